Context: an optimization exercise on an open-source flow, tuned for small area, a short achievable clock period and few clock cycles. The choices shown serve that exercise and are no tape-out recipe. At most, simulation tests tie the RTL to the original design; equivalence was not proved. Order is by start time. A run may have started before the one above it ended, and the first run may already hold edits. The series may have gaps, and a smaller design here may also do less where the tests do not look. Function not checked in runs 2 to 7, 9, 10, 15 and 16: the RTL went through the layout flow alone. Power figures rest on the tool's default switching activity, not on a simulated workload.

==> flow/config.mk <==
export PLATFORM = sky130hd
export DESIGN_NAME = mvm_top
export DESIGN_NICKNAME = mvm_top
export VERILOG_FILES = /design/flow/design.v
export SDC_FILE = /design/flow/constraint.sdc
export NUM_CORES = 4
export LEC_CHECK = 0
export CAP_MARGIN = 20
export CORE_MARGIN = 2
export CORE_UTILIZATION = 40
export SLEW_MARGIN = 20
==> flow/design.v <==
module mem #(
    parameter DATAW = 64,
    parameter DEPTH = 16,
    parameter ADDRW = $clog2(DEPTH)
)(
    input  clk,
    input  [DATAW-1:0] wdata,
    input  [ADDRW-1:0] waddr,
    input  wen,
    input  [ADDRW-1:0] raddr,
    output logic [DATAW-1:0] rdata
);
logic [DATAW-1:0] mem_array [0:DEPTH-1];
always_ff @(posedge clk) begin
    if (wen)
        mem_array[waddr] <= wdata;
    rdata <= mem_array[raddr];
end
endmodule
module dot8 # (
    parameter IWIDTH = 8,
    parameter OWIDTH = 32
)(
    input clk,
    input rst,
    input signed [8*IWIDTH-1:0] vec0,
    input signed [8*IWIDTH-1:0] vec1,
    input ivalid,
    output signed [OWIDTH-1:0] result,
    output ovalid
);
logic signed [IWIDTH-1:0] a0, a1, a2, a3, a4, a5, a6, a7;
logic signed [IWIDTH-1:0] b0, b1, b2, b3, b4, b5, b6, b7;
logic signed [2*IWIDTH+1:0] mul_1, mul_2, mul_3, mul_4, mul_5, mul_6, mul_7, mul_8;
logic signed [2*IWIDTH+2:0] f_add_1, f_add_2, f_add_3, f_add_4;
logic signed [2*IWIDTH+3:0] s_add_1, s_add_2;
logic signed [OWIDTH-1:0] final_result;
logic ro_valid1, ro_valid2, ro_valid3, ro_valid4, ro_valid5;
always_ff @ (posedge clk) begin
    if (rst) begin
        ro_valid1 <= 0;
        ro_valid2 <= 0;
        ro_valid3 <= 0;
        ro_valid4 <= 0;
        ro_valid5 <= 0;
        mul_1 <= 0;
        mul_2 <= 0;
        mul_3 <= 0;
        mul_4 <= 0;
        mul_5 <= 0;
        mul_6 <= 0;
        mul_7 <= 0;
        mul_8 <= 0;
        f_add_1 <= 0;
        f_add_2 <= 0;
        f_add_3 <= 0;
        f_add_4 <= 0;
        s_add_1 <= 0;
        s_add_2 <= 0;
        final_result <= 0;
    end else begin
        ro_valid1 <= ivalid;
        a0 <= vec0[8*IWIDTH-1:7*IWIDTH];
        a1 <= vec0[7*IWIDTH-1:6*IWIDTH];
        a2 <= vec0[6*IWIDTH-1:5*IWIDTH];
        a3 <= vec0[5*IWIDTH-1:4*IWIDTH];
        a4 <= vec0[4*IWIDTH-1:3*IWIDTH];
        a5 <= vec0[3*IWIDTH-1:2*IWIDTH];
        a6 <= vec0[2*IWIDTH-1:1*IWIDTH];
        a7 <= vec0[1*IWIDTH-1:0*IWIDTH];
        b0 <= vec1[8*IWIDTH-1:7*IWIDTH];
        b1 <= vec1[7*IWIDTH-1:6*IWIDTH];
        b2 <= vec1[6*IWIDTH-1:5*IWIDTH];
        b3 <= vec1[5*IWIDTH-1:4*IWIDTH];
        b4 <= vec1[4*IWIDTH-1:3*IWIDTH];
        b5 <= vec1[3*IWIDTH-1:2*IWIDTH];
        b6 <= vec1[2*IWIDTH-1:1*IWIDTH];
        b7 <= vec1[1*IWIDTH-1:0*IWIDTH];
        ro_valid2 <= ro_valid1;
        mul_1 <= a0 * b0;
        mul_2 <= a1 * b1;
        mul_3 <= a2 * b2;
        mul_4 <= a3 * b3;
        mul_5 <= a4 * b4;
        mul_6 <= a5 * b5;
        mul_7 <= a6 * b6;
        mul_8 <= a7 * b7;
        ro_valid3 <= ro_valid2;
        f_add_1 <= mul_1 + mul_2;
        f_add_2 <= mul_3 + mul_4;
        f_add_3 <= mul_5 + mul_6;
        f_add_4 <= mul_7 + mul_8;
        ro_valid4 <= ro_valid3;
        s_add_1 <= f_add_1 + f_add_2;
        s_add_2 <= f_add_3 + f_add_4;
        ro_valid5 <= ro_valid4;
        final_result <= s_add_1 + s_add_2;
    end
end
assign result = final_result;
assign ovalid = ro_valid5;
endmodule
module accum # (
    parameter DATAW = 32,
    parameter ACCUMW = 32
)(
    input  clk,
    input  rst,
    input  signed [DATAW-1:0] data,
    input  ivalid,
    input  first,
    input  last,
    output signed [ACCUMW-1:0] result,
    output ovalid
);
logic signed [ACCUMW-1:0] accum_reg;
logic ovalid_reg;
always_ff @(posedge clk) begin
    if (rst) begin
        accum_reg <= 0;
        ovalid_reg <= 1'b0;
    end else begin
        ovalid_reg <= 1'b0;
        if (ivalid) begin
            if (first) begin
                accum_reg <= data;
            end else begin
                accum_reg <= accum_reg + data;
            end
            if (last) begin
                ovalid_reg <= 1'b1;
            end
        end
    end
end
assign result = accum_reg;
assign ovalid = ovalid_reg;
endmodule
module ctrl # (
    parameter VEC_ADDRW = 8,
    parameter MAT_ADDRW = 9, 
    parameter VEC_SIZEW = VEC_ADDRW + 1,
    parameter MAT_SIZEW = MAT_ADDRW + 1
)(
    input  clk,
    input  rst,
    input  start,
    input  [VEC_ADDRW-1:0] vec_start_addr,
    input  [VEC_SIZEW-1:0] vec_num_words,
    input  [MAT_ADDRW-1:0] mat_start_addr,
    input  [MAT_SIZEW-1:0] mat_num_rows_per_olane,
    output [VEC_ADDRW-1:0] vec_raddr,
    output [MAT_ADDRW-1:0] mat_raddr,
    output accum_first,
    output accum_last,
    output ovalid,
    output busy
);
typedef enum logic {
    IDLE = 1'b0,
    COMPUTE = 1'b1
} state_t;
state_t current_state, next_state;
logic [VEC_ADDRW-1:0] reg_vec_start_addr;
logic [VEC_SIZEW-1:0] reg_vec_num_words;
logic [MAT_ADDRW-1:0] reg_mat_start_addr;
logic [MAT_SIZEW-1:0] reg_mat_num_rows_per_olane;
logic [VEC_SIZEW-1:0] vec_word_counter;
logic [MAT_SIZEW-1:0] mat_row_counter;
logic [VEC_ADDRW-1:0] reg_vec_raddr;
logic [MAT_ADDRW-1:0] reg_mat_raddr;
logic reg_accum_first;
logic reg_accum_last;
logic reg_ovalid;
logic reg_busy;
always_comb begin
    case (current_state)
        IDLE: begin
            if (start)
                next_state = COMPUTE;
            else
                next_state = IDLE;
        end
        COMPUTE: begin
            if ((mat_row_counter == reg_mat_num_rows_per_olane - 1) && 
                (vec_word_counter == reg_vec_num_words - 1))
                next_state = IDLE;
            else
                next_state = COMPUTE;
        end
        default: next_state = IDLE;
    endcase
end
always_ff @(posedge clk) begin
    if (rst) begin
        current_state <= IDLE;
    end else begin
        current_state <= next_state;
    end
end
always_ff @(posedge clk) begin
    if (rst) begin
        reg_vec_start_addr <= 0;
        reg_vec_num_words <= 0;
        reg_mat_start_addr <= 0;
        reg_mat_num_rows_per_olane <= 0;
        vec_word_counter <= 0;
        mat_row_counter <= 0;
        reg_vec_raddr <= 0;
        reg_mat_raddr <= 0;
        reg_accum_first <= 1'b0;
        reg_accum_last <= 1'b0;
        reg_ovalid <= 1'b0;
        reg_busy <= 1'b0;
    end else begin
        case (current_state)
            IDLE: begin
                if (start) begin
                    reg_vec_start_addr <= vec_start_addr;
                    reg_vec_num_words <= vec_num_words;
                    reg_mat_start_addr <= mat_start_addr;
                    reg_mat_num_rows_per_olane <= mat_num_rows_per_olane;
                    vec_word_counter <= 0;
                    mat_row_counter <= 0;
                    reg_vec_raddr <= vec_start_addr;
                    reg_mat_raddr <= mat_start_addr;
                    reg_accum_first <= 1'b1;
                    reg_accum_last <= (vec_num_words == 1);
                    reg_ovalid <= 1'b1;
                    reg_busy <= 1'b1;
                end else begin
                    reg_accum_first <= 1'b0;
                    reg_accum_last <= 1'b0;
                    reg_ovalid <= 1'b0;
                    reg_busy <= 1'b0;
                    reg_ovalid <= 1'b0;
                    reg_accum_first <= 1'b0;
                    reg_accum_last <= 1'b0;
                end
            end
            COMPUTE: begin
                reg_busy <= 1'b1;
                reg_ovalid <= 1'b1;
                if (vec_word_counter == reg_vec_num_words - 1) begin
                    vec_word_counter <= 0;
                    mat_row_counter <= mat_row_counter + 1;
                    reg_vec_raddr <= reg_vec_start_addr;
                    reg_mat_raddr <= reg_mat_start_addr + (mat_row_counter + 1) * reg_vec_num_words;
                    reg_accum_first <= 1'b1;
                    reg_accum_last <= (reg_vec_num_words == 1);
                end else begin
                    vec_word_counter <= vec_word_counter + 1;
                    reg_vec_raddr <= reg_vec_raddr + 1;
                    reg_mat_raddr <= reg_mat_raddr + 1;
                    reg_accum_first <= 1'b0;
                    reg_accum_last <= (vec_word_counter == reg_vec_num_words - 2);
                end
                if ((mat_row_counter == reg_mat_num_rows_per_olane - 1) && 
                    (vec_word_counter == reg_vec_num_words - 1)) begin
                    reg_busy <= 1'b0;
                    reg_ovalid <= 1'b0;
                    reg_accum_first <= 1'b0;
                    reg_accum_last <= 1'b0;
                end
            end
            default: begin
                reg_accum_first <= 1'b0;
                reg_accum_last <= 1'b0;
                reg_ovalid <= 1'b0;
                reg_busy <= 1'b0;
            end
        endcase
    end
end
assign vec_raddr = reg_vec_raddr;
assign mat_raddr = reg_mat_raddr;
assign accum_first = reg_accum_first;
assign accum_last = reg_accum_last;
assign ovalid = reg_ovalid;
assign busy = reg_busy;
endmodule
module mvm # (
    parameter IWIDTH = 8,
    parameter OWIDTH = 32,
    parameter MEM_DATAW = IWIDTH * 8,
    parameter VEC_MEM_DEPTH = 256,
    parameter VEC_ADDRW = $clog2(VEC_MEM_DEPTH),
    parameter MAT_MEM_DEPTH = 512,
    parameter MAT_ADDRW = $clog2(MAT_MEM_DEPTH),
    parameter NUM_OLANES = 8
)(
    input clk,
    input rst,
    input [MEM_DATAW-1:0] i_vec_wdata,
    input [VEC_ADDRW-1:0] i_vec_waddr,
    input i_vec_wen,
    input [MEM_DATAW-1:0] i_mat_wdata,
    input [MAT_ADDRW-1:0] i_mat_waddr,
    input [NUM_OLANES-1:0] i_mat_wen,
    input i_start,
    input [VEC_ADDRW-1:0] i_vec_start_addr,
    input [VEC_ADDRW:0] i_vec_num_words,
    input [MAT_ADDRW-1:0] i_mat_start_addr,
    input [MAT_ADDRW:0] i_mat_num_rows_per_olane,
    output o_busy,
    output [NUM_OLANES*OWIDTH-1:0] o_result,
    output o_valid
);
localparam VEC_SIZEW = VEC_ADDRW + 1;
localparam MAT_SIZEW = MAT_ADDRW + 1;
logic [VEC_ADDRW-1:0] vec_raddr;
logic [MAT_ADDRW-1:0] mat_raddr;
logic accum_first;
logic accum_last;
logic ctrl_ovalid;
logic ctrl_busy;
logic [MEM_DATAW-1:0] vec_rdata;
logic [NUM_OLANES-1:0][MEM_DATAW-1:0] mat_rdata;
logic [NUM_OLANES-1:0][OWIDTH-1:0] dot_result;
logic [NUM_OLANES-1:0] dot_ovalid;
logic [NUM_OLANES-1:0][OWIDTH-1:0] accum_result;
logic [NUM_OLANES-1:0] accum_ovalid;
logic ctrl_ovalid_1;
logic accum_first_1, accum_first_2, accum_first_3, accum_first_4, accum_first_5, accum_first_6;
logic accum_last_1, accum_last_2, accum_last_3, accum_last_4, accum_last_5, accum_last_6;
always_ff @(posedge clk) begin
    if (rst) begin
        ctrl_ovalid_1 <= 0;
        accum_first_1 <= 0;
        accum_first_2 <= 0;
        accum_first_3 <= 0;
        accum_first_4 <= 0;
        accum_first_5 <= 0;
        accum_first_6 <= 0;
        accum_last_1 <= 0;
        accum_last_2 <= 0;
        accum_last_3 <= 0;
        accum_last_4 <= 0;
        accum_last_5 <= 0;
        accum_last_6 <= 0;
    end else begin
        ctrl_ovalid_1 <= ctrl_ovalid;
        accum_first_1 <= accum_first;
        accum_last_1 <= accum_last;
        accum_first_2 <= accum_first_1;
        accum_last_2 <= accum_last_1;
        accum_first_3 <= accum_first_2;
        accum_last_3 <= accum_last_2;
        accum_first_4 <= accum_first_3;
        accum_last_4 <= accum_last_3;
        accum_first_5 <= accum_first_4;
        accum_last_5 <= accum_last_4;
        accum_first_6 <= accum_first_5;
        accum_last_6 <= accum_last_5;
    end
end
mem #(
    .DATAW(MEM_DATAW),
    .DEPTH(VEC_MEM_DEPTH)
) vec_memory (
    .clk(clk),
    .wdata(i_vec_wdata),
    .waddr(i_vec_waddr),
    .wen(i_vec_wen),
    .raddr(vec_raddr),
    .rdata(vec_rdata)
);
genvar i;
generate
    for (i = 0; i < NUM_OLANES; i++) begin : output_lane
        mem #(
            .DATAW(MEM_DATAW),
            .DEPTH(MAT_MEM_DEPTH)
        ) mat_memory (
            .clk(clk),
            .wdata(i_mat_wdata),
            .waddr(i_mat_waddr),
            .wen(i_mat_wen[i]),
            .raddr(mat_raddr),
            .rdata(mat_rdata[i])
        );
        dot8 #(
            .IWIDTH(IWIDTH),
            .OWIDTH(OWIDTH)
        ) dot_unit (
            .clk(clk),
            .rst(rst),
            .vec0(vec_rdata),
            .vec1(mat_rdata[i]),
            .ivalid(ctrl_ovalid_1),
            .result(dot_result[i]),
            .ovalid(dot_ovalid[i])
        );
        accum #(
            .DATAW(OWIDTH),
            .ACCUMW(OWIDTH)
        ) accumulator (
            .clk(clk),
            .rst(rst),
            .data(dot_result[i]),
            .ivalid(dot_ovalid[i]),
            .first(accum_first_6),
            .last(accum_last_6),
            .result(accum_result[i]),
            .ovalid(accum_ovalid[i])
        );
    end
endgenerate
ctrl #(
    .VEC_ADDRW(VEC_ADDRW),
    .MAT_ADDRW(MAT_ADDRW),
    .VEC_SIZEW(VEC_SIZEW),
    .MAT_SIZEW(MAT_SIZEW)
) controller (
    .clk(clk),
    .rst(rst),
    .start(i_start),
    .vec_start_addr(i_vec_start_addr),
    .vec_num_words(i_vec_num_words),
    .mat_start_addr(i_mat_start_addr),
    .mat_num_rows_per_olane(i_mat_num_rows_per_olane),
    .vec_raddr(vec_raddr),
    .mat_raddr(mat_raddr),
    .accum_first(accum_first),
    .accum_last(accum_last),
    .ovalid(ctrl_ovalid),
    .busy(ctrl_busy)
);
assign o_busy = ctrl_busy;
assign o_valid = accum_ovalid[0];
assign o_result = accum_result;
endmodule
module mvm_top (
    input  clk,
    input  rst,
    input  [63:0] i_vec_wdata,
    input  [2:0]  i_vec_waddr,
    input  i_vec_wen,
    input  [63:0] i_mat_wdata,
    input  [3:0]  i_mat_waddr,
    input  [1:0]  i_mat_wen,
    input  i_start,
    input  [2:0]  i_vec_start_addr,
    input  [3:0]  i_vec_num_words,
    input  [3:0]  i_mat_start_addr,
    input  [4:0]  i_mat_num_rows_per_olane,
    output o_busy,
    output [63:0] o_result,
    output o_valid
);
mvm #(
    .IWIDTH(8),
    .OWIDTH(32),
    .VEC_MEM_DEPTH(8),
    .MAT_MEM_DEPTH(16),
    .NUM_OLANES(2)
) u_mvm (
    .clk(clk),
    .rst(rst),
    .i_vec_wdata(i_vec_wdata),
    .i_vec_waddr(i_vec_waddr),
    .i_vec_wen(i_vec_wen),
    .i_mat_wdata(i_mat_wdata),
    .i_mat_waddr(i_mat_waddr),
    .i_mat_wen(i_mat_wen),
    .i_start(i_start),
    .i_vec_start_addr(i_vec_start_addr),
    .i_vec_num_words(i_vec_num_words),
    .i_mat_start_addr(i_mat_start_addr),
    .i_mat_num_rows_per_olane(i_mat_num_rows_per_olane),
    .o_busy(o_busy),
    .o_result(o_result),
    .o_valid(o_valid)
);
endmodule
==> flow/run.sh <==
#!/bin/bash
# synth_recipe.tcl (not shown) runs the flow's synth.tcl, then flattens the netlist and writes it again
# the make line also repeats each setting of config.mk as NAME=value (left out here)
make -C /OpenROAD-flow-scripts/flow DESIGN_CONFIG=/design/flow/config.mk WORK_HOME=/design/flow/orfs CLKGATE_MAP_FILE= SYNTH_SCRIPT=/design/flow/synth_recipe.tcl finish
==> flow/constraint.sdc <==
create_clock -name core_clock -period 5.3 [get_ports {clk}]
set_input_delay 1.0600 -clock core_clock [delete_from_list [all_inputs] [get_ports {clk}]]
set_output_delay 1.0600 -clock core_clock [all_outputs]
set_load 0.01 [all_outputs]
==> flow_summary.ini, run 1 <==
[setup_path]
worstSetupEndpointType = flop
crit_arrival_ns = 5.94
setup.worst_path.class = reg2reg
cp_cell_sequence = buf_4 -> and2_1 -> fa_1 -> inv_1 -> fa_1 -> inv_1 -> fa_1 -> inv_1 -> fa_1 -> inv_1 -> ha_1 -> inv_1 -> o21bai_1 -> a21oi_1 -> o21bai_1 -> a21oi_1 -> o21ai_0 -> o41ai_1 -> xnor2_1 -> nor2_1
r2r-end = u_mvm.output_lane[1].dot_unit.mul_3[16]$_SDFF_PP0_
slowest_stage = edfxtp_1
slowest_delay_ns = 0.54
crit_top_cell = inv_1
r2r-start = u_mvm.output_lane[0].dot_unit.a2[6]$_DFFE_PN_
reg2reg_depth = 20
worstPathRequired_ns = 6.13
critical_path.max_fanout = 8
reg2reg_slack_ns = 0.19
start_kind = flop

[clocking]
cts.path.max_buffers = 4
clk_latency_ns = 0.97
path_clk_slew_ns = 0.06
cts_buffers = 379
root_buffer = clkbuf_16
cts_sinks = 3592
cts_tree = done
cts-htree-levels = 5

[logic_synthesis]
syn_nets = 13820
ys_warn_count = 6
synth-seq-cells = 3592
seq_area_frac_synth_pct = 56.6
ys.flop_type = edfxtp_1
async_reset_ff_share_pct = 0
synth_cells = 11980
synth_cell_types = 84
avgSynthCellArea_um2 = 14.7
synth_area_um2 = 176000
synth_edf_count = 2752

[finish]
regArea_um2 = 99500
multi_input_area_um2 = 69800
syn_to_final_growth_pct = 13.6
largest_register_ff_count = 2048
fin_nets = 14339
drive_gt1_share_pct = 14.2
n_fill_cell = 38361
top_register = u_mvm.output_lane.mat_memory.mem_array
stdcell_area_um2 = 200000
final_util_pct = 45.6

[timing]
period_needed_ns = 5.11
worstMarginPinSlew_ns = 1.07
setup_viol = 0
drv_slew = 0
finClkSkew_ns = 0.0671
fin_crit_sh_pct = 96.4
timing.hold.ws_ns = 0.398
setup_tns_ns = 0
maxSlewHeadroom_pct = 28.8
hold_violations = 0
fmax_mhz = 196

[global_routing]
grt.overflow.total = 0
grt_pass1_wl_um = 638000
gr-usage-all-layers_pct = 19.2
grt_pass1_vias = 97521
antenna_found_initial = 83
grt_max_degree = 159

[route]
drt_pass1_iterations = 6
antenna_left = 0
wire_per_inst_um = 22.9
drt_iter0_markers = 7503
vias_per_cell = 5.13
drc = 0
wirelength_um = 427000
vias = 95705

[worst_hold_path]
worstHoldEndpoint = u_mvm.output_lane[1].dot_unit.b0[7]$_DFFE_PN_
min_path_type = reg2reg
hold_start = u_mvm.output_lane[1].mat_memory.rdata[63]$_DFF_P_
hold_depth = 0

[place]
place_area_um2 = 186000
io_buffers = 222
gp_congestion = 0.847
hpwl_um = 280000

[pwr]
power_switching_mw = 37.4
swShare_pct = 35.6
seq_power_share_pct = 33.5
total_power_mw = 105
clockPowerShare_pct = 25.6
ir_drop_uv = 566
combinationalPowerShare_pct = 40.9
power_density_nw_per_um2 = 526
power_leakage_nw = 74.9
cellInternalPower_mw = 67.6

[run]
drv_cap = 0

[floorplanning]
core_um2 = 438000
start_util_pct = 40.1
die_w_um = 667
die_h_um = 667
io_pins = 223
die_area_um2 = 445000
rows = 243

[outcome]
outcome = timing/DRC/antenna clean
-- area by class of cell --
cell class | instances | share of cell area (%)
diodes | 71 | 0.0890
clock buffers | 514 | 5.31
clock inverters | 194 | 1.05
inverters | 1448 | 2.73
multi-input cells | 6578 | 35.0
flip-flops and latches | 3592 | 49.8
well taps | 5757 | 3.61
repair buffers | 500 | 2.44
-- routing by layer --
layer  GRT usage (%)  up-vias  wire length [µm]  share of wire [%]
met2            31.7     2207            205000                 48
met1            26.7    49312            188000                 44
li1                -    43667                 -                  -
met3            2.79      501             23400                5.5
met5               0        -               125              0.029
met4            4.64       18             10000                2.3
-- cells in the final DEF (no fill, tap or decap), types with 240 or more instances in the layout --
cell type,synthesis,routed
ha_1,785,785
dfxtp_1,840,831
inv_1,1447,1447
xnor2_1,300,300
nor2_1,636,598
and2_1,666,666
o21ai_0,245,240
nand2_1,506,506
mux4_2,756,756
a21oi_1,287,287
edfxtp_1,2752,2752
fa_1,898,898
clkbuf_16,0,389
nor2b_1,298,297
-- per-stage QoR --
step	instances	setup WS, ns
6_report	18654	0.193
5_1_grt	18635	-0.00792
4_1_cts	18512	0.0700
3_5_place_dp	17804	0.108
3_3_place_gp	17804	0.204
2_1_floorplan	11980	0.559
-- critical path: cells and delay by family, from the launching register on --
| family | cells | cell delay (ns) |
|---|---|---|
| AND/OR/NAND/NOR | 2 | 0.22 |
| XOR/XNOR | 1 | 0.25 |
| flip-flops | 1 | 0.54 |
| buffers and inverters | 6 | 0.49 |
| AO/OA/AOI/OAI | 6 | 1.18 |
| adder cells (fa/ha/maj) | 5 | 2.28 |
-- Yosys cell counts (64+ instances only) --
master | count | area (µm²)
edfxtp_1 | 2752 | 82600
inv_1 | 1447 | 5430
fa_1 | 898 | 18000
dfxtp_1 | 840 | 16800
ha_1 | 785 | 9820
mux4_2 | 756 | 17000
and2_1 | 666 | 4170
nor2_1 | 636 | 2390
nand2_1 | 506 | 1900
xnor2_1 | 300 | 2630
nor2b_1 | 298 | 1860
clkbuf_1 | 296 | 1110
a21oi_1 | 287 | 1440
o21ai_0 | 245 | 1230
nor3_1 | 157 | 786
xor2_1 | 143 | 1250
a21o_1 | 105 | 788
mux2_2 | 102 | 1150
nand2b_1 | 100 | 626
buf_1 | 65 | 244
nand3_1 | 64 | 320
-- cells by family after synthesis --
kind of cell / count (synthesis) / synth area share, %
AOI/OAI and AO/OA: 995 / 3.62
xor gates and xnor gates: 443 / 2.21
adders and majority gates: 1683 / 15.8
buffers and inverters: 1810 / 3.87
DFF: 3592 / 56.6
muxes: 879 / 10.5
and+or+nand+nor: 2578 / 7.43
-- power groups by stage --
stage	clock [mW]	combinational, mW	sequential (mW)
3_3_place_gp	0	42.7	35.9
2_1_floorplan	0	32.4	34.4
6_report	26.9	42.9	35.1
5_1_grt	28.6	49.4	35.3
3_5_place_dp	0	42.9	35.9
4_1_cts	27.5	43.3	35.3
-- worst max-delay path by stage --
| stage | start | to | slack (ns) | cells past startpoint |
|---|---|---|---|---|
| 2_1_floorplan | i_mat_waddr[3] | u_mvm.output_lane[0].mat_memory.mem_array[0][0]$_DFFE_PP_ | 0.56 | 2 |
| 3_3_place_gp | u_mvm.output_lane[0].dot_unit.a7[2]$_DFFE_PN_ | u_mvm.output_lane[0].dot_unit.mul_8[14]$_SDFF_PP0_ | 0.20 | 19 |
| 3_5_place_dp | u_mvm.output_lane[0].dot_unit.a7[2]$_DFFE_PN_ | u_mvm.output_lane[0].dot_unit.mul_8[14]$_SDFF_PP0_ | 0.11 | 19 |
| 4_1_cts | u_mvm.output_lane[0].dot_unit.a7[2]$_DFFE_PN_ | u_mvm.output_lane[0].dot_unit.mul_8[14]$_SDFF_PP0_ | 0.07 | 19 |
| 5_1_grt | u_mvm.output_lane[0].dot_unit.a7[4]$_DFFE_PN_ | u_mvm.output_lane[1].dot_unit.mul_8[14]$_SDFF_PP0_ | -0.008 | 20 |
| 6_report | u_mvm.output_lane[0].dot_unit.a2[6]$_DFFE_PN_ | u_mvm.output_lane[1].dot_unit.mul_3[16]$_SDFF_PP0_ | 0.19 | 20 |
-- repair_timing --
item                                    in CTS  in global routing
hold buffers                                 0                  0
endpoints found under the hold margin        0                  0
setup buffers                                0                 70
endpoints found under the setup margin       0                 21
gates resized for setup                      0                  7
Testbench counts, summed over its fixed seeds: cycles 22,636.
## Run 2: large edit since run 1, in outline
flow/design.v: 475 -> 3953 lines; modules unchanged: 0
  mem: edited, 19 -> 25 lines
  dot8: edited, 83 -> 3516 lines, shown in part
  accum: edited, 36 -> 159 lines
  ctrl: edited, 143 -> 95 lines
  mvm: edited, 151 -> 121 lines
  mvm_top: edited, 43 -> 37 lines
==> module mem as of run 2 <==
module mem #(
    parameter DATAW = 64,
    parameter DEPTH = 16,
    parameter ADDRW = $clog2(DEPTH)
)(
    input  clk,
    input  [DATAW-1:0] wdata,
    input  [ADDRW-1:0] waddr,
    input  wen,
    input  [ADDRW-2:0] raddr0,    
    input  [ADDRW-2:0] raddr1,    
    output [DATAW-1:0] rdata0,
    output [DATAW-1:0] rdata1
);
logic [DATAW-1:0] bank0 [0:DEPTH/2-1];
logic [DATAW-1:0] bank1 [0:DEPTH/2-1];
always_ff @(posedge clk) begin
    if (wen && !waddr[0])
        bank0[waddr[ADDRW-1:1]] <= wdata;
    if (wen && waddr[0])
        bank1[waddr[ADDRW-1:1]] <= wdata;
end
assign rdata0 = bank0[raddr0];
assign rdata1 = bank1[raddr1];
endmodule
==> module dot8, changes in run 2, first 60 of 3597 lines <==
@@ -1,83 +1,3516 @@
-module dot8 # (
-    parameter IWIDTH = 8,
-    parameter OWIDTH = 32
-)(
-    input clk,
-    input rst,
-    input signed [8*IWIDTH-1:0] vec0,
-    input signed [8*IWIDTH-1:0] vec1,
-    input ivalid,
-    output signed [OWIDTH-1:0] result,
-    output ovalid
+module dot8 (
+    input  clk,
+    input  [63:0] m0,
+    input  [63:0] m1,
+    input  [63:0] v0,
+    input  [63:0] v1,
+    output [131:0] rows
 );
-logic signed [IWIDTH-1:0] a0, a1, a2, a3, a4, a5, a6, a7;
-logic signed [IWIDTH-1:0] b0, b1, b2, b3, b4, b5, b6, b7;
-logic signed [2*IWIDTH+1:0] mul_1, mul_2, mul_3, mul_4, mul_5, mul_6, mul_7, mul_8;
-logic signed [2*IWIDTH+2:0] f_add_1, f_add_2, f_add_3, f_add_4;
-logic signed [2*IWIDTH+3:0] s_add_1, s_add_2;
-logic signed [OWIDTH-1:0] final_result;
-logic ro_valid1, ro_valid2, ro_valid3, ro_valid4, ro_valid5;
-always_ff @ (posedge clk) begin
-    if (rst) begin
-        ro_valid1 <= 0;
-        ro_valid2 <= 0;
-        ro_valid3 <= 0;
-        ro_valid4 <= 0;
-        ro_valid5 <= 0;
-        mul_1 <= 0;
-        mul_2 <= 0;
-        mul_3 <= 0;
-        mul_4 <= 0;
-        mul_5 <= 0;
-        mul_6 <= 0;
-        mul_7 <= 0;
-        mul_8 <= 0;
-        f_add_1 <= 0;
-        f_add_2 <= 0;
-        f_add_3 <= 0;
-        f_add_4 <= 0;
-        s_add_1 <= 0;
-        s_add_2 <= 0;
-        final_result <= 0;
-    end else begin
-        ro_valid1 <= ivalid;
-        a0 <= vec0[8*IWIDTH-1:7*IWIDTH];
-        a1 <= vec0[7*IWIDTH-1:6*IWIDTH];
-        a2 <= vec0[6*IWIDTH-1:5*IWIDTH];
-        a3 <= vec0[5*IWIDTH-1:4*IWIDTH];
-        a4 <= vec0[4*IWIDTH-1:3*IWIDTH];
-        a5 <= vec0[3*IWIDTH-1:2*IWIDTH];
-        a6 <= vec0[2*IWIDTH-1:1*IWIDTH];
-        a7 <= vec0[1*IWIDTH-1:0*IWIDTH];
-        b0 <= vec1[8*IWIDTH-1:7*IWIDTH];
==> module accum as of run 2 <==
module accum (
    input  clk,
    input  [131:0] rows,
    input  first,
    output logic [21:0] result
);
logic [21:0] acc_s, acc_c;
wire s1 = rows[9] ^ rows[31];
wire c2 = rows[9] & rows[31];
wire s3 = rows[10] ^ rows[32] ^ rows[54];
wire c4 = (rows[10] & rows[32]) | (rows[10] & rows[54]) | (rows[32] & rows[54]);
wire s5 = rows[76] ^ rows[98];
wire c6 = rows[76] & rows[98];
wire s7 = rows[11] ^ rows[33] ^ rows[55];
wire c8 = (rows[11] & rows[33]) | (rows[11] & rows[55]) | (rows[33] & rows[55]);
wire s9 = rows[77] ^ rows[99];
wire c10 = rows[77] & rows[99];
wire s11 = rows[12] ^ rows[34] ^ rows[56];
wire c12 = (rows[12] & rows[34]) | (rows[12] & rows[56]) | (rows[34] & rows[56]);
wire s13 = rows[13] ^ rows[35] ^ rows[57];
wire c14 = (rows[13] & rows[35]) | (rows[13] & rows[57]) | (rows[35] & rows[57]);
wire s15 = rows[14] ^ rows[36] ^ rows[58];
wire c16 = (rows[14] & rows[36]) | (rows[14] & rows[58]) | (rows[36] & rows[58]);
wire s17 = rows[6] ^ rows[28];
wire c18 = rows[6] & rows[28];
wire s19 = rows[7] ^ rows[29] ^ rows[51];
wire c20 = (rows[7] & rows[29]) | (rows[7] & rows[51]) | (rows[29] & rows[51]);
wire s21 = rows[73] ^ (acc_s[7] & ~first);
wire c22 = rows[73] & (acc_s[7] & ~first);
wire s23 = rows[8] ^ rows[30] ^ rows[52];
wire c24 = (rows[8] & rows[30]) | (rows[8] & rows[52]) | (rows[30] & rows[52]);
wire s25 = (acc_s[8] & ~first) ^ (acc_c[8] & ~first);
wire c26 = (acc_s[8] & ~first) & (acc_c[8] & ~first);
wire s27 = s1 ^ rows[53] ^ rows[75];
wire c28 = (s1 & rows[53]) | (s1 & rows[75]) | (rows[53] & rows[75]);
wire s29 = rows[97] ^ (acc_s[9] & ~first) ^ (acc_c[9] & ~first);
wire c30 = (rows[97] & (acc_s[9] & ~first)) | (rows[97] & (acc_c[9] & ~first)) | ((acc_s[9] & ~first) & (acc_c[9] & ~first));
wire s31 = c2 ^ s3 ^ s5;
wire c32 = (c2 & s3) | (c2 & s5) | (s3 & s5);
wire s33 = rows[120] ^ (acc_s[10] & ~first) ^ (acc_c[10] & ~first);
wire c34 = (rows[120] & (acc_s[10] & ~first)) | (rows[120] & (acc_c[10] & ~first)) | ((acc_s[10] & ~first) & (acc_c[10] & ~first));
wire s35 = c4 ^ c6 ^ s7;
wire c36 = (c4 & c6) | (c4 & s7) | (c6 & s7);
wire s37 = s9 ^ (acc_s[11] & ~first) ^ (acc_c[11] & ~first);
wire c38 = (s9 & (acc_s[11] & ~first)) | (s9 & (acc_c[11] & ~first)) | ((acc_s[11] & ~first) & (acc_c[11] & ~first));
wire s39 = c8 ^ c10 ^ s11;
wire c40 = (c8 & c10) | (c8 & s11) | (c10 & s11);
wire s41 = rows[78] ^ (acc_s[12] & ~first) ^ (acc_c[12] & ~first);
wire c42 = (rows[78] & (acc_s[12] & ~first)) | (rows[78] & (acc_c[12] & ~first)) | ((acc_s[12] & ~first) & (acc_c[12] & ~first));
wire s43 = c12 ^ s13 ^ rows[79];
wire c44 = (c12 & s13) | (c12 & rows[79]) | (s13 & rows[79]);
wire s45 = rows[101] ^ (acc_s[13] & ~first) ^ (acc_c[13] & ~first);
wire c46 = (rows[101] & (acc_s[13] & ~first)) | (rows[101] & (acc_c[13] & ~first)) | ((acc_s[13] & ~first) & (acc_c[13] & ~first));
wire s47 = c14 ^ s15 ^ rows[80];
wire c48 = (c14 & s15) | (c14 & rows[80]) | (s15 & rows[80]);
wire s49 = rows[102] ^ (acc_s[14] & ~first) ^ (acc_c[14] & ~first);
wire c50 = (rows[102] & (acc_s[14] & ~first)) | (rows[102] & (acc_c[14] & ~first)) | ((acc_s[14] & ~first) & (acc_c[14] & ~first));
wire s51 = c16 ^ rows[15] ^ rows[37];
wire c52 = (c16 & rows[15]) | (c16 & rows[37]) | (rows[15] & rows[37]);
wire s53 = rows[59] ^ (acc_s[15] & ~first) ^ (acc_c[15] & ~first);
wire c54 = (rows[59] & (acc_s[15] & ~first)) | (rows[59] & (acc_c[15] & ~first)) | ((acc_s[15] & ~first) & (acc_c[15] & ~first));
wire s55 = rows[16] ^ rows[38] ^ (acc_s[16] & ~first);
wire c56 = (rows[16] & rows[38]) | (rows[16] & (acc_s[16] & ~first)) | (rows[38] & (acc_s[16] & ~first));
wire s57 = rows[17] ^ rows[39] ^ rows[61];
wire c58 = (rows[17] & rows[39]) | (rows[17] & rows[61]) | (rows[39] & rows[61]);
wire s59 = rows[0] ^ rows[22];
wire c60 = rows[0] & rows[22];
wire s61 = rows[1] ^ (acc_s[1] & ~first);
wire c62 = rows[1] & (acc_s[1] & ~first);
wire s63 = rows[2] ^ (acc_s[2] & ~first);
wire c64 = rows[2] & (acc_s[2] & ~first);
wire s65 = rows[3] ^ (acc_s[3] & ~first);
wire c66 = rows[3] & (acc_s[3] & ~first);
wire s67 = rows[4] ^ rows[26] ^ (acc_s[4] & ~first);
wire c68 = (rows[4] & rows[26]) | (rows[4] & (acc_s[4] & ~first)) | (rows[26] & (acc_s[4] & ~first));
wire s69 = rows[5] ^ (acc_s[5] & ~first);
wire c70 = rows[5] & (acc_s[5] & ~first);
wire s71 = s17 ^ rows[50] ^ (acc_s[6] & ~first);
wire c72 = (s17 & rows[50]) | (s17 & (acc_s[6] & ~first)) | (rows[50] & (acc_s[6] & ~first));
wire s73 = c18 ^ s19 ^ s21;
wire c74 = (c18 & s19) | (c18 & s21) | (s19 & s21);
wire s75 = c20 ^ c22 ^ s23;
wire c76 = (c20 & c22) | (c20 & s23) | (c22 & s23);
wire s77 = c24 ^ c26 ^ s27;
wire c78 = (c24 & c26) | (c24 & s27) | (c26 & s27);
wire s79 = c28 ^ c30 ^ s31;
wire c80 = (c28 & c30) | (c28 & s31) | (c30 & s31);
wire s81 = c32 ^ c34 ^ s35;
wire c82 = (c32 & c34) | (c32 & s35) | (c34 & s35);
wire s83 = c36 ^ c38 ^ s39;
wire c84 = (c36 & c38) | (c36 & s39) | (c38 & s39);
wire s85 = c40 ^ c42 ^ s43;
wire c86 = (c40 & c42) | (c40 & s43) | (c42 & s43);
wire s87 = c44 ^ c46 ^ s47;
wire c88 = (c44 & c46) | (c44 & s47) | (c46 & s47);
wire s89 = c48 ^ c50 ^ s51;
wire c90 = (c48 & c50) | (c48 & s51) | (c50 & s51);
wire s91 = c52 ^ c54 ^ s55;
wire c92 = (c52 & c54) | (c52 & s55) | (c54 & s55);
wire s93 = c56 ^ s57 ^ (acc_s[17] & ~first);
wire c94 = (c56 & s57) | (c56 & (acc_s[17] & ~first)) | (s57 & (acc_s[17] & ~first));
wire s95 = c58 ^ rows[18] ^ (acc_s[18] & ~first);
wire c96 = (c58 & rows[18]) | (c58 & (acc_s[18] & ~first)) | (rows[18] & (acc_s[18] & ~first));
wire s97 = rows[19] ^ (acc_s[19] & ~first);
wire c98 = rows[19] & (acc_s[19] & ~first);
wire s99 = rows[20] ^ (acc_s[20] & ~first);
wire c100 = rows[20] & (acc_s[20] & ~first);
wire s101 = rows[21] ^ (acc_s[21] & ~first);
wire c102 = rows[21] & (acc_s[21] & ~first);
wire s103 = s59 ^ (acc_s[0] & ~first);
wire c104 = s59 & (acc_s[0] & ~first);
wire s105 = c60 ^ s61 ^ (acc_c[1] & ~first);
wire c106 = (c60 & s61) | (c60 & (acc_c[1] & ~first)) | (s61 & (acc_c[1] & ~first));
wire s107 = c62 ^ s63 ^ (acc_c[2] & ~first);
wire c108 = (c62 & s63) | (c62 & (acc_c[2] & ~first)) | (s63 & (acc_c[2] & ~first));
wire s109 = c64 ^ s65 ^ (acc_c[3] & ~first);
wire c110 = (c64 & s65) | (c64 & (acc_c[3] & ~first)) | (s65 & (acc_c[3] & ~first));
wire s111 = c66 ^ s67 ^ (acc_c[4] & ~first);
wire c112 = (c66 & s67) | (c66 & (acc_c[4] & ~first)) | (s67 & (acc_c[4] & ~first));
wire s113 = c68 ^ s69 ^ (acc_c[5] & ~first);
wire c114 = (c68 & s69) | (c68 & (acc_c[5] & ~first)) | (s69 & (acc_c[5] & ~first));
wire s115 = c70 ^ s71 ^ (acc_c[6] & ~first);
wire c116 = (c70 & s71) | (c70 & (acc_c[6] & ~first)) | (s71 & (acc_c[6] & ~first));
wire s117 = c72 ^ s73 ^ (acc_c[7] & ~first);
wire c118 = (c72 & s73) | (c72 & (acc_c[7] & ~first)) | (s73 & (acc_c[7] & ~first));
wire s119 = c74 ^ s75 ^ s25;
wire c120 = (c74 & s75) | (c74 & s25) | (s75 & s25);
wire s121 = c76 ^ s77 ^ s29;
wire c122 = (c76 & s77) | (c76 & s29) | (s77 & s29);
wire s123 = c78 ^ s79 ^ s33;
wire c124 = (c78 & s79) | (c78 & s33) | (s79 & s33);
wire s125 = c80 ^ s81 ^ s37;
wire c126 = (c80 & s81) | (c80 & s37) | (s81 & s37);
wire s127 = c82 ^ s83 ^ s41;
wire c128 = (c82 & s83) | (c82 & s41) | (s83 & s41);
wire s129 = c84 ^ s85 ^ s45;
wire c130 = (c84 & s85) | (c84 & s45) | (s85 & s45);
wire s131 = c86 ^ s87 ^ s49;
wire c132 = (c86 & s87) | (c86 & s49) | (s87 & s49);
wire s133 = c88 ^ s89 ^ s53;
wire c134 = (c88 & s89) | (c88 & s53) | (s89 & s53);
wire s135 = c90 ^ s91 ^ (acc_c[16] & ~first);
wire c136 = (c90 & s91) | (c90 & (acc_c[16] & ~first)) | (s91 & (acc_c[16] & ~first));
wire s137 = c92 ^ s93 ^ (acc_c[17] & ~first);
wire c138 = (c92 & s93) | (c92 & (acc_c[17] & ~first)) | (s93 & (acc_c[17] & ~first));
wire s139 = c94 ^ s95 ^ (acc_c[18] & ~first);
wire c140 = (c94 & s95) | (c94 & (acc_c[18] & ~first)) | (s95 & (acc_c[18] & ~first));
wire s141 = c96 ^ s97 ^ (acc_c[19] & ~first);
wire c142 = (c96 & s97) | (c96 & (acc_c[19] & ~first)) | (s97 & (acc_c[19] & ~first));
wire s143 = c98 ^ s99 ^ (acc_c[20] & ~first);
wire c144 = (c98 & s99) | (c98 & (acc_c[20] & ~first)) | (s99 & (acc_c[20] & ~first));
wire s145 = c100 ^ s101 ^ (acc_c[21] & ~first);
wire c146 = (c100 & s101) | (c100 & (acc_c[21] & ~first)) | (s101 & (acc_c[21] & ~first));
always_ff @(posedge clk) begin
    acc_s <= {c144, c142, c140, c138, c136, c134, c132, c130, c128, c126, c124, c122, c120, c118, c116, c114, c112, c110, c108, c106, c104, s103};
    acc_c <= {s145, s143, s141, s139, s137, s135, s133, s131, s129, s127, s125, s123, s121, s119, s117, s115, s113, s111, s109, s107, s105, (acc_c[0] & ~first)};
    result <= acc_s + acc_c;
end
endmodule
==> module ctrl as of run 2 <==
module ctrl (
    input  clk,
    input  rst,
    input  start,
    input  [2:0] vec_start_addr,
    input  [3:0] vec_num_words,
    input  [3:0] mat_start_addr,
    input  [4:0] mat_num_rows_per_olane,
    output logic       g_valid,
    output logic       g_first,      
    output logic       g_last,       
    output logic [1:0] vrow0,        
    output logic [1:0] vrow1,
    output logic [2:0] mrow0,        
    output logic [2:0] mrow1,
    output logic       psel,         
    output logic       mask0,        
    output logic       mask1,        
    output logic       busy
);
logic [2:0] j_vs;
logic [1:0] j_g;        
logic       j_odd;      
logic [4:0] r;          
logic [1:0] g;          
logic [2:0] va;         
logic [3:0] ma;         
logic       n_valid, n_first, n_last;
logic [4:0] n_r;
logic [1:0] n_g;
logic [2:0] n_va;
logic [3:0] n_ma;
logic       accept;
assign accept = start && !busy;
always_comb begin
    n_valid = g_valid;
    n_r = r;
    n_g = g;
    n_va = va;
    n_ma = ma;
    n_first = 1'b0;
    if (accept) begin
        n_valid = 1'b1;
        n_r = mat_num_rows_per_olane - 5'd1;
        n_g = 2'((vec_num_words - 4'd1) >> 1);
        n_va = vec_start_addr;
        n_ma = mat_start_addr;
        n_first = 1'b1;
    end else if (g_valid) begin
        if (g == 2'd0) begin
            if (r == 5'd0) begin
                n_valid = 1'b0;
            end else begin
                n_r = r - 5'd1;
                n_g = j_g;
                n_va = j_vs;
                n_ma = ma + (j_odd ? 4'd1 : 4'd2);
                n_first = 1'b1;
            end
        end else begin
            n_g = g - 2'd1;
            n_va = va + 3'd2;
            n_ma = ma + 4'd2;
        end
    end
    n_last = (n_g == 2'd0);
end
always_ff @(posedge clk) begin
    if (accept) begin
        j_vs <= vec_start_addr;
        j_g <= 2'((vec_num_words - 4'd1) >> 1);
        j_odd <= vec_num_words[0];
    end
    r <= n_r;
    g <= n_g;
    va <= n_va;
    ma <= n_ma;
    g_first <= n_first;
    g_last <= n_last;
    vrow0 <= 2'((n_va + 3'd1) >> 1);
    vrow1 <= n_va[2:1];
    mrow0 <= 3'((n_ma + 4'd1) >> 1);
    mrow1 <= n_ma[3:1];
    psel <= n_va[0] ^ n_ma[0];
    mask0 <= n_last && (accept ? vec_num_words[0] : j_odd) && n_ma[0];
    mask1 <= n_last && (accept ? vec_num_words[0] : j_odd) && !n_ma[0];
    if (rst) begin
        g_valid <= 1'b0;
        busy <= 1'b0;
    end else begin
        g_valid <= n_valid;
        busy <= n_valid && !(n_g == 2'd0 && n_r == 5'd0);
    end
end
endmodule
==> module mvm as of run 2 <==
module mvm (
    input  clk,
    input  rst,
    input  [63:0] i_vec_wdata,
    input  [2:0]  i_vec_waddr,
    input  i_vec_wen,
    input  [63:0] i_mat_wdata,
    input  [3:0]  i_mat_waddr,
    input  [1:0]  i_mat_wen,
    input  i_start,
    input  [2:0]  i_vec_start_addr,
    input  [3:0]  i_vec_num_words,
    input  [3:0]  i_mat_start_addr,
    input  [4:0]  i_mat_num_rows_per_olane,
    output o_busy,
    output [63:0] o_result,
    output o_valid
);
localparam NL = 2;
logic       g_valid, g_first, g_last, psel, mask0, mask1;
logic [1:0] vrow0, vrow1;
logic [2:0] mrow0, mrow1;
ctrl controller (
    .clk(clk),
    .rst(rst),
    .start(i_start),
    .vec_start_addr(i_vec_start_addr),
    .vec_num_words(i_vec_num_words),
    .mat_start_addr(i_mat_start_addr),
    .mat_num_rows_per_olane(i_mat_num_rows_per_olane),
    .g_valid(g_valid),
    .g_first(g_first),
    .g_last(g_last),
    .vrow0(vrow0),
    .vrow1(vrow1),
    .mrow0(mrow0),
    .mrow1(mrow1),
    .psel(psel),
    .mask0(mask0),
    .mask1(mask1),
    .busy(o_busy)
);
logic [63:0] vb0, vb1;
logic [NL-1:0][63:0] mb0, mb1;
mem #(.DATAW(64), .DEPTH(8)) vec_memory (
    .clk(clk),
    .wdata(i_vec_wdata),
    .waddr(i_vec_waddr),
    .wen(i_vec_wen),
    .raddr0(vrow0),
    .raddr1(vrow1),
    .rdata0(vb0),
    .rdata1(vb1)
);
logic valid1, valid2, valid3, first1, first2, first3, last1, last2, last3;
logic out4, out5;
logic [63:0] w_v0, w_v1;
logic [NL-1:0][63:0] w_m0, w_m1;
logic [NL-1:0][21:0] res;
always_ff @(posedge clk) begin
    w_v0 <= (psel ? vb1 : vb0) & {64{!mask0}};
    w_v1 <= (psel ? vb0 : vb1) & {64{!mask1}};
end
genvar i;
generate
    for (i = 0; i < NL; i++) begin : lane
        logic [131:0] rows;
        mem #(.DATAW(64), .DEPTH(16)) mat_memory (
            .clk(clk),
            .wdata(i_mat_wdata),
            .waddr(i_mat_waddr),
            .wen(i_mat_wen[i]),
            .raddr0(mrow0),
            .raddr1(mrow1),
            .rdata0(mb0[i]),
            .rdata1(mb1[i])
        );
        always_ff @(posedge clk) begin
            w_m0[i] <= mb0[i];
            w_m1[i] <= mb1[i];
        end
        dot8 dot_unit (
            .clk(clk),
            .m0(w_m0[i]),
            .m1(w_m1[i]),
            .v0(w_v0),
            .v1(w_v1),
            .rows(rows)
        );
        accum accumulator (
            .clk(clk),
            .rows(rows),
            .first(first3),
            .result(res[i])
        );
        assign o_result[32*i +: 32] = {{10{res[i][21]}}, res[i]};
    end
endgenerate
always_ff @(posedge clk) begin
    first1 <= g_first;
    first2 <= first1;
    first3 <= first2;
    last1 <= g_last;
    last2 <= last1;
    last3 <= last2;
    if (rst) begin
        valid1 <= 1'b0;
        valid2 <= 1'b0;
        valid3 <= 1'b0;
        out4 <= 1'b0;
        out5 <= 1'b0;
    end else begin
        valid1 <= g_valid;
        valid2 <= valid1;
        valid3 <= valid2;
        out4 <= valid3 && last3;
        out5 <= out4;
    end
end
assign o_valid = out5;
endmodule
==> module mvm_top, changes in run 2 <==
@@ -17,11 +17,5 @@
     output o_valid
 );
-mvm #(
-    .IWIDTH(8),
-    .OWIDTH(32),
-    .VEC_MEM_DEPTH(8),
-    .MAT_MEM_DEPTH(16),
-    .NUM_OLANES(2)
-) u_mvm (
+mvm u_mvm (
     .clk(clk),
     .rst(rst),
--- a/flow/config.mk
+++ b/flow/config.mk
@@ -6,4 +6,5 @@
 export NUM_CORES = 4
 export LEC_CHECK = 0
+export ABC_CLOCK_PERIOD_IN_PS = 2500
 export CAP_MARGIN = 20
 export CORE_MARGIN = 2
==> flow_summary.ini, run 2 <==
[worst_hold_path]
min_path_type = reg2reg

[logic_synthesis]
syn_nets = 14151
synth_top_area_share_pct = 42.2
synth_common_cells = edfxtp_1, fa_1, inv_1, dfxtp_1, nand2_1
synth_cells = 11867
synthTopCellsByArea = edfxtp_1, fa_1, dfxtp_1
async_reset_ff_share_pct = 0
synth.most_common_cell = edfxtp_1
seq_area_frac_synth_pct = 54.3
avgSynthCellArea_um2 = 15.4
ys.flop_type = edfxtp_1
synth_area_um2 = 182000
synth_top_area_cell = edfxtp_1
synth-seq-cells = 3663
synth_cell_types = 64
ys_warn_count = 6
synth_edf_count = 2565

[timing]
rsz0062_at_grt = false
setup_tns_ns = 0
setup_viol = 0
period_needed_ns = 4.02
finClkSkew_ns = 0.118
fmax_mhz = 248
worstMarginPinSlew_ns = 1.25
drv_slew = 0
hold_violations = 0
maxSlewHeadroom_pct = 16.5
fin_crit_sh_pct = 75.9

[setup_path]
start_kind = flop
critical_path.max_fanout = 8
worstPathRequired_ns = 6.16
crit_arrival_ns = 4.88
worstSetupEndpointType = flop
setup.worst_path.class = reg2reg

[clocking]
cts.path.max_buffers = 4
path_clk_slew_ns = 0.06
clk_latency_ns = 1.05
cts_hold_buf = 0
cts_buffers = 376
root_buffer = clkbuf_16
cts_setup_buffers = 0
cts_sinks = 3663
cts-htree-levels = 5
cts_tree = done
cts_resized = 0

[floorplanning]
die_area_um2 = 461000
die_w_um = 679
start_util_pct = 40.2
core_um2 = 453000
io_pins = 223
die_h_um = 679
rows = 247

[global_routing]
grt_max_degree = 108
grt_pass1_wl_um = 787000
grt_pass1_vias = 101149
antenna_found_initial = 96
grt.overflow.total = 0
gr-usage-all-layers_pct = 24.5

[finish]
syn_to_final_growth_pct = 13.2
multi_input_area_um2 = 74500
final_util_pct = 45.5
final_cell_mix = edfxtp_1, fa_1, inv_1, dfxtp_1, nand2_1
final_cells = 18775
fin_nets = 14636
drive_gt1_share_pct = 14.6
stdcell_area_um2 = 206000
regArea_um2 = 99100
final_common_cell = edfxtp_1
n_fill_cell = 39661

[place]
dp.cells = 17949
io_buffers = 221
place_area_um2 = 193000
gp_congestion = 1.03
hpwl_um = 429000

[route]
drt_pass1_iterations = 6
antenna_left = 0
drt_iter0_markers = 10455
wirelength_um = 566000
wire_per_inst_um = 30.2
vias = 98680
drc = 0
vias_per_cell = 5.26

[run]
drv_cap = 0

[outcome]
outcome = timing/DRC/antenna clean
[run 2: final timing paths]
path / to / startpoint / cells after the start / slack, ns
max: u_mvm.lane[0].dot_unit.ra_c9_21$_DFF_P_ / u_mvm.w_m1[61]$_DFF_P_ / 6 / 1.28
min: u_mvm.first1$_DFF_P_ / u_mvm.controller.g_first$_SDFF_PP1_ / 0 / 0.31
max reg2reg: u_mvm.lane[0].dot_unit.ra_c9_21$_DFF_P_ / u_mvm.w_m1[61]$_DFF_P_ / 6 / 1.28
min reg2reg: u_mvm.first1$_DFF_P_ / u_mvm.controller.g_first$_SDFF_PP1_ / 0 / 0.31
[run 2: per-layer routing]
layer	track usage [%]	up-vias	part of all wire (%)
li1	-	40088	-
met2	36.4	4469	44
met3	7.08	998	10
met4	8.76	28	4.0
met5	0	-	0.031
met1	34.3	53097	42
[run 2: layout make-up]
class,count,area share (%)
inverter,2018,3.67
multi-input combinational,5805,36.1
clock inverter,183,1.07
tap,5976,3.62
sequential,3663,48.0
timing repair buffer,488,2.26
antenna,121,0.147
clock buffer,521,5.14
[run 2: logic make-up (layout without fill, tap and decap cells)]
group	after synthesis	in the layout	synth area share, %
adder cells (fa/ha/maj)	2127	2127	23.0
buffers and inverters	2399	3210	5.03
AO/OA/AOI/OAI	155	155	0.544
flip-flops	3663	3663	54.3
multiplexers	1026	1026	10.2
XOR/XNOR	49	49	0.235
other	0	121	0
AND/OR/NAND/NOR	2448	2448	6.67
[run 2: stage by stage]
step / setup slack [ns] / hold WS [ns]
after global routing: 1.32 / 0.318
final: 1.28 / 0.309
after CTS: 1.44 / 0.318
after global placement: 1.50 / 0.311
after floorplan: 0.541 / 0.310
after detailed placement: 1.48 / 0.312
[run 2: critical path, cell delays in order, from the launching register on]
cell	delay (ns)
dfxtp_1	1.01
nand2_1	0.20
fa_1	0.68
fa_1	0.85
inv_1	0.11
fa_1	0.47
fa_1	0.52
Power of run 2 is not shown: default switching activity piles up to over one toggle a cycle in this logic, so the estimate is an artifact.
==> run 3, diff against run 2 <==
--- a/flow/config.mk
+++ b/flow/config.mk
@@ -10,3 +10,4 @@
 export CORE_MARGIN = 2
 export CORE_UTILIZATION = 40
+export SETUP_SLACK_MARGIN = 2.5
 export SLEW_MARGIN = 20
==> flow_summary.ini, run 3 <==
[outcome]
outcome = complete, but fails checks
so_faults = antenna rules

[setup_path]
reg2reg_slack_ns = 2.04
setup.worst_path.class = reg2reg
worstPathRequired_ns = 6.21
r2r-start = u_mvm.w_v0[60]$_DFF_P_
worstSetupEndpointType = flop
crit_arrival_ns = 4.18
reg2reg_depth = 9
start_kind = flop
r2r-end = u_mvm.lane[1].dot_unit.ra_c7_18$_DFF_P_
critical_path.max_fanout = 4

[global_routing]
grt.overflow.total = 0
grt_max_degree = 79
antenna_found_initial = 96
grt_pass1_vias = 102976
grt_pass1_wl_um = 815000
gr-usage-all-layers_pct = 25.6

[timing]
drv_slew = 0
worstMarginPinSlew_ns = 0.926
fin_crit_sh_pct = 61.6
finClkSkew_ns = 0.105
setup_viol = 0
timing.hold.ws_ns = 0.273
maxSlewHeadroom_pct = 38.3
rsz0062_at_grt = true
fmax_mhz = 306
hold_violations = 0
period_needed_ns = 3.26
setup_tns_ns = 0

[place]
gp_congestion = 1.04
io_buffers = 221
hpwl_um = 423000

[logic_synthesis]
syn_nets = 14151
synth_edf_count = 2565
seq_area_frac_synth_pct = 54.3
synth_top_area_share_pct = 42.2
ys_warn_count = 6
synth_top_area_cell = edfxtp_1
avgSynthCellArea_um2 = 15.4
synth-seq-cells = 3663
synth.most_common_cell = edfxtp_1
synth_cells = 11867
ys.flop_type = edfxtp_1
synth_common_cells = edfxtp_1, fa_1, inv_1, dfxtp_1, nand2_1
synth_cell_types = 64
async_reset_ff_share_pct = 0
synthTopCellsByArea = edfxtp_1, fa_1, dfxtp_1
synth_area_um2 = 182000

[route]
wirelength_um = 605000
antenna_left = 1
vias = 101925
drt_pass1_iterations = 6
drc = 0
wire_per_inst_um = 31.6
vias_per_cell = 5.32
drt_iter0_markers = 11740

[floorplanning]
die_h_um = 679
io_pins = 223
core_um2 = 453000
start_util_pct = 40.2
die_w_um = 679
die_area_um2 = 461000
rows = 247

[clocking]
cts.path.max_buffers = 4
root_buffer = clkbuf_16
cts_tree = done
cts_sinks = 3663
path_clk_slew_ns = 0.07
cts-htree-levels = 5
cts_buffers = 382
clk_latency_ns = 1.06
cts_hold_buf = 0

[finish]
fin_nets = 15033
syn_to_final_growth_pct = 18.7
n_fill_cell = 38520
final_common_cell = edfxtp_1
final_util_pct = 47.8
drive_gt1_share_pct = 32.8
final_cell_mix = edfxtp_1, inv_1, fa_1, nand2_1, fa_2

[worst_hold_path]
min_path_type = reg2reg
hold_start = u_mvm.lane[1].dot_unit.ra_c13_12$_DFF_P_
worstHoldEndpoint = u_mvm.lane[1].dot_unit.rb_c13_4$_DFF_P_
hold_depth = 0

[run]
drv_cap = 0
## run 3: final cells by class
type / count / area, µm² / share of cell area (%)
clock buffers: 501 / 10500 / 4.85
flip-flops and latches: 3663 / 100000 / 46.2
well taps: 5976 / 7480 / 3.45
inverters: 2018 / 7630 / 3.53
clock inverters: 215 / 2430 / 1.12
repair buffers: 879 / 10500 / 4.86
multi-input cells: 5805 / 77700 / 35.9
diodes: 97 / 243 / 0.112
## run 3: kinds of logic after synthesis
kind of cell	count (synthesis)	synth area share, %
multiplexers	1026	10.2
AO/OA/AOI/OAI	155	0.544
adder cells (fa/ha/maj)	2127	23.0
AND/OR/NAND/NOR	2448	6.67
buffers and inverters	2399	5.03
XOR/XNOR	49	0.235
flip-flops	3663	54.3
## run 3: critical path, stage by stage, from the launching register on
cell     delay [ns]
dfxtp_4        0.50
buf_6          0.17
nand2_4        0.05
fa_1           0.53
inv_2          0.05
fa_1           0.53
inv_1          0.05
fa_2           0.61
inv_2          0.06
fa_2           0.59
## run 3: how the worst max path moves through the flow
stage	startpoint	end	slack [ns]	cells past startpoint
floorplan	i_vec_waddr[1]	u_mvm.vec_memory.bank1[2][0]$_DFFE_PP_	1.96	2
global placement	i_mat_wen[1]	u_mvm.lane[1].mat_memory.bank0[0][20]$_DFFE_PP_	1.45	4
detailed placement	i_mat_wen[1]	u_mvm.lane[1].mat_memory.bank0[0][14]$_DFFE_PP_	1.44	4
CTS	u_mvm.w_v0[44]$_DFF_P_	u_mvm.lane[1].dot_unit.ra_c7_18$_DFF_P_	2.13	8
global route	u_mvm.w_v0[0]$_DFF_P_	u_mvm.lane[1].dot_unit.ra_c7_16$_DFF_P_	2.05	9
finish	u_mvm.w_v0[60]$_DFF_P_	u_mvm.lane[1].dot_unit.ra_c7_18$_DFF_P_	2.04	9
## run 3: per-layer routing
layer | track usage (%) | wire [µm] | vias up
li1 | - | - | 40922
met1 | 34.5 | 237000 | 54223
met2 | 37.2 | 260000 | 5274
met3 | 7.78 | 65300 | 1494
met4 | 13.5 | 41800 | 12
met5 | 0.354 | 272 | -
## run 3: through the flow
| stage | instances | setup WS [ns] | cell area [µm²] |
|---|---|---|---|
| 2_1_floorplan | 11867 | 1.96 | 183000 |
| 3_3_place_gp | 17941 | 1.45 | 193000 |
| 3_5_place_dp | 17941 | 1.44 | 193000 |
| 4_1_cts | 18924 | 2.13 | 212000 |
| 5_1_grt | 19116 | 2.05 | 216000 |
| 6_report | 19154 | 2.04 | 217000 |
## run 3: what timing repair did
action                     4_1_cts  5_1_grt
pin swaps                      349      630
resized for setup             1653     1100
cloned                           3        8
setup buffers                  264      125
setup endpoints to repair      504      383
Power of run 3 is left out for the same reason.
==> run 4: too many edits to list; what changed since run 3 <==
flow/design.v: 3953 -> 3963 lines; modules unchanged: 4
  dot8: edited, 3516 -> 3516 lines, shown in part
  fa: new, 10 lines
  accum: edited, 159 -> 159 lines
==> module dot8 as of run 4, first 62 of 3516 lines <==
module dot8 (
    input  clk,
    input  [63:0] m0,
    input  [63:0] m1,
    input  [63:0] v0,
    input  [63:0] v1,
    output [131:0] rows
);
wire t1 = ~(m0[0] & v0[0]);
wire t2 = ~(m0[8] & v0[8]);
wire t3 = ~(m0[16] & v0[16]);
wire t4 = ~(m0[24] & v0[24]);
wire t5 = ~(m0[32] & v0[32]);
wire t6 = ~(m0[40] & v0[40]);
wire t7 = ~(m0[48] & v0[48]);
wire t8 = ~(m0[56] & v0[56]);
wire t9 = ~(m1[0] & v1[0]);
wire t10 = ~(m1[8] & v1[8]);
wire t11 = ~(m1[16] & v1[16]);
wire t12 = ~(m1[24] & v1[24]);
wire t13 = ~(m1[32] & v1[32]);
wire t14 = ~(m1[40] & v1[40]);
wire t15 = ~(m1[48] & v1[48]);
wire t16 = ~(m1[56] & v1[56]);
wire t17 = ~(m0[0] & v0[1]);
wire t18 = ~(m0[1] & v0[0]);
wire t19 = ~(m0[8] & v0[9]);
wire t20 = ~(m0[9] & v0[8]);
wire t21 = ~(m0[16] & v0[17]);
wire t22 = ~(m0[17] & v0[16]);
wire t23 = ~(m0[24] & v0[25]);
wire t24 = ~(m0[25] & v0[24]);
wire t25 = ~(m0[32] & v0[33]);
wire t26 = ~(m0[33] & v0[32]);
wire t27 = ~(m0[40] & v0[41]);
wire t28 = ~(m0[41] & v0[40]);
wire t29 = ~(m0[48] & v0[49]);
wire t30 = ~(m0[49] & v0[48]);
wire t31 = ~(m0[56] & v0[57]);
wire t32 = ~(m0[57] & v0[56]);
wire t33 = ~(m1[0] & v1[1]);
wire t34 = ~(m1[1] & v1[0]);
wire t35 = ~(m1[8] & v1[9]);
wire t36 = ~(m1[9] & v1[8]);
wire t37 = ~(m1[16] & v1[17]);
wire t38 = ~(m1[17] & v1[16]);
wire t39 = ~(m1[24] & v1[25]);
wire t40 = ~(m1[25] & v1[24]);
wire t41 = ~(m1[32] & v1[33]);
wire t42 = ~(m1[33] & v1[32]);
wire t43 = ~(m1[40] & v1[41]);
wire t44 = ~(m1[41] & v1[40]);
wire t45 = ~(m1[48] & v1[49]);
wire t46 = ~(m1[49] & v1[48]);
wire t47 = ~(m1[56] & v1[57]);
wire t48 = ~(m1[57] & v1[56]);
wire t49 = ~(m0[0] & v0[2]);
wire t50 = ~(m0[1] & v0[1]);
wire t51 = ~(m0[2] & v0[0]);
wire t52 = ~(m0[8] & v0[10]);
wire t53 = ~(m0[9] & v0[9]);
wire t54 = ~(m0[10] & v0[8]);
==> module fa as of run 4 <==
module fa (
    input  a,
    input  b,
    input  c,
    output s,
    output co
);
assign s = a ^ b ^ c;
assign co = (a & b) | (a & c) | (b & c);
endmodule
==> module accum as of run 4 <==
module accum (
    input  clk,
    input  [131:0] rows,
    input  first,
    output logic [21:0] result
);
logic [21:0] acc_s, acc_c;
wire s2961 = ~(rows[9] ^ rows[31]);
wire c2962 = rows[9] | rows[31];
wire s2963, c2964;
fa u_s2963 (.a(rows[10]), .b(rows[32]), .c(rows[54]), .s(s2963), .co(c2964));
wire s2965 = ~(rows[76] ^ rows[98]);
wire c2966 = rows[76] | rows[98];
wire s2967, c2968;
fa u_s2967 (.a(rows[11]), .b(rows[33]), .c(rows[55]), .s(s2967), .co(c2968));
wire s2969 = ~(rows[77] ^ rows[99]);
wire c2970 = rows[77] | rows[99];
wire s2971, c2972;
fa u_s2971 (.a(rows[12]), .b(rows[34]), .c(rows[56]), .s(s2971), .co(c2972));
wire s2973, c2974;
fa u_s2973 (.a(rows[13]), .b(rows[35]), .c(rows[57]), .s(s2973), .co(c2974));
wire s2975, c2976;
fa u_s2975 (.a(rows[14]), .b(rows[36]), .c(rows[58]), .s(s2975), .co(c2976));
wire s2977 = ~(rows[6] ^ rows[28]);
wire c2978 = rows[6] | rows[28];
wire s2979, c2980;
fa u_s2979 (.a(rows[7]), .b(rows[29]), .c(rows[51]), .s(s2979), .co(c2980));
wire s2981 = ~(rows[73] ^ (acc_s[7] | first));
wire c2982 = rows[73] | (acc_s[7] | first);
wire s2983, c2984;
fa u_s2983 (.a(rows[8]), .b(rows[30]), .c(rows[52]), .s(s2983), .co(c2984));
wire s2985 = ~((acc_s[8] | first) ^ (acc_c[8] | first));
wire c2986 = (acc_s[8] | first) | (acc_c[8] | first);
wire s2987, c2988;
fa u_s2987 (.a(s2961), .b(rows[53]), .c(rows[75]), .s(s2987), .co(c2988));
wire s2989, c2990;
fa u_s2989 (.a(rows[97]), .b((acc_s[9] | first)), .c((acc_c[9] | first)), .s(s2989), .co(c2990));
wire s2991, c2992;
fa u_s2991 (.a(c2962), .b(s2963), .c(s2965), .s(s2991), .co(c2992));
wire s2993, c2994;
fa u_s2993 (.a(rows[120]), .b((acc_s[10] | first)), .c((acc_c[10] | first)), .s(s2993), .co(c2994));
wire s2995, c2996;
fa u_s2995 (.a(c2964), .b(c2966), .c(s2967), .s(s2995), .co(c2996));
wire s2997, c2998;
fa u_s2997 (.a(s2969), .b((acc_s[11] | first)), .c((acc_c[11] | first)), .s(s2997), .co(c2998));
wire s2999, c3000;
fa u_s2999 (.a(c2968), .b(c2970), .c(s2971), .s(s2999), .co(c3000));
wire s3001, c3002;
fa u_s3001 (.a(rows[78]), .b((acc_s[12] | first)), .c((acc_c[12] | first)), .s(s3001), .co(c3002));
wire s3003, c3004;
fa u_s3003 (.a(c2972), .b(s2973), .c(rows[79]), .s(s3003), .co(c3004));
wire s3005, c3006;
fa u_s3005 (.a(rows[101]), .b((acc_s[13] | first)), .c((acc_c[13] | first)), .s(s3005), .co(c3006));
wire s3007, c3008;
fa u_s3007 (.a(c2974), .b(s2975), .c(rows[80]), .s(s3007), .co(c3008));
wire s3009, c3010;
fa u_s3009 (.a(rows[102]), .b((acc_s[14] | first)), .c((acc_c[14] | first)), .s(s3009), .co(c3010));
wire s3011, c3012;
fa u_s3011 (.a(c2976), .b(rows[15]), .c(rows[37]), .s(s3011), .co(c3012));
wire s3013, c3014;
fa u_s3013 (.a(rows[59]), .b((acc_s[15] | first)), .c((acc_c[15] | first)), .s(s3013), .co(c3014));
wire s3015, c3016;
fa u_s3015 (.a(rows[16]), .b(rows[38]), .c((acc_s[16] | first)), .s(s3015), .co(c3016));
wire s3017, c3018;
fa u_s3017 (.a(rows[17]), .b(rows[39]), .c(rows[61]), .s(s3017), .co(c3018));
wire s3019 = ~(rows[0] ^ rows[22]);
wire c3020 = rows[0] | rows[22];
wire s3021 = ~(rows[1] ^ (acc_s[1] | first));
wire c3022 = rows[1] | (acc_s[1] | first);
wire s3023 = ~(rows[2] ^ (acc_s[2] | first));
wire c3024 = rows[2] | (acc_s[2] | first);
wire s3025 = ~(rows[3] ^ (acc_s[3] | first));
wire c3026 = rows[3] | (acc_s[3] | first);
wire s3027, c3028;
fa u_s3027 (.a(rows[4]), .b(rows[26]), .c((acc_s[4] | first)), .s(s3027), .co(c3028));
wire s3029 = ~(rows[5] ^ (acc_s[5] | first));
wire c3030 = rows[5] | (acc_s[5] | first);
wire s3031, c3032;
fa u_s3031 (.a(s2977), .b(rows[50]), .c((acc_s[6] | first)), .s(s3031), .co(c3032));
wire s3033, c3034;
fa u_s3033 (.a(c2978), .b(s2979), .c(s2981), .s(s3033), .co(c3034));
wire s3035, c3036;
fa u_s3035 (.a(c2980), .b(c2982), .c(s2983), .s(s3035), .co(c3036));
wire s3037, c3038;
fa u_s3037 (.a(c2984), .b(c2986), .c(s2987), .s(s3037), .co(c3038));
wire s3039, c3040;
fa u_s3039 (.a(c2988), .b(c2990), .c(s2991), .s(s3039), .co(c3040));
wire s3041, c3042;
fa u_s3041 (.a(c2992), .b(c2994), .c(s2995), .s(s3041), .co(c3042));
wire s3043, c3044;
fa u_s3043 (.a(c2996), .b(c2998), .c(s2999), .s(s3043), .co(c3044));
wire s3045, c3046;
fa u_s3045 (.a(c3000), .b(c3002), .c(s3003), .s(s3045), .co(c3046));
wire s3047, c3048;
fa u_s3047 (.a(c3004), .b(c3006), .c(s3007), .s(s3047), .co(c3048));
wire s3049, c3050;
fa u_s3049 (.a(c3008), .b(c3010), .c(s3011), .s(s3049), .co(c3050));
wire s3051, c3052;
fa u_s3051 (.a(c3012), .b(c3014), .c(s3015), .s(s3051), .co(c3052));
wire s3053, c3054;
fa u_s3053 (.a(c3016), .b(s3017), .c((acc_s[17] | first)), .s(s3053), .co(c3054));
wire s3055, c3056;
fa u_s3055 (.a(c3018), .b(rows[18]), .c((acc_s[18] | first)), .s(s3055), .co(c3056));
wire s3057 = ~(acc_s[19] | first);
wire c3058 = (acc_s[19] | first);
wire s3059 = ~(acc_s[20] | first);
wire c3060 = (acc_s[20] | first);
wire s3061 = ~(acc_s[21] | first);
wire c3062 = (acc_s[21] | first);
wire s3063 = ~(s3019 ^ (acc_s[0] | first));
wire c3064 = s3019 | (acc_s[0] | first);
wire s3065, c3066;
fa u_s3065 (.a(c3020), .b(s3021), .c((acc_c[1] | first)), .s(s3065), .co(c3066));
wire s3067, c3068;
fa u_s3067 (.a(c3022), .b(s3023), .c((acc_c[2] | first)), .s(s3067), .co(c3068));
wire s3069, c3070;
fa u_s3069 (.a(c3024), .b(s3025), .c((acc_c[3] | first)), .s(s3069), .co(c3070));
wire s3071, c3072;
fa u_s3071 (.a(c3026), .b(s3027), .c((acc_c[4] | first)), .s(s3071), .co(c3072));
wire s3073, c3074;
fa u_s3073 (.a(c3028), .b(s3029), .c((acc_c[5] | first)), .s(s3073), .co(c3074));
wire s3075, c3076;
fa u_s3075 (.a(c3030), .b(s3031), .c((acc_c[6] | first)), .s(s3075), .co(c3076));
wire s3077, c3078;
fa u_s3077 (.a(c3032), .b(s3033), .c((acc_c[7] | first)), .s(s3077), .co(c3078));
wire s3079, c3080;
fa u_s3079 (.a(c3034), .b(s3035), .c(s2985), .s(s3079), .co(c3080));
wire s3081, c3082;
fa u_s3081 (.a(c3036), .b(s3037), .c(s2989), .s(s3081), .co(c3082));
wire s3083, c3084;
fa u_s3083 (.a(c3038), .b(s3039), .c(s2993), .s(s3083), .co(c3084));
wire s3085, c3086;
fa u_s3085 (.a(c3040), .b(s3041), .c(s2997), .s(s3085), .co(c3086));
wire s3087, c3088;
fa u_s3087 (.a(c3042), .b(s3043), .c(s3001), .s(s3087), .co(c3088));
wire s3089, c3090;
fa u_s3089 (.a(c3044), .b(s3045), .c(s3005), .s(s3089), .co(c3090));
wire s3091, c3092;
fa u_s3091 (.a(c3046), .b(s3047), .c(s3009), .s(s3091), .co(c3092));
wire s3093, c3094;
fa u_s3093 (.a(c3048), .b(s3049), .c(s3013), .s(s3093), .co(c3094));
wire s3095, c3096;
fa u_s3095 (.a(c3050), .b(s3051), .c((acc_c[16] | first)), .s(s3095), .co(c3096));
wire s3097, c3098;
fa u_s3097 (.a(c3052), .b(s3053), .c((acc_c[17] | first)), .s(s3097), .co(c3098));
wire s3099, c3100;
fa u_s3099 (.a(c3054), .b(s3055), .c((acc_c[18] | first)), .s(s3099), .co(c3100));
wire s3101, c3102;
fa u_s3101 (.a(c3056), .b(s3057), .c((acc_c[19] | first)), .s(s3101), .co(c3102));
wire s3103, c3104;
fa u_s3103 (.a(c3058), .b(s3059), .c((acc_c[20] | first)), .s(s3103), .co(c3104));
wire s3105, c3106;
fa u_s3105 (.a(c3060), .b(s3061), .c((acc_c[21] | first)), .s(s3105), .co(c3106));
always_ff @(posedge clk) begin
    acc_s <= {c3104, c3102, c3100, c3098, c3096, c3094, c3092, c3090, c3088, c3086, c3084, c3082, c3080, c3078, c3076, c3074, c3072, c3070, c3068, c3066, c3064, s3063};
    acc_c <= {s3105, s3103, s3101, s3099, s3097, s3095, s3093, s3091, s3089, s3087, s3085, s3083, s3081, s3079, s3077, s3075, s3073, s3071, s3069, s3067, s3065, (acc_c[0] | first)};
    result <= ~(acc_s + acc_c + 22'd1);
end
endmodule
--- a/flow/config.mk
+++ b/flow/config.mk
@@ -6,8 +6,8 @@
 export NUM_CORES = 4
 export LEC_CHECK = 0
-export ABC_CLOCK_PERIOD_IN_PS = 2500
 export CAP_MARGIN = 20
 export CORE_MARGIN = 2
 export CORE_UTILIZATION = 40
-export SETUP_SLACK_MARGIN = 2.5
 export SLEW_MARGIN = 20
+export SYNTH_HIERARCHICAL = 1
+export SYNTH_MINIMUM_KEEP_SIZE = 0
==> flow_summary.ini, run 4 <==
[outcome]
outcome = timing/DRC/antenna clean

[setup_path]
reg2reg_slack_ns = 1.44
start_kind = flop
critical_path.max_fanout = 8
worstPathRequired_ns = 6.11
crit_arrival_ns = 4.67
worstSetupEndpointType = flop
reg2reg_depth = 5
setup.worst_path.class = reg2reg

[route]
antenna_left = 0
drt_pass1_iterations = 7
wire_per_inst_um = 36.0
vias = 95291
vias_per_cell = 5.74
drc = 0
drt_iter0_markers = 11758
wirelength_um = 597000

[floorplanning]
die_w_um = 667
io_pins = 223
start_util_pct = 40.2
rows = 243
core_um2 = 438000
die_h_um = 667
die_area_um2 = 445000

[place]
dp_worst_setup_slack_ns = 1.23
io_buffers = 221
gp_congestion = 1.04
hpwl_um = 430000

[logic_synthesis]
avgSynthCellArea_um2 = 17.5
syn_nets = 12305
ys_warn_count = 12
synth_cells = 10019
synth_area_um2 = 176000

[finish]
fin_nets = 12720
final_cell_mix = edfxtp_1, fa_1, nand2_1, dfxtp_1, mux4_2
syn_to_final_growth_pct = 12.7
drive_gt1_share_pct = 18.5
final_common_cell = edfxtp_1

[clocking]
cts_setup_buffers = 0
cts_resized = 0
cts_tree = done
cts_sinks = 3663
root_buffer = clkbuf_16
path_clk_slew_ns = 0.06
cts_hold_buf = 0
cts.path.max_buffers = 4
clk_latency_ns = 1.00
cts_buffers = 382
cts-htree-levels = 5

[worst_hold_path]
hold_depth = 0
min_path_type = reg2reg

[global_routing]
grt.overflow.total = 0
grt_pass1_wl_um = 813000
gr-usage-all-layers_pct = 26.8
grt_max_degree = 95
grt_pass1_vias = 99691
antenna_found_initial = 94

[timing]
fmax_mhz = 259
drv_slew = 0
maxSlewHeadroom_pct = 11.1
fin_crit_sh_pct = 72.9
hold_violations = 0
worstMarginPinSlew_ns = 1.33
setup_tns_ns = 0
finClkSkew_ns = 0.0888
period_needed_ns = 3.86
setup_viol = 0
setup_ws_ns = 1.44
rsz0062_at_grt = false

[run]
drv_cap = 0
-- run 4: path summary, 6_finish.rpt --
| check | to | startpoint |
|---|---|---|
| min | u_mvm.first2$_DFF_P_ | u_mvm.first1$_DFF_P_ |
| max reg2reg | u_mvm.lane[0].dot_unit.ra_c7_17$_DFF_P_ | u_mvm.w_m0[16]$_DFF_P_ |
| min reg2reg | u_mvm.first2$_DFF_P_ | u_mvm.first1$_DFF_P_ |
| max | u_mvm.lane[0].dot_unit.ra_c7_17$_DFF_P_ | u_mvm.w_m0[16]$_DFF_P_ |
-- run 4: final cells by class --
cell class	instances	area (µm²)
timing repair buffer	479	4770
clock buffer	520	10800
antenna	77	193
fill	37466	240000
multi-input combinational	5804	73300
tap	5757	7200
sequential	3663	99200
clock inverter	197	2270
inverter	104	390
-- run 4: critical path: stages, from the launching register on --
cell and delay (ns):
dfxtp_1 1.15, and2_1 0.28, fa_1 0.48, fa_1 0.49
fa_1 0.72, fa_1 0.52
-- run 4: stage by stage --
step           hold slack [ns]  util [%]  instances  cell area, µm²
2_1_floorplan            0.310         -      10019          176000
3_3_place_gp             0.310      42.2      15805          185000
3_5_place_dp             0.312      42.2      15806          185000
4_1_cts                  0.323      45.2      16523          198000
5_1_grt                  0.330      45.2      16531          198000
6_report                 0.324      45.2      16601          198000
-- run 4: layer usage --
layer,wire length (µm),GRT usage (%)
met1,233000,36.0
met2,265000,40.3
met3,63600,7.47
met4,35200,12.9
met5,266,0.119
Power of run 4 is left out for the same reason.
==> run 5, diff against run 4 <==
--- a/flow/config.mk
+++ b/flow/config.mk
@@ -8,5 +8,6 @@
 export CAP_MARGIN = 20
 export CORE_MARGIN = 2
-export CORE_UTILIZATION = 40
+export CORE_UTILIZATION = 60
+export CTS_CLUSTER_SIZE = 30
 export SLEW_MARGIN = 20
 export SYNTH_HIERARCHICAL = 1
==> flow_summary.ini, run 5 <==
[outcome]
outcome = timing/DRC/antenna clean

[route]
drc = 0
drt_pass1_iterations = 8
vias = 96159
wirelength_um = 554000
drt_iter0_markers = 13384
wire_per_inst_um = 37.5
vias_per_cell = 6.51
antenna_left = 0

[timing]
maxSlewHeadroom_pct = 7.59
drv_slew = 0
setup_tns_ns = 0
hold_violations = 0
fmax_mhz = 251
rsz0062_at_grt = false
setup_viol = 0
period_needed_ns = 3.99
worstMarginPinSlew_ns = 1.39
finClkSkew_ns = 0.105
fin_crit_sh_pct = 75.3

[floorplanning]
die_h_um = 545
start_util_pct = 60.3
io_pins = 223
die_area_um2 = 297000
core_um2 = 291000
rows = 198
die_w_um = 545

[place]
io_buffers = 221
gp_congestion = 1.08
hpwl_um = 404000
place_area_um2 = 182000

[setup_path]
cp_cell_sequence = nand2_1 -> fa_1 -> fa_1 -> fa_1 -> fa_1
slowest_delay_ns = 1.20
slowest_stage = dfxtp_1
crit_arrival_ns = 4.77
crit_path_start = u_mvm.w_v1[47]$_DFF_P_
worstPathRequired_ns = 6.08
reg2reg_depth = 5
worstSetupPathDepth = 5
r2r-start = u_mvm.w_v1[47]$_DFF_P_
crit_top_cell = fa_1
start_kind = flop
worstSetupEndpointType = flop
r2r-end = u_mvm.lane[1].dot_unit.ra_c14_9$_DFF_P_
critical-path-top-delay-family = adder cells
setup.worst_path.class = reg2reg
reg2reg_slack_ns = 1.31
critPathBufInv = 0
crit_path_end = u_mvm.lane[1].dot_unit.ra_c14_9$_DFF_P_
critical_path.max_fanout = 9

[clocking]
cts_hold_buf = 0
cts_setup_buffers = 0
clk_latency_ns = 1.00
root_buffer = clkbuf_16
cts_tree = done
path_clk_slew_ns = 0.06
cts_resized = 0
cts.path.max_buffers = 4
cts_buffers = 372
cts-htree-levels = 5
cts_sinks = 3663

[global_routing]
grt_pass1_vias = 99207
grt_max_degree = 101
gr-usage-all-layers_pct = 37.7
grt.overflow.total = 0
grt_pass1_wl_um = 764000
antenna_found_initial = 111

[finish]
final_common_cell = edfxtp_1
drive_gt1_share_pct = 17.7
fin_nets = 12719
final_cell_mix = edfxtp_1, fa_1, nand2_1, dfxtp_1, mux4_2
syn_to_final_growth_pct = 11.0
stdcell_area_um2 = 195000

[run]
drv_cap = 0

[logic_synthesis]
ys_warn_count = 12
synth_cells = 10019
syn_nets = 12305
synth_area_um2 = 176000
avgSynthCellArea_um2 = 17.5

[worst_hold_path]
min_path_type = reg2reg
## run 5: changes by cell type in the layout (fill, tap and decap cells not counted), moves of 4 or more
cell and change:
buf_4 +14, clkinvlp_4 -13, dfxtp_2 -67, clkinv_2 -4
buf_2 +9, clkdlybuf4s50_1 -9, buf_12 -4, clkinv_4 -10
clkbuf_16 -11, clkinv_1 -8, dfxtp_1 +66, bufinv_16 -10
clkbuf_1 +23, diode_2 +51
## run 5: worst reg2reg max path, stage by stage, from the launching register on
cell	delay, ns
dfxtp_1	1.20
nand2_1	0.22
fa_1	0.59
fa_1	0.44
fa_1	0.49
fa_1	0.89
## run 5: stage by stage
stage / std cells / utilization, % / hold slack [ns] / setup WS [ns]
global route: 14690 / 66.9 / 0.333 / 1.35
detailed placement: 13958 / 62.6 / 0.312 / 1.36
global placement: 13958 / 62.6 / 0.311 / 1.41
finish: 14775 / 67.0 / 0.327 / 1.31
CTS: 14646 / 66.9 / 0.326 / 1.50
floorplan: 10019 / - / 0.310 / 0.105
## run 5: final cells by class
type / instances / area, µm²
Sequential cell: 3663 / 99100
Fill cell: 19637 / 96300
Multi-Input combinational cell: 5804 / 73300
Clock buffer: 535 / 10600
Tap cell: 3900 / 4880
Timing Repair Buffer: 488 / 4740
Clock inverter: 153 / 1740
Inverter: 104 / 390
Antenna cell: 128 / 320
## run 5: worst min-delay path by stage
| stage | startpoint | end | cells past startpoint |
|---|---|---|---|
| 6_report | u_mvm.controller.g_first$_SDFF_PP1_ | u_mvm.first1$_DFF_P_ | 0 |
| 5_1_grt | u_mvm.lane[1].dot_unit.ra_c10_21$_DFF_P_ | u_mvm.lane[1].dot_unit.rb_c10_5$_DFF_P_ | 0 |
| 4_1_cts | u_mvm.lane[0].dot_unit.ra_c0_1$_DFF_P_ | u_mvm.lane[0].dot_unit.rb_c0_1$_DFF_P_ | 0 |
| 3_5_place_dp | u_mvm.lane[0].dot_unit.ra_c0_1$_DFF_P_ | u_mvm.lane[0].dot_unit.rb_c0_1$_DFF_P_ | 0 |
| 3_3_place_gp | u_mvm.first2$_DFF_P_ | u_mvm.first3$_DFF_P_ | 0 |
| 2_1_floorplan | u_mvm.controller.g_first$_SDFF_PP1_ | u_mvm.first1$_DFF_P_ | 0 |
## run 5: layer usage
| layer | track usage [%] | wire length [µm] | vias up |
|---|---|---|---|
| met5 | 1.96 | 1040 | - |
| met4 | 15.9 | 27000 | 47 |
| met3 | 14.9 | 81600 | 1489 |
| met2 | 52.7 | 235000 | 6853 |
| met1 | 52.9 | 209000 | 51480 |
| li1 | - | - | 36290 |
Power of run 5 is left out for the same reason.
==> run 6, diff against run 5 <==
--- a/flow/design.v
+++ b/flow/design.v
@@ -3858,6 +3858,10 @@
     .rdata1(vb1)
 );
-logic valid1, valid2, valid3, first1, first2, first3, last1, last2, last3;
-logic out4, out5;
+localparam TREE_STAGES = 2;
+localparam ROWW = 132;                
+localparam TD = TREE_STAGES + 1;      
+logic [TD:1] valid_d, first_d, last_d;
+logic out_a, out_b;
+wire  first_t = first_d[TD];
 logic [63:0] w_v0, w_v1;
 logic [NL-1:0][63:0] w_m0, w_m1;
@@ -3870,5 +3874,5 @@
 generate
     for (i = 0; i < NL; i++) begin : lane
-        logic [131:0] rows;
+        logic [ROWW-1:0] rows;
         mem #(.DATAW(64), .DEPTH(16)) mat_memory (
             .clk(clk),
@@ -3896,5 +3900,5 @@
             .clk(clk),
             .rows(rows),
-            .first(first3),
+            .first(first_t),
             .result(res[i])
         );
@@ -3903,25 +3907,17 @@
 endgenerate
 always_ff @(posedge clk) begin
-    first1 <= g_first;
-    first2 <= first1;
-    first3 <= first2;
-    last1 <= g_last;
-    last2 <= last1;
-    last3 <= last2;
+    first_d <= {first_d[TD-1:1], g_first};
+    last_d <= {last_d[TD-1:1], g_last};
     if (rst) begin
-        valid1 <= 1'b0;
-        valid2 <= 1'b0;
-        valid3 <= 1'b0;
-        out4 <= 1'b0;
-        out5 <= 1'b0;
+        valid_d <= '0;
+        out_a <= 1'b0;
+        out_b <= 1'b0;
     end else begin
-        valid1 <= g_valid;
-        valid2 <= valid1;
-        valid3 <= valid2;
-        out4 <= valid3 && last3;
-        out5 <= out4;
+        valid_d <= {valid_d[TD-1:1], g_valid};
+        out_a <= valid_d[TD] && last_d[TD];    
+        out_b <= out_a;                        
     end
 end
-assign o_valid = out5;
+assign o_valid = out_b;
 endmodule
 module mvm_top (
--- a/flow/config.mk
+++ b/flow/config.mk
@@ -8,6 +8,6 @@
 export CAP_MARGIN = 20
 export CORE_MARGIN = 2
-export CORE_UTILIZATION = 60
-export CTS_CLUSTER_SIZE = 30
+export CORE_UTILIZATION = 40
+export SETUP_SLACK_MARGIN = 2.3
 export SLEW_MARGIN = 20
 export SYNTH_HIERARCHICAL = 1
==> flow_summary.ini, run 6 <==
[outcome]
outcome = timing/DRC/antenna clean

[clocking]
cts_hold_buf = 0
path_clk_slew_ns = 0.06
root_buffer = clkbuf_16
cts_sinks = 3663
cts_tree = done
cts_buffers = 383
cts.path.max_buffers = 4
clk_latency_ns = 1.03
cts-htree-levels = 5

[worst_hold_path]
hold_start = u_mvm.lane[1].dot_unit.ra_c1_0$_DFF_P_
hold_depth = 0
min_path_type = reg2reg
worstHoldEndpoint = u_mvm.lane[1].dot_unit.rb_c1_0$_DFF_P_

[setup_path]
crit_arrival_ns = 4.05
r2r-end = u_mvm.lane[0].dot_unit.ra_c13_12$_DFF_P_
slowest_delay_ns = 0.75
critical_path.max_fanout = 7
reg2reg_depth = 6
reg2reg_slack_ns = 2.09
worstSetupEndpointType = flop
slowest_stage = fa_2
r2r-start = u_mvm.w_v0[39]$_DFF_P_
worstPathRequired_ns = 6.14
setup.worst_path.class = reg2reg
cp_cell_sequence = buf_12 -> and2_1 -> fa_1 -> fa_2 -> fa_1 -> fa_2
start_kind = flop

[route]
drc = 0
vias_per_cell = 5.68
drt_pass1_iterations = 6
vias = 96684
wirelength_um = 634000
wire_per_inst_um = 37.2
antenna_left = 0
drt_iter0_markers = 11689

[place]
io_buffers = 221
hpwl_um = 436000
gp_congestion = 1.01

[finish]
multi_input_area_um2 = 74800
syn_to_final_growth_pct = 17.9
drive_gt1_share_pct = 28.8
n_fill_cell = 36647
fin_nets = 13167
final_common_cell = edfxtp_1
final_cell_mix = edfxtp_1, fa_1, nand2_1, dfxtp_1, mux4_2
regArea_um2 = 100000
final_util_pct = 47.3

[floorplanning]
core_um2 = 438000
die_area_um2 = 445000
die_w_um = 667
die_h_um = 667
start_util_pct = 40.2
io_pins = 223
rows = 243

[timing]
worstMarginPinSlew_ns = 1.08
finClkSkew_ns = 0.106
period_needed_ns = 3.21
maxSlewHeadroom_pct = 27.6
hold_violations = 0
fin_crit_sh_pct = 60.5
setup_viol = 0
drv_slew = 0
rsz0062_at_grt = true
fmax_mhz = 312
setup_tns_ns = 0

[global_routing]
grt_pass1_wl_um = 840000
grt_pass1_vias = 100848
antenna_found_initial = 76
grt_max_degree = 94
grt.overflow.total = 0
gr-usage-all-layers_pct = 27.9

[logic_synthesis]
syn_nets = 12305
synth_area_um2 = 176000
synth_cells = 10019
ys_warn_count = 12
avgSynthCellArea_um2 = 17.5

[run]
drv_cap = 0
==> run 6: cell types whose count changed in the layout (fill, tap and decap cells not counted), moves of 30 or more <==
cell     before   now
fa_1       2053  1612
fa_2          0   441
dfxtp_1    1066   735
dfxtp_4      11   260
buf_12       50   273
buf_4       216   299
dfxtp_2      21   103
buf_6         1    82
nand2_1    1637  1572
diode_2     128    64
nand2_2       0    39
and2_1      453   423
and2_4        0    30
==> run 6: how the worst max path moves through the flow <==
stage	start	slack, ns	to
final	u_mvm.w_v0[39]$_DFF_P_	2.09	u_mvm.lane[0].dot_unit.ra_c13_12$_DFF_P_
after detailed placement	i_mat_waddr[3]	1.37	u_mvm.lane[0].mat_memory.bank1[4][50]$_DFFE_PP_
after global placement	i_mat_waddr[3]	1.46	u_mvm.lane[0].mat_memory.bank1[4][44]$_DFFE_PP_
after CTS	u_mvm.w_m1[39]$_DFF_P_	2.15	u_mvm.lane[0].dot_unit.ra_c14_9$_DFF_P_
after global routing	u_mvm.w_v0[39]$_DFF_P_	2.09	u_mvm.lane[0].dot_unit.ra_c13_12$_DFF_P_
after floorplan	i_vec_wen	1.64	u_mvm.vec_memory.bank0[1][0]$_DFFE_PP_
==> run 6: final cells by class <==
cell class	instances	area share [%]
Antenna cell	64	0.0773
Clock buffer	529	5.13
Clock inverter	181	1.08
Inverter	104	0.188
Multi-Input combinational cell	5804	36.1
Sequential cell	3663	48.3
Tap cell	5757	3.47
Timing Repair Buffer	925	5.66
==> run 6: timing repair <==
item,CTS,global route
gates cloned,3,18
pin swaps,225,398
resized for setup,873,457
setup endpoints to repair,431,197
hold endpoints to repair,0,0
buffers inserted,327,88
==> run 6: per-stage QoR <==
step,cell area [µm²],std cells,setup WS (ns),hold slack [ns]
global placement,185000,15815,1.46,0.312
detailed placement,185000,15817,1.37,0.313
global route,207000,16969,2.09,0.326
floorplan,176000,10019,1.64,0.310
finish,207000,17027,2.09,0.324
CTS,204000,16857,2.15,0.323
==> run 6: metal layers <==
layer	GRT usage [%]	wire, µm
met1	37.3	246000
met2	42.0	281000
met3	7.53	64800
met4	13.9	41100
met5	0.402	358
==> run 6: critical path, delay by kind of cell (launching register included) <==
kind          cells  cell delay, ns
simple gates      1            0.18
buf+inv           1            0.16
flops             1            0.35
fa+ha+maj         4            2.37
Power of run 6 is left out for the same reason.
==> run 7: too many edits to list; what changed since run 6 <==
flow/design.v: 3959 -> 4358 lines; modules unchanged: 4
  dot8: edited, 3516 -> 3926 lines, shown in part
  accum: edited, 159 -> 135 lines
  mvm: edited, 117 -> 130 lines
==> module dot8, changes in run 7, first 44 of 1904 lines <==
@@ -5,5 +5,5 @@
     input  [63:0] v0,
     input  [63:0] v1,
-    output [131:0] rows
+    output [109:0] rows
 );
 wire t1 = ~(m0[0] & v0[0]);
@@ -2451,207 +2451,9 @@
 wire s2443, c2444;
 fa u_s2443 (.a(c2140), .b(c2142), .c(s2143), .s(s2443), .co(c2444));
-wire s2445, c2446;
-fa u_s2445 (.a(s2145), .b(s2147), .c(s2149), .s(s2445), .co(c2446));
-wire s2447, c2448;
-fa u_s2447 (.a(c2146), .b(c2148), .c(c2150), .s(s2447), .co(c2448));
-wire s2449, c2450;
-fa u_s2449 (.a(s2151), .b(s2153), .c(s2155), .s(s2449), .co(c2450));
-wire s2451, c2452;
-fa u_s2451 (.a(c2152), .b(c2154), .c(c2156), .s(s2451), .co(c2452));
-wire s2453, c2454;
-fa u_s2453 (.a(c2158), .b(c2160), .c(s2161), .s(s2453), .co(c2454));
-wire s2455, c2456;
-fa u_s2455 (.a(s2163), .b(s2165), .c(s2167), .s(s2455), .co(c2456));
-wire s2457, c2458;
-fa u_s2457 (.a(s2169), .b(s2171), .c(s2173), .s(s2457), .co(c2458));
-wire s2459, c2460;
-fa u_s2459 (.a(c2162), .b(c2164), .c(c2166), .s(s2459), .co(c2460));
-wire s2461, c2462;
-fa u_s2461 (.a(c2168), .b(c2170), .c(c2172), .s(s2461), .co(c2462));
-wire s2463, c2464;
-fa u_s2463 (.a(c2174), .b(s2175), .c(s2177), .s(s2463), .co(c2464));
-wire s2465, c2466;
-fa u_s2465 (.a(s2179), .b(s2181), .c(s2183), .s(s2465), .co(c2466));
-wire s2467, c2468;
-fa u_s2467 (.a(s2185), .b(s2187), .c(s2189), .s(s2467), .co(c2468));
-wire s2469, c2470;
-fa u_s2469 (.a(s2191), .b(s1781), .c(t240), .s(s2469), .co(c2470));
-wire s2471, c2472;
-fa u_s2471 (.a(c2176), .b(c2178), .c(c2180), .s(s2471), .co(c2472));
-wire s2473, c2474;
-fa u_s2473 (.a(c2182), .b(c2184), .c(c2186), .s(s2473), .co(c2474));
-wire s2475, c2476;
-fa u_s2475 (.a(c2188), .b(c2190), .c(c2192), .s(s2475), .co(c2476));
-wire s2477, c2478;
-fa u_s2477 (.a(s2193), .b(s2195), .c(s2197), .s(s2477), .co(c2478));
==> module accum as of run 7 <==
module accum (
    input  clk,
    input  [109:0] rows,
    input  first,
    output logic [21:0] result
);
logic [21:0] acc_s, acc_c;
wire s2985 = ~(rows[11] ^ rows[33]);
wire c2986 = rows[11] | rows[33];
wire s2987 = ~(rows[7] ^ rows[29]);
wire c2988 = rows[7] | rows[29];
wire s2989 = ~(rows[8] ^ rows[30]);
wire c2990 = rows[8] | rows[30];
wire s2991, c2992;
fa u_s2991 (.a(rows[9]), .b(rows[31]), .c(rows[53]), .s(s2991), .co(c2992));
wire s2993 = ~(rows[75] ^ (acc_s[9] | first));
wire c2994 = rows[75] | (acc_s[9] | first);
wire s2995, c2996;
fa u_s2995 (.a(rows[10]), .b(rows[32]), .c(rows[54]), .s(s2995), .co(c2996));
wire s2997 = ~((acc_s[10] | first) ^ (acc_c[10] | first));
wire c2998 = (acc_s[10] | first) | (acc_c[10] | first);
wire s2999, c3000;
fa u_s2999 (.a(s2985), .b(rows[55]), .c(rows[77]), .s(s2999), .co(c3000));
wire s3001, c3002;
fa u_s3001 (.a(rows[99]), .b((acc_s[11] | first)), .c((acc_c[11] | first)), .s(s3001), .co(c3002));
wire s3003, c3004;
fa u_s3003 (.a(c2986), .b(rows[12]), .c(rows[34]), .s(s3003), .co(c3004));
wire s3005, c3006;
fa u_s3005 (.a(rows[56]), .b((acc_s[12] | first)), .c((acc_c[12] | first)), .s(s3005), .co(c3006));
wire s3007, c3008;
fa u_s3007 (.a(rows[13]), .b(rows[35]), .c(rows[57]), .s(s3007), .co(c3008));
wire s3009, c3010;
fa u_s3009 (.a(rows[79]), .b((acc_s[13] | first)), .c((acc_c[13] | first)), .s(s3009), .co(c3010));
wire s3011, c3012;
fa u_s3011 (.a(rows[14]), .b(rows[36]), .c(rows[58]), .s(s3011), .co(c3012));
wire s3013, c3014;
fa u_s3013 (.a(rows[80]), .b((acc_s[14] | first)), .c((acc_c[14] | first)), .s(s3013), .co(c3014));
wire s3015, c3016;
fa u_s3015 (.a(rows[15]), .b(rows[37]), .c((acc_s[15] | first)), .s(s3015), .co(c3016));
wire s3017, c3018;
fa u_s3017 (.a(rows[16]), .b(rows[38]), .c(rows[60]), .s(s3017), .co(c3018));
wire s3019 = ~(rows[0] ^ rows[22]);
wire c3020 = rows[0] | rows[22];
wire s3021 = ~(rows[1] ^ (acc_s[1] | first));
wire c3022 = rows[1] | (acc_s[1] | first);
wire s3023 = ~(rows[2] ^ (acc_s[2] | first));
wire c3024 = rows[2] | (acc_s[2] | first);
wire s3025 = ~(rows[3] ^ (acc_s[3] | first));
wire c3026 = rows[3] | (acc_s[3] | first);
wire s3027, c3028;
fa u_s3027 (.a(rows[4]), .b(rows[26]), .c((acc_s[4] | first)), .s(s3027), .co(c3028));
wire s3029 = ~(rows[5] ^ (acc_s[5] | first));
wire c3030 = rows[5] | (acc_s[5] | first);
wire s3031 = ~(rows[6] ^ (acc_s[6] | first));
wire c3032 = rows[6] | (acc_s[6] | first);
wire s3033, c3034;
fa u_s3033 (.a(s2987), .b(rows[51]), .c((acc_s[7] | first)), .s(s3033), .co(c3034));
wire s3035, c3036;
fa u_s3035 (.a(c2988), .b(s2989), .c((acc_s[8] | first)), .s(s3035), .co(c3036));
wire s3037, c3038;
fa u_s3037 (.a(c2990), .b(s2991), .c(s2993), .s(s3037), .co(c3038));
wire s3039, c3040;
fa u_s3039 (.a(c2992), .b(c2994), .c(s2995), .s(s3039), .co(c3040));
wire s3041, c3042;
fa u_s3041 (.a(c2996), .b(c2998), .c(s2999), .s(s3041), .co(c3042));
wire s3043, c3044;
fa u_s3043 (.a(c3000), .b(c3002), .c(s3003), .s(s3043), .co(c3044));
wire s3045, c3046;
fa u_s3045 (.a(c3004), .b(c3006), .c(s3007), .s(s3045), .co(c3046));
wire s3047, c3048;
fa u_s3047 (.a(c3008), .b(c3010), .c(s3011), .s(s3047), .co(c3048));
wire s3049, c3050;
fa u_s3049 (.a(c3012), .b(c3014), .c(s3015), .s(s3049), .co(c3050));
wire s3051, c3052;
fa u_s3051 (.a(c3016), .b(s3017), .c((acc_s[16] | first)), .s(s3051), .co(c3052));
wire s3053, c3054;
fa u_s3053 (.a(c3018), .b(rows[17]), .c((acc_s[17] | first)), .s(s3053), .co(c3054));
wire s3055, c3056;
fa u_s3055 (.a(rows[18]), .b(rows[40]), .c((acc_s[18] | first)), .s(s3055), .co(c3056));
wire s3057 = ~(acc_s[19] | first);
wire c3058 = (acc_s[19] | first);
wire s3059 = ~(acc_s[20] | first);
wire c3060 = (acc_s[20] | first);
wire s3061 = ~(acc_s[21] | first);
wire c3062 = (acc_s[21] | first);
wire s3063 = ~(s3019 ^ (acc_s[0] | first));
wire c3064 = s3019 | (acc_s[0] | first);
wire s3065, c3066;
fa u_s3065 (.a(c3020), .b(s3021), .c((acc_c[1] | first)), .s(s3065), .co(c3066));
wire s3067, c3068;
fa u_s3067 (.a(c3022), .b(s3023), .c((acc_c[2] | first)), .s(s3067), .co(c3068));
wire s3069, c3070;
fa u_s3069 (.a(c3024), .b(s3025), .c((acc_c[3] | first)), .s(s3069), .co(c3070));
wire s3071, c3072;
fa u_s3071 (.a(c3026), .b(s3027), .c((acc_c[4] | first)), .s(s3071), .co(c3072));
wire s3073, c3074;
fa u_s3073 (.a(c3028), .b(s3029), .c((acc_c[5] | first)), .s(s3073), .co(c3074));
wire s3075, c3076;
fa u_s3075 (.a(c3030), .b(s3031), .c((acc_c[6] | first)), .s(s3075), .co(c3076));
wire s3077, c3078;
fa u_s3077 (.a(c3032), .b(s3033), .c((acc_c[7] | first)), .s(s3077), .co(c3078));
wire s3079, c3080;
fa u_s3079 (.a(c3034), .b(s3035), .c((acc_c[8] | first)), .s(s3079), .co(c3080));
wire s3081, c3082;
fa u_s3081 (.a(c3036), .b(s3037), .c((acc_c[9] | first)), .s(s3081), .co(c3082));
wire s3083, c3084;
fa u_s3083 (.a(c3038), .b(s3039), .c(s2997), .s(s3083), .co(c3084));
wire s3085, c3086;
fa u_s3085 (.a(c3040), .b(s3041), .c(s3001), .s(s3085), .co(c3086));
wire s3087, c3088;
fa u_s3087 (.a(c3042), .b(s3043), .c(s3005), .s(s3087), .co(c3088));
wire s3089, c3090;
fa u_s3089 (.a(c3044), .b(s3045), .c(s3009), .s(s3089), .co(c3090));
wire s3091, c3092;
fa u_s3091 (.a(c3046), .b(s3047), .c(s3013), .s(s3091), .co(c3092));
wire s3093, c3094;
fa u_s3093 (.a(c3048), .b(s3049), .c((acc_c[15] | first)), .s(s3093), .co(c3094));
wire s3095, c3096;
fa u_s3095 (.a(c3050), .b(s3051), .c((acc_c[16] | first)), .s(s3095), .co(c3096));
wire s3097, c3098;
fa u_s3097 (.a(c3052), .b(s3053), .c((acc_c[17] | first)), .s(s3097), .co(c3098));
wire s3099, c3100;
fa u_s3099 (.a(c3054), .b(s3055), .c((acc_c[18] | first)), .s(s3099), .co(c3100));
wire s3101, c3102;
fa u_s3101 (.a(c3056), .b(s3057), .c((acc_c[19] | first)), .s(s3101), .co(c3102));
wire s3103, c3104;
fa u_s3103 (.a(c3058), .b(s3059), .c((acc_c[20] | first)), .s(s3103), .co(c3104));
wire s3105, c3106;
fa u_s3105 (.a(c3060), .b(s3061), .c((acc_c[21] | first)), .s(s3105), .co(c3106));
always_ff @(posedge clk) begin
    acc_s <= {c3104, c3102, c3100, c3098, c3096, c3094, c3092, c3090, c3088, c3086, c3084, c3082, c3080, c3078, c3076, c3074, c3072, c3070, c3068, c3066, c3064, s3063};
    acc_c <= {s3105, s3103, s3101, s3099, s3097, s3095, s3093, s3091, s3089, s3087, s3085, s3083, s3081, s3079, s3077, s3075, s3073, s3071, s3069, s3067, s3065, (acc_c[0] | first)};
    result <= ~(acc_s + acc_c + 22'd1);
end
endmodule
==> module mvm, changes in run 7 <==
@@ -41,11 +41,24 @@
     .busy(o_busy)
 );
+logic [63:0] wr_vdata, wr_mdata;
+logic [2:0]  wr_vaddr;
+logic [3:0]  wr_maddr;
+logic        wr_ven;
+logic [1:0]  wr_men;
+always_ff @(posedge clk) begin
+    wr_vdata <= i_vec_wdata;
+    wr_vaddr <= i_vec_waddr;
+    wr_ven <= i_vec_wen;
+    wr_mdata <= i_mat_wdata;
+    wr_maddr <= i_mat_waddr;
+    wr_men <= i_mat_wen;
+end
 logic [63:0] vb0, vb1;
 logic [NL-1:0][63:0] mb0, mb1;
 mem #(.DATAW(64), .DEPTH(8)) vec_memory (
     .clk(clk),
-    .wdata(i_vec_wdata),
-    .waddr(i_vec_waddr),
-    .wen(i_vec_wen),
+    .wdata(wr_vdata),
+    .waddr(wr_vaddr),
+    .wen(wr_ven),
     .raddr0(vrow0),
     .raddr1(vrow1),
@@ -53,6 +66,6 @@
     .rdata1(vb1)
 );
-localparam TREE_STAGES = 2;
-localparam ROWW = 132;                
+localparam TREE_STAGES = 3;
+localparam ROWW = 110;                
 localparam TD = TREE_STAGES + 1;      
 logic [TD:1] valid_d, first_d, last_d;
@@ -72,7 +85,7 @@
         mem #(.DATAW(64), .DEPTH(16)) mat_memory (
             .clk(clk),
-            .wdata(i_mat_wdata),
-            .waddr(i_mat_waddr),
-            .wen(i_mat_wen[i]),
+            .wdata(wr_mdata),
+            .waddr(wr_maddr),
+            .wen(wr_men[i]),
             .raddr0(mrow0),
             .raddr1(mrow1),
--- a/flow/config.mk
+++ b/flow/config.mk
@@ -9,5 +9,5 @@
 export CORE_MARGIN = 2
 export CORE_UTILIZATION = 40
-export SETUP_SLACK_MARGIN = 2.3
+export SETUP_SLACK_MARGIN = 2.8
 export SLEW_MARGIN = 20
 export SYNTH_HIERARCHICAL = 1
==> flow_summary.ini, run 7 <==
[outcome]
outcome = timing/DRC/antenna clean

[setup_path]
worstPathRequired_ns = 4.24
critical_path.max_fanout = 5
r2r-end = u_mvm.lane[0].mat_memory.bank0[3][29]$_DFFE_PP_
r2r-start = u_mvm.wr_maddr[2]$_DFF_P_
start_kind = flop
reg2reg_slack_ns = 2.50
crit_arrival_ns = 1.77
reg2reg_depth = 3
setup.worst_path.class = reg2out
worstSetupEndpointType = primary output

[floorplanning]
die_w_um = 686
core_um2 = 464000
die_area_um2 = 471000
start_util_pct = 40.2
die_h_um = 686
io_pins = 223
rows = 250

[global_routing]
antenna_found_initial = 86
grt_max_degree = 92
grt.overflow.total = 0
grt_pass1_vias = 104851
grt_pass1_wl_um = 863000
gr-usage-all-layers_pct = 26.9

[logic_synthesis]
syn_nets = 12821
ys_warn_count = 12
synth_cells = 10535
synth_area_um2 = 186000
avgSynthCellArea_um2 = 17.7

[route]
drc = 0
wire_per_inst_um = 35.7
drt_iter0_markers = 12503
drt_pass1_iterations = 8
vias = 99684
antenna_left = 0
vias_per_cell = 5.54
wirelength_um = 642000

[worst_hold_path]
hold_start = u_mvm.lane[0].dot_unit.rb_c9_9$_DFF_P_
min_path_type = reg2reg
worstHoldEndpoint = u_mvm.lane[0].dot_unit.rc_c9_3$_DFF_P_
hold_depth = 0

[place]
gp_congestion = 0.989
io_buffers = 221
dp_worst_setup_slack_ns = 2.07
hpwl_um = 442000

[finish]
fin_nets = 13600
final_common_cell = edfxtp_1
drive_gt1_share_pct = 24.6
final_cell_mix = edfxtp_1, fa_1, nand2_1, dfxtp_1, mux4_2
syn_to_final_growth_pct = 16.6

[timing]
fmax_mhz = 354
setup_viol = 0
maxSlewHeadroom_pct = 27.5
setup_tns_ns = 0
hold_violations = 0
fin_crit_sh_pct = 53.4
drv_slew = 0
setup_ws_ns = 2.47
worstMarginPinSlew_ns = 1.09
period_needed_ns = 2.83
rsz0062_at_grt = true
finClkSkew_ns = 0.144

[clocking]
path_clk_slew_ns = 0.06
cts_sinks = 4190
cts.path.max_buffers = 4
cts_buffers = 438
cts_tree = done
cts-htree-levels = 5
clk_latency_ns = 1.10
root_buffer = clkbuf_16

[run]
drv_cap = 0
==> run 7: timing repair <==
item / 4_1_cts / 5_1_grt
endpoints found under the setup margin: 1290 / 454
hold buffers: 0 / 0
hold endpoints to repair: 0 / 0
resized for setup: 848 / 216
pin swaps: 65 / 116
gates cloned: 1 / 5
setup buffers: 311 / 40
==> run 7: how the worst max path moves through the flow <==
stage	start	endpoint
floorplan	u_mvm.wr_vaddr[0]$_DFF_P_	u_mvm.vec_memory.bank1[0][0]$_DFFE_PP_
global placement	u_mvm.w_v1[39]$_DFF_P_	u_mvm.lane[0].dot_unit.ra_c8_33$_DFF_P_
detailed placement	i_start	u_mvm.controller.busy$_SDFF_PP0_
CTS	u_mvm.lane[1].accumulator.result[21]$_DFF_P_	o_result[63]
global route	u_mvm.wr_maddr[2]$_DFF_P_	u_mvm.lane[0].mat_memory.bank0[7][37]$_DFFE_PP_
finish	u_mvm.lane[0].accumulator.result[21]$_DFF_P_	o_result[22]
==> run 7: cell type report <==
| type | instances | area, µm² |
|---|---|---|
| multi-input combinational | 5815 | 73700 |
| antenna | 104 | 260 |
| sequential | 4190 | 111000 |
| clock inverter | 246 | 2720 |
| timing repair buffer | 763 | 9400 |
| clock buffer | 584 | 12200 |
| tap | 6174 | 7720 |
| inverter | 106 | 398 |
| fill | 38987 | 246000 |
==> run 7: stage by stage <==
stage / std cells / util [%] / hold WS (ns) / area [µm²]
global placement: 16689 / 42.1 / 0.312 / 195000
CTS: 17833 / 46.5 / 0.287 / 216000
finish: 17982 / 46.8 / 0.312 / 217000
floorplan: 10535 / - / 0.310 / 187000
global route: 17925 / 46.8 / 0.305 / 217000
detailed placement: 16691 / 42.1 / 0.312 / 195000
==> run 7: worst max-delay path: stages, from the launching register on <==
cell	delay, ns
dfxtp_4	0.37
buf_6	0.13
buf_12	0.12
buf_6	0.11
==> run 7: routing by layer <==
metal  GRT usage, %  up-vias  share of wire (%)
met5              0        -              0.019
met2           39.9     5737                 44
met4           14.1       20                6.2
li1               -    38696                  -
met3           7.17     1186                 11
met1           36.6    54045                 39
Power of run 7 is left out for the same reason.
==> run 8, diff against run 7 <==
--- a/flow/design.v
+++ b/flow/design.v
@@ -4232,24 +4232,11 @@
     .busy(o_busy)
 );
-logic [63:0] wr_vdata, wr_mdata;
-logic [2:0]  wr_vaddr;
-logic [3:0]  wr_maddr;
-logic        wr_ven;
-logic [1:0]  wr_men;
-always_ff @(posedge clk) begin
-    wr_vdata <= i_vec_wdata;
-    wr_vaddr <= i_vec_waddr;
-    wr_ven <= i_vec_wen;
-    wr_mdata <= i_mat_wdata;
-    wr_maddr <= i_mat_waddr;
-    wr_men <= i_mat_wen;
-end
 logic [63:0] vb0, vb1;
 logic [NL-1:0][63:0] mb0, mb1;
 mem #(.DATAW(64), .DEPTH(8)) vec_memory (
     .clk(clk),
-    .wdata(wr_vdata),
-    .waddr(wr_vaddr),
-    .wen(wr_ven),
+    .wdata(i_vec_wdata),
+    .waddr(i_vec_waddr),
+    .wen(i_vec_wen),
     .raddr0(vrow0),
     .raddr1(vrow1),
@@ -4276,7 +4263,7 @@
         mem #(.DATAW(64), .DEPTH(16)) mat_memory (
             .clk(clk),
-            .wdata(wr_mdata),
-            .waddr(wr_maddr),
-            .wen(wr_men[i]),
+            .wdata(i_mat_wdata),
+            .waddr(i_mat_waddr),
+            .wen(i_mat_wen[i]),
             .raddr0(mrow0),
             .raddr1(mrow1),
--- a/flow/config.mk
+++ b/flow/config.mk
@@ -9,5 +9,5 @@
 export CORE_MARGIN = 2
 export CORE_UTILIZATION = 40
-export SETUP_SLACK_MARGIN = 2.8
+export SETUP_SLACK_MARGIN = 2.6
 export SLEW_MARGIN = 20
 export SYNTH_HIERARCHICAL = 1
==> flow_summary.ini, run 8 <==
[global_routing]
grt_max_degree = 103
grt_pass1_vias = 103718
antenna_found_initial = 114
grt.overflow.total = 0
grt_pass1_wl_um = 848000
gr-usage-all-layers_pct = 26.8

[floorplanning]
start_util_pct = 40.2
die_area_um2 = 464000
die_w_um = 681
rows = 248
core_um2 = 456000
io_pins = 223
die_h_um = 681

[worst_hold_path]
hold_start = u_mvm.lane[1].dot_unit.rb_c2_0$_DFF_P_
hold_depth = 0
worstHoldEndpoint = u_mvm.lane[1].dot_unit.rc_c2_0$_DFF_P_
min_path_type = reg2reg

[setup_path]
reg2reg_depth = 4
r2r-end = u_mvm.lane[1].dot_unit.ra_c10_29$_DFF_P_
start_kind = flop
reg2reg_slack_ns = 2.51
crit_arrival_ns = 3.63
worstPathRequired_ns = 6.14
worstSetupEndpointType = flop
setup.worst_path.class = reg2reg
critical_path.max_fanout = 16
r2r-start = u_mvm.w_v1[52]$_DFF_P_

[clocking]
clk_latency_ns = 1.02
cts.path.max_buffers = 4
cts_tree = done
cts_buffers = 415
cts-htree-levels = 5
cts_hold_buf = 0
root_buffer = clkbuf_16
cts_sinks = 4052
path_clk_slew_ns = 0.06

[finish]
fin_nets = 13249
final_cell_mix = edfxtp_1, fa_1, nand2_1, dfxtp_1, mux4_2
n_fill_cell = 38657
multi_input_area_um2 = 73400
syn_to_final_growth_pct = 14.4
regArea_um2 = 108000
drive_gt1_share_pct = 21.8
final_common_cell = edfxtp_1

[run]
drv_cap = 0

[route]
drt_iter0_markers = 12844
drc = 0
wire_per_inst_um = 35.6
vias_per_cell = 5.66
vias = 99143
drt_pass1_iterations = 8
antenna_left = 0
wirelength_um = 625000

[logic_synthesis]
synth_cells = 10397
ys_warn_count = 12
syn_nets = 12683
synth_area_um2 = 183000
avgSynthCellArea_um2 = 17.6

[timing]
fmax_mhz = 358
drv_slew = 0
rsz0062_at_grt = true
period_needed_ns = 2.79
finClkSkew_ns = 0.0889
setup_tns_ns = 0
fin_crit_sh_pct = 52.6
setup_viol = 0
hold_violations = 0
worstMarginPinSlew_ns = 1.04
maxSlewHeadroom_pct = 30.8

[place]
hpwl_um = 440000
gp_congestion = 1.00
io_buffers = 221

[outcome]
outcome = timing/DRC/antenna clean
==> run 8: cell types whose count changed in the layout (fill, tap and decap cells not counted), moves of 42 or more <==
cell / before / now
buf_6: 89 / 38
fa_1: 1985 / 2038
clkdlybuf4s50_1: 155 / 113
dfxtp_4: 252 / 147
buf_12: 219 / 119
fa_2: 68 / 15
buf_4: 255 / 207
==> run 8: how the worst max path moves through the flow <==
| stage | startpoint | to | cells after the start |
|---|---|---|---|
| 3_3_place_gp | i_mat_waddr[3] | u_mvm.lane[1].mat_memory.bank0[6][32]$_DFFE_PP_ | 4 |
| 2_1_floorplan | i_vec_wen | u_mvm.vec_memory.bank0[1][0]$_DFFE_PP_ | 1 |
| 6_report | u_mvm.w_v1[52]$_DFF_P_ | u_mvm.lane[1].dot_unit.ra_c10_29$_DFF_P_ | 4 |
| 5_1_grt | u_mvm.lane[0].accumulator.result[21]$_DFF_P_ | o_result[29] | 3 |
| 4_1_cts | u_mvm.lane[0].accumulator.result[21]$_DFF_P_ | o_result[28] | 3 |
| 3_5_place_dp | i_mat_waddr[3] | u_mvm.lane[1].mat_memory.bank0[6][32]$_DFFE_PP_ | 4 |
==> run 8: cell type report <==
| class | count | area share [%] |
|---|---|---|
| inverters | 106 | 0.189 |
| multi-input cells | 5815 | 35.0 |
| flip-flops and latches | 4052 | 51.2 |
| clock inverters | 234 | 1.36 |
| diodes | 76 | 0.0906 |
| well taps | 6125 | 3.65 |
| clock buffers | 546 | 5.53 |
| repair buffers | 573 | 2.97 |
==> run 8: layer usage <==
layer	vias to the layer above	track usage, %	wire [µm]
met1	53594	36.3	244000
met2	6331	39.3	272000
met5	-	0.208	337
met4	38	12.3	33500
li1	37781	-	-
met3	1399	8.78	74200
==> run 8: through the flow <==
step	instance area [µm²]	std cells	setup slack [ns]	utilization (%)	hold WS, ns
6_report	210000	17527	2.51	46.0	0.317
5_1_grt	210000	17462	2.52	46.0	0.320
4_1_cts	209000	17392	2.47	45.7	0.303
3_5_place_dp	193000	16535	1.02	42.2	0.312
3_3_place_gp	193000	16535	1.05	42.2	0.311
2_1_floorplan	184000	10397	1.64	-	0.310
==> run 8: critical path: stages, from the launching register on <==
cell and delay, ns:
dfxtp_4 0.79, nand2_1 0.17, fa_1 0.63, fa_1 0.45, fa_1 0.55
==> run 8: timing repair <==
item	in CTS	in global routing
setup endpoints to repair	2017	205
gates resized for setup	503	86
setup buffers	77	58
pin swaps	1	2
cloned	0	1
Testbench counts for the RTL of run 8, summed over its fixed seeds: cycles 13,267.
Power of run 8 is left out for the same reason.
## Run 9: large edit since run 8, in outline
flow/design.v: 4345 -> 4370 lines; modules unchanged: 2
  mem: edited, 25 -> 32 lines
  dot8: edited, 3926 -> 3931 lines, shown in part
  accum: edited, 135 -> 137 lines
  ctrl: edited, 95 -> 95 lines
  mvm: edited, 117 -> 128 lines
==> module mem as of run 9 <==
module mem #(
    parameter DATAW = 64,
    parameter DEPTH = 16,
    parameter ADDRW = $clog2(DEPTH)
)(
    input  clk,
    input  [DATAW-1:0] wdata,
    input  [DEPTH-1:0] wsel,       
    input  [DEPTH/2-1:0] rsel0,    
    input  [DEPTH/2-1:0] rsel1,    
    output logic [DATAW-1:0] rdata0,
    output logic [DATAW-1:0] rdata1
);
logic [DATAW-1:0] bank0 [0:DEPTH/2-1];
logic [DATAW-1:0] bank1 [0:DEPTH/2-1];
always_ff @(posedge clk) begin
    for (int r = 0; r < DEPTH/2; r++) begin
        if (wsel[2*r])
            bank0[r] <= wdata;
        if (wsel[2*r+1])
            bank1[r] <= wdata;
    end
end
always_comb begin
    rdata0 = '0;
    rdata1 = '0;
    for (int r = 0; r < DEPTH/2; r++) begin
        rdata0 = rdata0 | (bank0[r] & {DATAW{rsel0[r]}});
        rdata1 = rdata1 | (bank1[r] & {DATAW{rsel1[r]}});
    end
end
endmodule
==> module dot8, changes in run 9, first 58 of 2064 lines <==
@@ -7,1028 +7,1028 @@
     output [109:0] rows
 );
-wire t1 = ~(m0[0] & v0[0]);
-wire t2 = ~(m0[8] & v0[8]);
-wire t3 = ~(m0[16] & v0[16]);
-wire t4 = ~(m0[24] & v0[24]);
-wire t5 = ~(m0[32] & v0[32]);
-wire t6 = ~(m0[40] & v0[40]);
-wire t7 = ~(m0[48] & v0[48]);
-wire t8 = ~(m0[56] & v0[56]);
-wire t9 = ~(m1[0] & v1[0]);
-wire t10 = ~(m1[8] & v1[8]);
-wire t11 = ~(m1[16] & v1[16]);
-wire t12 = ~(m1[24] & v1[24]);
-wire t13 = ~(m1[32] & v1[32]);
-wire t14 = ~(m1[40] & v1[40]);
-wire t15 = ~(m1[48] & v1[48]);
-wire t16 = ~(m1[56] & v1[56]);
-wire t17 = ~(m0[0] & v0[1]);
-wire t18 = ~(m0[1] & v0[0]);
-wire t19 = ~(m0[8] & v0[9]);
-wire t20 = ~(m0[9] & v0[8]);
-wire t21 = ~(m0[16] & v0[17]);
-wire t22 = ~(m0[17] & v0[16]);
-wire t23 = ~(m0[24] & v0[25]);
-wire t24 = ~(m0[25] & v0[24]);
-wire t25 = ~(m0[32] & v0[33]);
-wire t26 = ~(m0[33] & v0[32]);
-wire t27 = ~(m0[40] & v0[41]);
-wire t28 = ~(m0[41] & v0[40]);
-wire t29 = ~(m0[48] & v0[49]);
-wire t30 = ~(m0[49] & v0[48]);
-wire t31 = ~(m0[56] & v0[57]);
-wire t32 = ~(m0[57] & v0[56]);
-wire t33 = ~(m1[0] & v1[1]);
-wire t34 = ~(m1[1] & v1[0]);
-wire t35 = ~(m1[8] & v1[9]);
-wire t36 = ~(m1[9] & v1[8]);
-wire t37 = ~(m1[16] & v1[17]);
-wire t38 = ~(m1[17] & v1[16]);
-wire t39 = ~(m1[24] & v1[25]);
-wire t40 = ~(m1[25] & v1[24]);
-wire t41 = ~(m1[32] & v1[33]);
-wire t42 = ~(m1[33] & v1[32]);
-wire t43 = ~(m1[40] & v1[41]);
-wire t44 = ~(m1[41] & v1[40]);
-wire t45 = ~(m1[48] & v1[49]);
-wire t46 = ~(m1[49] & v1[48]);
-wire t47 = ~(m1[56] & v1[57]);
-wire t48 = ~(m1[57] & v1[56]);
-wire t49 = ~(m0[0] & v0[2]);
-wire t50 = ~(m0[1] & v0[1]);
-wire t51 = ~(m0[2] & v0[0]);
-wire t52 = ~(m0[8] & v0[10]);
-wire t53 = ~(m0[9] & v0[9]);
-wire t54 = ~(m0[10] & v0[8]);
-wire t55 = ~(m0[16] & v0[18]);
==> module accum, changes in run 9 <==
@@ -2,8 +2,9 @@
     input  clk,
     input  [109:0] rows,
-    input  first,
+    input  first_in,      
     output logic [21:0] result
 );
 logic [21:0] acc_s, acc_c;
+logic first;
 wire s2985 = ~(rows[11] ^ rows[33]);
 wire c2986 = rows[11] | rows[33];
@@ -129,4 +130,5 @@
 fa u_s3105 (.a(c3060), .b(s3061), .c((acc_c[21] | first)), .s(s3105), .co(c3106));
 always_ff @(posedge clk) begin
+    first <= first_in;
     acc_s <= {c3104, c3102, c3100, c3098, c3096, c3094, c3092, c3090, c3088, c3086, c3084, c3082, c3080, c3078, c3076, c3074, c3072, c3070, c3068, c3066, c3064, s3063};
     acc_c <= {s3105, s3103, s3101, s3099, s3097, s3095, s3093, s3091, s3089, s3087, s3085, s3083, s3081, s3079, s3077, s3075, s3073, s3071, s3069, s3067, s3065, (acc_c[0] | first)};
==> module ctrl, changes in run 9 <==
@@ -10,8 +10,8 @@
     output logic       g_first,      
     output logic       g_last,       
-    output logic [1:0] vrow0,        
-    output logic [1:0] vrow1,
-    output logic [2:0] mrow0,        
-    output logic [2:0] mrow1,
+    output logic [3:0] vsel0,        
+    output logic [3:0] vsel1,
+    output logic [7:0] msel0,        
+    output logic [7:0] msel1,
     output logic       psel,         
     output logic       mask0,        
@@ -78,8 +78,8 @@
     g_first <= n_first;
     g_last <= n_last;
-    vrow0 <= 2'((n_va + 3'd1) >> 1);
-    vrow1 <= n_va[2:1];
-    mrow0 <= 3'((n_ma + 4'd1) >> 1);
-    mrow1 <= n_ma[3:1];
+    vsel0 <= 4'(5'd1 << ((4'(n_va) + 4'd1) >> 1));
+    vsel1 <= 4'd1 << n_va[2:1];
+    msel0 <= 8'(9'd1 << ((5'(n_ma) + 5'd1) >> 1));
+    msel1 <= 8'd1 << n_ma[3:1];
     psel <= n_va[0] ^ n_ma[0];
     mask0 <= n_last && (accept ? vec_num_words[0] : j_odd) && n_ma[0];
==> module mvm as of run 9 <==
module mvm (
    input  clk,
    input  rst,
    input  [63:0] i_vec_wdata,
    input  [2:0]  i_vec_waddr,
    input  i_vec_wen,
    input  [63:0] i_mat_wdata,
    input  [3:0]  i_mat_waddr,
    input  [1:0]  i_mat_wen,
    input  i_start,
    input  [2:0]  i_vec_start_addr,
    input  [3:0]  i_vec_num_words,
    input  [3:0]  i_mat_start_addr,
    input  [4:0]  i_mat_num_rows_per_olane,
    output o_busy,
    output [63:0] o_result,
    output o_valid
);
localparam NL = 2;
logic       g_valid, g_first, g_last, psel, mask0, mask1;
logic [3:0] vsel0, vsel1;
logic [7:0] msel0, msel1;
ctrl controller (
    .clk(clk),
    .rst(rst),
    .start(i_start),
    .vec_start_addr(i_vec_start_addr),
    .vec_num_words(i_vec_num_words),
    .mat_start_addr(i_mat_start_addr),
    .mat_num_rows_per_olane(i_mat_num_rows_per_olane),
    .g_valid(g_valid),
    .g_first(g_first),
    .g_last(g_last),
    .vsel0(vsel0),
    .vsel1(vsel1),
    .msel0(msel0),
    .msel1(msel1),
    .psel(psel),
    .mask0(mask0),
    .mask1(mask1),
    .busy(o_busy)
);
logic [63:0] wr_vdata, wr_mdata;
logic [7:0]  wr_vsel;
logic [NL-1:0][15:0] wr_msel;
always_ff @(posedge clk) begin
    wr_vdata <= i_vec_wdata;
    wr_mdata <= i_mat_wdata;
end
genvar wa;
generate
    for (wa = 0; wa < 8; wa++) begin : vsel
        always_ff @(posedge clk)
            wr_vsel[wa] <= i_vec_wen && (i_vec_waddr == wa);
    end
    for (wa = 0; wa < 16; wa++) begin : msel
        always_ff @(posedge clk) begin
            wr_msel[0][wa] <= i_mat_wen[0] && (i_mat_waddr == wa);
            wr_msel[1][wa] <= i_mat_wen[1] && (i_mat_waddr == wa);
        end
    end
endgenerate
logic [63:0] vb0, vb1;
logic [NL-1:0][63:0] mb0, mb1;
mem #(.DATAW(64), .DEPTH(8)) vec_memory (
    .clk(clk),
    .wdata(wr_vdata),
    .wsel(wr_vsel),
    .rsel0(vsel0),
    .rsel1(vsel1),
    .rdata0(vb0),
    .rdata1(vb1)
);
localparam TREE_STAGES = 3;
localparam ROWW = 110;                
localparam TD = TREE_STAGES + 1;      
logic [TD:1] valid_d, first_d, last_d;
logic out_a, out_b;
wire  first_t = first_d[TD-1];       
logic [63:0] p_v0, p_v1;
logic [NL-1:0][21:0] res;
assign p_v0 = (psel ? vb1 : vb0) & {64{!mask0}};
assign p_v1 = (psel ? vb0 : vb1) & {64{!mask1}};
genvar i;
generate
    for (i = 0; i < NL; i++) begin : lane
        logic [ROWW-1:0] rows;
        mem #(.DATAW(64), .DEPTH(16)) mat_memory (
            .clk(clk),
            .wdata(wr_mdata),
            .wsel(wr_msel[i]),
            .rsel0(msel0),
            .rsel1(msel1),
            .rdata0(mb0[i]),
            .rdata1(mb1[i])
        );
        dot8 dot_unit (
            .clk(clk),
            .m0(mb0[i]),
            .m1(mb1[i]),
            .v0(p_v0),
            .v1(p_v1),
            .rows(rows)
        );
        accum accumulator (
            .clk(clk),
            .rows(rows),
            .first_in(first_t),
            .result(res[i])
        );
        assign o_result[32*i +: 32] = {{10{res[i][21]}}, res[i]};
    end
endgenerate
always_ff @(posedge clk) begin
    first_d <= {first_d[TD-1:1], g_first};
    last_d <= {last_d[TD-1:1], g_last};
    if (rst) begin
        valid_d <= '0;
        out_a <= 1'b0;
        out_b <= 1'b0;
    end else begin
        valid_d <= {valid_d[TD-1:1], g_valid};
        out_a <= valid_d[TD] && last_d[TD];    
        out_b <= out_a;                        
    end
end
assign o_valid = out_b;
endmodule
--- a/flow/config.mk
+++ b/flow/config.mk
@@ -9,4 +9,6 @@
 export CORE_MARGIN = 2
 export CORE_UTILIZATION = 40
+export CTS_CLUSTER_DIAMETER = 100
+export CTS_CLUSTER_SIZE = 24
 export SETUP_SLACK_MARGIN = 2.6
 export SLEW_MARGIN = 20
==> flow_summary.ini, run 9 <==
[logic_synthesis]
ys_warn_count = 16
synth_cells = 11635
synth_area_um2 = 186000
avgSynthCellArea_um2 = 16.0
syn_nets = 13921

[clocking]
cts_buffers = 219
root_buffer = clkbuf_16
cts.path.max_buffers = 4
cts_hold_buf = 0
cts_sinks = 4368
path_clk_slew_ns = 0.11
clk_latency_ns = 1.03
cts-htree-levels = 4
cts_tree = done

[global_routing]
top_usage_layer = met2
grt_pass1_vias = 100917
grt_max_degree = 87
grt_pass1_wl_um = 836000
grt_use_met1_pct = 35.0
gr-usage-met3_pct = 8.05
antenna_found_initial = 125
grt.overflow.total = 0
gr-usage-all-layers_pct = 25.8
grtUsageMet2_pct = 38.1

[outcome]
outcome = timing/DRC/antenna clean

[finish]
n_fill_cell = 41319
final_common_cell = edfxtp_1
drive_gt1_share_pct = 8.73
multi_input_area_um2 = 67900
syn_to_final_growth_pct = 7.58
fin_nets = 13997
final_cell_mix = edfxtp_1, fa_1, nand2_1, dfxtp_1, a22oi_1
regArea_um2 = 114000

[setup_path]
critPathBufInv = 0
reg2reg_depth = 4
crit_top_cell = fa_1
slowest_stage = fa_1
critical-path-top-delay-family = adder cells
slowest_delay_ns = 0.77
crit_arrival_ns = 3.63
cp_cell_sequence = nand2_1 -> fa_1 -> fa_1 -> fa_1
start_kind = flop
worstSetupEndpointType = flop
critical_path.max_fanout = 8
setup.worst_path.class = reg2reg
worstSetupPathDepth = 4
worstPathRequired_ns = 6.12

[timing]
fmax_mhz = 356
drv_slew = 0
finClkSkew_ns = 0.129
setup_tns_ns = 0
maxSlewHeadroom_pct = 21.2
setup_viol = 0
period_needed_ns = 2.81
hold_violations = 0
rsz0062_at_grt = false
fin_crit_sh_pct = 52.9
worstMarginPinSlew_ns = 1.18

[floorplanning]
rows = 250
die_h_um = 686
core_um2 = 464000
io_pins = 223
die_w_um = 686
start_util_pct = 40.2
die_area_um2 = 471000

[worst_hold_path]
hold_depth = 0
min_path_type = reg2reg

[place]
hpwl_um = 460000
io_buffers = 221
gp_congestion = 1.04

[route]
drt_pass1_iterations = 6
vias = 102789
antenna_left = 0
wire_per_inst_um = 34.1
wirelength_um = 618000
drt_iter0_markers = 13795
drc = 0
vias_per_cell = 5.68

[run]
drv_cap = 0
[run 9: cell types whose count changed in the layout (fill, tap and decap cells not counted), sizes merged, moves of 20 or more]
cell	delta
a22oi	+1280
buf	-234
bufinv	-47
clkbuf	-206
clkdlybuf4s50	+42
clkinv	-127
clkinvlp	-24
dfxtp	+316
diode	-25
mux2	-256
mux4	-640
nand2	+130
nand4	+257
nor2	+20
[run 9: area by class of cell]
class / instances / area share, %
diodes: 51 / 0.0637
clock buffers: 339 / 2.99
clock inverters: 41 / 0.346
inverters: 113 / 0.215
multi-input cells: 6622 / 33.9
flip-flops and latches: 4368 / 56.8
well taps: 6174 / 3.86
repair buffers: 387 / 1.82
[run 9: per-stage QoR]
step	instances	hold slack [ns]	worst slack (ns)	instance area (µm²)	utilization [%]
after global routing	18050	0.295	2.58	200000	43.2
after detailed placement	17653	0.312	1.89	193000	41.6
final	18095	0.289	2.49	200000	43.2
after global placement	17653	0.312	1.88	193000	41.6
after floorplan	11635	0.310	2.59	186000	-
after CTS	18039	0.286	2.40	200000	43.1
[run 9: worst paths after layout]
check                                          start                                 endpoint  slack, ns
max           u_mvm.lane[0].dot_unit.wv0[29]$_DFF_P_  u_mvm.lane[0].dot_unit.ra_c6_19$_DFF_P_       2.49
min          u_mvm.lane[1].dot_unit.rb_c11_9$_DFF_P_  u_mvm.lane[1].dot_unit.rc_c11_4$_DFF_P_       0.29
max reg2reg   u_mvm.lane[0].dot_unit.wv0[29]$_DFF_P_  u_mvm.lane[0].dot_unit.ra_c6_19$_DFF_P_       2.49
min reg2reg  u_mvm.lane[1].dot_unit.rb_c11_9$_DFF_P_  u_mvm.lane[1].dot_unit.rc_c11_4$_DFF_P_       0.29
[run 9: layer usage]
metal / share of wire [%] / routed length [µm]
met1: 39 / 242000
met3: 12 / 75200
met2: 43 / 267000
met5: 0.059 / 362
met4: 5.4 / 33300
[run 9: what timing repair did]
action                                 4_1_cts  5_1_grt
endpoints found under the hold margin        0        0
gates resized for setup                    388      127
setup endpoints to repair                  521      119
pin swaps                                    1        3
buffers inserted                             6        5
Power of run 9 is not shown: the default activity estimate is doubtful for this run.
==> run 10, diff against run 9 <==
--- a/flow/config.mk
+++ b/flow/config.mk
@@ -9,6 +9,4 @@
 export CORE_MARGIN = 2
 export CORE_UTILIZATION = 40
-export CTS_CLUSTER_DIAMETER = 100
-export CTS_CLUSTER_SIZE = 24
 export SETUP_SLACK_MARGIN = 2.6
 export SLEW_MARGIN = 20
==> flow_summary.ini, run 10 <==
[place]
place_area_um2 = 193000
hpwl_um = 460000
dp.cells = 17653
io_buffers = 221
gp_congestion = 1.04

[finish]
stdcell_area_um2 = 209000
final_util_pct = 45.0
n_fill_cell = 40504
fin_nets = 14219
multi_input_area_um2 = 68000
final_cell_mix = edfxtp_1, fa_1, nand2_1, dfxtp_1, a22oi_1
regArea_um2 = 114000
syn_to_final_growth_pct = 12.1
drive_gt1_share_pct = 12.3
final_cells = 18557
final_common_cell = edfxtp_1

[route]
wirelength_um = 624000
drc = 0
wire_per_inst_um = 33.6
drt_pass1_iterations = 8
drt_iter0_markers = 14507
vias_per_cell = 5.65
antenna_left = 0
vias = 104921

[global_routing]
grt_max_degree = 87
grt.overflow.total = 0
gr-usage-all-layers_pct = 26.0
grt_pass1_vias = 103340
grt_pass1_wl_um = 846000
antenna_found_initial = 132

[clocking]
cts_buffers = 440
cts.path.max_buffers = 4
clk_latency_ns = 1.06
cts-htree-levels = 5
path_clk_slew_ns = 0.07
cts_sinks = 4368
root_buffer = clkbuf_16
cts_hold_buf = 0
cts_tree = done

[logic_synthesis]
ys_warn_count = 16
synth_cells = 11635
syn_nets = 13921
synth_area_um2 = 186000
avgSynthCellArea_um2 = 16.0

[timing]
setup_tns_ns = 0
finClkSkew_ns = 0.111
maxSlewHeadroom_pct = 21.5
fin_crit_sh_pct = 52.5
setup_viol = 0
drv_slew = 0
worstMarginPinSlew_ns = 1.17
fmax_mhz = 360
rsz0062_at_grt = true
period_needed_ns = 2.78
hold_violations = 0

[worst_hold_path]
min_path_type = reg2reg

[floorplanning]
die_w_um = 686
start_util_pct = 40.2
io_pins = 223
die_area_um2 = 471000
die_h_um = 686
rows = 250
core_um2 = 464000

[outcome]
outcome = timing/DRC/antenna clean

[run]
drv_cap = 0

[setup_path]
worstPathRequired_ns = 6.09
critPathBufInv = 1
slowest_delay_ns = 0.90
slowest_stage = dfxtp_2
cp_cell_sequence = buf_4 -> a22oi_1 -> nand2_1 -> mux2i_1 -> nor2_1
setup.worst_path.class = reg2reg
worstSetupEndpointType = flop
critical-path-top-delay-family = simple AND/OR/NAND/NOR gates
crit_arrival_ns = 3.57
critical_path.max_fanout = 29
start_kind = flop
## run 10: what timing repair did
item,CTS,global route
endpoints found under the hold margin,0,0
gates resized for setup,475,123
setup buffers,11,1
pin swaps,1,6
setup endpoints to repair,530,125
## run 10: cell type report
cell class / instances / share of cell area [%]
clock buffer: 618 / 6.01
antenna: 67 / 0.0803
sequential: 4368 / 54.5
tap: 6174 / 3.70
timing repair buffer: 388 / 1.79
inverter: 113 / 0.207
clock inverter: 207 / 1.15
multi-input combinational: 6622 / 32.6
## run 10: layer usage
layer	vias up	wire length (µm)	track usage (%)
met5	-	405	0
met4	58	33300	11.8
met3	1257	77200	8.14
met2	6237	270000	38.3
met1	55621	243000	35.3
li1	41748	-	-
## run 10: metrics by stage
| stage | hold slack, ns | worst slack (ns) |
|---|---|---|
| floorplan | 0.310 | 2.59 |
| global placement | 0.312 | 1.88 |
| detailed placement | 0.312 | 1.89 |
| CTS | 0.313 | 2.46 |
| global route | 0.323 | 2.50 |
| finish | 0.324 | 2.52 |
## run 10: worst paths after layout
kind | endpoint | startpoint | slack [ns] | cells past startpoint
worst min-delay path | u_mvm.lane[0].dot_unit.rb_c8_9$_DFF_P_ | u_mvm.lane[0].dot_unit.ra_c8_34$_DFF_P_ | 0.32 | 0
worst max-delay path | u_mvm.lane[0].dot_unit.wv0[41]$_DFF_P_ | u_mvm.controller.vsel0[0]$_SDFF_PP0_ | 2.52 | 5
worst min register to register | u_mvm.lane[0].dot_unit.rb_c8_9$_DFF_P_ | u_mvm.lane[0].dot_unit.ra_c8_34$_DFF_P_ | 0.32 | 0
worst max register to register | u_mvm.lane[0].dot_unit.wv0[41]$_DFF_P_ | u_mvm.controller.vsel0[0]$_SDFF_PP0_ | 2.52 | 5
## run 10: worst reg2reg max path: cells and delay by family, from the launching register on
kind            cells  cell delay [ns]
compound gates      1             0.13
buf+inv             1             0.39
flops               1             0.90
mux                 1             0.18
simple gates        2             0.93
Power of run 10 is not shown: the default activity estimate is doubtful for this run.
==> run 11, diff against run 10 <==
--- a/flow/design.v
+++ b/flow/design.v
@@ -3976,8 +3976,10 @@
     input  [109:0] rows,
     input  first_in,      
-    output logic [21:0] result
+    output logic [21:0] result,
+    output [31-22:0] sext           
 );
 logic [21:0] acc_s, acc_c;
 logic first;
+wire  [21:0] sum = ~(acc_s + acc_c + 22'd1);
 wire s2985 = ~(rows[11] ^ rows[33]);
 wire c2986 = rows[11] | rows[33];
@@ -4106,6 +4108,20 @@
     acc_s <= {c3104, c3102, c3100, c3098, c3096, c3094, c3092, c3090, c3088, c3086, c3084, c3082, c3080, c3078, c3076, c3074, c3072, c3070, c3068, c3066, c3064, s3063};
     acc_c <= {s3105, s3103, s3101, s3099, s3097, s3095, s3093, s3091, s3089, s3087, s3085, s3083, s3081, s3079, s3077, s3075, s3073, s3071, s3069, s3067, s3065, (acc_c[0] | first)};
-    result <= ~(acc_s + acc_c + 22'd1);
+    result <= sum;
 end
+genvar k;
+generate
+    for (k = 0; k < 32-22; k++) begin : sx
+        sreg u_sreg (.clk(clk), .d(sum[21]), .q(sext[k]));
+    end
+endgenerate
+endmodule
+module sreg (
+    input  clk,
+    input  d,
+    output logic q
+);
+always_ff @(posedge clk)
+    q <= d;
 endmodule
 module ctrl (
@@ -4285,4 +4301,5 @@
 logic [63:0] p_v0, p_v1;
 logic [NL-1:0][21:0] res;
+logic [NL-1:0][9:0]  sext;
 assign p_v0 = (psel ? vb1 : vb0) & {64{!mask0}};
 assign p_v1 = (psel ? vb0 : vb1) & {64{!mask1}};
@@ -4312,7 +4329,8 @@
             .rows(rows),
             .first_in(first_t),
-            .result(res[i])
+            .result(res[i]),
+            .sext(sext[i])
         );
-        assign o_result[32*i +: 32] = {{10{res[i][21]}}, res[i]};
+        assign o_result[32*i +: 32] = {sext[i], res[i]};
     end
 endgenerate
--- a/flow/config.mk
+++ b/flow/config.mk
@@ -9,5 +9,7 @@
 export CORE_MARGIN = 2
 export CORE_UTILIZATION = 40
-export SETUP_SLACK_MARGIN = 2.6
+export CTS_CLUSTER_DIAMETER = 100
+export CTS_CLUSTER_SIZE = 24
+export SETUP_SLACK_MARGIN = 2.7
 export SLEW_MARGIN = 20
 export SYNTH_HIERARCHICAL = 1
==> flow_summary.ini, run 11 <==
[setup_path]
slowest_delay_ns = 0.75
worstSetupEndpointType = flop
crit_top_cell = fa_1
setup.worst_path.class = reg2reg
critical_path.max_fanout = 8
crit_arrival_ns = 3.51
slowest_stage = fa_1
worstPathRequired_ns = 6.12
start_kind = flop
cp_cell_sequence = nand2_1 -> fa_1 -> fa_1 -> fa_1
reg2reg_slack_ns = 2.61

[route]
drt_iter0_markers = 14114
antenna_left = 0
vias = 103211
drc = 0
wire_per_inst_um = 33.8
drt_pass1_iterations = 6
wirelength_um = 615000
vias_per_cell = 5.67

[clocking]
cts.path.max_buffers = 4
cts-htree-levels = 4
root_buffer = clkbuf_16
path_clk_slew_ns = 0.10
cts_buffers = 224
clk_latency_ns = 1.05
cts_sinks = 4388
cts_tree = done

[timing]
rsz0062_at_grt = true
fmax_mhz = 372
finClkSkew_ns = 0.119
worstMarginPinSlew_ns = 1.29
hold_violations = 0
fin_crit_sh_pct = 50.7
setup_ws_ns = 2.61
setup_tns_ns = 0
period_needed_ns = 2.69
setup_viol = 0
drv_slew = 0
maxSlewHeadroom_pct = 13.6

[finish]
n_fill_cell = 40946
syn_to_final_growth_pct = 8.04
fin_nets = 14034
drive_gt1_share_pct = 10.3
final_common_cell = edfxtp_1
final_cell_mix = edfxtp_1, fa_1, nand2_1, dfxtp_1, a22oi_1
final_cells = 18199
final_util_pct = 43.4

[global_routing]
grt_pass1_vias = 102282
grt.overflow.total = 0
grt_pass1_wl_um = 835000
gr-usage-all-layers_pct = 25.7
grt_max_degree = 80
antenna_found_initial = 112

[floorplanning]
die_h_um = 687
io_pins = 223
rows = 250
start_util_pct = 40.2
die_area_um2 = 472000
core_um2 = 464000
die_w_um = 687

[logic_synthesis]
synth_area_um2 = 186000
avgSynthCellArea_um2 = 16.0
ys_warn_count = 17
syn_nets = 13929
synth_cells = 11643

[place]
gp_congestion = 1.03
io_buffers = 221
dp.cells = 17682
hpwl_um = 456000
dp_worst_setup_slack_ns = 1.89

[outcome]
outcome = timing/DRC/antenna clean

[worst_hold_path]
min_path_type = reg2reg

[run]
drv_cap = 0
run 11: path summary, 6_finish.rpt:
path,depth (start not counted),start,end
worst max-delay path,4,u_mvm.lane[1].dot_unit.wv0[27]$_DFF_P_,u_mvm.lane[1].dot_unit.ra_c4_11$_DFF_P_
worst min-delay path,0,u_mvm.first_d[1]$_DFF_P_,u_mvm.first_d[2]$_DFF_P_
worst max register to register,4,u_mvm.lane[1].dot_unit.wv0[27]$_DFF_P_,u_mvm.lane[1].dot_unit.ra_c4_11$_DFF_P_
worst min register to register,0,u_mvm.first_d[1]$_DFF_P_,u_mvm.first_d[2]$_DFF_P_
run 11: area by class of cell:
type / instances / area (µm²) / area share [%]
well taps: 6174 / 7720 / 3.84
diodes: 111 / 278 / 0.138
flip-flops and latches: 4388 / 114000 / 56.8
inverters: 115 / 439 / 0.218
clock buffers: 346 / 6150 / 3.05
clock inverters: 46 / 734 / 0.365
multi-input cells: 6624 / 68000 / 33.8
repair buffers: 395 / 3600 / 1.79
run 11: metrics by stage:
step | hold slack, ns | instance area, µm²
2_1_floorplan | 0.310 | 186000
5_1_grt | 0.270 | 201000
6_report | 0.274 | 201000
4_1_cts | 0.264 | 201000
3_3_place_gp | 0.311 | 193000
3_5_place_dp | 0.312 | 193000
run 11: worst max-delay path, delay by kind of cell (launching register included):
kind | cells | cell delay, ns
and+or+nand+nor | 1 | 0.14
DFF | 1 | 0.56
adders and majority gates | 3 | 1.79
run 11: repair_timing:
action	4_1_cts	5_1_grt
gates resized for setup	654	199
hold buffers	0	0
buffers inserted	8	6
setup endpoints to repair	668	170
pin swaps	5	9
run 11: metal layers:
layer	track usage [%]	part of all wire, %
met5	0	0.053
met4	12.1	5.7
met3	7.21	12
met2	38.1	43
met1	35.0	39
Testbench counts for the RTL of run 11, summed over its fixed seeds: cycles 13,267.
Power of run 11 is not shown: the default activity estimate is doubtful for this run.
==> run 12, diff against run 11 <==
--- a/flow/config.mk
+++ b/flow/config.mk
@@ -11,5 +11,5 @@
 export CTS_CLUSTER_DIAMETER = 100
 export CTS_CLUSTER_SIZE = 24
-export SETUP_SLACK_MARGIN = 2.7
+export SETUP_SLACK_MARGIN = 2.9
 export SLEW_MARGIN = 20
 export SYNTH_HIERARCHICAL = 1
==> flow_summary.ini, run 12 <==
[timing]
maxSlewHeadroom_pct = 25.0
setup_tns_ns = 0
worstMarginPinSlew_ns = 1.13
hold_violations = 0
finClkSkew_ns = 0.123
setup_ws_ns = 2.74
period_needed_ns = 2.56
setup_viol = 0
fmax_mhz = 390
drv_slew = 0
rsz0062_at_grt = true
fin_crit_sh_pct = 48.4

[global_routing]
grt_pass1_vias = 102348
grt.overflow.total = 0
gr-usage-all-layers_pct = 26.0
grt_pass1_wl_um = 845000
antenna_found_initial = 101
grt_max_degree = 88

[setup_path]
crit_top_cell = fa_2
critical-path-top-delay-family = adder cells
worstPathRequired_ns = 6.12
worstSetupEndpointType = flop
setup.worst_path.class = reg2reg
reg2reg_slack_ns = 2.74
critical_path.max_fanout = 8
slowest_stage = fa_2
slowest_delay_ns = 0.78
start_kind = flop
crit_arrival_ns = 3.38
r2r-start = u_mvm.lane[1].dot_unit.wm0[1]$_DFF_P_
r2r-end = u_mvm.lane[1].dot_unit.ra_c4_13$_DFF_P_
reg2reg_depth = 4
cp_cell_sequence = nand2_1 -> fa_2 -> fa_2 -> fa_2
critPathBufInv = 0
worstSetupPathDepth = 4

[clocking]
cts_hold_buf = 0
cts-htree-levels = 4
cts_sinks = 4388
clk_latency_ns = 1.03
path_clk_slew_ns = 0.09
cts_tree = done
cts.path.max_buffers = 4
cts_buffers = 222
root_buffer = clkbuf_16

[run]
drv_cap = 0

[finish]
final_cell_mix = edfxtp_1, fa_1, nand2_1, a22oi_1, dfxtp_1
syn_to_final_growth_pct = 10.1
final_common_cell = edfxtp_1
fin_nets = 14152
n_fill_cell = 40712
drive_gt1_share_pct = 17.1

[place]
hpwl_um = 463000
gp_congestion = 1.04
io_buffers = 221
dp_worst_setup_slack_ns = 1.89

[worst_hold_path]
hold_depth = 0
worstHoldEndpoint = u_mvm.last_d[1]$_DFF_P_
hold_start = u_mvm.controller.g_last$_DFF_P_
min_path_type = reg2reg

[logic_synthesis]
synth_cells = 11643
synth_area_um2 = 186000
syn_nets = 13929
avgSynthCellArea_um2 = 16.0
ys_warn_count = 17

[route]
drt_pass1_iterations = 8
drc = 0
wirelength_um = 626000
antenna_left = 0
wire_per_inst_um = 34.2
vias = 103532
vias_per_cell = 5.66
drt_iter0_markers = 13263

[floorplanning]
start_util_pct = 40.2
io_pins = 223
core_um2 = 464000
die_h_um = 687
die_area_um2 = 472000
die_w_um = 687
rows = 250

[outcome]
outcome = timing/DRC/antenna clean
## run 12: timing repair
action                     in CTS  in global routing
pin swaps                     266                326
setup endpoints to repair     917                342
gates cloned                    0                  2
resized for setup            1548                409
setup buffers                  63                 56
## run 12: final cells by class
cell class	instances	area [µm²]	share of cell area, %
repair buffers	515	5140	2.51
flip-flops and latches	4388	115000	56.2
diodes	78	195	0.0951
inverters	115	439	0.214
clock buffers	343	6050	2.95
clock inverters	45	694	0.338
well taps	6174	7720	3.76
multi-input cells	6624	69700	34.0
## run 12: worst max-delay path by stage
stage	from	end
floorplan	i_start	u_mvm.controller.msel0[2]$_SDFF_PP0_
global placement	i_start	u_mvm.controller.msel0[2]$_SDFF_PP0_
detailed placement	i_start	u_mvm.controller.msel0[2]$_SDFF_PP0_
CTS	u_mvm.controller.busy$_SDFF_PP0_	o_busy
global route	u_mvm.controller.j_odd$_DFF_P_	u_mvm.controller.msel0[2]$_SDFF_PP0_
finish	u_mvm.lane[1].dot_unit.wm0[1]$_DFF_P_	u_mvm.lane[1].dot_unit.ra_c4_13$_DFF_P_
## run 12: routing by layer
layer / vias up / global-route usage (%) / routed length [µm]
met2: 5667 / 39.1 / 276000
met1: 55289 / 35.3 / 247000
met3: 1139 / 7.30 / 69700
li1: 41391 / - / -
met4: 46 / 11.6 / 32400
met5: - / 0 / 347
## run 12: through the flow
step / std cells / util (%) / cell area, µm² / hold WS [ns]
2_1_floorplan: 11643 / - / 186000 / 0.310
3_3_place_gp: 17693 / 41.7 / 193000 / 0.312
3_5_place_dp: 17694 / 41.7 / 193000 / 0.312
4_1_cts: 18145 / 43.8 / 203000 / 0.308
5_1_grt: 18223 / 44.2 / 205000 / 0.329
6_report: 18282 / 44.2 / 205000 / 0.333
Power of run 12 is not shown: the default activity estimate is doubtful for this run.
==> run 13, diff against run 12 <==
--- a/flow/config.mk
+++ b/flow/config.mk
@@ -11,5 +11,5 @@
 export CTS_CLUSTER_DIAMETER = 100
 export CTS_CLUSTER_SIZE = 24
-export SETUP_SLACK_MARGIN = 2.9
+export SETUP_SLACK_MARGIN = 3.1
 export SLEW_MARGIN = 20
 export SYNTH_HIERARCHICAL = 1
==> flow_summary.ini, run 13 <==
[outcome]
outcome = timing/DRC/antenna clean

[route]
vias_per_cell = 5.71
vias = 105378
wire_per_inst_um = 34.4
drt_pass1_iterations = 6
antenna_left = 0
wirelength_um = 635000
drc = 0
drt_iter0_markers = 13684

[timing]
setup_viol = 0
drv_slew = 0
period_needed_ns = 2.62
worstMarginPinSlew_ns = 1.09
timing.hold.ws_ns = 0.314
finClkSkew_ns = 0.115
fmax_mhz = 382
setup_tns_ns = 0
rsz0062_at_grt = true
maxSlewHeadroom_pct = 27.1
fin_crit_sh_pct = 49.4
hold_violations = 0

[worst_hold_path]
hold_start = u_mvm.lane[1].dot_unit.rb_c11_9$_DFF_P_
worstHoldEndpoint = u_mvm.lane[1].dot_unit.rc_c11_4$_DFF_P_
hold_depth = 0
min_path_type = reg2reg

[run]
drv_cap = 0

[place]
io_buffers = 221
gp_congestion = 1.04
hpwl_um = 456000

[clocking]
cts_buffers = 222
cts_sinks = 4388
cts_tree = done
cts_hold_buf = 0
root_buffer = clkbuf_16
cts.path.max_buffers = 4
cts-htree-levels = 4
clk_latency_ns = 1.05
path_clk_slew_ns = 0.10

[global_routing]
antenna_found_initial = 115
grt_pass1_wl_um = 852000
grt.overflow.total = 0
grt_pass1_vias = 103636
grt_max_degree = 83
gr-usage-all-layers_pct = 26.2

[finish]
drive_gt1_share_pct = 28.7
fin_nets = 14302
multi_input_area_um2 = 73800
regArea_um2 = 116000
syn_to_final_growth_pct = 13.7
final_common_cell = edfxtp_1
final_cell_mix = edfxtp_1, a22oi_1, nand2_1, dfxtp_1, fa_1
n_fill_cell = 39979

[floorplanning]
core_um2 = 464000
die_h_um = 687
rows = 250
io_pins = 223
die_w_um = 687
start_util_pct = 40.2
die_area_um2 = 472000

[setup_path]
crit_path_start = u_mvm.lane[1].dot_unit.wm0[2]$_DFF_P_
worstSetupEndpointType = flop
reg2reg_slack_ns = 2.68
r2r-end = u_mvm.lane[1].dot_unit.ra_c2_5$_DFF_P_
start_kind = flop
critical_path.max_fanout = 8
reg2reg_depth = 5
worstPathRequired_ns = 6.19
crit_arrival_ns = 3.50
setup.worst_path.class = reg2reg
r2r-start = u_mvm.lane[1].dot_unit.wm0[2]$_DFF_P_

[logic_synthesis]
ys_warn_count = 17
avgSynthCellArea_um2 = 16.0
synth_cells = 11643
synth_area_um2 = 186000
syn_nets = 13929
run 13: cell type report:
class	count	share of cell area [%]
repair buffers	663	3.41
well taps	6174	3.64
multi-input cells	6626	34.8
clock buffers	344	2.88
inverters	115	0.207
flip-flops and latches	4388	54.6
diodes	84	0.0992
clock inverters	48	0.378
run 13: worst max path at each step:
stage	to	slack, ns
2_1_floorplan	u_mvm.controller.msel0[2]$_SDFF_PP0_	2.59
3_3_place_gp	u_mvm.controller.msel0[2]$_SDFF_PP0_	1.90
3_5_place_dp	u_mvm.controller.msel0[2]$_SDFF_PP0_	1.95
4_1_cts	o_result[4]	2.67
5_1_grt	u_mvm.controller.msel0[2]$_SDFF_PP0_	2.66
6_report	u_mvm.lane[1].dot_unit.ra_c2_5$_DFF_P_	2.68
run 13: through the flow:
step	instance area, µm²	std cells	worst slack (ns)	utilization [%]
6_report	212000	18442	2.68	45.7
5_1_grt	212000	18377	2.66	45.7
4_1_cts	208000	18228	2.67	44.8
3_5_place_dp	193000	17677	1.95	41.7
3_3_place_gp	193000	17677	1.90	41.7
2_1_floorplan	187000	11643	2.59	-
run 13: worst max-delay path: stages (launching register included):
cell	delay, ns
dfxtp_4	0.49
buf_6	0.14
nand2_4	0.05
fa_2	0.74
fa_2	0.50
fa_2	0.53
run 13: what timing repair did:
action / 4_1_cts / 5_1_grt
endpoints found under the hold margin: 0 / 0
endpoints found under the setup margin: 1054 / 632
buffers inserted: 154 / 126
gates cloned: 5 / 4
resized for setup: 2826 / 806
pin swaps: 829 / 627
run 13: layer usage:
layer	vias to the layer above	track usage (%)	part of all wire, %
met5	-	0	0.062
met4	58	13.1	6.2
met1	55934	35.0	38
met3	1309	7.66	12
li1	41702	-	-
met2	6375	39.1	44
Power of run 13 is not shown: the default activity estimate is doubtful for this run.
==> run 14, diff against run 13 <==
--- a/flow/design.v
+++ b/flow/design.v
@@ -4145,16 +4145,17 @@
     output logic       busy
 );
-logic [2:0] j_vs;
-logic [1:0] j_g;        
-logic       j_odd;      
-logic [4:0] r;          
-logic [1:0] g;          
-logic [2:0] va;         
-logic [3:0] ma;         
-logic       n_valid, n_first, n_last;
+logic [3:0] j_vsel0, j_vsel1;    
+logic       j_vpar;              
+logic [1:0] j_g;                 
+logic       j_odd;               
+logic [4:0] r;                   
+logic       r_zero;              
+logic [1:0] g;                   
+logic       vpar, mpar;          
+logic       n_valid, n_first, n_last, n_rzero, n_vpar, n_mpar, n_odd;
 logic [4:0] n_r;
 logic [1:0] n_g;
-logic [2:0] n_va;
-logic [3:0] n_ma;
+logic [3:0] n_vsel0, n_vsel1;
+logic [7:0] n_msel0, n_msel1;
 logic       accept;
 assign accept = start && !busy;
@@ -4162,53 +4163,84 @@
     n_valid = g_valid;
     n_r = r;
+    n_rzero = r_zero;
     n_g = g;
-    n_va = va;
-    n_ma = ma;
+    n_last = g_last;
+    n_vsel0 = vsel0;
+    n_vsel1 = vsel1;
+    n_msel0 = msel0;
+    n_msel1 = msel1;
+    n_vpar = vpar;
+    n_mpar = mpar;
     n_first = 1'b0;
+    n_odd = j_odd;
     if (accept) begin
         n_valid = 1'b1;
         n_r = mat_num_rows_per_olane - 5'd1;
+        n_rzero = (mat_num_rows_per_olane == 5'd1);
         n_g = 2'((vec_num_words - 4'd1) >> 1);
-        n_va = vec_start_addr;
-        n_ma = mat_start_addr;
+        n_last = (vec_num_words <= 4'd2);
+        n_vsel0 = 4'(5'd1 << ((4'(vec_start_addr) + 4'd1) >> 1));
+        n_vsel1 = 4'd1 << vec_start_addr[2:1];
+        n_msel0 = 8'(9'd1 << ((5'(mat_start_addr) + 5'd1) >> 1));
+        n_msel1 = 8'd1 << mat_start_addr[3:1];
+        n_vpar = vec_start_addr[0];
+        n_mpar = mat_start_addr[0];
         n_first = 1'b1;
+        n_odd = vec_num_words[0];
     end else if (g_valid) begin
-        if (g == 2'd0) begin
-            if (r == 5'd0) begin
+        if (g_last) begin
+            if (r_zero) begin
                 n_valid = 1'b0;
             end else begin
                 n_r = r - 5'd1;
+                n_rzero = (r == 5'd1);
                 n_g = j_g;
-                n_va = j_vs;
-                n_ma = ma + (j_odd ? 4'd1 : 4'd2);
+                n_last = (j_g == 2'd0);
+                n_vsel0 = j_vsel0;
+                n_vsel1 = j_vsel1;
+                n_vpar = j_vpar;
+                if (!j_odd) begin
+                    n_msel0 = msel0 << 1;
+                    n_msel1 = msel1 << 1;
+                end else if (!mpar) begin
+                    n_msel0 = msel0 << 1;
+                end else begin
+                    n_msel1 = msel1 << 1;
+                end
+                n_mpar = mpar ^ j_odd;
                 n_first = 1'b1;
             end
         end else begin
             n_g = g - 2'd1;
-            n_va = va + 3'd2;
-            n_ma = ma + 4'd2;
+            n_last = (g == 2'd1);
+            n_vsel0 = vsel0 << 1;
+            n_vsel1 = vsel1 << 1;
+            n_msel0 = msel0 << 1;
+            n_msel1 = msel1 << 1;
         end
     end
-    n_last = (n_g == 2'd0);
 end
 always_ff @(posedge clk) begin
     if (accept) begin
-        j_vs <= vec_start_addr;
-        j_g <= 2'((vec_num_words - 4'd1) >> 1);
+        j_vsel0 <= n_vsel0;
+        j_vsel1 <= n_vsel1;
+        j_vpar <= vec_start_addr[0];
+        j_g <= n_g;
         j_odd <= vec_num_words[0];
     end
     r <= n_r;
+    r_zero <= n_rzero;
     g <= n_g;
-    va <= n_va;
-    ma <= n_ma;
     g_first <= n_first;
     g_last <= n_last;
-    vsel0 <= 4'(5'd1 << ((4'(n_va) + 4'd1) >> 1));
-    vsel1 <= 4'd1 << n_va[2:1];
-    msel0 <= 8'(9'd1 << ((5'(n_ma) + 5'd1) >> 1));
-    msel1 <= 8'd1 << n_ma[3:1];
-    psel <= n_va[0] ^ n_ma[0];
-    mask0 <= n_last && (accept ? vec_num_words[0] : j_odd) && n_ma[0];
-    mask1 <= n_last && (accept ? vec_num_words[0] : j_odd) && !n_ma[0];
+    vsel0 <= n_vsel0;
+    vsel1 <= n_vsel1;
+    msel0 <= n_msel0;
+    msel1 <= n_msel1;
+    vpar <= n_vpar;
+    mpar <= n_mpar;
+    psel <= n_vpar ^ n_mpar;
+    mask0 <= n_last && n_odd && n_mpar;
+    mask1 <= n_last && n_odd && !n_mpar;
     if (rst) begin
         g_valid <= 1'b0;
@@ -4216,5 +4248,5 @@
     end else begin
         g_valid <= n_valid;
-        busy <= n_valid && !(n_g == 2'd0 && n_r == 5'd0);
+        busy <= n_valid && !(n_last && n_rzero);
     end
 end
--- a/flow/config.mk
+++ b/flow/config.mk
@@ -11,5 +11,6 @@
 export CTS_CLUSTER_DIAMETER = 100
 export CTS_CLUSTER_SIZE = 24
-export SETUP_SLACK_MARGIN = 3.1
+export PLACE_DENSITY = 0.75
+export SETUP_SLACK_MARGIN = 2.9
 export SLEW_MARGIN = 20
 export SYNTH_HIERARCHICAL = 1
==> flow_summary.ini, run 14 <==
[finish]
multi_input_area_um2 = 69100
regArea_um2 = 116000
final_cell_mix = edfxtp_1, fa_1, nand2_1, a22oi_1, dfxtp_1
final_common_cell = edfxtp_1
drive_gt1_share_pct = 15.3
syn_to_final_growth_pct = 10.0
fin_nets = 14171
n_fill_cell = 39942

[place]
hpwl_um = 457000
gp_congestion = 1.09
io_buffers = 222

[clocking]
root_buffer = clkbuf_16
clk_latency_ns = 1.06
cts_buffers = 218
cts-htree-levels = 4
cts_tree = done
cts_sinks = 4390
cts.path.max_buffers = 4
path_clk_slew_ns = 0.10

[floorplanning]
start_util_pct = 40.2
die_w_um = 687
die_h_um = 687
die_area_um2 = 472000
io_pins = 223
rows = 250
core_um2 = 464000

[setup_path]
setup.worst_path.class = reg2reg
r2r-start = u_mvm.lane[0].dot_unit.wv0[3]$_DFF_P_
r2r-end = u_mvm.lane[0].dot_unit.ra_c3_9$_DFF_P_
crit_path_start = u_mvm.lane[0].dot_unit.wv0[3]$_DFF_P_
worstPathRequired_ns = 6.21
reg2reg_slack_ns = 2.72
crit_arrival_ns = 3.49
start_kind = flop
critical_path.max_fanout = 6
worstSetupEndpointType = flop
reg2reg_depth = 5

[logic_synthesis]
synth_area_um2 = 187000
synth_cells = 11657
avgSynthCellArea_um2 = 16.0
ys_warn_count = 17
syn_nets = 13943

[global_routing]
grt_pass1_vias = 104816
grt_max_degree = 104
antenna_found_initial = 115
grt.overflow.total = 0
grt_pass1_wl_um = 845000
gr-usage-all-layers_pct = 25.8

[timing]
worstMarginPinSlew_ns = 1.29
fin_crit_sh_pct = 48.8
hold_violations = 0
rsz0062_at_grt = true
period_needed_ns = 2.58
setup_tns_ns = 0
setup_viol = 0
drv_slew = 0
maxSlewHeadroom_pct = 13.7
fmax_mhz = 387
finClkSkew_ns = 0.120

[route]
drt_iter0_markers = 15816
drt_pass1_iterations = 7
vias_per_cell = 5.82
antenna_left = 0
wirelength_um = 631000
vias = 106446
drc = 0
wire_per_inst_um = 34.5

[worst_hold_path]
hold_depth = 0
hold_start = u_mvm.lane[0].dot_unit.rb_c11_9$_DFF_P_
min_path_type = reg2reg
worstHoldEndpoint = u_mvm.lane[0].dot_unit.rc_c11_4$_DFF_P_

[outcome]
outcome = timing/DRC/antenna clean

[run]
drv_cap = 0
-- run 14: worst max-delay path: stages (launching register included) --
cell	delay (ns)
dfxtp_4	0.45
buf_12	0.14
nand2_4	0.05
fa_2	0.78
fa_1	0.49
fa_2	0.53
-- run 14: worst max-delay path by stage --
stage	to	slack, ns	cells past startpoint
after detailed placement	u_mvm.controller.msel0[6]$_DFFE_PP_	2.32	4
final	u_mvm.lane[0].dot_unit.ra_c3_9$_DFF_P_	2.72	5
after global placement	u_mvm.lane[1].dot_unit.wv1[62]$_DFF_P_	2.33	5
after CTS	o_result[37]	2.60	1
after floorplan	u_mvm.controller.msel0[0]$_SDFFCE_PN0P_	2.96	5
after global routing	o_busy	2.70	1
-- run 14: cell type report --
cell class | instances | share of cell area (%)
repair buffers | 532 | 2.85
inverters | 109 | 0.199
flip-flops and latches | 4390 | 56.2
clock inverters | 38 | 0.319
diodes | 85 | 0.104
multi-input cells | 6634 | 33.6
clock buffers | 343 | 2.91
well taps | 6174 | 3.76
-- run 14: metrics by stage --
stage          cell area [µm²]  std cells  hold slack (ns)  utilization, %  setup slack [ns]
6_report                205000      18305            0.328            44.3              2.72
5_1_grt                 205000      18225            0.333            44.2              2.70
4_1_cts                 203000      18151            0.324            43.7              2.60
3_5_place_dp            193000      17689            0.312            41.7              2.32
3_3_place_gp            193000      17686            0.312            41.7              2.33
2_1_floorplan           187000      11657            0.310               -              2.96
-- run 14: layer usage --
layer | vias to the layer above | track usage [%] | part of all wire (%)
met5 | - | 0 | 0.12
met4 | 84 | 13.7 | 6.8
met3 | 1564 | 10.5 | 15
met2 | 8070 | 37.6 | 43
met1 | 55264 | 33.1 | 35
li1 | 41464 | - | -
-- run 14: timing repair --
item	in CTS	in global routing
endpoints found under the setup margin	917	353
buffers inserted	75	52
hold buffers	0	0
gates resized for setup	1318	450
pin swaps	130	222
gates cloned	6	17
Testbench counts for the RTL of run 14, summed over its fixed seeds: cycles 13,267.
Power of run 14 is not shown: default switching activity piles up to over one toggle a cycle in this logic, so the estimate is an artifact.
==> run 15, diff against run 14 <==
--- a/flow/design.v
+++ b/flow/design.v
@@ -35,5 +35,5 @@
     input  [63:0] m0,
     input  [63:0] m1,
-    input  [63:0] v0,
+    input  [63:0] v0,        
     input  [63:0] v1,
     output [109:0] rows
@@ -3488,10 +3488,10 @@
 logic rc_c18_0;
 logic rc_c18_1;
-logic [63:0] wm0, wm1, wv0, wv1;
+logic [63:0] wm0, wm1;
+wire  [63:0] wv0 = v0;
+wire  [63:0] wv1 = v1;
 always_ff @(posedge clk) begin
     wm0 <= m0;
     wm1 <= m1;
-    wv0 <= v0;
-    wv1 <= v1;
     ra_c0_0 <= s1697;
     ra_c0_1 <= s1699;
@@ -4334,6 +4334,8 @@
 logic [NL-1:0][21:0] res;
 logic [NL-1:0][9:0]  sext;
-assign p_v0 = (psel ? vb1 : vb0) & {64{!mask0}};
-assign p_v1 = (psel ? vb0 : vb1) & {64{!mask1}};
+always_ff @(posedge clk) begin
+    p_v0 <= (psel ? vb1 : vb0) & {64{!mask0}};
+    p_v1 <= (psel ? vb0 : vb1) & {64{!mask1}};
+end
 genvar i;
 generate
--- a/flow/config.mk
+++ b/flow/config.mk
@@ -11,5 +11,4 @@
 export CTS_CLUSTER_DIAMETER = 100
 export CTS_CLUSTER_SIZE = 24
-export PLACE_DENSITY = 0.75
 export SETUP_SLACK_MARGIN = 2.9
 export SLEW_MARGIN = 20
==> flow_summary.ini, run 15 <==
[global_routing]
grt_pass1_wl_um = 868000
gr-usage-all-layers_pct = 27.1
grt_pass1_vias = 104620
grt.overflow.total = 0
antenna_found_initial = 103
grt_max_degree = 95

[setup_path]
setup.worst_path.class = reg2reg
slowest_delay_ns = 0.61
critPathBufInv = 2
critical_path.max_fanout = 5
cp_cell_sequence = buf_12 -> buf_12 -> nand2_1 -> fa_1 -> fa_2 -> fa_2
worstPathRequired_ns = 6.12
crit_arrival_ns = 3.40
start_kind = flop
slowest_stage = fa_2
worstSetupEndpointType = flop
critical-path-top-delay-family = adder cells

[finish]
final_common_cell = edfxtp_1
drive_gt1_share_pct = 14.9
final_cell_mix = edfxtp_1, fa_1, nand2_1, a22oi_1, dfxtp_1
fin_nets = 14215
syn_to_final_growth_pct = 11.6

[timing]
hold_violations = 0
finClkSkew_ns = 0.0933
drv_slew = 0
fmax_mhz = 388
period_needed_ns = 2.58
setup_tns_ns = 0
rsz0062_at_grt = true
setup_viol = 0
worstMarginPinSlew_ns = 1.17
fin_crit_sh_pct = 48.7
maxSlewHeadroom_pct = 22.0

[place]
io_buffers = 222
hpwl_um = 435000
gp_congestion = 1.01

[floorplanning]
die_w_um = 683
core_um2 = 459000
die_area_um2 = 466000
rows = 249
start_util_pct = 40.1
die_h_um = 683
io_pins = 223

[clocking]
cts_tree = done
cts.path.max_buffers = 4
root_buffer = clkbuf_16
cts_buffers = 215
path_clk_slew_ns = 0.10
cts-htree-levels = 4
cts_hold_buf = 0
cts_sinks = 4262
clk_latency_ns = 1.02

[route]
drt_iter0_markers = 15534
wire_per_inst_um = 35.7
wirelength_um = 655000
vias = 107301
drt_pass1_iterations = 5
antenna_left = 0
drc = 0
vias_per_cell = 5.84

[worst_hold_path]
min_path_type = reg2reg

[run]
drv_cap = 0

[outcome]
outcome = timing/DRC/antenna clean

[logic_synthesis]
synth_area_um2 = 184000
ys_warn_count = 17
syn_nets = 13815
synth_cells = 11529
avgSynthCellArea_um2 = 16.0
## run 15: cell count changes in the layout (fill, tap and decap cells not counted), sizes merged
cell	delta
buf	+180
dfxtp	-128
diode	+29
bufbuf	-5
clkinv	+3
inv	+3
bufinv	-1
clkinvlp	-1
xnor2	-1
## run 15: cell type report
cell class | instances | area (µm²)
inverters | 109 | 409
fillers | 40241 | 254000
multi-input cells | 6633 | 68800
flip-flops and latches | 4262 | 113000
well taps | 6149 | 7690
diodes | 114 | 285
clock buffers | 342 | 5950
clock inverters | 42 | 596
repair buffers | 708 | 9030
## run 15: worst register-to-register path: cells and delay by family, from the launching register on
| family | cells | cell delay (ns) |
|---|---|---|
| buf+inv | 2 | 0.32 |
| flops | 1 | 0.51 |
| simple gates | 1 | 0.09 |
| fa+ha+maj | 3 | 1.52 |
## run 15: worst paths after layout
check,startpoint,endpoint,slack [ns],depth (start not counted)
worst max-delay path,u_mvm.p_v1[59]$_DFF_P_,u_mvm.lane[1].dot_unit.ra_c8_29$_DFF_P_,2.72,6
worst min-delay path,u_mvm.lane[0].dot_unit.ra_c10_30$_DFF_P_,u_mvm.lane[0].dot_unit.rb_c10_10$_DFF_P_,0.33,0
worst max register to register,u_mvm.p_v1[59]$_DFF_P_,u_mvm.lane[1].dot_unit.ra_c8_29$_DFF_P_,2.72,6
worst min register to register,u_mvm.lane[0].dot_unit.ra_c10_30$_DFF_P_,u_mvm.lane[0].dot_unit.rb_c10_10$_DFF_P_,0.33,0
## run 15: per-layer routing
metal,part of all wire (%),global-route usage [%],vias to the layer above,wire [µm]
met3,14,9.37,1643,88900
met4,7.1,14.6,56,46500
met5,0.063,0,-,416
met1,37,35.8,56411,242000
met2,42,39.3,7725,278000
li1,-,-,41466,-
## run 15: through the flow
step | util [%] | worst slack (ns) | cells | hold slack [ns] | area [µm²]
floorplan | - | 2.96 | 11529 | 0.310 | 184000
global placement | 41.6 | 2.14 | 17561 | 0.311 | 191000
detailed placement | 41.6 | 2.12 | 17562 | 0.312 | 191000
CTS | 44.1 | 2.71 | 18167 | 0.322 | 203000
global route | 44.7 | 2.75 | 18308 | 0.331 | 205000
finish | 44.8 | 2.72 | 18359 | 0.330 | 206000
## run 15: repair_timing
action | in CTS | in global routing
buffers inserted | 215 | 60
setup endpoints to repair | 742 | 358
gates cloned | 6 | 18
pin swaps | 133 | 334
resized for setup | 1184 | 435
Power of run 15 is left out for the same reason.
==> run 16, diff against run 15 <==
--- a/flow/config.mk
+++ b/flow/config.mk
@@ -8,5 +8,5 @@
 export CAP_MARGIN = 20
 export CORE_MARGIN = 2
-export CORE_UTILIZATION = 40
+export CORE_UTILIZATION = 50
 export CTS_CLUSTER_DIAMETER = 100
 export CTS_CLUSTER_SIZE = 24
==> flow_summary.ini, run 16 <==
[outcome]
outcome = timing/DRC/antenna clean

[clocking]
root_buffer = clkbuf_16
cts_hold_buf = 0
cts_tree = done
cts.path.max_buffers = 4
clk_latency_ns = 1.05
cts-htree-levels = 4
cts_buffers = 211
path_clk_slew_ns = 0.09
cts_sinks = 4262

[setup_path]
critPathBufInv = 1
cp_cell_sequence = buf_12 -> a22oi_2 -> nand4_1
critical-path-top-delay-family = simple AND/OR/NAND/NOR gates
start_kind = flop
worstSetupEndpointType = flop
critical_path.max_fanout = 67
worstPathRequired_ns = 5.78
crit_arrival_ns = 3.20
slowest_stage = nand4_1
slowest_delay_ns = 0.92
setup.worst_path.class = reg2reg

[route]
top_layer = met5
drc = 0
drt_pass1_iterations = 6
wirelength_um = 702000
wl_met3_um = 106000
vias = 109516
drt_iter0_markers = 16964
m1WireLength_um = 261000
wl_met2_um = 291000
antenna_left = 0
vias_per_cell = 6.34
wire_per_inst_um = 40.7

[timing]
period_needed_ns = 2.72
drv_slew = 0
fin_crit_sh_pct = 51.2
finClkSkew_ns = 0.104
rsz0062_at_grt = true
setup_tns_ns = 0
worstMarginPinSlew_ns = 1.19
setup_viol = 0
fmax_mhz = 368
maxSlewHeadroom_pct = 20.4
timing.hold.ws_ns = 0.323
hold_violations = 0

[floorplanning]
start_util_pct = 50.3
io_pins = 223
die_w_um = 611
die_area_um2 = 373000
die_h_um = 611
rows = 222
core_um2 = 366000

[finish]
syn_to_final_growth_pct = 12.4
fin_nets = 14382
final_common_cell = edfxtp_1
drive_gt1_share_pct = 18.4
final_cell_mix = edfxtp_1, nand2_1, fa_1, a22oi_1, dfxtp_1
stdcell_area_um2 = 207000

[logic_synthesis]
syn_nets = 13815
synth_cells = 11529
ys_warn_count = 17
synth_area_um2 = 184000
avgSynthCellArea_um2 = 16.0

[place]
hpwl_um = 469000
place_area_um2 = 189000
io_buffers = 222
gp_congestion = 1.05

[global_routing]
grt_pass1_vias = 106932
grt_max_degree = 85
grt_pass1_wl_um = 912000
antenna_found_initial = 139
grt.overflow.total = 0
gr-usage-all-layers_pct = 36.3

[worst_hold_path]
min_path_type = reg2reg

[run]
drv_cap = 0
run 16: routing by layer:
| metal | vias up | GRT usage, % |
|---|---|---|
| met4 | 32 | 17.4 |
| met1 | 57700 | 50.5 |
| li1 | 41890 | - |
| met3 | 1563 | 13.5 |
| met2 | 8331 | 50.6 |
| met5 | - | 0 |
run 16: cell type report:
class	instances	area [µm²]
Inverter	109	414
Fill cell	28425	159000
Tap cell	4816	6030
Clock inverter	37	569
Clock buffer	337	5860
Antenna cell	201	503
Multi-Input combinational cell	6634	69700
Timing Repair Buffer	878	11300
Sequential cell	4262	113000
run 16: final timing paths:
kind	to	startpoint	slack [ns]	cells past startpoint
hold / removal	u_mvm.last_d[4]$_DFF_P_	u_mvm.last_d[3]$_DFF_P_	0.32	0
setup reg to reg	u_mvm.lane[0].dot_unit.wm0[45]$_DFF_P_	u_mvm.controller.msel0[7]$_DFFE_PP_	2.58	3
hold reg to reg	u_mvm.last_d[4]$_DFF_P_	u_mvm.last_d[3]$_DFF_P_	0.32	0
setup / recovery	u_mvm.lane[0].dot_unit.wm0[45]$_DFF_P_	u_mvm.controller.msel0[7]$_DFFE_PP_	2.58	3
run 16: timing repair:
item / 4_1_cts / 5_1_grt
endpoints found under the setup margin: 772 / 426
cloned: 25 / 24
pin swaps: 270 / 448
buffers inserted: 286 / 118
resized for setup: 1387 / 588
run 16: through the flow:
stage	std cells	worst slack [ns]	utilization, %
floorplan	11529	2.96	-
global placement	16245	1.79	51.8
detailed placement	16245	1.80	51.8
CTS	16930	2.75	55.4
global route	17228	2.69	56.5
finish	17274	2.58	56.6
Power of run 16 is left out for the same reason.
==> run 17, diff against run 16 <==
--- a/flow/design.v
+++ b/flow/design.v
@@ -35,5 +35,5 @@
     input  [63:0] m0,
     input  [63:0] m1,
-    input  [63:0] v0,        
+    input  [63:0] v0,
     input  [63:0] v1,
     output [109:0] rows
@@ -3488,10 +3488,10 @@
 logic rc_c18_0;
 logic rc_c18_1;
-logic [63:0] wm0, wm1;
-wire  [63:0] wv0 = v0;
-wire  [63:0] wv1 = v1;
+logic [63:0] wm0, wm1, wv0, wv1;
 always_ff @(posedge clk) begin
     wm0 <= m0;
     wm1 <= m1;
+    wv0 <= v0;
+    wv1 <= v1;
     ra_c0_0 <= s1697;
     ra_c0_1 <= s1699;
@@ -4334,8 +4334,6 @@
 logic [NL-1:0][21:0] res;
 logic [NL-1:0][9:0]  sext;
-always_ff @(posedge clk) begin
-    p_v0 <= (psel ? vb1 : vb0) & {64{!mask0}};
-    p_v1 <= (psel ? vb0 : vb1) & {64{!mask1}};
-end
+assign p_v0 = (psel ? vb1 : vb0) & {64{!mask0}};
+assign p_v1 = (psel ? vb0 : vb1) & {64{!mask1}};
 genvar i;
 generate
--- a/flow/config.mk
+++ b/flow/config.mk
@@ -8,5 +8,5 @@
 export CAP_MARGIN = 20
 export CORE_MARGIN = 2
-export CORE_UTILIZATION = 50
+export CORE_UTILIZATION = 40
 export CTS_CLUSTER_DIAMETER = 100
 export CTS_CLUSTER_SIZE = 24
==> flow_summary.ini, run 17 <==
[setup_path]
critical_path.max_fanout = 45
worstPathRequired_ns = 5.76
worstSetupEndpointType = flop
start_kind = flop
setup.worst_path.class = reg2reg
crit_arrival_ns = 3.03

[finish]
syn_to_final_growth_pct = 9.81
fin_nets = 14158
final_common_cell = edfxtp_1
drive_gt1_share_pct = 15.0
final_cells = 18318
final_cell_mix = edfxtp_1, fa_1, nand2_1, a22oi_1, dfxtp_1
n_fill_cell = 40907

[floorplanning]
start_util_pct = 40.2
rows = 250
core_um2 = 464000
die_h_um = 687
die_w_um = 687
die_area_um2 = 472000
io_pins = 223

[global_routing]
gr-usage-all-layers_pct = 26.3
grt_pass1_vias = 103954
grt_pass1_wl_um = 852000
grt.overflow.total = 0
grt_max_degree = 85
antenna_found_initial = 105

[logic_synthesis]
synth_area_um2 = 187000
avgSynthCellArea_um2 = 16.0
synth_cells = 11657
syn_nets = 13943
ys_warn_count = 17

[timing]
fmax_mhz = 389
setup_viol = 0
rsz0062_at_grt = true
setup_tns_ns = 0
setup_ws_ns = 2.73
finClkSkew_ns = 0.0997
worstMarginPinSlew_ns = 1.20
fin_crit_sh_pct = 48.5
maxSlewHeadroom_pct = 19.6
drv_slew = 0
period_needed_ns = 2.57
hold_violations = 0

[route]
drt_pass1_iterations = 6
wire_per_inst_um = 34.9
drt_iter0_markers = 13835
vias_per_cell = 5.73
wirelength_um = 640000
vias = 104949
drc = 0
antenna_left = 0

[place]
hpwl_um = 463000
gp_congestion = 1.04
io_buffers = 222
dp.cells = 17724
dp_worst_setup_slack_ns = 2.00

[clocking]
cts_tree = done
cts_sinks = 4390
cts_buffers = 221
clk_latency_ns = 1.03
root_buffer = clkbuf_16
cts-htree-levels = 4
path_clk_slew_ns = 0.10
cts.path.max_buffers = 4

[outcome]
outcome = timing/DRC/antenna clean

[worst_hold_path]
min_path_type = reg2reg

[run]
drv_cap = 0
## run 17: repair_timing
action,in CTS,in global routing
cloned,8,12
buffers inserted,36,42
hold buffers,0,0
endpoints found under the setup margin,959,345
pin swaps,80,263
gates resized for setup,1299,386
## run 17: metrics by stage
step           instance area [µm²]  hold slack [ns]  util [%]
2_1_floorplan               187000            0.310         -
3_3_place_gp                194000            0.312      41.7
3_5_place_dp                194000            0.312      41.7
4_1_cts                     203000            0.320      43.7
5_1_grt                     205000            0.333      44.1
6_report                    205000            0.330      44.2
## run 17: critical path, stage by stage (launching register included)
cell and delay [ns]:
edfxtp_1 0.49, buf_6 0.27, a22oi_1 0.26, nand4_1 0.88
## run 17: path summary, 6_finish.rpt
| check | cells past startpoint | slack, ns | end | from |
|---|---|---|---|---|
| worst max-delay path | 3 | 2.73 | u_mvm.lane[1].dot_unit.wm1[61]$_DFF_P_ | u_mvm.controller.msel1[6]$_DFFE_PP_ |
| worst min-delay path | 0 | 0.33 | u_mvm.lane[0].dot_unit.rc_c13_3$_DFF_P_ | u_mvm.lane[0].dot_unit.rb_c13_7$_DFF_P_ |
| worst max register to register | 3 | 2.73 | u_mvm.lane[1].dot_unit.wm1[61]$_DFF_P_ | u_mvm.controller.msel1[6]$_DFFE_PP_ |
| worst min register to register | 0 | 0.33 | u_mvm.lane[0].dot_unit.rc_c13_3$_DFF_P_ | u_mvm.lane[0].dot_unit.rb_c13_7$_DFF_P_ |
## run 17: layout make-up
class | instances | area (µm²) | area share, %
sequential | 4390 | 115000 | 56.3
multi-input combinational | 6633 | 68900 | 33.6
tap | 6174 | 7720 | 3.77
clock buffer | 347 | 6170 | 3.01
timing repair buffer | 517 | 5340 | 2.61
clock inverter | 44 | 743 | 0.363
inverter | 109 | 409 | 0.200
antenna | 104 | 260 | 0.127
## run 17: layer usage
layer / vias up / GRT usage [%] / part of all wire (%) / wire (µm)
li1: 41446 / - / - / -
met1: 55860 / 35.6 / 39 / 248000
met2: 6336 / 38.7 / 43 / 276000
met3: 1257 / 7.90 / 12 / 77700
met4: 50 / 12.6 / 5.9 / 37600
met5: - / 0 / 0.051 / 328
Testbench counts for the RTL of run 17, summed over its fixed seeds: cycles 13,267.
Power of run 17 is left out for the same reason.
==> run 18, diff against run 17 <==
--- a/flow/config.mk
+++ b/flow/config.mk
@@ -11,5 +11,5 @@
 export CTS_CLUSTER_DIAMETER = 100
 export CTS_CLUSTER_SIZE = 24
-export SETUP_SLACK_MARGIN = 2.9
+export SETUP_SLACK_MARGIN = 3.0
 export SLEW_MARGIN = 20
 export SYNTH_HIERARCHICAL = 1
==> flow_summary.ini, run 18 <==
[route]
drt_pass1_iterations = 6
wire_per_inst_um = 34.6
drt_iter0_markers = 14017
vias_per_cell = 5.73
drc = 0
vias = 105350
wirelength_um = 636000
antenna_left = 0

[floorplanning]
io_pins = 223
die_w_um = 687
die_h_um = 687
core_um2 = 464000
start_util_pct = 40.2
die_area_um2 = 472000
rows = 250

[global_routing]
gr-usage-all-layers_pct = 26.3
antenna_found_initial = 121
grt_pass1_vias = 103660
grt_pass1_wl_um = 854000
grt_max_degree = 97
grt.overflow.total = 0

[logic_synthesis]
ys_warn_count = 17
synth_area_um2 = 187000
synth_cells = 11657
avgSynthCellArea_um2 = 16.0
syn_nets = 13943

[setup_path]
critical_path.max_fanout = 8
cp_cell_sequence = and2_1 -> fa_2 -> fa_2 -> fa_2
crit_path_end = u_mvm.lane[1].dot_unit.ra_c8_29$_DFF_P_
slowest_delay_ns = 0.80
setup.worst_path.class = reg2reg
slowest_stage = fa_2
worstSetupEndpointType = flop
crit_arrival_ns = 3.43
crit_top_cell = fa_2
r2r-end = u_mvm.lane[1].dot_unit.ra_c8_29$_DFF_P_
crit_path_start = u_mvm.lane[1].dot_unit.wv0[1]$_DFF_P_
r2r-start = u_mvm.lane[1].dot_unit.wv0[1]$_DFF_P_
start_kind = flop
reg2reg_depth = 4
reg2reg_slack_ns = 2.73
worstPathRequired_ns = 6.16

[finish]
drive_gt1_share_pct = 19.4
syn_to_final_growth_pct = 11.1
final_cell_mix = edfxtp_1, nand2_1, fa_1, a22oi_1, dfxtp_1
n_fill_cell = 40787
fin_nets = 14226
stdcell_area_um2 = 207000
regArea_um2 = 116000
multi_input_area_um2 = 70300
final_common_cell = edfxtp_1

[clocking]
clk_latency_ns = 1.02
cts.path.max_buffers = 4
cts-htree-levels = 4
path_clk_slew_ns = 0.10
cts_sinks = 4390
root_buffer = clkbuf_16
cts_tree = done
cts_buffers = 220

[timing]
drv_slew = 0
hold_violations = 0
fmax_mhz = 388
maxSlewHeadroom_pct = 23.2
period_needed_ns = 2.57
setup_viol = 0
setup_tns_ns = 0
finClkSkew_ns = 0.109
worstMarginPinSlew_ns = 1.15
rsz0062_at_grt = true
fin_crit_sh_pct = 48.6

[run]
drv_cap = 0

[worst_hold_path]
min_path_type = reg2reg

[place]
io_buffers = 222
gp_congestion = 1.04
hpwl_um = 462000
place_area_um2 = 194000

[outcome]
outcome = timing/DRC/antenna clean
==> run 18: cell type report <==
cell class	instances	share of cell area (%)
antenna	108	0.130
clock buffer	338	2.91
clock inverter	45	0.347
inverter	109	0.197
multi-input combinational	6633	33.9
sequential	4390	55.9
tap	6174	3.72
timing repair buffer	586	2.93
==> run 18: worst min path at each step <==
stage                                                       start                                endpoint  slack, ns  cells past startpoint
final                                    u_mvm.first_d[0]$_DFF_P_                u_mvm.first_d[1]$_DFF_P_       0.30                      0
after global routing                     u_mvm.first_d[0]$_DFF_P_                u_mvm.first_d[1]$_DFF_P_       0.31                      0
after CTS                                u_mvm.first_d[0]$_DFF_P_                u_mvm.first_d[1]$_DFF_P_       0.31                      0
after detailed placement                 u_mvm.first_d[1]$_DFF_P_                u_mvm.first_d[2]$_DFF_P_       0.31                      0
after global placement    u_mvm.lane[0].dot_unit.ra_c8_34$_DFF_P_  u_mvm.lane[0].dot_unit.rb_c8_9$_DFF_P_       0.31                      0
after floorplan               u_mvm.controller.g_first$_SDFF_PP1_                u_mvm.first_d[0]$_DFF_P_       0.31                      0
==> run 18: per-stage QoR <==
stage / std cells / hold WS (ns) / worst slack [ns] / util (%)
3_5_place_dp: 17722 / 0.312 / 2.07 / 41.7
4_1_cts: 18209 / 0.308 / 2.68 / 44.1
5_1_grt: 18279 / 0.311 / 2.73 / 44.6
2_1_floorplan: 11657 / 0.310 / 3.02 / -
3_3_place_gp: 17719 / 0.312 / 2.05 / 41.7
6_report: 18383 / 0.300 / 2.73 / 44.7
==> run 18: critical path: cells and delay by family (launching register included) <==
kind | cells | cell delay [ns]
adders and majority gates | 3 | 1.76
and+or+nand+nor | 1 | 0.18
DFF | 1 | 0.48
==> run 18: what timing repair did <==
item                                    4_1_cts  5_1_grt
pin swaps                                   397      427
endpoints found under the setup margin     1082      437
resized for setup                          1852      576
hold buffers                                  0        0
gates cloned                                  9        9
setup buffers                                95       55
==> run 18: metal layers <==
| layer | track usage, % | wire [µm] |
|---|---|---|
| met1 | 35.6 | 245000 |
| met2 | 38.4 | 275000 |
| met3 | 8.16 | 79000 |
| met4 | 12.6 | 36400 |
| met5 | 0 | 359 |
Power of run 18 is left out for the same reason.
==> run 19, diff against run 18 <==
--- a/flow/config.mk
+++ b/flow/config.mk
@@ -6,11 +6,11 @@
 export NUM_CORES = 4
 export LEC_CHECK = 0
-export CAP_MARGIN = 20
+export CAP_MARGIN = 0
 export CORE_MARGIN = 2
 export CORE_UTILIZATION = 40
 export CTS_CLUSTER_DIAMETER = 100
 export CTS_CLUSTER_SIZE = 24
-export SETUP_SLACK_MARGIN = 3.0
-export SLEW_MARGIN = 20
+export SETUP_SLACK_MARGIN = 2.9
+export SLEW_MARGIN = 0
 export SYNTH_HIERARCHICAL = 1
 export SYNTH_MINIMUM_KEEP_SIZE = 0
==> flow_summary.ini, run 19 <==
[floorplanning]
start_util_pct = 40.2
die_area_um2 = 472000
rows = 250
core_um2 = 464000
io_pins = 223
die_w_um = 687
die_h_um = 687

[logic_synthesis]
syn_nets = 13943
synth_area_um2 = 187000
ys_warn_count = 17
synth_cells = 11657
avgSynthCellArea_um2 = 16.0

[setup_path]
critical_path.max_fanout = 17
reg2reg_slack_ns = 2.64
start_kind = flop
r2r-start = u_mvm.controller.msel1[2]$_DFFE_PP_
worstSetupEndpointType = flop
crit_path_start = u_mvm.controller.msel1[2]$_DFFE_PP_
setup.worst_path.class = reg2reg
r2r-end = u_mvm.lane[1].dot_unit.wm1[26]$_DFF_P_
worstPathRequired_ns = 5.76
crit_arrival_ns = 3.12
reg2reg_depth = 4

[global_routing]
antenna_found_initial = 105
grt_pass1_wl_um = 853000
grt_pass1_vias = 103793
gr-usage-all-layers_pct = 26.3
grt.overflow.total = 0
grt_max_degree = 85

[timing]
period_needed_ns = 2.66
rsz0062_at_grt = true
setup_ws_ns = 2.64
setup_viol = 0
maxSlewHeadroom_pct = 7.27
drv_slew = 0
setup_tns_ns = 0
finClkSkew_ns = 0.0921
hold_violations = 0
fin_crit_sh_pct = 50.2
timing.hold.ws_ns = 0.333
worstMarginPinSlew_ns = 1.39
fmax_mhz = 376

[finish]
drive_gt1_share_pct = 14.2
final_util_pct = 44.0
syn_to_final_growth_pct = 9.50
final_cell_mix = edfxtp_1, fa_1, nand2_1, a22oi_1, dfxtp_1
multi_input_area_um2 = 68700
regArea_um2 = 115000
fin_nets = 14151
n_fill_cell = 40997
final_common_cell = edfxtp_1

[run]
drv_cap = 0

[route]
drc = 0
wl_met3_um = 77000
wirelength_um = 635000
vias_per_cell = 5.75
wire_per_inst_um = 34.7
vias = 105258
m1WireLength_um = 247000
drt_pass1_iterations = 6
top_layer = met5
wl_met2_um = 274000
drt_iter0_markers = 14106
antenna_left = 0

[place]
gp_congestion = 1.04
dp_worst_setup_slack_ns = 1.98
io_buffers = 222
hpwl_um = 463000

[clocking]
path_clk_slew_ns = 0.10
cts.path.max_buffers = 4
cts_tree = done
root_buffer = clkbuf_16
cts_hold_buf = 0
clk_latency_ns = 1.02
cts_buffers = 221
cts_sinks = 4390
cts-htree-levels = 4

[worst_hold_path]
hold_start = u_mvm.last_d[3]$_DFF_P_
min_path_type = reg2reg
worstHoldEndpoint = u_mvm.last_d[4]$_DFF_P_
hold_depth = 0

[outcome]
outcome = timing/DRC/antenna clean
## run 19: area by class of cell
| class | instances | share of cell area, % |
|---|---|---|
| Sequential cell | 4390 | 56.5 |
| Timing Repair Buffer | 510 | 2.54 |
| Tap cell | 6174 | 3.78 |
| Antenna cell | 94 | 0.115 |
| Inverter | 109 | 0.200 |
| Clock inverter | 48 | 0.345 |
| Clock buffer | 334 | 2.95 |
| Multi-Input combinational cell | 6633 | 33.6 |
## run 19: per-stage QoR
| step | instance area, µm² | std cells |
|---|---|---|
| CTS | 203000 | 18144 |
| global placement | 194000 | 17720 |
| detailed placement | 194000 | 17720 |
| floorplan | 187000 | 11657 |
| global route | 204000 | 18211 |
| finish | 204000 | 18292 |
## run 19: worst max path at each step
stage,end,depth (start not counted)
finish,u_mvm.lane[1].dot_unit.wm1[26]$_DFF_P_,4
global route,o_busy,1
CTS,o_busy,1
detailed placement,u_mvm.controller.mask0$_DFF_P_,7
global placement,u_mvm.controller.j_vsel1[0]$_DFFE_PP_,6
floorplan,u_mvm.controller.msel0[0]$_SDFFCE_PN0P_,5
## run 19: per-layer routing
metal	vias to the layer above	GRT usage (%)
met1	56127	35.9
met4	46	12.5
met5	-	0
met3	1279	7.68
met2	6357	38.7
li1	41449	-
## run 19: timing repair
action | CTS | global route
cloned | 7 | 7
setup endpoints to repair | 987 | 315
gates resized for setup | 1279 | 333
endpoints found under the hold margin | 0 | 0
pin swaps | 67 | 171
setup buffers | 35 | 47
## run 19: worst max-delay path, stage by stage (launching register included)
cell,delay [ns]
edfxtp_1,0.54
buf_6,0.20
buf_16,0.18
a22oi_1,0.20
nand4_1,0.97
Power of run 19 is left out for the same reason.

port drivers added, routing unchanged:
Ports are ideal in the flow. The routed layouts listed here were re-timed in OpenROAD. Step 1 assumes that a clkbuf_16 drives the clock port and a buf_2 every other input. Step 2 adds t to the input delays and takes it off the output delays; t is the mean of the earliest and latest rising clock arrival at the registers after step 1. Input paths then give back, and output paths get back, about the clock's delay inside the block. Three values: ideal, step 1, step 2; two values: the first two.
run | t, ns | slack for setup (ns) | clock arrival spread, ns | worst data-port slew with drivers (ns)
run 1 | 1.056 | 0.193 / 0.193 / 0.193 | 0.071 / 0.071 | 0.34
run 2 | 1.112 | 1.276 / 1.276 / 1.276 | 0.122 / 0.122 | 0.16
run 3 | 1.111 | 2.036 / 2.036 / 1.537 | 0.109 / 0.109 | 0.12
run 4 | 1.066 | 1.438 / 1.438 / 1.220 | 0.091 / 0.092 | 0.23
run 5 | 1.062 | 1.312 / 1.312 / 1.312 | 0.106 / 0.106 | 0.18
run 6 | 1.099 | 2.092 / 2.092 / 1.448 | 0.108 / 0.108 | 0.15
run 7 | 1.148 | 2.471 / 2.344 / 1.980 | 0.150 / 0.150 | 0.11
run 8 | 1.105 | 2.510 / 2.436 / 1.583 | 0.098 / 0.098 | 0.22
run 9 | 1.088 | 2.494 / 2.494 / 1.978 | 0.148 / 0.147 | 0.15
run 10 | 1.124 | 2.519 / 2.442 / 2.004 | 0.111 / 0.112 | 0.16
run 11 | 1.113 | 2.613 / 2.609 / 1.933 | 0.121 / 0.121 | 0.13
run 12 | 1.095 | 2.736 / 2.647 / 2.002 | 0.133 / 0.133 | 0.10
run 13 | 1.102 | 2.684 / 2.675 / 1.998 | 0.136 / 0.136 | 0.13
run 14 | 1.107 | 2.715 / 2.628 / 2.458 | 0.134 / 0.134 | 0.12
run 15 | 1.085 | 2.721 / 2.700 / 2.159 | 0.112 / 0.112 | 0.10
run 16 | 1.115 | 2.584 / 2.584 / 2.323 | 0.110 / 0.110 | 0.13
run 17 | 1.110 | 2.729 / 2.629 / 2.069 | 0.122 / 0.122 | 0.21
run 18 | 1.099 | 2.726 / 2.627 / 2.134 | 0.111 / 0.111 | 0.19
run 19 | 1.091 | 2.642 / 2.638 / 2.094 | 0.122 / 0.122 | 0.19
For run 8, which loses most, drivers alone change the setup slack by -0.074 ns; drivers and shift together by -0.927 ns.
